This is an optimization exercise on Yosys and OpenROAD, whose aim is small area, a short achievable clock period and few clock cycles per item, not a production implementation.
RTL that was checked went through simulation tests only; none was proved equivalent to the original.
Runs are listed by start time; runs that overlapped did not see each other's results, and the first one shown may already differ from the original design.
Some runs may be left out. An edit can pass the tests and still lose a function that they never use.
The RTL of runs 5, 7, 11, 12, 19, 23 and 24 was laid out without a check of its function.
Power figures rest on the tool's default switching activity, not on a simulated workload.

==> flow/design.v <==
module cc_block (
	input					i_clk, i_rstn,
	input					i_start,
	input			[255:0]	i_key,
	input			[95:0]	i_non,
	input			[31:0]	i_cnt,
	output	wire	[511:0]	o_stream,
	output	wire			o_done
);
	parameter CONSTANT0 = 32'h61707865;
	parameter CONSTANT1 = 32'h3320646e;
	parameter CONSTANT2 = 32'h79622d32;
	parameter CONSTANT3 = 32'h6b206574;
	parameter IDLE	= 2'b00;
	parameter RND	= 2'b01;
	parameter ADD	= 2'b11;
	parameter DONE	= 2'b10;
	reg		[1:0]	r_fsm;
	reg		[4:0]	r_cnt_rnd;
	reg		[3:0]	r_cnt_calc;
	reg		[31:0]	r_block0, r_block1, r_block2, r_block3, r_block4, r_block5, r_block6, r_block7, r_block8, r_block9, r_block10, r_block11, r_block12, r_block13, r_block14, r_block15;
	wire	[31:0]	w_block4, w_block5, w_block6, w_block7, w_block8, w_block9, w_block10, w_block11, w_block13, w_block14, w_block15;
	wire			w_rnd_done;
	assign	w_block4	= i_key[31:0];
	assign	w_block5	= i_key[63:32];
	assign	w_block6	= i_key[95:64];
	assign	w_block7	= i_key[127:96];
	assign	w_block8	= i_key[159:128];
	assign	w_block9	= i_key[191:160];
	assign	w_block10	= i_key[223:192];
	assign	w_block11	= i_key[255:224];
	assign	w_block13	= i_non[31:0];
	assign	w_block14	= i_non[63:32];
	assign	w_block15	= i_non[95:64];
	assign	w_rnd_done	= (r_cnt_rnd == 5'd19 && r_cnt_calc == 4'd11);
	assign	o_stream = {r_block15, r_block14, r_block13, r_block12,
						r_block11, r_block10, r_block9,  r_block8,
						r_block7,  r_block6,  r_block5,  r_block4,
						r_block3,  r_block2,  r_block1,  r_block0};
	assign	o_done = (r_fsm == DONE);
	always @(posedge i_clk, negedge i_rstn) begin
		if (!i_rstn)
			r_fsm <= IDLE;
		else
			case(r_fsm)
				IDLE	: r_fsm <= (i_start) ? RND : IDLE;
				RND		: r_fsm <= (w_rnd_done) ? ADD : RND;
				ADD		: r_fsm <= DONE;
				DONE	: r_fsm <= IDLE;
				default : r_fsm	<= IDLE;
			endcase
	end
	always @(posedge i_clk, negedge i_rstn) begin
		if (!i_rstn)
			r_cnt_rnd <= 5'd0;
		else if (r_fsm == IDLE)
			r_cnt_rnd <= 5'd0;
		else if (r_fsm == RND)
			r_cnt_rnd <= (r_cnt_calc == 4'd11) ? r_cnt_rnd + 1'b1 : r_cnt_rnd;
		else
			r_cnt_rnd <= r_cnt_rnd;
	end
	always @(posedge i_clk, negedge i_rstn) begin
		if (!i_rstn)
			r_cnt_calc <= 4'd0;
		else if (r_fsm == RND)
			r_cnt_calc <= (r_cnt_calc == 4'd11) ? 4'd0 : r_cnt_calc + 1'b1;
		else
			r_cnt_calc <= 4'd0;
	end
	always @(posedge i_clk, negedge i_rstn) begin
		if (!i_rstn) begin
			r_block0	<= 32'd0;
			r_block1	<= 32'd0;
			r_block2	<= 32'd0;
			r_block3	<= 32'd0;
			r_block4	<= 32'd0;
			r_block5	<= 32'd0;
			r_block6	<= 32'd0;
			r_block7	<= 32'd0;
			r_block8	<= 32'd0;
			r_block9	<= 32'd0;
			r_block10	<= 32'd0;
			r_block11	<= 32'd0;
			r_block12	<= 32'd0;
			r_block13	<= 32'd0;
			r_block14	<= 32'd0;
			r_block15	<= 32'd0;
		end
		else if (i_start) begin
			r_block0	<= CONSTANT0;
			r_block1	<= CONSTANT1;
			r_block2	<= CONSTANT2;
			r_block3	<= CONSTANT3;
			r_block4	<= w_block4;
			r_block5	<= w_block5;
			r_block6	<= w_block6;
			r_block7	<= w_block7;
			r_block8	<= w_block8;
			r_block9	<= w_block9;
			r_block10	<= w_block10;
			r_block11	<= w_block11;
			r_block12	<= i_cnt;
			r_block13	<= w_block13;
			r_block14	<= w_block14;
			r_block15	<= w_block15;
		end
		else if(r_fsm==RND) begin
			if (r_cnt_rnd[0]==0)   
				case (r_cnt_calc)
					4'd0: begin   
						r_block0	<= r_block0 + r_block4;
						r_block1	<= r_block1 + r_block5;
						r_block2	<= r_block2 + r_block6;
						r_block3	<= r_block3 + r_block7;
					end
					4'd1: begin   
						r_block12	<= r_block12 ^ r_block0;
						r_block13	<= r_block13 ^ r_block1;
						r_block14	<= r_block14 ^ r_block2;
						r_block15	<= r_block15 ^ r_block3;
					end
					4'd2: begin   
						r_block12	<= {r_block12[15:0],r_block12[31:16]};
						r_block13	<= {r_block13[15:0],r_block13[31:16]};
						r_block14	<= {r_block14[15:0],r_block14[31:16]};
						r_block15	<= {r_block15[15:0],r_block15[31:16]};
					end
					4'd3: begin   
						r_block8	<= r_block8  + r_block12;
						r_block9	<= r_block9  + r_block13;
						r_block10	<= r_block10 + r_block14;
						r_block11	<= r_block11 + r_block15;
					end
					4'd4: begin   
						r_block4	<= r_block4 ^ r_block8;
						r_block5	<= r_block5 ^ r_block9;
						r_block6	<= r_block6 ^ r_block10;
						r_block7	<= r_block7 ^ r_block11;
					end
					4'd5: begin   
						r_block4	<= {r_block4[19:0],r_block4[31:20]};
						r_block5	<= {r_block5[19:0],r_block5[31:20]};
						r_block6	<= {r_block6[19:0],r_block6[31:20]};
						r_block7	<= {r_block7[19:0],r_block7[31:20]};
					end
					4'd6: begin   
						r_block0	<= r_block0 + r_block4;
						r_block1	<= r_block1 + r_block5;
						r_block2	<= r_block2 + r_block6;
						r_block3	<= r_block3 + r_block7;
					end
					4'd7: begin   
						r_block12	<= r_block12 ^ r_block0;
						r_block13	<= r_block13 ^ r_block1;
						r_block14	<= r_block14 ^ r_block2;
						r_block15	<= r_block15 ^ r_block3;
					end
					4'd8: begin   
						r_block12	<= {r_block12[23:0],r_block12[31:24]};
						r_block13	<= {r_block13[23:0],r_block13[31:24]};
						r_block14	<= {r_block14[23:0],r_block14[31:24]};
						r_block15	<= {r_block15[23:0],r_block15[31:24]};
					end
					4'd9: begin   
						r_block8	<= r_block8  + r_block12;
						r_block9	<= r_block9  + r_block13;
						r_block10	<= r_block10 + r_block14;
						r_block11	<= r_block11 + r_block15;
					end
					4'd10: begin   
						r_block4	<= r_block4 ^ r_block8;
						r_block5	<= r_block5 ^ r_block9;
						r_block6	<= r_block6 ^ r_block10;
						r_block7	<= r_block7 ^ r_block11;
					end
					4'd11: begin   
						r_block4	<= {r_block4[24:0],r_block4[31:25]};
						r_block5	<= {r_block5[24:0],r_block5[31:25]};
						r_block6	<= {r_block6[24:0],r_block6[31:25]};
						r_block7	<= {r_block7[24:0],r_block7[31:25]};
					end
					default: begin
						r_block0	<= 32'd0;
						r_block1	<= 32'd0;
						r_block2	<= 32'd0;
						r_block3	<= 32'd0;
						r_block4	<= 32'd0;
						r_block5	<= 32'd0;
						r_block6	<= 32'd0;
						r_block7	<= 32'd0;
						r_block8	<= 32'd0;
						r_block9	<= 32'd0;
						r_block10	<= 32'd0;
						r_block11	<= 32'd0;
						r_block12	<= 32'd0;
						r_block13	<= 32'd0;
						r_block14	<= 32'd0;
						r_block15	<= 32'd0;
					end
				endcase
			else   
				case (r_cnt_calc)
					4'd0: begin   
						r_block0	<= r_block0 + r_block5;
						r_block1	<= r_block1 + r_block6;
						r_block2	<= r_block2 + r_block7;
						r_block3	<= r_block3 + r_block4;
					end
					4'd1: begin   
						r_block15	<= r_block15 ^ r_block0;
						r_block12	<= r_block12 ^ r_block1;
						r_block13	<= r_block13 ^ r_block2;
						r_block14	<= r_block14 ^ r_block3;
					end
					4'd2: begin   
						r_block15	<= {r_block15[15:0],r_block15[31:16]};
						r_block12	<= {r_block12[15:0],r_block12[31:16]};
						r_block13	<= {r_block13[15:0],r_block13[31:16]};
						r_block14	<= {r_block14[15:0],r_block14[31:16]};
					end
					4'd3: begin   
						r_block10	<= r_block10 + r_block15;
						r_block11	<= r_block11 + r_block12;
						r_block8	<= r_block8  + r_block13;
						r_block9	<= r_block9  + r_block14;
					end
					4'd4: begin   
						r_block5	<= r_block5 ^ r_block10;
						r_block6	<= r_block6 ^ r_block11;
						r_block7	<= r_block7 ^ r_block8;
						r_block4	<= r_block4 ^ r_block9;
					end
					4'd5: begin   
						r_block5	<= {r_block5[19:0],r_block5[31:20]};
						r_block6	<= {r_block6[19:0],r_block6[31:20]};
						r_block7	<= {r_block7[19:0],r_block7[31:20]};
						r_block4	<= {r_block4[19:0],r_block4[31:20]};
					end
					4'd6: begin   
						r_block0	<= r_block0 + r_block5;
						r_block1	<= r_block1 + r_block6;
						r_block2	<= r_block2 + r_block7;
						r_block3	<= r_block3 + r_block4;
					end
					4'd7: begin   
						r_block15	<= r_block15 ^ r_block0;
						r_block12	<= r_block12 ^ r_block1;
						r_block13	<= r_block13 ^ r_block2;
						r_block14	<= r_block14 ^ r_block3;
					end
					4'd8: begin   
						r_block15	<= {r_block15[23:0],r_block15[31:24]};
						r_block12	<= {r_block12[23:0],r_block12[31:24]};
						r_block13	<= {r_block13[23:0],r_block13[31:24]};
						r_block14	<= {r_block14[23:0],r_block14[31:24]};
					end
					4'd9: begin   
						r_block10	<= r_block10 + r_block15;
						r_block11	<= r_block11 + r_block12;
						r_block8	<= r_block8  + r_block13;
						r_block9	<= r_block9  + r_block14;
					end
					4'd10: begin   
						r_block5	<= r_block5 ^ r_block10;
						r_block6	<= r_block6 ^ r_block11;
						r_block7	<= r_block7 ^ r_block8;
						r_block4	<= r_block4 ^ r_block9;
					end
					4'd11: begin   
						r_block5	<= {r_block5[24:0],r_block5[31:25]};
						r_block6	<= {r_block6[24:0],r_block6[31:25]};
						r_block7	<= {r_block7[24:0],r_block7[31:25]};
						r_block4	<= {r_block4[24:0],r_block4[31:25]};
					end
					default: begin
						r_block0	<= 32'd0;
						r_block1	<= 32'd0;
						r_block2	<= 32'd0;
						r_block3	<= 32'd0;
						r_block4	<= 32'd0;
						r_block5	<= 32'd0;
						r_block6	<= 32'd0;
						r_block7	<= 32'd0;
						r_block8	<= 32'd0;
						r_block9	<= 32'd0;
						r_block10	<= 32'd0;
						r_block11	<= 32'd0;
						r_block12	<= 32'd0;
						r_block13	<= 32'd0;
						r_block14	<= 32'd0;
						r_block15	<= 32'd0;
					end
				endcase
		end
		else if(r_fsm==ADD) begin
			r_block0	<= r_block0  + CONSTANT0;
			r_block1	<= r_block1  + CONSTANT1;
			r_block2	<= r_block2  + CONSTANT2;
			r_block3	<= r_block3  + CONSTANT3;
			r_block4	<= r_block4  + w_block4;
			r_block5	<= r_block5  + w_block5;
			r_block6	<= r_block6  + w_block6;
			r_block7	<= r_block7  + w_block7;
			r_block8	<= r_block8  + w_block8;
			r_block9	<= r_block9  + w_block9;
			r_block10	<= r_block10 + w_block10;
			r_block11	<= r_block11 + w_block11;
			r_block12	<= r_block12 + i_cnt;
			r_block13	<= r_block13 + w_block13;
			r_block14	<= r_block14 + w_block14;
			r_block15	<= r_block15 + w_block15;
		end
	end
endmodule 
==> flow/run.sh <==
#!/bin/bash
# synth_recipe.tcl (not shown) runs the flow's synth.tcl, then flattens the netlist and writes it again
# the make line also repeats each setting of config.mk as NAME=value (left out here)
make -C /OpenROAD-flow-scripts/flow DESIGN_CONFIG=/design/flow/config.mk WORK_HOME=/design/flow/orfs CLKGATE_MAP_FILE= SYNTH_SCRIPT=/design/flow/synth_recipe.tcl finish
==> flow/config.mk <==
export PLATFORM = sky130hd
export DESIGN_NAME = cc_block
export DESIGN_NICKNAME = cc_block
export VERILOG_FILES = /design/flow/design.v
export SDC_FILE = /design/flow/constraint.sdc
export NUM_CORES = 8
export LEC_CHECK = 0
export CAP_MARGIN = 20
export CORE_MARGIN = 2
export CORE_UTILIZATION = 40
export SLEW_MARGIN = 20
==> flow/constraint.sdc <==
create_clock -name core_clock -period 5.5 [get_ports {i_clk}]
set_input_delay 1.1000 -clock core_clock [delete_from_list [all_inputs] [get_ports {i_clk}]]
set_output_delay 1.1000 -clock core_clock [all_outputs]
set_load 0.01 [all_outputs]
==> results by group, run 1 <==
Status
  – Status: finished clean

Die
  – Die ar.: 205,000 um2
  – Std cell rows: 164
  – Chip height: 452 um
  – Core Area: 200,000 um2
  – Top-level port count: 900
  – Die W: 452 um
  – Starting density of the core: 40.3%

Critical path
  – Cell depth of the worst setup path: 12
  – Data arrival, critical path: 5420 ps
  – Worst Reg2Reg Path Length in Cells: 12
  – Crit path max-delay family: compound AO/OA/AOI/OAI gates
  – Max incr delay on CP: 1040 ps
  – CP Cell Sequence: ha_1, a211oi_1, o211ai_1, a311oi_1, a21oi_1, a221oi_1, o21ai_0, o41ai_2, nor2_1, nor2_1, xor2_1, a21oi_1
  – Crit end category: register
  – Worst path buffer plus inverter count: 0
  – Critical Path Start Type: register
  – Slowest stage cell, crit path: dfrtp_1
  – Crit-path max FO: 10
  – WS Path Type: register to register
  – Worst EP required: 6140 ps

Yosys
  – Post-synth top area cell: dfrtp_1
  – Top cells by area, synth: dfrtp_1 16%, ha_1 14%, xnor2_1 7.4%
  – Ys async rst share: 100%
  – Sequential fraction of the synthesis area: 16.3%
  – Mapped Area: 80,400 um2
  – Syn_nets: 11.8k
  – Post-synth EDFFs: 0
  – Top FF cell, synth: dfrtp_1
  – List of most frequent post-synthesis cells: 1,118 x o21ai_0, 1,008 x a21oi_1, 891 x nand2_1, 877 x ha_1, 724 x nor2_1
  – Register bit count reported by yosys: 523
  – Synth warn: 1
  – Share of the synthesized area in the top cell type: 16.3%
  – Cell variety after synth: 98
  – Syn Area/Cell: 7.66 um2
  – Most common cell in the netlist: o21ai_0
  – Post-Synthesis Cells: 10.5k

STA
  – Relative slew slack: 16.9%
  – RSZ-0062 raised after global routing: false
  – Pins over their slew limit: 0
  – Min cycle time layout: 4780 ps
  – Skew final: 47.4 ps
  – Final Hold Fails: 0
  – Period utilisation layout: 86.9%
  – Max Fclk: 209 MHz
  – Slew of the pin with the lowest slew margin: 1250 ps
  – Final setup viols: 0
  – Setup TNS: 0 ps
  – Worst slack on hold paths: 320 ps

Clock network
  – Post-cts sizing count: 0
  – TritonCTS clock tree: yes
  – # clock sinks: 523
  – H-tree depth: 3
  – Clk buf depth: 3
  – Worst skew pair latency: 780 ps
  – Post-CTS Setup Bufs: 0
  – CTS clk-pin slew, worst paths: 60 ps
  – CTS root buf: clkbuf_16
  – CTS Hold Bufs: 0
  – CTS buffer count: 80

Cells and area
  – Fin util: 48.6%
  – Post-layout nets: 12.6k
  – P&R area growth vs syn: 20.8%
  – Post-route cell area: 97,100 um2
  – Share of layout cells above drive strength 1: 6.02%

GRT
  – Pin count of the biggest net entering global routing: 113
  – Initial antenna violation count: 50
  – GRT overflow: 0
  – Overall global routing resource usage: 51.6%
  – Vias in the first global route: 92.4k
  – Global-route wire length before repair: 744,000 um

Routing
  – Initial DRC count: 15.6k
  – Detailed Routing Iterations Pass 1: 15
  – WL per Instance: 39.3 um
  – Total routed wirelength: 553,000 um
  – Vias: 99.6k
  – DRC: 0
  – Drt via density: 7.08
  – ANT nets after route: 0

Placed design
  – Post-DP Area: 94,100 um2
  – Routability Congestion: 1.12
  – Port-buffer cells: 899
  – Dpl hpwl: 432,000 um

Power
  – Pwr Density: 303 nW/um2
  – Peak supply drop: 0.000246 V
  – Pleak: 0.0401 uW

Hold path
  – Hold Crit Class: input pin to asynchronous set/reset pin

Job
  – Max-cap violations: 0
-- metal layers --
| layer | vias up | GRT usage (%) | part of all wire [%] |
|---|---|---|---|
| met5 | - | 0 | 0.030 |
| met4 | 26 | 51.7 | 13 |
| met3 | 2084 | 14.6 | 13 |
| met2 | 7854 | 75.0 | 40 |
| met1 | 47734 | 59.6 | 35 |
| li1 | 41853 | - | - |
-- worst reg2reg max path, cell delays in order, from the launching register on --
cell      delay (ps)
dfrtp_1         1040
ha_1             410
a211oi_1         450
o211ai_1         260
a311oi_1         400
a21oi_1          240
a221oi_1         470
o21ai_0          190
o41ai_2          620
nor2_1           120
nor2_1           160
xor2_1           200
a21oi_1          100
-- power breakdown --
part           switching, uW  internal [uW]  total (uW)
registers               2420           4270        6690
logic                   9870           6790       16700
clock network           2510           3560        6070
total                  14800          14600       29400
-- worst paths after layout --
kind	start	to	slack [ps]
min in group core_clock	r_cnt_rnd[4]	r_cnt_rnd[4]	560
min	i_rstn	r_block13[15]	320
min reg2reg	r_cnt_rnd[4]	r_cnt_rnd[4]	560
max	r_block13[1]	r_block13[27]	720
max reg2reg	r_block13[1]	r_block13[27]	720
max in group asynchronous	i_rstn	r_block5[2]	3910
-- registers in the layout, summed over array words and instances (netlist names), 4 cells and up --
signal / count
r_block1: 32
r_block10: 32
r_cnt_rnd: 5
r_block9: 32
r_block5: 32
r_block3: 32
r_block0: 32
r_block8: 32
r_block11: 32
r_block14: 32
r_cnt_calc: 4
r_block4: 32
r_block7: 32
r_block13: 32
r_block2: 32
r_block12: 32
r_block6: 32
r_block15: 32
-- kinds of logic (layout without fill, tap and decap cells) --
logic type      after synthesis  count (layout)  synth area share, %
buf+inv                     794            1676                 3.72
simple gates               2602            2602                 14.9
flops                       523             523                 16.3
fa+ha+maj                   905             905                 14.3
compound gates             4329            4329                 35.5
other cells                   0              36                    0
xor+xnor                    956             956                 10.4
mux                         382             382                 4.80
-- per-stage QoR --
stage,instances,setup WS [ps],power [uW]
final,14065,722,29400
after global routing,14046,592,30300
after CTS,14029,969,28600
after detailed placement,13885,438,22500
after global placement,13882,506,22400
after floorplan,10491,1590,15400
-- final cells by class --
| class | count | area, um2 |
|---|---|---|
| clock buffer | 109 | 2280 |
| inverter | 240 | 908 |
| antenna | 36 | 90.1 |
| fill | 19475 | 103000 |
| timing repair buffer | 1292 | 12300 |
| tap | 2656 | 3320 |
| multi-input combinational | 9174 | 64500 |
| clock inverter | 35 | 598 |
| sequential | 523 | 13100 |
-- layout by cell type (no fill, tap or decap), types with 36 or more instances in the layout --
master and instances:
o21ai_0 1118, a21oi_1 1007, clkdlybuf4s50_1 897, nand2_1 885, ha_1 877, nor2_1 708
xnor2_1 675, dfrtp_1 521, a21o_1 435, buf_4 364, mux2i_1 355, xor2_1 281
a222oi_1 253, inv_1 236, nand3_1 173, nor3_1 162, a211oi_1 161, o22ai_1 139
nand2b_1 122, o211ai_1 120, nor2b_1 109, o21a_1 109, o221ai_1 107, a221oi_1 106
a31oi_1 106, o21bai_1 97, and3_1 91, clkbuf_16 81, nand4_1 80, o31ai_1 69
or3_1 60, a22oi_1 57, a221o_1 42, and2_1 38, diode_2 36
Testbench counts, summed over its fixed seeds: cycles 46,464, blocks 192.
==> run 2: changes to the inputs <==
==> flow/design.v (replaced) <==
module cc_block (
	input					i_clk, i_rstn,
	input					i_start,
	input			[255:0]	i_key,
	input			[95:0]	i_non,
	input			[31:0]	i_cnt,
	output	wire	[511:0]	o_stream,
	output	wire			o_done
);
	localparam [127:0] SIGMA = {32'h6b206574, 32'h79622d32, 32'h3320646e, 32'h61707865};
	wire	[511:0]	w_init = {i_non, i_cnt, i_key, SIGMA};
	reg		[511:0]	r_x;		 
	reg				r_busy;
	reg		[5:0]	r_step;
	reg				r_done;
	wire			w_h = r_step[0];	 
	function automatic integer perm;
		input integer r, j;
		case (r)
			0: perm = (4 - j) % 4;
			1: perm = (5 - j) % 4;
			2: perm = (6 - j) % 4;
			default: perm = (7 - j) % 4;
		endcase
	endfunction
	wire	[511:0]	w_nx;
	genvar gj, gr;
	generate
		for (gj = 0; gj < 4; gj = gj + 1) begin : g_col
			wire [31:0] a = r_x[32*gj +: 32];
			wire [31:0] b = r_x[32*(4+gj) +: 32];
			wire [31:0] c = r_x[32*(8+gj) +: 32];
			wire [31:0] d = r_x[32*(12+gj) +: 32];
			wire [31:0] a1 = a + b;
			wire [31:0] t  = d ^ a1;
			wire [31:0] t16 = {t[15:0], t[31:16]};
			wire [31:0] t8  = {t[23:0], t[31:24]};
			wire [31:0] d1 = w_h ? t8 : t16;
			wire [31:0] c1 = c + d1;
			wire [31:0] u  = b ^ c1;
			wire [31:0] u12 = {u[19:0], u[31:20]};
			wire [31:0] u7  = {u[24:0], u[31:25]};
		end
		for (gr = 0; gr < 4; gr = gr + 1) begin : g_row
			for (gj = 0; gj < 4; gj = gj + 1) begin : g_pos
				localparam integer K = (gr == 0) ? (4 - gj) % 4 : (gr == 1) ? (5 - gj) % 4 :
									   (gr == 2) ? (6 - gj) % 4 : (7 - gj) % 4;
				wire [31:0] s0, s1;
				if (gr == 0) begin : g_a
					assign s0 = g_col[gj].a1; assign s1 = g_col[K].a1;
				end else if (gr == 1) begin : g_b
					assign s0 = g_col[gj].u12; assign s1 = g_col[K].u7;
				end else if (gr == 2) begin : g_c
					assign s0 = g_col[gj].c1; assign s1 = g_col[K].c1;
				end else begin : g_d
					assign s0 = g_col[gj].t16; assign s1 = g_col[K].t8;
				end
				assign w_nx[32*(4*gr+gj) +: 32] = w_h ? s1 : s0;
			end
		end
	endgenerate
	always @(posedge i_clk) begin
		if (i_start)
			r_x <= w_init;
		else
			r_x <= w_nx;
	end
	always @(posedge i_clk, negedge i_rstn) begin
		if (!i_rstn) begin
			r_busy	<= 1'b0;
			r_step	<= 6'd0;
			r_done	<= 1'b0;
		end
		else begin
			r_done	<= r_busy && (r_step == 6'd39);
			if (i_start) begin
				r_busy	<= 1'b1;
				r_step	<= 6'd0;
			end
			else if (r_busy) begin
				r_busy	<= (r_step != 6'd39);
				r_step	<= r_step + 6'd1;
			end
		end
	end
	genvar gw;
	generate
		for (gw = 0; gw < 16; gw = gw + 1) begin : g_out
			assign o_stream[32*gw +: 32] = r_x[32*gw +: 32] + w_init[32*gw +: 32];
		end
	endgenerate
	assign o_done = r_done;
endmodule
==> results by group, run 2 <==
Die
  – Chip height: 372 um
  – Std cell rows: 135
  – Top-level port count: 900
  – Die W: 372 um
  – Starting density of the core: 40.1%
  – Core Area: 135,000 um2
  – Die ar.: 138,000 um2

GRT
  – Initial antenna violation count: 67
  – GRT overflow: 0
  – Overall global routing resource usage: 48.0%
  – Global-route wire length before repair: 475,000 um
  – Vias in the first global route: 67.7k
  – Pin count of the biggest net entering global routing: 196

Yosys
  – Ys async rst share: 1.54%
  – Top FF cell, synth: dfxtp_1
  – Most common cell in the netlist: nand2_1
  – Post-synth EDFFs: 0
  – Post-synth top area cell: dfxtp_1
  – Synth warn: 1
  – List of most frequent post-synthesis cells: 716 x nand2_1, 708 x nor2_1, 629 x ha_1, 555 x a21oi_1, 552 x xnor2_1
  – Cell variety after synth: 108
  – Share of the synthesized area in the top cell type: 18.9%
  – Syn_nets: 8,048
  – Top cells by area, synth: dfxtp_1 19%, ha_1 15%, xnor2_1 8.9%
  – Sequential fraction of the synthesis area: 19.3%
  – Mapped Area: 54,200 um2
  – Register bit count reported by yosys: 520
  – Syn Area/Cell: 7.72 um2
  – Post-Synthesis Cells: 7,012

STA
  – Skew final: 36.6 ps
  – Max Fclk: 161 MHz
  – Pins over their slew limit: 0
  – RSZ-0062 raised after global routing: true
  – Final setup viols: 171
  – Period utilisation layout: 113%
  – Final Hold Fails: 0
  – Relative slew slack: 18.7%
  – Min cycle time layout: 6200 ps
  – Slew of the pin with the lowest slew margin: 1220 ps
  – Final setup margin: -705 ps
  – Setup TNS: -62,720 ps

Critical path
  – Data arrival, critical path: 6820 ps
  – Crit end category: register
  – Worst EP required: 6110 ps
  – Slowest stage cell, crit path: a2111oi_4
  – CP most frequent cell: buf_4
  – Critical Path Start Type: register
  – Crit-path max FO: 4
  – Max incr delay on CP: 430 ps
  – Worst Reg2Reg Path Length in Cells: 32
  – WS Path Type: register to register

Routing
  – WL per Instance: 28.9 um
  – Detailed Routing Iterations Pass 1: 8
  – Initial DRC count: 8,696
  – DRC: 0
  – ANT nets after route: 0
  – Drt via density: 5.87
  – Vias: 71.5k
  – Total routed wirelength: 351,000 um

Job
  – Max-cap violations: 0

Placed design
  – Routability Congestion: 1.12
  – Dpl hpwl: 290,000 um
  – Port-buffer cells: 899

Clock network
  – CTS Hold Bufs: 0
  – H-tree depth: 3
  – CTS buffer count: 72
  – # clock sinks: 520
  – TritonCTS clock tree: yes
  – Worst skew pair latency: 680 ps
  – Clk buf depth: 3
  – CTS clk-pin slew, worst paths: 70 ps
  – CTS root buf: clkbuf_16

Cells and area
  – Max FFs per register: 512
  – P&R area growth vs syn: 74.0%
  – Most frequent cells in the layout: 2,335 x buf_4, 698 x nand2_1, 694 x clkdlybuf4s50_1
  – Share of layout cells above drive strength 1: 36.3%
  – Filler Cell Count: 10.9k
  – Multi-input logic area: 49,200 um2
  – Top reg by flops: r_x
  – FF+latch area: 10,500 um2
  – Post-layout nets: 11.3k
  – Largest registers: r_x: 512 flops, r_step: 6 flops
  – Commonest non-fill, non-tap cell in the layout: buf_4

Hold path
  – Hold Path Depth: 1
  – Hold Crit Class: register to register

Status
  – Status: failed layout checks
  – SO Faults: setup timing
==> run 2: metrics by stage <==
| step | hold slack, ps | area [um2] | instances | worst slack [ps] | utilization [%] |
|---|---|---|---|---|---|
| final | 562 | 94300 | 12173 | -705 | 69.8 |
| after global routing | 593 | 94200 | 12148 | -840 | 69.8 |
| after floorplan | 498 | 54200 | 7012 | 29.8 | - |
| after detailed placement | 555 | 81900 | 11746 | -1330 | 60.7 |
| after CTS | 567 | 90700 | 12054 | -417 | 67.2 |
| after global placement | 536 | 81900 | 11746 | -1290 | 60.7 |
==> run 2: kinds of logic (layout without fill, tap and decap cells) <==
logic type	count (synthesis)	count (layout)	synth area share, %
AOI/OAI and AO/OA	2153	2153	25.8
xor gates and xnor gates	924	924	15.6
adders and majority gates	649	649	15.3
buffers and inverters	486	3823	3.42
DFF	520	520	19.3
muxes	151	151	2.83
other	0	43	0
and+or+nand+nor	2129	2129	17.7
==> run 2: path summary, 6_finish.rpt <==
check	from	end	slack, ps
worst max-delay path	r_x[128]	r_x[134]	-700
worst min-delay path	r_step[5]	r_done	560
worst max register to register	r_x[128]	r_x[134]	-700
worst min register to register	r_step[5]	r_done	560
max in group asynchronous	i_rstn	r_step[0]	4480
min in group asynchronous	i_rstn	r_busy	720
==> run 2: area by class of cell <==
type | count | area share, %
inverters | 275 | 1.11
flip-flops and latches | 520 | 11.1
clock buffers | 101 | 2.22
multi-input cells | 6006 | 52.2
clock inverters | 27 | 0.346
diodes | 43 | 0.114
well taps | 1781 | 2.36
repair buffers | 3420 | 30.5
==> run 2: what timing repair did <==
| item | 4_1_cts | 5_1_grt |
|---|---|---|
| endpoints found under the setup margin | 393 | 344 |
| pin swaps | 479 | 471 |
| resized for setup | 1365 | 655 |
| setup buffers | 255 | 126 |
| gates cloned | 0 | 0 |
==> run 2: critical path, delay by kind of cell, from the launching register on <==
family | cells | cell delay, ps
flops | 1 | 340
simple gates | 3 | 510
buf+inv | 6 | 900
compound gates | 17 | 2840
fa+ha+maj | 4 | 1090
xor+xnor | 2 | 480
==> run 2: layer usage <==
layer | wire, um | global-route usage [%] | vias up | part of all wire [%]
li1 | - | - | 31664 | -
met1 | 134000 | 59.1 | 33992 | 38
met2 | 145000 | 71.0 | 4581 | 41
met3 | 38000 | 12.1 | 1188 | 11
met4 | 34000 | 38.0 | 38 | 9.7
met5 | 258 | 0 | - | 0.073
Testbench counts for the RTL of run 2, summed over its fixed seeds: cycles 7,872, blocks 192.
Power of run 2 is not shown: default switching activity piles up to over one toggle a cycle in this logic, so the estimate is an artifact.
==> run 3: changes to the inputs <==
--- a/flow/config.mk
+++ b/flow/config.mk
@@ -7,5 +7,6 @@
 export LEC_CHECK = 0
 export CAP_MARGIN = 20
 export CORE_MARGIN = 2
-export CORE_UTILIZATION = 40
+export CORE_UTILIZATION = 60
+export GPL_TIMING_DRIVEN = 0
 export SLEW_MARGIN = 20
==> results by group, run 3 <==
Die
  – Std cell rows: 110
  – Starting density of the core: 60.4%
  – Top-level port count: 900
  – Die W: 304 um
  – Chip height: 304 um

Yosys
  – Sequential fraction of the synthesis area: 19.3%
  – Share of the synthesized area in the top cell type: 18.9%
  – Synth warn: 1
  – XOR/XNOR Fraction of Synth Area: 15.6%
  – Synth Area in Adders: 15.3%
  – Syn_nets: 8,048
  – Register bit count reported by yosys: 520
  – Ys async rst share: 1.54%
  – Most common cell in the netlist: nand2_1
  – Top cells by area, synth: dfxtp_1 19%, ha_1 15%, xnor2_1 8.9%
  – Top FF cell, synth: dfxtp_1
  – Post-Synthesis Cells: 7,012
  – Area share of and/or/nand/nor cells after synthesis: 17.7%
  – Cell variety after synth: 108
  – Post-synth top area cell: dfxtp_1
  – Synth Area in Compound Gates: 25.8%
  – List of most frequent post-synthesis cells: 716 x nand2_1, 708 x nor2_1, 629 x ha_1, 555 x a21oi_1, 552 x xnor2_1
  – Mapped Area: 54,200 um2
  – Post-synthesis mux area share: 2.83%
  – Largest family of logic cells by synthesized area: compound AO/OA/AOI/OAI gates
  – Syn Area/Cell: 7.72 um2
  – Post-synth EDFFs: 0

Placed design
  – Routability Congestion: 1.36
  – Dpl hpwl: 251,000 um
  – Port-buffer cells: 898

Clock network
  – # clock sinks: 520
  – H-tree depth: 2
  – CTS root buf: clkbuf_16
  – Clk buf depth: 3
  – CTS buffer count: 60

Status
  – Failed at: global routing (5_1_grt)
  – Status: did not finish
  – Stop Error: [ERROR GRT-0116] Global routing finished with congestion. Check the congestion regions in the DRC Viewer.

GRT
  – Overall global routing resource usage: 77.6%
  – Vias in the first global route: 74.9k
  – Pin count of the biggest net entering global routing: 16
  – GRT overflow: 12
  – Global-route wire length before repair: 530,000 um
[run 3: cell counts after synthesis]
Identical to the previous run, type by type.
[run 3: logic make-up after synthesis]
| kind of cell | Yosys count |
|---|---|
| fa+ha+maj | 649 |
| mux | 151 |
| compound gates | 2153 |
| buf+inv | 486 |
| flops | 520 |
| xor+xnor | 924 |
| simple gates | 2129 |
[run 3: routing by layer]
| metal | global-route usage, % | overflow |
|---|---|---|
| met1 | 74.4 | 0 |
| met5 | 38.2 | 0 |
| met4 | 81.5 | 4 |
| met2 | 94.8 | 7 |
| met3 | 63.1 | 1 |
[run 3: worst max path at each step]
stage / startpoint / end / slack, ps / cells past startpoint
2_1_floorplan: r_x[0] / r_x[166] / 30 / 25
3_3_place_gp: r_x[160] / r_x[130] / -2260 / 25
3_5_place_dp: r_x[0] / r_x[187] / -2040 / 27
4_1_cts: r_x[224] / r_x[235] / -400 / 27
[run 3: through the flow]
step | std cells | cell area, um2 | setup slack [ps] | TNS [ps] | hold WS (ps)
floorplan | 7012 | 54200 | 29.8 | 0 | 498
global placement | 9086 | 64700 | -2260 | -329060 | 537
detailed placement | 9090 | 64800 | -2040 | -351200 | 552
CTS | 9548 | 76200 | -402 | -17560 | 567
[run 3: timing repair]
action | CTS
buffers inserted | 376
hold buffers | 0
resized for setup | 1545
hold endpoints to repair | 0
setup endpoints to repair | 414
pin swaps | 463
==> run 4: changes to the inputs <==
--- a/flow/config.mk
+++ b/flow/config.mk
@@ -8,5 +8,4 @@
 export CAP_MARGIN = 20
 export CORE_MARGIN = 2
 export CORE_UTILIZATION = 60
-export GPL_TIMING_DRIVEN = 0
 export SLEW_MARGIN = 20
==> results by group, run 4 <==
Yosys
  – Post-synth EDFFs: 0
  – Area share of and/or/nand/nor cells after synthesis: 17.7%
  – List of most frequent post-synthesis cells: 716 x nand2_1, 708 x nor2_1, 629 x ha_1, 555 x a21oi_1, 552 x xnor2_1
  – Top cells by area, synth: dfxtp_1 19%, ha_1 15%, xnor2_1 8.9%
  – Register bit count reported by yosys: 520
  – Mapped Area: 54,200 um2
  – Cell variety after synth: 108
  – XOR/XNOR Fraction of Synth Area: 15.6%
  – Post-synth top area cell: dfxtp_1
  – Top FF cell, synth: dfxtp_1
  – Syn_nets: 8,048
  – Post-synthesis mux area share: 2.83%
  – Sequential fraction of the synthesis area: 19.3%
  – Synth warn: 1
  – Post-Synthesis Cells: 7,012
  – Synth Area in Compound Gates: 25.8%
  – Syn Area/Cell: 7.72 um2
  – Most common cell in the netlist: nand2_1
  – Synth Area in Adders: 15.3%
  – Ys async rst share: 1.54%
  – Largest family of logic cells by synthesized area: compound AO/OA/AOI/OAI gates
  – Share of the synthesized area in the top cell type: 18.9%

Placed design
  – Routability Congestion: 1.30
  – Post-DP Area: 78,100 um2
  – Port-buffer cells: 899
  – Dpl hpwl: 244,000 um

Clock network
  – Clk buf depth: 3
  – CTS buffer count: 59
  – H-tree depth: 2
  – # clock sinks: 520
  – CTS root buf: clkbuf_16
  – CTS Hold Bufs: 0

GRT
  – Pin count of the biggest net entering global routing: 203
  – GRT overflow: 5,596
  – Global-route wire length before repair: 735,000 um
  – Vias in the first global route: 103k
  – Overall global routing resource usage: 101%

Status
  – Status: did not finish
  – Stop Error: [ERROR GRT-0116] Global routing finished with congestion. Check the congestion regions in the DRC Viewer.
  – Failed at: global routing (5_1_grt)

Die
  – Std cell rows: 110
  – Top-level port count: 900
  – Starting density of the core: 60.4%
  – Chip height: 304 um
  – Die W: 304 um
-- run 4: cell counts after synthesis --
Identical to the previous run, type by type.
-- run 4: logic make-up after synthesis --
family | after synthesis
compound gates | 2153
mux | 151
simple gates | 2129
flops | 520
buf+inv | 486
xor+xnor | 924
fa+ha+maj | 649
-- run 4: worst min path at each step --
stage / cells after the start / slack, ps / endpoint
after CTS: 1 / 600 / r_done
after detailed placement: 1 / 560 / r_done
after floorplan: 2 / 500 / r_x[130]
after global placement: 2 / 530 / r_step[1]
-- run 4: repair_timing --
action,in CTS
endpoints found under the hold margin,0
pin swaps,508
endpoints found under the setup margin,375
setup buffers,327
resized for setup,1175
-- run 4: routing by layer --
layer  GRT usage (%)  GRT overflow
met3            88.4           180
met4             109          1365
met2             120          3900
met5            70.1            24
met1            92.4           127
-- run 4: per-stage QoR --
| stage | worst slack [ps] | cells | utilization (%) |
|---|---|---|---|
| after floorplan | 29.8 | 7012 | - |
| after global placement | -957 | 10760 | 87.0 |
| after detailed placement | -1110 | 10760 | 87.0 |
| after CTS | -346 | 11144 | 96.7 |
==> run 5: changes to the inputs <==
==> flow/design.v (replaced) <==
module cc_block (
	input					i_clk, i_rstn,
	input					i_start,
	input			[255:0]	i_key,
	input			[95:0]	i_non,
	input			[31:0]	i_cnt,
	output	wire	[511:0]	o_stream,
	output	wire			o_done
);
	localparam [127:0] SIGMA = {32'h6b206574, 32'h79622d32, 32'h3320646e, 32'h61707865};
	wire	[511:0]	w_init = {i_non, i_cnt, i_key, SIGMA};
	reg		[511:0]	r_x;		 
	reg				r_busy;		 
	reg		[5:0]	r_step;		 
	reg				r_fin;		 
	reg				r_done;
	wire			w_h = r_step[0];
	wire	[511:0]	w_nx;
	genvar gj, gr;
	generate
		for (gj = 0; gj < 4; gj = gj + 1) begin : g_col
			wire [31:0] a = r_x[32*gj +: 32];
			wire [31:0] b = r_x[32*(4+gj) +: 32];
			wire [31:0] c = r_x[32*(8+gj) +: 32];
			wire [31:0] d = r_x[32*(12+gj) +: 32];
			wire [31:0] a1 = a + b;
			wire [31:0] t  = d ^ a1;
			wire [31:0] t16 = {t[15:0], t[31:16]};
			wire [31:0] t8  = {t[23:0], t[31:24]};
			wire [31:0] y2 = r_fin ? w_init[32*(8+gj) +: 32] : (w_h ? t8 : t16);
			wire [31:0] c1 = c + y2;
			wire [31:0] u  = b ^ c1;
			wire [31:0] u12 = {u[19:0], u[31:20]};
			wire [31:0] u7  = {u[24:0], u[31:25]};
		end
		for (gr = 0; gr < 4; gr = gr + 1) begin : g_row
			for (gj = 0; gj < 4; gj = gj + 1) begin : g_pos
				localparam integer K = (4 + gr - gj) % 4;
				localparam integer W = 4 * gr + gj;
				wire [31:0] s0, s1, nx;
				if (gr == 0) begin : g_a
					assign s0 = g_col[gj].a1;  assign s1 = g_col[K].a1;
				end else if (gr == 1) begin : g_b
					assign s0 = g_col[gj].u12; assign s1 = g_col[K].u7;
				end else if (gr == 2) begin : g_c
					assign s0 = g_col[gj].c1;  assign s1 = g_col[K].c1;
				end else begin : g_d
					assign s0 = g_col[gj].t16; assign s1 = g_col[K].t8;
				end
				if (gr == 2) begin : g_wc
					assign nx = w_h ? s1 : s0;
				end else begin : g_wo
					wire [31:0] sum = r_x[32*W +: 32] + w_init[32*W +: 32];
					assign nx = r_fin ? sum : (w_h ? s1 : s0);
				end
				assign w_nx[32*W +: 32] = nx;
			end
		end
	endgenerate
	always @(posedge i_clk) begin
		if (i_start)
			r_x <= w_init;
		else
			r_x <= w_nx;
	end
	always @(posedge i_clk, negedge i_rstn) begin
		if (!i_rstn) begin
			r_busy	<= 1'b0;
			r_step	<= 6'd0;
			r_fin	<= 1'b0;
			r_done	<= 1'b0;
		end
		else begin
			r_fin	<= r_busy && (r_step == 6'd39);
			r_done	<= r_fin;
			if (i_start) begin
				r_busy	<= 1'b1;
				r_step	<= 6'd0;
			end
			else begin
				if (r_step == 6'd39)
					r_busy	<= 1'b0;
				r_step	<= r_step + 6'd1;
			end
		end
	end
	assign o_stream = r_x;
	assign o_done = r_done;
endmodule
==> flow/flow/run.sh (new file) <==
#!/bin/bash
# Layout flow: the standard flow (standard.sh), with synthesis mapping
# adders to plain logic for ABC instead of the library's half/full adder cells.
set -uo pipefail
cd "$(dirname "${BASH_SOURCE[0]}")/.."
bash standard.sh ADDER_MAP_FILE= finish > flow_standard.log 2>&1
==> flow/standard.sh (new file) <==
#!/bin/bash
# synth_recipe.tcl (not shown) runs the flow's synth.tcl, then flattens the netlist and writes it again
# the make line also repeats each setting of config.mk as NAME=value (left out here)
make -C /OpenROAD-flow-scripts/flow DESIGN_CONFIG=/design/flow/config.mk WORK_HOME=/design/flow/orfs CLKGATE_MAP_FILE= SYNTH_SCRIPT=/design/flow/synth_recipe.tcl "${@:-finish}"
--- a/flow/config.mk
+++ b/flow/config.mk
@@ -5,7 +5,9 @@
 export SDC_FILE = /design/flow/constraint.sdc
 export NUM_CORES = 8
 export LEC_CHECK = 0
+export ABC_AREA = 1
 export CAP_MARGIN = 20
 export CORE_MARGIN = 2
-export CORE_UTILIZATION = 60
+export CORE_UTILIZATION = 40
+export SETUP_SLACK_MARGIN = 1.5
 export SLEW_MARGIN = 20
removed: flow/run.sh
==> results by group, run 5 <==
Routing
  – Initial DRC count: 15.7k
  – ANT nets after route: 0
  – Vias: 101k
  – Drt via density: 6.14
  – DRC: 0
  – Total routed wirelength: 500,000 um
  – Detailed Routing Iterations Pass 1: 17
  – WL per Instance: 30.4 um

Critical path
  – Worst Reg2Reg Path Length in Cells: 35
  – Worst setup path startpoint: r_x[213]
  – Cell depth of the worst setup path: 35
  – Crit-path max FO: 3
  – Worst path buffer plus inverter count: 8
  – WS Path Type: register to register
  – Worst setup path endpoint: r_x[248]
  – Crit end category: register
  – Data arrival, critical path: 5290 ps
  – R2r setup slk: 850 ps
  – Reg-to-reg endpoint: r_x[248]
  – Slowest stage cell, crit path: dfxtp_2
  – Worst EP required: 6140 ps
  – Max incr delay on CP: 350 ps
  – Worst r2r src: r_x[213]
  – Critical Path Start Type: register
  – CP most frequent cell: nand2_2
  – Crit path max-delay family: simple AND/OR/NAND/NOR gates

Yosys
  – Area share of and/or/nand/nor cells after synthesis: 51.3%
  – Synth warn: 1
  – Sequential fraction of the synthesis area: 16.3%
  – Ys async rst share: 1.73%
  – Synth Area in Compound Gates: 16.2%
  – XOR/XNOR Fraction of Synth Area: 3.45%
  – Most common cell in the netlist: nand2_1
  – Post-synth top area cell: nand2_1
  – Share of the synthesized area in the top cell type: 22.1%
  – List of most frequent post-synthesis cells: 3,777 x nand2_1, 1,557 x inv_1, 1,505 x nor2_1, 1,242 x nand3_1, 797 x a21oi_1
  – Syn_nets: 12.5k
  – Synth Area in Adders: 0%
  – Top cells by area, synth: nand2_1 22%, dfxtp_1 16%, nand3_1 9.7%
  – Syn Area/Cell: 5.30 um2
  – Cell variety after synth: 72
  – Mapped Area: 64,300 um2
  – Post-synth EDFFs: 0
  – Top FF cell, synth: dfxtp_1
  – Register bit count reported by yosys: 521
  – Largest family of logic cells by synthesized area: simple AND/OR/NAND/NOR gates
  – Post-synthesis mux area share: 0%
  – Post-Synthesis Cells: 12.1k

Placed design
  – Routability Congestion: 1.26
  – Dpl hpwl: 397,000 um
  – Port-buffer cells: 899

Cells and area
  – Top reg by flops: r_x
  – Post-layout nets: 14.6k
  – P&R area growth vs syn: 60.9%
  – Max FFs per register: 508
  – Largest registers: r_x: 508 flops, r_step: 6 flops
  – Commonest non-fill, non-tap cell in the layout: nand2_1
  – Filler Cell Count: 14.1k
  – Most frequent cells in the layout: 2,743 x nand2_1, 1,470 x inv_1, 1,280 x nor2_1
  – Share of layout cells above drive strength 1: 34.4%

Die
  – Core Area: 160,000 um2
  – Starting density of the core: 40.2%
  – Die W: 405 um
  – Std cell rows: 147
  – Die ar.: 164,000 um2
  – Chip height: 405 um
  – Top-level port count: 900

Clock network
  – # clock sinks: 521
  – Worst skew pair latency: 710 ps
  – H-tree depth: 3
  – Clk buf depth: 3
  – CTS clk-pin slew, worst paths: 60 ps
  – CTS buffer count: 76
  – TritonCTS clock tree: yes
  – CTS root buf: clkbuf_16

Status
  – Status: finished clean

STA
  – Pins over their slew limit: 0
  – Relative slew slack: 10.6%
  – Period utilisation layout: 84.5%
  – Final Hold Fails: 0
  – Slew of the pin with the lowest slew margin: 1330 ps
  – Skew final: 31.2 ps
  – Setup TNS: 0 ps
  – Max Fclk: 215 MHz
  – RSZ-0062 raised after global routing: true
  – Min cycle time layout: 4650 ps
  – Final setup viols: 0

GRT
  – Initial antenna violation count: 77
  – Pin count of the biggest net entering global routing: 148
  – Vias in the first global route: 89.9k
  – Overall global routing resource usage: 56.3%
  – Global-route wire length before repair: 652,000 um
  – GRT overflow: 0

Hold path
  – Worst Min Path Start: r_busy
  – Hold Crit Class: register to register

Job
  – Max-cap violations: 0
run 5: cells by family after synthesis:
| logic type | Yosys count |
|---|---|
| AO/OA/AOI/OAI | 1796 |
| XOR/XNOR | 232 |
| buffers and inverters | 2091 |
| flip-flops | 521 |
| AND/OR/NAND/NOR | 7491 |
run 5: through the flow:
step | utilization [%] | hold WS, ps | cell area [um2] | worst slack [ps] | cells
after floorplan | - | 391 | 64300 | 1960 | 12131
after global placement | 51.4 | 474 | 82200 | 170 | 15771
after detailed placement | 51.4 | 495 | 82200 | 149 | 15771
after CTS | 58.5 | 504 | 93600 | 1300 | 16178
after global routing | 64.6 | 521 | 103000 | 899 | 16420
final | 64.6 | 516 | 103000 | 852 | 16457
run 5: what timing repair did:
action | CTS | global route
endpoints found under the setup margin | 243 | 242
resized for setup | 1757 | 2013
pin swaps | 370 | 734
gates cloned | 0 | 0
buffers inserted | 273 | 221
hold buffers | 0 | 0
run 5: final cells by class:
class	count	area, um2	area share (%)
diodes	58	145	0.140
clock buffers	104	2160	2.09
repair buffers	2334	21700	21.0
clock inverters	30	362	0.350
flip-flops and latches	521	10900	10.6
multi-input cells	9519	58600	56.7
inverters	1805	6910	6.69
well taps	2086	2610	2.52
run 5: worst min path at each step:
stage | end | slack [ps] | cells past startpoint
2_1_floorplan | r_done | 390 | 0
3_3_place_gp | r_fin | 470 | 2
3_5_place_dp | r_fin | 490 | 2
4_1_cts | r_fin | 500 | 2
5_1_grt | r_fin | 520 | 2
6_report | r_fin | 520 | 2
run 5: metal layers:
metal	GRT usage [%]	vias up	wire length, um
met1	61.3	46371	162000
met2	78.0	8407	190000
met5	0.208	-	565
met3	26.4	2974	81200
met4	57.4	56	65900
li1	-	43186	-
run 5: worst min-delay path, stage by stage (launching register included):
cell and delay [ps]:
dfrtp_1 370, inv_1 70, nor2_1 40
Power of run 5 is left out for the same reason.
==> run 6: changes to the inputs <==
==> flow/design.v: back to that of run 2 <==
==> flow/run.sh (new file) <==
#!/bin/bash
# synth_recipe.tcl (not shown) runs the flow's synth.tcl, then flattens the netlist and writes it again
# the make line also repeats each setting of config.mk as NAME=value (left out here)
make -C /OpenROAD-flow-scripts/flow DESIGN_CONFIG=/design/flow/config.mk WORK_HOME=/design/flow/orfs CLKGATE_MAP_FILE= SYNTH_SCRIPT=/design/flow/synth_recipe.tcl finish
--- a/flow/config.mk
+++ b/flow/config.mk
@@ -9,5 +9,4 @@
 export CAP_MARGIN = 20
 export CORE_MARGIN = 2
 export CORE_UTILIZATION = 40
-export SETUP_SLACK_MARGIN = 1.5
 export SLEW_MARGIN = 20
removed: flow/flow/run.sh
removed: flow/standard.sh
==> results by group, run 6 <==
Status
  – Status: finished clean

Cells and area
  – Max FFs per register: 512
  – Most frequent cells in the layout: 2,402 x nand2_1, 1,038 x inv_1, 892 x clkdlybuf4s50_1
  – Largest registers: r_x: 512 flops, r_step: 6 flops
  – Post-layout nets: 11.4k
  – Multi-input logic area: 43,400 um2
  – FF+latch area: 10,500 um2
  – Fin util: 52.4%
  – Top reg by flops: r_x
  – P&R area growth vs syn: 29.9%
  – Commonest non-fill, non-tap cell in the layout: nand2_1
  – Filler Cell Count: 14.6k
  – Share of layout cells above drive strength 1: 8.29%

Critical path
  – Max incr delay on CP: 610 ps
  – CP most frequent cell: nand3_1
  – Critical Path Start Type: input pin
  – Crit path max-delay family: buffers and inverters
  – Data arrival, critical path: 4290 ps
  – Crit end category: output pin
  – R2r setup slk: 180 ps
  – Worst path buffer plus inverter count: 4
  – Worst Reg2Reg Path Length in Cells: 28
  – CP Cell Sequence: clkdlybuf4s50_1, ha_1, inv_1, fa_1, o21ai_1, a21oi_1, inv_1, nand3_1, nand3_1, nand2_1, o211ai_1, nand2_1, nand3_1, xor2_1, clkdlybuf4s50_1
  – Slowest stage cell, crit path: clkdlybuf4s50_1
  – Worst r2r src: r_x[137]
  – Crit-path max FO: 3
  – WS Path Type: input pin to output pin
  – Worst EP required: 4400 ps
  – Reg-to-reg endpoint: r_x[185]

Routing
  – WL per Instance: 27.0 um
  – Total routed wirelength: 332,000 um
  – Initial DRC count: 8,454
  – Detailed Routing Iterations Pass 1: 28
  – ANT nets after route: 0
  – DRC: 0
  – Vias: 71.5k
  – Drt via density: 5.80

Clock network
  – TritonCTS clock tree: yes
  – H-tree depth: 3
  – CTS clk-pin slew, worst paths: 50 ps
  – # clock sinks: 520
  – Worst skew pair latency: 710 ps
  – CTS Hold Bufs: 0
  – CTS buffer count: 70
  – Clk buf depth: 3
  – CTS root buf: clkbuf_16

STA
  – Setup TNS: 0 ps
  – Min cycle time layout: 5390 ps
  – Final setup viols: 0
  – Period utilisation layout: 98.0%
  – Skew final: 45.1 ps
  – Relative slew slack: 28.0%
  – Final setup margin: 107 ps
  – Final Hold Fails: 0
  – Max Fclk: 185 MHz
  – Slew of the pin with the lowest slew margin: 1080 ps
  – Pins over their slew limit: 0

Hold path
  – Worst Min Path Start: r_step[3]
  – Hold Path Depth: 1
  – Hold Crit Class: register to register
  – Worst Hold End: r_step[3]

Yosys
  – Synth warn: 1
  – Post-synth EDFFs: 0
  – Post-synth top area cell: dfxtp_1
  – Cell variety after synth: 67
  – Ys async rst share: 1.54%
  – List of most frequent post-synthesis cells: 2,415 x nand2_1, 1,040 x inv_1, 758 x nand3_1, 706 x a21oi_1, 675 x nor2_1
  – Syn Area/Cell: 6.36 um2
  – Post-Synthesis Cells: 9,098
  – Register bit count reported by yosys: 520
  – Share of the synthesized area in the top cell type: 17.7%
  – Syn_nets: 10.1k
  – Most common cell in the netlist: nand2_1
  – Mapped Area: 57,900 um2
  – Top cells by area, synth: dfxtp_1 18%, nand2_1 16%, ha_1 14%
  – Sequential fraction of the synthesis area: 18.0%
  – Top FF cell, synth: dfxtp_1

GRT
  – Overall global routing resource usage: 42.9%
  – Initial antenna violation count: 31
  – Global-route wire length before repair: 461,000 um
  – Pin count of the biggest net entering global routing: 174
  – GRT overflow: 0
  – Vias in the first global route: 66.7k

Die
  – Std cell rows: 139
  – Chip height: 384 um
  – Die ar.: 148,000 um2
  – Starting density of the core: 40.3%
  – Top-level port count: 900
  – Core Area: 144,000 um2
  – Die W: 384 um

Job
  – Max-cap violations: 0

Placed design
  – Port-buffer cells: 899
  – Dpl hpwl: 287,000 um
  – Pre-CTS setup slack: -40.4 ps
  – Routability Congestion: 1.13
-- run 6: cell types whose count changed in the layout (fill, tap and decap cells not counted), moves of 282 or more --
cell     previous run  this run
buf_4            1123       434
inv_1            1470      1038
inv_2             291         9
nand2_4           426         0
nor2_1           1280       670
nand3_2           439        25
nand2_1          2743      2402
xor2_1            127       447
ha_1                0       612
nand2_2           907        33
-- run 6: layout make-up --
type / count / area share (%)
sequential: 520 / 13.9
tap: 1903 / 3.17
multi-input combinational: 7362 / 57.6
clock inverter: 32 / 0.662
clock buffer: 94 / 2.65
inverter: 1052 / 5.27
timing repair buffer: 1345 / 16.6
antenna: 18 / 0.0599
-- run 6: per-stage QoR --
stage,cell area [um2],hold WS (ps),cells
global route,75200,590,12324
CTS,74600,547,12304
detailed placement,72100,540,12178
finish,75200,549,12326
floorplan,57900,496,9098
global placement,72100,525,12178
-- run 6: worst max-delay path by stage --
stage	start	to	slack (ps)	depth (start not counted)
2_1_floorplan	r_x[224]	r_x[217]	1250	36
3_3_place_gp	i_key[128]	o_stream[276]	3	15
5_1_grt	r_x[160]	r_x[154]	-9	29
6_report	i_non[64]	o_stream[510]	110	15
3_5_place_dp	i_key[128]	o_stream[276]	-40	15
4_1_cts	i_key[192]	o_stream[342]	8	14
-- run 6: cell families after synthesis --
group | synth area share (%)
compound gates | 17.8
xor+xnor | 11.0
fa+ha+maj | 14.3
buf+inv | 7.97
flops | 18.0
simple gates | 30.9
-- run 6: timing repair --
| item | in CTS | in global routing |
|---|---|---|
| pin swaps | 0 | 8 |
| endpoints found under the setup margin | 3 | 138 |
| buffers inserted | 0 | 4 |
| endpoints found under the hold margin | 0 | 0 |
| resized for setup | 1 | 143 |
-- run 6: routing by layer --
| metal | GRT usage (%) | vias to the layer above | wire length, um |
|---|---|---|---|
| met1 | 55.3 | 33359 | 134000 |
| met2 | 66.0 | 4243 | 142000 |
| met3 | 8.37 | 886 | 32500 |
| li1 | - | 32969 | - |
| met5 | 0 | - | 131 |
| met4 | 25.6 | 22 | 23400 |
Testbench counts for the RTL of run 6, summed over its fixed seeds: cycles 7,872, blocks 192.
Power of run 6 is left out for the same reason.
==> run 7: changes to the inputs <==
--- a/flow/design.v
+++ b/flow/design.v
@@ -83,10 +83,29 @@
 			end
 		end
 	end
+	function automatic [31:0] add_bk;
+		input [31:0] x, y;
+		reg [31:0] p, g, gg, pp;
+		integer i, k;
+		begin
+			p = x ^ y; g = x & y; gg = g; pp = p;
+			for (k = 1; k < 32; k = k * 2)
+				for (i = 2*k - 1; i < 32; i = i + 2*k) begin
+					gg[i] = gg[i] | (pp[i] & gg[i-k]);
+					pp[i] = pp[i] & pp[i-k];
+				end
+			for (k = 8; k >= 1; k = k / 2)
+				for (i = 3*k - 1; i < 32; i = i + 2*k) begin
+					gg[i] = gg[i] | (pp[i] & gg[i-k]);
+					pp[i] = pp[i] & pp[i-k];
+				end
+			add_bk = p ^ {gg[30:0], 1'b0};
+		end
+	endfunction
 	genvar gw;
 	generate
 		for (gw = 0; gw < 16; gw = gw + 1) begin : g_out
-			assign o_stream[32*gw +: 32] = r_x[32*gw +: 32] + w_init[32*gw +: 32];
+			assign o_stream[32*gw +: 32] = add_bk(r_x[32*gw +: 32], w_init[32*gw +: 32]);
 		end
 	endgenerate
 	assign o_done = r_done;
==> flow/flow/run.sh (new file) <==
#!/bin/bash
# Layout flow: the standard flow (standard.sh) with the input and output
# port buffers made from the library's smallest buffer instead of the delay
# cell the placer picks by default. Every port still gets its own buffer.
set -uo pipefail
cd "$(dirname "${BASH_SOURCE[0]}")/.."
bash standard.sh 'BUFFER_PORTS_ARGS=-buffer_cell sky130_fd_sc_hd__buf_1' finish > flow_standard.log 2>&1
==> flow/standard.sh (new file) <==
#!/bin/bash
# synth_recipe.tcl (not shown) runs the flow's synth.tcl, then flattens the netlist and writes it again
# the make line also repeats each setting of config.mk as NAME=value (left out here)
make -C /OpenROAD-flow-scripts/flow DESIGN_CONFIG=/design/flow/config.mk WORK_HOME=/design/flow/orfs CLKGATE_MAP_FILE= SYNTH_SCRIPT=/design/flow/synth_recipe.tcl "${@:-finish}"
--- a/flow/config.mk
+++ b/flow/config.mk
@@ -9,4 +9,5 @@
 export CAP_MARGIN = 20
 export CORE_MARGIN = 2
 export CORE_UTILIZATION = 40
+export SETUP_SLACK_MARGIN = 0.3
 export SLEW_MARGIN = 20
removed: flow/run.sh
==> results by group, run 7 <==
Critical path
  – Data arrival, critical path: 5780 ps
  – Crit end category: register
  – Worst setup path startpoint: r_x[208]
  – Crit-path max FO: 4
  – Worst r2r src: r_x[208]
  – Slowest stage cell, crit path: dfxtp_1
  – CP most frequent cell: nand2_1
  – Max incr delay on CP: 400 ps
  – Worst EP required: 6110 ps
  – WS Path Type: register to register
  – Critical Path Start Type: register

Yosys
  – Top FF cell, synth: dfxtp_1
  – Post-Synthesis Cells: 7,479
  – Synth Area in Compound Gates: 12.6%
  – Post-synthesis mux area share: 0%
  – Syn_nets: 8,728
  – Ys async rst share: 1.54%
  – Sequential fraction of the synthesis area: 19.8%
  – Syn Area/Cell: 7.06 um2
  – Synth Area in Adders: 23.3%
  – Largest family of logic cells by synthesized area: simple AND/OR/NAND/NOR gates
  – Post-synth EDFFs: 0
  – XOR/XNOR Fraction of Synth Area: 9.03%
  – Area share of and/or/nand/nor cells after synthesis: 28.2%
  – Cell variety after synth: 63
  – Post-synth top area cell: dfxtp_1
  – List of most frequent post-synthesis cells: 2,094 x nand2_1, 811 x inv_1, 724 x nand3_1, 662 x ha_1, 512 x dfxtp_1
  – Most common cell in the netlist: nand2_1
  – Top cells by area, synth: dfxtp_1 19%, ha_1 16%, nand2_1 15%
  – Mapped Area: 52,800 um2
  – Register bit count reported by yosys: 520
  – Share of the synthesized area in the top cell type: 19.4%
  – Synth warn: 1

STA
  – Pins over their slew limit: 0
  – RSZ-0062 raised after global routing: true
  – Relative slew slack: 33.0%
  – Period utilisation layout: 93.9%
  – Skew final: 40.8 ps
  – Final Hold Fails: 0
  – Slew of the pin with the lowest slew margin: 1010 ps
  – Min cycle time layout: 5160 ps
  – Max Fclk: 194 MHz
  – Final setup viols: 0

Clock network
  – CTS buffer count: 73
  – Clk buf depth: 3
  – # clock sinks: 520
  – Worst skew pair latency: 690 ps
  – CTS clk-pin slew, worst paths: 60 ps
  – H-tree depth: 3
  – CTS Hold Bufs: 0
  – TritonCTS clock tree: yes
  – CTS root buf: clkbuf_16

Die
  – Die W: 367 um
  – Std cell rows: 133
  – Top-level port count: 900
  – Core Area: 131,000 um2
  – Starting density of the core: 40.2%
  – Chip height: 367 um
  – Die ar.: 135,000 um2

Routing
  – Drt via density: 5.69
  – Initial DRC count: 7,714
  – Detailed Routing Iterations Pass 1: 8
  – Vias: 62.1k
  – WL per Instance: 28.4 um
  – Total routed wirelength: 309,000 um
  – ANT nets after route: 0
  – DRC: 0

GRT
  – Overall global routing resource usage: 43.9%
  – GRT overflow: 0
  – Pin count of the biggest net entering global routing: 146
  – Initial antenna violation count: 40
  – Global-route wire length before repair: 421,000 um
  – Vias in the first global route: 58.3k

Status
  – Status: finished clean

Placed design
  – Routability Congestion: 1.07
  – Dpl hpwl: 269,000 um
  – Port-buffer cells: 899

Cells and area
  – FF+latch area: 10,500 um2
  – P&R area growth vs syn: 28.9%
  – Fin util: 51.9%
  – Filler Cell Count: 13.5k
  – Max FFs per register: 512
  – Most frequent cells in the layout: 1,971 x nand2_1, 878 x buf_1, 793 x inv_1
  – Multi-input logic area: 39,900 um2
  – Share of layout cells above drive strength 1: 15.3%
  – Commonest non-fill, non-tap cell in the layout: nand2_1
  – Post-layout nets: 10.3k
  – Largest registers: r_x: 512 flops, r_step: 6 flops
  – Top reg by flops: r_x

Hold path
  – Hold Crit Class: input pin to asynchronous set/reset pin

Job
  – Max-cap violations: 0
-- run 7: changes by cell type in the layout (fill, tap and decap cells not counted), sizes merged, moves of 33 or more --
cell and change:
inv -237, a21oi -319, fa +180, clkdlybuf4s50 -892
xor2 -131, ha +33, o21a -38, nand2 -331
xnor2 -70, a31oi -36, o21ai -247, buf +1226
nor2 -306, nand3 -40
-- run 7: worst paths after layout --
path / to / slack (ps) / depth (start not counted)
min in group core_clock: r_step[3] / 550 / 1
worst min-delay path: r_done / 340 / 1
max in group asynchronous: r_step[0] / 4830 / 1
worst max register to register: r_x[250] / 340 / 34
worst min register to register: r_step[3] / 550 / 1
worst max-delay path: r_x[250] / 340 / 34
-- run 7: per-layer routing --
metal  vias to the layer above  global-route usage (%)  share of wire [%]
met2                      3637                    65.4                 42
met5                         -                       0              0.062
li1                      28119                       -                  -
met3                       779                    10.0                 11
met4                        32                    26.0                7.1
met1                     29500                    57.6                 41
-- run 7: repair_timing --
item                       in CTS  in global routing
pin swaps                       7                 52
buffers inserted               11                 53
setup endpoints to repair      83                298
gates cloned                    0                  0
gates resized for setup        57                327
-- run 7: cell type report --
class,instances,area share (%)
well taps,1755,3.23
clock inverters,34,0.688
inverters,816,4.52
clock buffers,98,3.06
flip-flops and latches,520,15.4
repair buffers,1686,14.4
multi-input cells,5979,58.6
diodes,16,0.0589
-- run 7: metrics by stage --
step           instance area, um2  hold WS [ps]  TNS (ps)  setup slack (ps)  instances
2_1_floorplan               52800           495         0               967       7479
3_3_place_gp                63600           519      -448              -255      10692
3_5_place_dp                63600           544      -350              -220      10692
4_1_cts                     66400           329         0               300      10835
5_1_grt                     68000           378         0               196      10894
6_report                    68000           338         0               337      10904
-- run 7: logic make-up (layout without fill, tap and decap cells) --
kind of cell | count (synthesis) | count (layout)
simple gates | 3516 | 3516
flops | 520 | 520
compound gates | 1073 | 1073
buf+inv | 980 | 2634
fa+ha+maj | 862 | 862
xor+xnor | 528 | 528
other cells | 0 | 16
-- run 7: critical path, delay by kind of cell (launching register included) --
family | cells | cell delay (ps)
simple gates | 26 | 3010
compound gates | 1 | 200
fa+ha+maj | 2 | 670
xor+xnor | 1 | 200
buf+inv | 4 | 590
flops | 1 | 400
Power of run 7 is left out for the same reason.
==> run 8: changes to the inputs <==
--- a/flow/design.v
+++ b/flow/design.v
@@ -23,6 +23,23 @@
 			default: perm = (7 - j) % 4;
 		endcase
 	endfunction
+	function automatic [31:0] add_ks;
+		input [31:0] x, y;
+		reg [31:0] p, g, gg, pp, gn, pn;
+		integer i, k;
+		begin
+			p = x ^ y; g = x & y; gg = g; pp = p;
+			for (k = 1; k < 32; k = k * 2) begin
+				gn = gg; pn = pp;
+				for (i = k; i < 32; i = i + 1) begin
+					gn[i] = gg[i] | (pp[i] & gg[i-k]);
+					pn[i] = pp[i] & pp[i-k];
+				end
+				gg = gn; pp = pn;
+			end
+			add_ks = p ^ {gg[30:0], 1'b0};
+		end
+	endfunction
 	wire	[511:0]	w_nx;
 	genvar gj, gr;
 	generate
@@ -31,12 +48,12 @@
 			wire [31:0] b = r_x[32*(4+gj) +: 32];
 			wire [31:0] c = r_x[32*(8+gj) +: 32];
 			wire [31:0] d = r_x[32*(12+gj) +: 32];
-			wire [31:0] a1 = a + b;
+			wire [31:0] a1 = add_ks(a, b);
 			wire [31:0] t  = d ^ a1;
 			wire [31:0] t16 = {t[15:0], t[31:16]};
 			wire [31:0] t8  = {t[23:0], t[31:24]};
 			wire [31:0] d1 = w_h ? t8 : t16;
-			wire [31:0] c1 = c + d1;
+			wire [31:0] c1 = add_ks(c, d1);
 			wire [31:0] u  = b ^ c1;
 			wire [31:0] u12 = {u[19:0], u[31:20]};
 			wire [31:0] u7  = {u[24:0], u[31:25]};
--- a/flow/config.mk
+++ b/flow/config.mk
@@ -9,5 +9,4 @@
 export CAP_MARGIN = 20
 export CORE_MARGIN = 2
 export CORE_UTILIZATION = 40
-export SETUP_SLACK_MARGIN = 0.3
 export SLEW_MARGIN = 20
==> results by group, run 8 <==
STA
  – Worst slack on hold paths: 354 ps
  – Period utilisation layout: 96.6%
  – Final setup margin: 187 ps
  – Final Hold Fails: 0
  – Slew of the pin with the lowest slew margin: 1130 ps
  – Relative slew slack: 24.4%
  – Max Fclk: 188 MHz
  – Min cycle time layout: 5310 ps
  – Pins over their slew limit: 0
  – Setup TNS: 0 ps
  – Final setup viols: 0
  – Skew final: 43.0 ps

Cells and area
  – P&R area growth vs syn: 20.6%
  – Post-layout nets: 9,837
  – Filler Cell Count: 13.6k
  – Max FFs per register: 512
  – Top reg by flops: r_x
  – Share of layout cells above drive strength 1: 8.11%
  – Largest registers: r_x: 512 flops, r_step: 6 flops
  – Most frequent cells in the layout: 1,961 x nand2_1, 895 x buf_1, 773 x inv_1
  – Commonest non-fill, non-tap cell in the layout: nand2_1
  – Fin util: 48.6%

Clock network
  – TritonCTS clock tree: yes
  – CTS clk-pin slew, worst paths: 60 ps
  – # clock sinks: 520
  – Clk buf depth: 3
  – CTS buffer count: 72
  – Worst skew pair latency: 690 ps
  – CTS root buf: clkbuf_16
  – H-tree depth: 3

GRT
  – GRT overflow: 0
  – Initial antenna violation count: 51
  – Global-route wire length before repair: 404,000 um
  – Overall global routing resource usage: 42.8%
  – Vias in the first global route: 55.7k
  – Pin count of the biggest net entering global routing: 137

Yosys
  – Mapped Area: 52,300 um2
  – Top FF cell, synth: dfxtp_1
  – Top cells by area, synth: dfxtp_1 20%, ha_1 16%, nand2_1 14%
  – Syn Area/Cell: 7.08 um2
  – Post-synth EDFFs: 0
  – Post-synth top area cell: dfxtp_1
  – Post-Synthesis Cells: 7,383
  – Sequential fraction of the synthesis area: 20.0%
  – Most common cell in the netlist: nand2_1
  – Syn_nets: 8,632
  – Register bit count reported by yosys: 520
  – Synth warn: 1
  – Cell variety after synth: 63
  – Share of the synthesized area in the top cell type: 19.6%
  – List of most frequent post-synthesis cells: 1,971 x nand2_1, 775 x inv_1, 700 x nand3_1, 662 x ha_1, 512 x dfxtp_1
  – Ys async rst share: 1.54%

Critical path
  – WS Path Type: register to register
  – CP most frequent cell: nand3_1
  – Slowest stage cell, crit path: dfxtp_1
  – Worst EP required: 6060 ps
  – Critical Path Start Type: register
  – Crit path max-delay family: simple AND/OR/NAND/NOR gates
  – Crit-path max FO: 4
  – Crit end category: register
  – Data arrival, critical path: 5870 ps
  – Max incr delay on CP: 510 ps
  – Worst path buffer plus inverter count: 5

Die
  – Top-level port count: 900
  – Std cell rows: 132
  – Core Area: 130,000 um2
  – Die W: 366 um
  – Chip height: 366 um
  – Die ar.: 134,000 um2
  – Starting density of the core: 40.3%

Routing
  – WL per Instance: 28.4 um
  – Initial DRC count: 7,095
  – Detailed Routing Iterations Pass 1: 6
  – ANT nets after route: 0
  – WL met2: 128,000 um
  – Vias: 59.6k
  – Top routing layer used: met5
  – Met3 wire length: 29,000 um
  – Drt via density: 5.73
  – Total routed wirelength: 296,000 um
  – Metal-1 WL: 118,000 um
  – DRC: 0

Hold path
  – Hold Crit Class: input pin to asynchronous set/reset pin

Job
  – Max-cap violations: 0

Placed design
  – Pre-CTS setup slack: 46.3 ps
  – Routability Congestion: 1.05
  – Dpl hpwl: 257,000 um
  – Port-buffer cells: 899

Status
  – Status: finished clean
-- run 8: cell count changes after synthesis, sizes merged, moves of 12 or more --
| cell | previous run | this run |
|---|---|---|
| nor2 | 379 | 459 |
| nand2 | 2104 | 1983 |
| a31oi | 43 | 135 |
| nor3 | 89 | 77 |
| nand3 | 731 | 708 |
| a21o | 70 | 56 |
| inv | 816 | 778 |
-- run 8: cells by family (layout without fill, tap and decap cells) --
group / after synthesis / count (layout) / share of synthesized area, %
DFF: 520 / 520 / 20.0
adders and majority gates: 862 / 862 / 23.5
AOI/OAI and AO/OA: 1111 / 1111 / 13.2
and+or+nand+nor: 3439 / 3439 / 27.9
buffers and inverters: 942 / 2201 / 6.87
other: 0 / 21 / 0
xor gates and xnor gates: 509 / 509 / 8.60
-- run 8: path summary, 6_finish.rpt --
path | startpoint | to | slack [ps] | cells after the start
worst min-delay path | i_rstn | r_done | 350 | 1
worst max register to register | r_x[203] | r_x[247] | 190 | 27
worst max-delay path | r_x[203] | r_x[247] | 190 | 27
max in group asynchronous | i_rstn | r_step[0] | 4780 | 1
worst min register to register | r_step[3] | r_step[3] | 570 | 1
min in group core_clock | r_step[3] | r_step[3] | 570 | 1
-- run 8: stage by stage --
stage	instances	area, um2
after global routing	10402	63100
final	10405	63100
after global placement	10249	60300
after detailed placement	10249	60300
after floorplan	7383	52300
after CTS	10377	62800
-- run 8: area by class of cell --
| cell class | instances | area, um2 | area share (%) |
|---|---|---|---|
| multi-input cells | 5921 | 38400 | 60.9 |
| well taps | 1742 | 2180 | 3.46 |
| clock inverters | 30 | 480 | 0.762 |
| clock buffers | 98 | 2060 | 3.27 |
| inverters | 780 | 2940 | 4.66 |
| repair buffers | 1293 | 6480 | 10.3 |
| diodes | 21 | 52.6 | 0.0833 |
| flip-flops and latches | 520 | 10500 | 16.6 |
-- run 8: routing by layer --
metal  global-route usage (%)  vias to the layer above
met5                        0                        -
met4                     26.4                       38
met3                     8.43                      669
met2                     65.9                     3289
met1                     55.0                    28381
li1                         -                    27234
-- run 8: repair_timing --
item | CTS | global route
endpoints found under the setup margin | 0 | 58
hold buffers | 0 | 0
buffers inserted | 0 | 7
resized for setup | 0 | 43
Testbench counts for the RTL of run 8, summed over its fixed seeds: cycles 7,872, blocks 192.
Power of run 8 is left out for the same reason.
==> run 9: changes to the inputs <==
--- a/flow/config.mk
+++ b/flow/config.mk
@@ -9,4 +9,5 @@
 export CAP_MARGIN = 20
 export CORE_MARGIN = 2
 export CORE_UTILIZATION = 40
+export GPL_TIMING_DRIVEN = 0
 export SLEW_MARGIN = 20
==> results by group, run 9 <==
Die
  – Die W: 366 um
  – Die ar.: 134,000 um2
  – Chip height: 366 um
  – Std cell rows: 132
  – Top-level port count: 900
  – Core Area: 130,000 um2
  – Starting density of the core: 40.3%

Cells and area
  – Post-layout nets: 9,659
  – Largest registers: r_x: 512 flops, r_step: 6 flops
  – Most frequent cells in the layout: 1,896 x nand2_1, 885 x buf_1, 769 x inv_1
  – Max FFs per register: 512
  – P&R area growth vs syn: 19.6%
  – Multi-input logic area: 39,900 um2
  – Filler Cell Count: 13.6k
  – Share of layout cells above drive strength 1: 8.10%
  – Post-route cell area: 62,600 um2
  – Commonest non-fill, non-tap cell in the layout: nand2_1
  – FF+latch area: 10,500 um2
  – Top reg by flops: r_x
  – Fin util: 48.3%

STA
  – Final setup viols: 7
  – RSZ-0062 raised after global routing: true
  – Setup TNS: -466 ps
  – Skew final: 26.3 ps
  – Final Hold Fails: 0
  – Pins over their slew limit: 0
  – Max Fclk: 175 MHz
  – Period utilisation layout: 104%
  – Final setup margin: -208 ps
  – Slew of the pin with the lowest slew margin: 1450 ps
  – Relative slew slack: 3.22%
  – Min cycle time layout: 5710 ps

Status
  – Status: failed layout checks
  – SO Faults: setup timing

Clock network
  – Clk buf depth: 3
  – CTS clk-pin slew, worst paths: 70 ps
  – CTS root buf: clkbuf_16
  – TritonCTS clock tree: yes
  – Worst skew pair latency: 690 ps
  – H-tree depth: 3
  – CTS buffer count: 72
  – # clock sinks: 520

Routing
  – ANT nets after route: 0
  – DRC: 0
  – Detailed Routing Iterations Pass 1: 6
  – Initial DRC count: 8,115
  – WL per Instance: 33.2 um
  – Vias: 61.9k
  – Total routed wirelength: 339,000 um
  – Drt via density: 6.05

Yosys
  – Sequential fraction of the synthesis area: 20.0%
  – Syn Area/Cell: 7.08 um2
  – Share of the synthesized area in the top cell type: 19.6%
  – Synth warn: 1
  – Post-synth top area cell: dfxtp_1
  – Post-synth EDFFs: 0
  – Ys async rst share: 1.54%
  – Most common cell in the netlist: nand2_1
  – Syn_nets: 8,632
  – Cell variety after synth: 63
  – Register bit count reported by yosys: 520
  – Top FF cell, synth: dfxtp_1
  – List of most frequent post-synthesis cells: 1,971 x nand2_1, 775 x inv_1, 700 x nand3_1, 662 x ha_1, 512 x dfxtp_1
  – Mapped Area: 52,300 um2
  – Top cells by area, synth: dfxtp_1 20%, ha_1 16%, nand2_1 14%
  – Post-Synthesis Cells: 7,383

GRT
  – GRT overflow: 0
  – Initial antenna violation count: 67
  – Pin count of the biggest net entering global routing: 12
  – Global-route wire length before repair: 447,000 um
  – Overall global routing resource usage: 49.0%
  – Vias in the first global route: 56.8k

Placed design
  – Routability Congestion: 1.10
  – Port-buffer cells: 899
  – Post-DP Area: 58,200 um2
  – Dpl hpwl: 292,000 um

Job
  – Max-cap violations: 0

Critical path
  – Crit end category: register
  – WS Path Type: register to register
  – Crit-path max FO: 5
  – Worst EP required: 6090 ps
  – Data arrival, critical path: 6300 ps
  – Critical Path Start Type: register

Hold path
  – Hold Crit Class: input pin to asynchronous set/reset pin
run 9: cell counts after synthesis:
Identical to the previous run, type by type.
run 9: cell families (layout without fill, tap and decap cells):
family	Yosys count	count (layout)	synth area share, %
buffers and inverters	942	2018	6.87
other	0	31	0
DFF	520	520	20.0
and+or+nand+nor	3439	3439	27.9
adders and majority gates	862	862	23.5
xor gates and xnor gates	509	509	8.60
AOI/OAI and AO/OA	1111	1111	13.2
run 9: path summary, 6_finish.rpt:
path                            from        end  depth (start not counted)  slack, ps
max in group asynchronous     i_rstn     r_busy                          1       4840
hold / removal                i_rstn  r_step[3]                          1        340
hold reg to reg            r_step[3]  r_step[3]                          1        560
setup reg to reg            r_x[224]   r_x[197]                         22       -210
setup / recovery            r_x[224]   r_x[197]                         22       -210
min in group core_clock    r_step[3]  r_step[3]                          1        560
run 9: repair_timing:
action | 4_1_cts | 5_1_grt
endpoints found under the setup margin | 184 | 223
resized for setup | 103 | 262
hold buffers | 0 | 0
setup buffers | 8 | 39
pin swaps | 7 | 34
cloned | 0 | 0
run 9: critical path, cell delays in order (launching register included):
cell	delay, ps
dfxtp_1	500
ha_1	250
fa_1	260
nand2_1	70
nand2_1	80
a21oi_2	80
o21ai_2	290
a21oi_4	130
xnor2_1	910
xor2_1	210
nand2_1	240
nand2_1	260
ha_1	430
nand2_1	140
nor4_2	350
nand2_1	140
o211ai_4	250
a21oi_1	130
nand2_1	100
nand2_1	100
nand2_1	90
nand3_1	360
nand3_1	240
run 9: per-layer routing:
metal | GRT usage, % | wire, um | vias to the layer above
met3 | 15.8 | 42200 | 1073
li1 | - | - | 26838
met4 | 36.4 | 30400 | 40
met1 | 60.3 | 129000 | 29709
met5 | 0.545 | 344 | -
met2 | 71.1 | 138000 | 4271
run 9: cell type report:
type | instances | area share, %
Multi-Input combinational cell | 5921 | 63.7
Sequential cell | 520 | 16.8
Timing Repair Buffer | 953 | 6.26
Inverter | 780 | 4.68
Tap cell | 1742 | 3.48
Clock buffer | 98 | 3.23
Buffer | 162 | 1.22
Clock inverter | 25 | 0.496
Antenna cell | 31 | 0.124
run 9: metrics by stage:
step | cells | setup slack, ps | hold slack, ps
floorplan | 7383 | 904 | 496
global placement | 10024 | -1400 | 520
detailed placement | 10031 | -881 | 544
CTS | 10162 | -63.7 | 313
global route | 10218 | -157 | 362
finish | 10232 | -208 | 337
Power of run 9 is left out for the same reason.
==> run 10: changes to the inputs <==
--- a/flow/config.mk
+++ b/flow/config.mk
@@ -8,6 +8,5 @@
 export ABC_AREA = 1
 export CAP_MARGIN = 20
 export CORE_MARGIN = 2
-export CORE_UTILIZATION = 40
-export GPL_TIMING_DRIVEN = 0
+export CORE_UTILIZATION = 48
 export SLEW_MARGIN = 20
==> results by group, run 10 <==
STA
  – Skew final: 23.1 ps
  – Pins over their slew limit: 0
  – Final Hold Fails: 0
  – Relative slew slack: 33.5%
  – Setup TNS: 0 ps
  – Final setup viols: 0
  – Period utilisation layout: 99.0%
  – Slew of the pin with the lowest slew margin: 995 ps
  – Max Fclk: 184 MHz
  – Min cycle time layout: 5450 ps

Critical path
  – Crit end category: register
  – Max incr delay on CP: 600 ps
  – Worst EP required: 6090 ps
  – Crit-path max FO: 5
  – Data arrival, critical path: 6040 ps
  – WS Path Type: register to register
  – R2r setup slk: 50 ps
  – Reg-to-reg endpoint: r_x[184]
  – Critical Path Start Type: register
  – Slowest stage cell, crit path: dfxtp_1
  – Worst r2r src: r_x[166]
  – CP most frequent cell: nand2_1
  – CP Cell Sequence: ha_1, nand2_1, inv_1, a21oi_1, nand2_2, nand2_1, nand2_2, a21oi_1, xor2_1, xor2_1, inv_1, nand2_1, nand2_1, ha_1, a21oi_1, nand2_1, a21oi_2, o21bai_1, nand2_1, nand2_1, xnor2_1, xor2_1, or2_2, nand3_1
  – Worst Reg2Reg Path Length in Cells: 24

Die
  – Std cell rows: 121
  – Core Area: 108,000 um2
  – Chip height: 334 um
  – Starting density of the core: 48.3%
  – Die ar.: 112,000 um2
  – Top-level port count: 900
  – Die W: 334 um

Yosys
  – Synth Area in Adders: 23.5%
  – Syn_nets: 8,632
  – Syn Area/Cell: 7.08 um2
  – Top FF cell, synth: dfxtp_1
  – Post-synth EDFFs: 0
  – Post-Synthesis Cells: 7,383
  – Synth Area in Compound Gates: 13.2%
  – Post-synthesis mux area share: 0%
  – Top cells by area, synth: dfxtp_1 20%, ha_1 16%, nand2_1 14%
  – Synth warn: 1
  – List of most frequent post-synthesis cells: 1,971 x nand2_1, 775 x inv_1, 700 x nand3_1, 662 x ha_1, 512 x dfxtp_1
  – Cell variety after synth: 63
  – Most common cell in the netlist: nand2_1
  – Register bit count reported by yosys: 520
  – Share of the synthesized area in the top cell type: 19.6%
  – Sequential fraction of the synthesis area: 20.0%
  – Mapped Area: 52,300 um2
  – Ys async rst share: 1.54%
  – Post-synth top area cell: dfxtp_1
  – XOR/XNOR Fraction of Synth Area: 8.60%
  – Area share of and/or/nand/nor cells after synthesis: 27.9%
  – Largest family of logic cells by synthesized area: simple AND/OR/NAND/NOR gates

Routing
  – Drt via density: 6.02
  – Total routed wirelength: 273,000 um
  – Detailed Routing Iterations Pass 1: 7
  – Vias: 59.8k
  – DRC: 0
  – ANT nets after route: 0
  – Initial DRC count: 7,340
  – WL per Instance: 27.5 um

Cells and area
  – Post-layout nets: 9,703
  – Post-route cell area: 61,400 um2
  – Most frequent cells in the layout: 1,962 x nand2_1, 897 x buf_1, 772 x inv_1
  – Share of layout cells above drive strength 1: 6.46%
  – Commonest non-fill, non-tap cell in the layout: nand2_1
  – Largest registers: r_x: 512 flops, r_step: 6 flops
  – P&R area growth vs syn: 17.4%
  – Max FFs per register: 512
  – Filler Cell Count: 10.9k
  – Top reg by flops: r_x
  – Fin util: 56.7%

Placed design
  – Dpl hpwl: 235,000 um
  – Routability Congestion: 1.08
  – Post-DP Area: 58,900 um2
  – Port-buffer cells: 899

GRT
  – GRT overflow: 0
  – Overall global routing resource usage: 47.1%
  – Global-route wire length before repair: 380,000 um
  – Pin count of the biggest net entering global routing: 163
  – Initial antenna violation count: 34
  – Vias in the first global route: 55.6k

Clock network
  – Worst skew pair latency: 660 ps
  – TritonCTS clock tree: yes
  – Clk buf depth: 3
  – # clock sinks: 520
  – CTS Hold Bufs: 0
  – CTS buffer count: 67
  – CTS clk-pin slew, worst paths: 60 ps
  – CTS root buf: clkbuf_16
  – H-tree depth: 3

Hold path
  – Hold Crit Class: input pin to asynchronous set/reset pin

Job
  – Max-cap violations: 0

Status
  – Status: finished clean
[run 10: cell counts after synthesis]
Identical to the previous run, type by type.
[run 10: worst max-delay path by stage]
stage	to	slack, ps	startpoint	depth (start not counted)
2_1_floorplan	o_stream[511]	900	i_non[64]	23
4_1_cts	o_stream[286]	60	i_key[128]	23
3_3_place_gp	o_stream[350]	-40	i_key[192]	23
6_report	r_x[184]	50	r_x[166]	24
5_1_grt	r_x[255]	-30	r_x[192]	31
3_5_place_dp	o_stream[350]	-5	i_key[192]	23
[run 10: through the flow]
stage               hold WS (ps)  std cells  setup slack [ps]
floorplan                    496       7383               904
global placement             515       9793             -42.3
detailed placement           530       9793             -4.76
CTS                          374       9912              65.0
global route                 418       9935             -34.3
finish                       387       9944              52.6
[run 10: area by class of cell]
| cell class | count | area, um2 | area share (%) |
|---|---|---|---|
| inverter | 780 | 2940 | 4.79 |
| sequential | 520 | 10500 | 17.0 |
| timing repair buffer | 1164 | 5470 | 8.90 |
| tap | 1414 | 1770 | 2.88 |
| clock buffer | 100 | 2000 | 3.25 |
| antenna | 26 | 65.1 | 0.106 |
| clock inverter | 19 | 313 | 0.509 |
| multi-input combinational | 5921 | 38400 | 62.5 |
[run 10: per-layer routing]
layer	track usage [%]	vias to the layer above	part of all wire, %	wire length [um]
met5	0	-	0.038	103
met4	30.5	16	7.8	21300
met3	11.7	834	11	31300
met2	73.3	3768	43	118000
met1	58.0	28265	38	103000
li1	-	26963	-	-
[run 10: logic make-up after synthesis]
| logic type | count (synthesis) |
|---|---|
| DFF | 520 |
| and+or+nand+nor | 3439 |
| buffers and inverters | 942 |
| AOI/OAI and AO/OA | 1111 |
| xor gates and xnor gates | 509 |
| adders and majority gates | 862 |
[run 10: worst max-delay path, delay by kind of cell (launching register included)]
| kind | cells | cell delay, ps |
|---|---|---|
| fa+ha+maj | 2 | 750 |
| xor+xnor | 4 | 1470 |
| simple gates | 11 | 1530 |
| flops | 1 | 600 |
| buf+inv | 2 | 120 |
| compound gates | 5 | 900 |
[run 10: repair_timing]
| action | in CTS | in global routing |
|---|---|---|
| setup endpoints to repair | 2 | 52 |
| gates resized for setup | 2 | 34 |
| buffers inserted | 0 | 6 |
| pin swaps | 0 | 1 |
Power of run 10 is left out for the same reason.
==> run 11: changes to the inputs <==
==> flow/design.v (replaced) <==
module cc_block (
	input					i_clk, i_rstn,
	input					i_start,
	input			[255:0]	i_key,
	input			[95:0]	i_non,
	input			[31:0]	i_cnt,
	output	wire	[511:0]	o_stream,
	output	wire			o_done
);
	localparam [127:0] SIGMA = {32'h6b206574, 32'h79622d32, 32'h3320646e, 32'h61707865};
	wire	[511:0]	w_init = {i_non, i_cnt, i_key, SIGMA};
	reg		[511:0]	r_x;		 
	reg				r_busy;
	reg		[5:0]	r_step;
	reg				r_done;
	wire			w_h = r_step[0];	 
	function automatic [31:0] add_ks;
		input [31:0] x, y;
		reg [31:0] p, g, gg, pp, gn, pn;
		integer i, k;
		begin
			p = x ^ y; g = x & y; gg = g; pp = p;
			for (k = 1; k < 32; k = k * 2) begin
				gn = gg; pn = pp;
				for (i = k; i < 32; i = i + 1) begin
					gn[i] = gg[i] | (pp[i] & gg[i-k]);
					pn[i] = pp[i] & pp[i-k];
				end
				gg = gn; pp = pn;
			end
			add_ks = p ^ {gg[30:0], 1'b0};
		end
	endfunction
	function automatic [31:0] add_bk;
		input [31:0] x, y;
		reg [31:0] p, g, gg, pp;
		integer i, k;
		begin
			p = x ^ y; g = x & y; gg = g; pp = p;
			for (k = 1; k < 32; k = k * 2)
				for (i = 2*k - 1; i < 32; i = i + 2*k) begin
					gg[i] = gg[i] | (pp[i] & gg[i-k]);
					pp[i] = pp[i] & pp[i-k];
				end
			for (k = 8; k >= 1; k = k / 2)
				for (i = 3*k - 1; i < 32; i = i + 2*k) begin
					gg[i] = gg[i] | (pp[i] & gg[i-k]);
					pp[i] = pp[i] & pp[i-k];
				end
			add_bk = p ^ {gg[30:0], 1'b0};
		end
	endfunction
	wire	[511:0]	w_nx;
	genvar gj;
	generate
		for (gj = 0; gj < 4; gj = gj + 1) begin : g_col
			wire [31:0] a = r_x[32*gj +: 32];
			wire [31:0] b = r_x[32*(4+gj) +: 32];
			wire [31:0] c = r_x[32*(8+gj) +: 32];
			wire [31:0] d = r_x[32*(12+gj) +: 32];
			wire [31:0] a1 = add_ks(a, b);
			wire [31:0] t  = d ^ a1;
			wire [31:0] t16 = {t[15:0], t[31:16]};
			wire [31:0] t8  = {t[23:0], t[31:24]};
			wire [31:0] d1 = w_h ? t8 : t16;
			wire [31:0] c1 = add_ks(c, d1);
			wire [31:0] u  = b ^ c1;
			wire [31:0] u12 = {u[19:0], u[31:20]};
			wire [31:0] u7  = {u[24:0], u[31:25]};
		end
		for (gj = 0; gj < 4; gj = gj + 1) begin : g_pos
			localparam integer S  = (gj == 0) ? 2 : (gj == 1) ? 0 : (gj == 2) ? 3 : 1;
			localparam integer TB = (gj == 0) ? 1 : (gj == 1) ? 2 : (gj == 2) ? 0 : 3;
			localparam integer TC = (gj == 0) ? 3 : (gj == 1) ? 1 : (gj == 2) ? 2 : 0;
			localparam integer TD = (gj == 0) ? 0 : (gj == 1) ? 3 : (gj == 2) ? 1 : 2;
			assign w_nx[32*gj +: 32]      = g_col[S].a1;
			assign w_nx[32*(4+gj) +: 32]  = w_h ? g_col[TB].u7 : g_col[S].u12;
			assign w_nx[32*(8+gj) +: 32]  = w_h ? g_col[TC].c1 : g_col[S].c1;
			assign w_nx[32*(12+gj) +: 32] = w_h ? g_col[TD].t8 : g_col[S].t16;
		end
	endgenerate
	always @(posedge i_clk) begin
		if (i_start)
			r_x <= w_init;
		else
			r_x <= w_nx;
	end
	always @(posedge i_clk, negedge i_rstn) begin
		if (!i_rstn) begin
			r_busy	<= 1'b0;
			r_step	<= 6'd0;
			r_done	<= 1'b0;
		end
		else begin
			r_done	<= r_busy && (r_step == 6'd39);
			if (i_start) begin
				r_busy	<= 1'b1;
				r_step	<= 6'd0;
			end
			else if (r_busy) begin
				r_busy	<= (r_step != 6'd39);
				r_step	<= r_step + 6'd1;
			end
		end
	end
	generate
		for (gj = 0; gj < 16; gj = gj + 1) begin : g_out
			assign o_stream[32*gj +: 32] = add_bk(r_x[32*gj +: 32], w_init[32*gj +: 32]);
		end
	endgenerate
	assign o_done = r_done;
endmodule
==> results by group, run 11 <==
Routing
  – Initial DRC count: 10.8k
  – WL met2: 134,000 um
  – Metal-1 WL: 118,000 um
  – Detailed Routing Iterations Pass 1: 9
  – Met3 wire length: 53,000 um
  – Top routing layer used: met5
  – DRC: 0
  – Total routed wirelength: 350,000 um
  – Drt via density: 6.27
  – ANT nets after route: 0
  – WL per Instance: 32.3 um
  – Vias: 67.8k

STA
  – Slew of the pin with the lowest slew margin: 1100 ps
  – Final setup margin: -82.3 ps
  – Pins over their slew limit: 0
  – Min cycle time layout: 5580 ps
  – Max Fclk: 179 MHz
  – Relative slew slack: 26.1%
  – Final Hold Fails: 0
  – Skew final: 40.1 ps
  – Final setup viols: 4
  – Period utilisation layout: 101%

Die
  – Starting density of the core: 48.3%
  – Top-level port count: 900
  – Core Area: 111,000 um2
  – Std cell rows: 122
  – Die ar.: 114,000 um2
  – Die W: 337 um
  – Chip height: 337 um

Critical path
  – Slowest stage cell, crit path: dfxtp_1
  – CP most frequent cell: nand2_1
  – Worst Reg2Reg Path Length in Cells: 25
  – WS Path Type: register to register
  – Data arrival, critical path: 6110 ps
  – Cell depth of the worst setup path: 25
  – Crit end category: register
  – Worst EP required: 6030 ps
  – Max incr delay on CP: 520 ps
  – Crit-path max FO: 4
  – Critical Path Start Type: register
  – Crit path max-delay family: simple AND/OR/NAND/NOR gates
  – Worst path buffer plus inverter count: 2

Placed design
  – Port-buffer cells: 899
  – Dpl hpwl: 303,000 um
  – Pre-CTS setup slack: -9.46 ps
  – Routability Congestion: 1.19

Yosys
  – Post-synth top area cell: dfxtp_1
  – Mapped Area: 53,300 um2
  – Sequential fraction of the synthesis area: 19.6%
  – Ys async rst share: 1.54%
  – Synth warn: 1
  – Cell variety after synth: 62
  – Most common cell in the netlist: nand2_1
  – Share of the synthesized area in the top cell type: 19.2%
  – Top cells by area, synth: dfxtp_1 19%, ha_1 16%, nand2_1 14%
  – Top FF cell, synth: dfxtp_1
  – List of most frequent post-synthesis cells: 2,035 x nand2_1, 832 x inv_1, 739 x nand3_1, 662 x ha_1, 512 x dfxtp_1
  – Post-synth EDFFs: 0
  – Syn Area/Cell: 7.04 um2
  – Register bit count reported by yosys: 520
  – Post-Synthesis Cells: 7,575
  – Syn_nets: 8,824

GRT
  – Overall global routing resource usage: 58.7%
  – Pin count of the biggest net entering global routing: 154
  – Initial antenna violation count: 78
  – Global-route wire length before repair: 459,000 um
  – Vias in the first global route: 61.8k
  – GRT overflow: 0

Clock network
  – CTS buffer count: 67
  – Worst skew pair latency: 690 ps
  – Clk buf depth: 3
  – TritonCTS clock tree: yes
  – # clock sinks: 520
  – CTS clk-pin slew, worst paths: 60 ps
  – H-tree depth: 3
  – CTS root buf: clkbuf_16

Cells and area
  – Largest registers: r_x: 512 flops, r_step: 6 flops
  – FF+latch area: 10,500 um2
  – Share of layout cells above drive strength 1: 13.8%
  – Most frequent cells in the layout: 2,003 x nand2_1, 896 x buf_1, 830 x inv_1
  – Commonest non-fill, non-tap cell in the layout: nand2_1
  – Top reg by flops: r_x
  – P&R area growth vs syn: 26.8%
  – Multi-input logic area: 39,400 um2
  – Max FFs per register: 512
  – Post-layout nets: 10.5k
  – Filler Cell Count: 10.0k

Status
  – SO Faults: setup timing
  – Status: failed layout checks

Job
  – Max-cap violations: 0

Hold path
  – Hold Crit Class: input pin to asynchronous set/reset pin
## run 11: cell families (layout without fill, tap and decap cells)
family          Yosys count  in the layout  synth area share [%]
compound gates         1066           1066                  12.8
flops                   520            520                  19.6
simple gates           3615           3615                  29.0
other cells               0             47                     0
fa+ha+maj               862            862                  23.0
xor+xnor                506            506                  8.38
buf+inv                1006           2713                  7.17
## run 11: worst paths after layout
check,from,to,slack [ps]
min in group core_clock,r_step[3],r_step[3],540
max in group asynchronous,i_rstn,r_step[0],4840
min,i_rstn,r_busy,330
max,r_x[238],r_x[195],-80
min reg2reg,r_step[3],r_step[3],540
max reg2reg,r_x[238],r_x[195],-80
## run 11: routing by layer
| metal | GRT usage (%) | up-vias |
|---|---|---|
| li1 | - | 28619 |
| met1 | 65.8 | 31398 |
| met2 | 81.3 | 5961 |
| met3 | 25.3 | 1793 |
| met4 | 59.0 | 54 |
| met5 | 0 | - |
## run 11: final cells by class
type,instances,area share [%]
multi-input cells,6049,58.2
flip-flops and latches,520,15.5
repair buffers,1750,15.3
inverters,844,4.70
clock buffers,92,2.88
well taps,1488,2.75
clock inverters,27,0.474
diodes,47,0.174
## run 11: stage by stage
| stage | cell area [um2] | TNS [ps] | utilization (%) | hold slack (ps) | instances |
|---|---|---|---|---|---|
| after floorplan | 53300 | 0 | - | 496 | 7575 |
| after global placement | 64900 | 0 | 58.7 | 525 | 10646 |
| after detailed placement | 64900 | -9.46 | 58.7 | 534 | 10646 |
| after CTS | 67100 | 0 | 60.8 | 330 | 10765 |
| after global routing | 67500 | -167 | 61.1 | 374 | 10783 |
| final | 67600 | -152 | 61.2 | 329 | 10817 |
## run 11: worst reg2reg max path: cells and delay by family (launching register included)
kind            cells  cell delay [ps]
xor+xnor            1              340
simple gates       17             3040
flops               1              520
compound gates      3              630
buf+inv             2              200
fa+ha+maj           2              730
## run 11: repair_timing
action | 4_1_cts | 5_1_grt
setup endpoints to repair | 1 | 173
gates resized for setup | 1 | 101
cloned | 0 | 0
hold buffers | 0 | 0
endpoints found under the hold margin | 0 | 0
buffers inserted | 0 | 5
pin swaps | 0 | 5
Power of run 11 is left out for the same reason.
==> run 12: changes to the inputs <==
--- a/flow/design.v
+++ b/flow/design.v
@@ -26,6 +26,7 @@
 					gn[i] = gg[i] | (pp[i] & gg[i-k]);
 					pn[i] = pp[i] & pp[i-k];
 				end
+				if (k == 1) gn[1] = g[1] | (p[1] & x[0] & y[0]);
 				gg = gn; pp = pn;
 			end
 			add_ks = p ^ {gg[30:0], 1'b0};
==> results by group, run 12 <==
Status
  – Status: failed layout checks
  – SO Faults: capacitance limit, slew limit, setup timing

Yosys
  – Cell variety after synth: 74
  – Share of the synthesized area in the top cell type: 19.8%
  – Post-synth EDFFs: 0
  – Mapped Area: 51,800 um2
  – Syn_nets: 8,253
  – Ys async rst share: 1.54%
  – Sequential fraction of the synthesis area: 20.2%
  – Synth warn: 1
  – Register bit count reported by yosys: 520
  – Post-Synthesis Cells: 7,014
  – Top cells by area, synth: dfxtp_1 20%, ha_1 16%, nand2_1 12%
  – List of most frequent post-synthesis cells: 1,711 x nand2_1, 660 x ha_1, 633 x inv_1, 557 x nand3_1, 512 x dfxtp_1
  – Most common cell in the netlist: nand2_1
  – Post-synth top area cell: dfxtp_1
  – Syn Area/Cell: 7.39 um2
  – Top FF cell, synth: dfxtp_1

Routing
  – Metal-1 WL: 117,000 um
  – Drt via density: 6.47
  – Initial DRC count: 11.9k
  – WL met2: 137,000 um
  – Total routed wirelength: 367,000 um
  – WL per Instance: 33.8 um
  – Met3 wire length: 60,500 um
  – Detailed Routing Iterations Pass 1: 15
  – Top routing layer used: met5
  – ANT nets after route: 0
  – DRC: 0
  – Vias: 70.2k

Die
  – Std cell rows: 120
  – Chip height: 333 um
  – Core Area: 107,000 um2
  – Die W: 333 um
  – Starting density of the core: 48.4%
  – Die ar.: 111,000 um2
  – Top-level port count: 900

Cells and area
  – Commonest non-fill, non-tap cell in the layout: nand2_1
  – Post-Layout Cell Count: 10.8k
  – Most frequent cells in the layout: 1,575 x nand2_1, 1,453 x buf_4, 859 x buf_1
  – P&R area growth vs syn: 41.3%
  – Post-layout nets: 10.6k
  – Top reg by flops: r_x
  – Max FFs per register: 512
  – FF+latch area: 10,500 um2
  – Share of layout cells above drive strength 1: 26.5%
  – Multi-input logic area: 40,400 um2
  – Largest registers: r_x: 512 flops, r_step: 6 flops
  – Filler Cell Count: 8,846

Critical path
  – CP most frequent cell: nand2_1
  – Data arrival, critical path: 6520 ps
  – Worst r2r src: r_x[98]
  – WS Path Type: register to register
  – Reg-to-reg endpoint: r_x[229]
  – Crit-path max FO: 5
  – Worst Reg2Reg Path Length in Cells: 21
  – Slowest stage cell, crit path: xor2_1
  – Crit path max-delay family: simple AND/OR/NAND/NOR gates
  – R2r setup slk: -470 ps
  – Worst EP required: 6050 ps
  – Max incr delay on CP: 1290 ps
  – Crit end category: register
  – CP Cell Sequence: ha_4, nand2_1, inv_1, nand2_2, nand2_2, buf_4, xor2_1, xor2_1, nand2_1, nand2_1, ha_1, nand2_1, nor2_1, inv_1, o21ai_0, a221oi_1, nand2_2, nand2_2, nand3_2, nand3_1, nand2_1
  – Critical Path Start Type: register
  – Worst path buffer plus inverter count: 3

GRT
  – Pin count of the biggest net entering global routing: 169
  – Global-route wire length before repair: 484,000 um
  – Initial antenna violation count: 60
  – Overall global routing resource usage: 62.6%
  – Vias in the first global route: 64.4k
  – GRT overflow: 0

Placed design
  – Dpl hpwl: 302,000 um
  – Port-buffer cells: 899
  – Routability Congestion: 1.23
  – Placed Instances: 10.6k

Hold path
  – Hold Crit Class: input pin to asynchronous set/reset pin

STA
  – Slew of the pin with the lowest slew margin: 2070 ps
  – Relative slew slack: -38.7%
  – Min cycle time layout: 5970 ps
  – RSZ-0062 raised after global routing: true
  – Period utilisation layout: 109%
  – Final Hold Fails: 0
  – Final setup margin: -472 ps
  – Max Fclk: 167 MHz
  – Skew final: 32.0 ps
  – Pins over their slew limit: 6
  – Setup TNS: -13,770 ps
  – Final setup viols: 77

Clock network
  – Clk buf depth: 3
  – TritonCTS clock tree: yes
  – Worst skew pair latency: 690 ps
  – CTS clk-pin slew, worst paths: 60 ps
  – # clock sinks: 520
  – CTS Hold Bufs: 0
  – CTS root buf: clkbuf_16
  – CTS buffer count: 66
  – H-tree depth: 3

Job
  – Max-cap violations: 2
-- run 12: cell types whose count changed after synthesis, sizes merged, moves of 34 or more --
cell	change
nand2	-214
inv	-202
nand3	-182
xor2	+56
nor2	-35
nand4	-34
-- run 12: worst register-to-register path, stage by stage, from the launching register on --
cell and delay [ps]:
dfxtp_2 580, ha_4 300, nand2_1 70, inv_1 50
nand2_2 60, nand2_2 60, buf_4 150, xor2_1 1290
xor2_1 360, nand2_1 260, nand2_1 230, ha_1 450
nand2_1 160, nor2_1 80, inv_1 80, o21ai_0 170
a221oi_1 610, nand2_2 130, nand2_2 310, nand3_2 130
nand3_1 230, nand2_1 80
-- run 12: cell type report --
type | instances | share of cell area (%)
tap | 1403 | 2.40
timing repair buffer | 2416 | 21.3
clock inverter | 24 | 0.441
clock buffer | 94 | 2.68
antenna | 56 | 0.191
multi-input combinational | 5687 | 55.2
sequential | 520 | 14.4
inverter | 642 | 3.33
-- run 12: worst max-delay path by stage --
stage / from / to / slack [ps] / cells past startpoint
6_report: r_x[98] / r_x[229] / -470 / 21
5_1_grt: r_x[98] / r_x[230] / -530 / 22
4_1_cts: i_key[0] / o_stream[159] / -70 / 28
3_5_place_dp: i_key[0] / o_stream[159] / -680 / 30
3_3_place_gp: i_key[0] / o_stream[159] / -770 / 30
2_1_floorplan: i_non[5] / o_stream[447] / 690 / 20
-- run 12: routing by layer --
| layer | GRT usage (%) | vias to the layer above |
|---|---|---|
| met1 | 67.6 | 32343 |
| met4 | 65.6 | 56 |
| met2 | 85.1 | 6970 |
| li1 | - | 28269 |
| met3 | 31.4 | 2555 |
| met5 | 2.13 | - |
-- run 12: logic make-up (layout without fill, tap and decap cells) --
family	Yosys count	after routing	synth area share, %
simple gates	3116	3116	26.4
compound gates	1131	1131	13.9
flops	520	520	20.2
xor+xnor	588	588	10.3
other cells	0	56	0
buf+inv	807	3176	5.98
fa+ha+maj	852	852	23.4
-- run 12: what timing repair did --
| item | 4_1_cts | 5_1_grt |
|---|---|---|
| pin swaps | 30 | 128 |
| gates resized for setup | 140 | 476 |
| setup buffers | 22 | 62 |
| setup endpoints to repair | 172 | 283 |
-- run 12: metrics by stage --
step                cell area [um2]  utilization, %  hold WS [ps]  setup WS [ps]
finish                        73200            68.4           419           -472
global route                  73100            68.3           440           -532
CTS                           70800            66.1           396          -72.1
detailed placement            67800            63.4           521           -683
global placement              67800            63.4           510           -774
floorplan                     51800               -           496            689
Power of run 12 is left out for the same reason.
==> run 13: changes to the inputs <==
==> flow/design.v: back to that of run 8 <==
--- a/flow/config.mk
+++ b/flow/config.mk
@@ -9,4 +9,5 @@
 export CAP_MARGIN = 20
 export CORE_MARGIN = 2
 export CORE_UTILIZATION = 48
+export SETUP_SLACK_MARGIN = 0.25
 export SLEW_MARGIN = 20
==> results by group, run 13 <==
Placed design
  – Routability Congestion: 1.08
  – Pre-CTS setup slack: -4.76 ps
  – Port-buffer cells: 899
  – Dpl hpwl: 235,000 um

Clock network
  – CTS buffer count: 67
  – CTS Hold Bufs: 0
  – # clock sinks: 520
  – H-tree depth: 3
  – CTS root buf: clkbuf_16
  – Worst skew pair latency: 650 ps
  – Clk buf depth: 3
  – TritonCTS clock tree: yes
  – CTS clk-pin slew, worst paths: 60 ps

Die
  – Die ar.: 112,000 um2
  – Die W: 334 um
  – Std cell rows: 121
  – Starting density of the core: 48.3%
  – Chip height: 334 um
  – Core Area: 108,000 um2
  – Top-level port count: 900

GRT
  – Global-route wire length before repair: 380,000 um
  – Pin count of the biggest net entering global routing: 163
  – Vias in the first global route: 55.6k
  – Initial antenna violation count: 32
  – GRT overflow: 0
  – Overall global routing resource usage: 47.1%

Cells and area
  – Max FFs per register: 512
  – Most frequent cells in the layout: 1,890 x nand2_1, 886 x buf_1, 768 x inv_1
  – Largest registers: r_x: 512 flops, r_step: 6 flops
  – P&R area growth vs syn: 19.3%
  – Share of layout cells above drive strength 1: 9.08%
  – Post-layout nets: 9,742
  – Commonest non-fill, non-tap cell in the layout: nand2_1
  – Fin util: 57.6%
  – Filler Cell Count: 10.8k
  – Top reg by flops: r_x

Yosys
  – Post-Synthesis Cells: 7,383
  – Mapped Area: 52,300 um2
  – Top FF cell, synth: dfxtp_1
  – List of most frequent post-synthesis cells: 1,971 x nand2_1, 775 x inv_1, 700 x nand3_1, 662 x ha_1, 512 x dfxtp_1
  – Register bit count reported by yosys: 520
  – Top cells by area, synth: dfxtp_1 20%, ha_1 16%, nand2_1 14%
  – Post-synth EDFFs: 0
  – Ys async rst share: 1.54%
  – Sequential fraction of the synthesis area: 20.0%
  – Cell variety after synth: 63
  – Synth warn: 1
  – Share of the synthesized area in the top cell type: 19.6%
  – Post-synth top area cell: dfxtp_1
  – Syn Area/Cell: 7.08 um2
  – Most common cell in the netlist: nand2_1
  – Syn_nets: 8,632

Routing
  – DRC: 0
  – Total routed wirelength: 274,000 um
  – Vias: 59.9k
  – Initial DRC count: 7,052
  – ANT nets after route: 0
  – WL per Instance: 27.5 um
  – Detailed Routing Iterations Pass 1: 9
  – Drt via density: 6.00

STA
  – Period utilisation layout: 94.1%
  – Final Hold Fails: 0
  – Final setup viols: 0
  – Min cycle time layout: 5180 ps
  – Setup TNS: 0 ps
  – Max Fclk: 193 MHz
  – Skew final: 21.9 ps
  – RSZ-0062 raised after global routing: true
  – Pins over their slew limit: 0
  – Slew of the pin with the lowest slew margin: 996 ps
  – Final setup margin: 324 ps
  – Relative slew slack: 33.4%

Critical path
  – Crit end category: register
  – Worst path buffer plus inverter count: 2
  – CP most frequent cell: nand2_1
  – Worst EP required: 6000 ps
  – Critical Path Start Type: register
  – CP Cell Sequence: ha_1, nand2_1, nor2_1, inv_1, o21ai_0, a21oi_1, xnor2_1, xor2_1, nand2_1, nand2_1, ha_1, nand2_1, inv_1, a21oi_1, o21ai_0, a21oi_1, nand2_1, or2_2, nand3_1, nand3_1
  – Slowest stage cell, crit path: xnor2_1
  – WS Path Type: register to register
  – Data arrival, critical path: 5680 ps
  – Max incr delay on CP: 680 ps
  – Crit path max-delay family: simple AND/OR/NAND/NOR gates
  – Crit-path max FO: 5

Status
  – Status: finished clean

Job
  – Max-cap violations: 0

Hold path
  – Hold Crit Class: input pin to asynchronous set/reset pin
run 13: cell count changes in the layout (fill, tap and decap cells not counted), moves of 51 or more:
| cell | change |
|---|---|
| buf_12 | -52 |
| buf_4 | -1157 |
| inv_1 | +155 |
| nand2_1 | +315 |
| nand2_2 | -145 |
| nand3_1 | +187 |
| nand3_2 | -51 |
run 13: stage by stage:
step / hold slack, ps / instance area [um2] / cells
2_1_floorplan: 496 / 52300 / 7383
3_3_place_gp: 515 / 58900 / 9793
3_5_place_dp: 530 / 58900 / 9793
4_1_cts: 374 / 61200 / 9915
5_1_grt: 418 / 62400 / 9973
6_report: 392 / 62400 / 9979
run 13: worst paths after layout:
path	cells past startpoint	slack (ps)	to	startpoint
max	20	320	r_x[346]	r_x[137]
min	1	390	r_done	i_rstn
max reg2reg	20	320	r_x[346]	r_x[137]
min reg2reg	2	570	r_step[4]	r_step[4]
max in group asynchronous	1	4730	r_step[0]	i_rstn
min in group core_clock	2	570	r_step[4]	r_step[4]
run 13: final cells by class:
class	count	area, um2	share of cell area (%)
Multi-Input combinational cell	5921	39100	62.6
Timing Repair Buffer	1203	5780	9.27
Sequential cell	520	10500	16.8
Tap cell	1414	1770	2.83
Antenna cell	22	55.1	0.0882
Inverter	780	2940	4.71
Clock buffer	100	2000	3.20
Clock inverter	19	313	0.501
run 13: cells by family (layout without fill, tap and decap cells):
family / count (synthesis) / count (layout) / synth area share (%)
buffers and inverters: 942 / 2102 / 6.87
other: 0 / 22 / 0
xor gates and xnor gates: 509 / 509 / 8.60
AOI/OAI and AO/OA: 1111 / 1111 / 13.2
and+or+nand+nor: 3439 / 3439 / 27.9
adders and majority gates: 862 / 862 / 23.5
DFF: 520 / 520 / 20.0
run 13: metal layers:
metal | track usage [%] | routed length, um | vias up
met5 | 0 | 120 | -
met4 | 30.3 | 21400 | 18
met3 | 12.3 | 31900 | 848
met2 | 73.5 | 119000 | 3773
met1 | 57.6 | 102000 | 28232
li1 | - | - | 27010
run 13: what timing repair did:
action	in CTS	in global routing
endpoints found under the setup margin	24	214
pin swaps	0	40
buffers inserted	3	42
gates resized for setup	12	238
Testbench counts for the RTL of run 13, summed over its fixed seeds: cycles 7,872, blocks 192.
Power of run 13 is left out for the same reason.
==> run 14: changes to the inputs <==
--- a/flow/config.mk
+++ b/flow/config.mk
@@ -6,8 +6,7 @@
 export NUM_CORES = 8
 export LEC_CHECK = 0
 export ABC_AREA = 1
-export CAP_MARGIN = 20
+export CAP_MARGIN = 0
 export CORE_MARGIN = 2
 export CORE_UTILIZATION = 48
-export SETUP_SLACK_MARGIN = 0.25
-export SLEW_MARGIN = 20
+export SLEW_MARGIN = 0
==> results by group, run 14 <==
Routing
  – ANT nets after route: 0
  – Total routed wirelength: 273,000 um
  – Initial DRC count: 7,340
  – DRC: 0
  – Vias: 59.8k
  – WL per Instance: 27.5 um
  – Drt via density: 6.02
  – Detailed Routing Iterations Pass 1: 7

Critical path
  – Worst EP required: 6090 ps
  – Critical Path Start Type: register
  – Crit end category: register
  – Crit-path max FO: 5
  – Slowest stage cell, crit path: dfxtp_1
  – Data arrival, critical path: 6040 ps
  – WS Path Type: register to register
  – Max incr delay on CP: 600 ps
  – R2r setup slk: 50 ps
  – Crit path max-delay family: simple AND/OR/NAND/NOR gates
  – Worst r2r src: r_x[166]
  – CP most frequent cell: nand2_1
  – CP Cell Sequence: ha_1, nand2_1, inv_1, a21oi_1, nand2_2, nand2_1, nand2_2, a21oi_1, xor2_1, xor2_1, inv_1, nand2_1, nand2_1, ha_1, a21oi_1, nand2_1, a21oi_2, o21bai_1, nand2_1, nand2_1, xnor2_1, xor2_1, or2_2, nand3_1
  – Worst Reg2Reg Path Length in Cells: 24
  – Reg-to-reg endpoint: r_x[184]
  – Worst path buffer plus inverter count: 2

Yosys
  – Synth warn: 1
  – Share of the synthesized area in the top cell type: 19.6%
  – List of most frequent post-synthesis cells: 1,971 x nand2_1, 775 x inv_1, 700 x nand3_1, 662 x ha_1, 512 x dfxtp_1
  – Most common cell in the netlist: nand2_1
  – Post-Synthesis Cells: 7,383
  – Mapped Area: 52,300 um2
  – Top FF cell, synth: dfxtp_1
  – Post-synth EDFFs: 0
  – Ys async rst share: 1.54%
  – Top cells by area, synth: dfxtp_1 20%, ha_1 16%, nand2_1 14%
  – Syn Area/Cell: 7.08 um2
  – Register bit count reported by yosys: 520
  – Post-synth top area cell: dfxtp_1
  – Sequential fraction of the synthesis area: 20.0%
  – Syn_nets: 8,632
  – Cell variety after synth: 63

GRT
  – Pin count of the biggest net entering global routing: 163
  – Global-route wire length before repair: 380,000 um
  – Vias in the first global route: 55.6k
  – Initial antenna violation count: 34
  – GRT overflow: 0
  – Overall global routing resource usage: 47.1%

Placed design
  – Pre-CTS setup slack: -4.76 ps
  – Routability Congestion: 1.08
  – Port-buffer cells: 899
  – Dpl hpwl: 235,000 um
  – Placed Instances: 9,793

Clock network
  – Clk buf depth: 3
  – CTS root buf: clkbuf_16
  – CTS buffer count: 67
  – Worst skew pair latency: 660 ps
  – TritonCTS clock tree: yes
  – H-tree depth: 3
  – CTS clk-pin slew, worst paths: 60 ps
  – # clock sinks: 520
  – CTS Hold Bufs: 0

Hold path
  – Hold Crit Class: input pin to asynchronous set/reset pin

Job
  – Max-cap violations: 0

STA
  – Final setup margin: 52.6 ps
  – Period utilisation layout: 99.0%
  – Skew final: 23.1 ps
  – Pins over their slew limit: 0
  – Final Hold Fails: 0
  – Final setup viols: 0
  – Relative slew slack: 33.5%
  – Min cycle time layout: 5450 ps
  – Max Fclk: 184 MHz
  – Slew of the pin with the lowest slew margin: 995 ps

Die
  – Die ar.: 112,000 um2
  – Chip height: 334 um
  – Top-level port count: 900
  – Std cell rows: 121
  – Die W: 334 um
  – Starting density of the core: 48.3%
  – Core Area: 108,000 um2

Cells and area
  – Share of layout cells above drive strength 1: 6.46%
  – Multi-input logic area: 38,400 um2
  – FF+latch area: 10,500 um2
  – Top reg by flops: r_x
  – Most frequent cells in the layout: 1,962 x nand2_1, 897 x buf_1, 772 x inv_1
  – P&R area growth vs syn: 17.4%
  – Commonest non-fill, non-tap cell in the layout: nand2_1
  – Post-Layout Cell Count: 9,944
  – Post-layout nets: 9,703
  – Largest registers: r_x: 512 flops, r_step: 6 flops
  – Filler Cell Count: 10.9k
  – Max FFs per register: 512

Status
  – Status: finished clean
==> run 14: stage by stage <==
stage / instance area (um2) / setup TNS (ps) / util (%) / hold slack (ps)
after floorplan: 52300 / 0 / - / 496
after global placement: 58900 / -42.3 / 54.3 / 515
after detailed placement: 58900 / -4.76 / 54.3 / 530
after CTS: 61200 / 0 / 56.4 / 374
after global routing: 61400 / -70.6 / 56.6 / 418
final: 61400 / 0 / 56.7 / 387
==> run 14: cells by family (layout without fill, tap and decap cells) <==
group,count (synthesis),in the layout,synth area share [%]
XOR/XNOR,509,509,8.60
flip-flops,520,520,20.0
AND/OR/NAND/NOR,3439,3439,27.9
adder cells (fa/ha/maj),862,862,23.5
other,0,26,0
AO/OA/AOI/OAI,1111,1111,13.2
buffers and inverters,942,2063,6.87
==> run 14: cell type report <==
type                            instances  share of cell area [%]
Antenna cell                           26                   0.106
Clock buffer                          100                    3.25
Clock inverter                         19                   0.509
Inverter                              780                    4.79
Multi-Input combinational cell       5921                    62.5
Sequential cell                       520                    17.0
Tap cell                             1414                    2.88
Timing Repair Buffer                 1164                    8.90
==> run 14: worst max-delay path by stage <==
stage | cells past startpoint | from | end
after floorplan | 23 | i_non[64] | o_stream[511]
after detailed placement | 23 | i_key[192] | o_stream[350]
after CTS | 23 | i_key[128] | o_stream[286]
after global routing | 31 | r_x[192] | r_x[255]
final | 24 | r_x[166] | r_x[184]
after global placement | 23 | i_key[192] | o_stream[350]
==> run 14: repair_timing <==
item	4_1_cts	5_1_grt
pin swaps	0	1
gates cloned	0	0
endpoints found under the setup margin	2	52
buffers inserted	0	6
resized for setup	2	34
==> run 14: layer usage <==
| metal | GRT usage [%] | up-vias | wire (um) |
|---|---|---|---|
| met5 | 0 | - | 103 |
| met4 | 30.5 | 16 | 21300 |
| met1 | 58.0 | 28265 | 103000 |
| li1 | - | 26963 | - |
| met3 | 11.7 | 834 | 31300 |
| met2 | 73.3 | 3768 | 118000 |
Power of run 14 is left out for the same reason.
==> run 15: changes to the inputs <==
--- a/flow/config.mk
+++ b/flow/config.mk
@@ -6,7 +6,8 @@
 export NUM_CORES = 8
 export LEC_CHECK = 0
 export ABC_AREA = 1
-export CAP_MARGIN = 0
+export CAP_MARGIN = 20
 export CORE_MARGIN = 2
 export CORE_UTILIZATION = 48
-export SLEW_MARGIN = 0
+export SETUP_SLACK_MARGIN = 0.8
+export SLEW_MARGIN = 20
==> results by group, run 15 <==
Clock network
  – TritonCTS clock tree: yes
  – CTS clk-pin slew, worst paths: 60 ps
  – Clk buf depth: 3
  – Worst skew pair latency: 650 ps
  – H-tree depth: 3
  – # clock sinks: 520
  – CTS root buf: clkbuf_16
  – CTS buffer count: 67

Critical path
  – CP Cell Sequence: ha_4, inv_4, fa_2, inv_2, nand3_2, nand2_2, nand3_2, nand2_2, nand3_2, nand2_2, nand2_2, nand2_4, nand3_4, o21ai_4, nand3_2, nand2_2, nand2_2, nand2_4, nand2_2, nand2_2, fa_2, buf_6
  – CP most frequent cell: nand2_2
  – Crit-path max FO: 2
  – Worst path buffer plus inverter count: 3
  – Max incr delay on CP: 580 ps
  – Slowest stage cell, crit path: dfxtp_1
  – Critical Path Start Type: register
  – Data arrival, critical path: 4040 ps
  – Worst EP required: 4400 ps
  – WS Path Type: register to output pin
  – Crit end category: output pin
  – Crit path max-delay family: simple AND/OR/NAND/NOR gates

Yosys
  – Register bit count reported by yosys: 520
  – List of most frequent post-synthesis cells: 1,971 x nand2_1, 775 x inv_1, 700 x nand3_1, 662 x ha_1, 512 x dfxtp_1
  – Syn_nets: 8,632
  – Mapped Area: 52,300 um2
  – Share of the synthesized area in the top cell type: 19.6%
  – Top cells by area, synth: dfxtp_1 20%, ha_1 16%, nand2_1 14%
  – Post-synth EDFFs: 0
  – Syn Area/Cell: 7.08 um2
  – Post-Synthesis Cells: 7,383
  – Synth warn: 1
  – Cell variety after synth: 63
  – Ys async rst share: 1.54%
  – Sequential fraction of the synthesis area: 20.0%
  – Post-synth top area cell: dfxtp_1
  – Top FF cell, synth: dfxtp_1
  – Most common cell in the netlist: nand2_1

Cells and area
  – P&R area growth vs syn: 35.9%
  – Most frequent cells in the layout: 1,651 x nand2_1, 727 x inv_1, 710 x buf_1
  – Share of layout cells above drive strength 1: 25.6%
  – Max FFs per register: 512
  – Filler Cell Count: 9,518
  – Post-route cell area: 71,100 um2
  – Multi-input logic area: 44,000 um2
  – Top reg by flops: r_x
  – FF+latch area: 10,700 um2
  – Fin util: 65.6%
  – Post-layout nets: 10.1k
  – Commonest non-fill, non-tap cell in the layout: nand2_1
  – Largest registers: r_x: 512 flops, r_step: 6 flops

STA
  – Min cycle time layout: 5140 ps
  – Pins over their slew limit: 0
  – Relative slew slack: 31.3%
  – Slew of the pin with the lowest slew margin: 1030 ps
  – Skew final: 17.3 ps
  – Max Fclk: 194 MHz
  – Final Hold Fails: 0
  – RSZ-0062 raised after global routing: true
  – Period utilisation layout: 93.5%
  – Final setup viols: 0

GRT
  – Pin count of the biggest net entering global routing: 163
  – Vias in the first global route: 58.3k
  – Overall global routing resource usage: 48.4%
  – Global-route wire length before repair: 392,000 um
  – Initial antenna violation count: 30
  – GRT overflow: 0

Routing
  – WL per Instance: 28.2 um
  – DRC: 0
  – ANT nets after route: 0
  – Initial DRC count: 7,733
  – Detailed Routing Iterations Pass 1: 9
  – Total routed wirelength: 291,000 um
  – Vias: 62.9k
  – Drt via density: 6.10

Die
  – Starting density of the core: 48.3%
  – Die W: 334 um
  – Core Area: 108,000 um2
  – Top-level port count: 900
  – Std cell rows: 121
  – Die ar.: 112,000 um2
  – Chip height: 334 um

Hold path
  – Hold Crit Class: input pin to asynchronous set/reset pin

Placed design
  – Port-buffer cells: 899
  – Dpl hpwl: 235,000 um
  – Post-DP Area: 58,900 um2
  – Routability Congestion: 1.08

Job
  – Max-cap violations: 0

Status
  – Status: finished clean
-- run 15: cell families (layout without fill, tap and decap cells) --
logic type	after synthesis	in the layout	share of synthesized area, %
and+or+nand+nor	3439	3439	27.9
AOI/OAI and AO/OA	1111	1111	13.2
buffers and inverters	942	2434	6.87
adders and majority gates	862	862	23.5
DFF	520	520	20.0
xor gates and xnor gates	509	509	8.60
other	0	21	0
-- run 15: cell type report --
| type | count | share of cell area [%] |
|---|---|---|
| sequential | 520 | 15.1 |
| antenna | 21 | 0.0739 |
| inverter | 780 | 4.15 |
| multi-input combinational | 5921 | 61.9 |
| timing repair buffer | 1535 | 13.1 |
| clock buffer | 100 | 2.81 |
| clock inverter | 19 | 0.440 |
| tap | 1414 | 2.49 |
-- run 15: stage by stage --
step,setup slack [ps],hold WS (ps),TNS [ps],std cells
detailed placement,-4.76,530,-4.76,9793
finish,358,389,0,10310
global placement,-42.3,515,-42.3,9793
CTS,591,374,0,10150
floorplan,904,496,0,7383
global route,265,413,0,10303
-- run 15: metal layers --
| metal | wire length, um | GRT usage (%) |
|---|---|---|
| met1 | 105000 | 58.8 |
| met2 | 123000 | 74.8 |
| met3 | 34400 | 11.8 |
| met4 | 28100 | 34.7 |
| met5 | 80 | 0 |
-- run 15: path summary, 6_finish.rpt --
check                      startpoint            end  slack, ps  cells past startpoint
min                            i_rstn         r_done        390                      1
min in group core_clock     r_step[3]      r_step[3]        560                      1
max                          r_x[352]  o_stream[382]        360                     22
max reg2reg                  r_x[160]       r_x[166]        740                     31
max in group asynchronous      i_rstn      r_step[0]       4730                      1
min reg2reg                 r_step[3]      r_step[3]        560                      1
-- run 15: repair_timing --
action / CTS / global route
hold buffers: 0 / 0
pin swaps: 152 / 324
setup buffers: 238 / 139
endpoints found under the setup margin: 375 / 412
resized for setup: 576 / 1318
Power of run 15 is left out for the same reason.
==> run 16: changes to the inputs <==
--- a/flow/config.mk
+++ b/flow/config.mk
@@ -9,5 +9,5 @@
 export CAP_MARGIN = 20
 export CORE_MARGIN = 2
 export CORE_UTILIZATION = 48
-export SETUP_SLACK_MARGIN = 0.8
+export SETUP_SLACK_MARGIN = 0.5
 export SLEW_MARGIN = 20
==> results by group, run 16 <==
Status
  – Status: finished clean

Clock network
  – Clk buf depth: 3
  – # clock sinks: 520
  – Worst skew pair latency: 660 ps
  – H-tree depth: 3
  – CTS buffer count: 67
  – CTS Hold Bufs: 0
  – CTS root buf: clkbuf_16
  – CTS clk-pin slew, worst paths: 60 ps
  – TritonCTS clock tree: yes

GRT
  – Initial antenna violation count: 35
  – Vias in the first global route: 56.1k
  – Global-route wire length before repair: 382,000 um
  – GRT overflow: 0
  – Overall global routing resource usage: 47.3%
  – Pin count of the biggest net entering global routing: 163

Cells and area
  – Post-route cell area: 64,500 um2
  – Largest registers: r_x: 512 flops, r_step: 6 flops
  – FF+latch area: 10,600 um2
  – Most frequent cells in the layout: 1,818 x nand2_1, 860 x buf_1, 755 x inv_1
  – Multi-input logic area: 40,400 um2
  – Top reg by flops: r_x
  – Commonest non-fill, non-tap cell in the layout: nand2_1
  – Post-layout nets: 9,816
  – P&R area growth vs syn: 23.4%
  – Share of layout cells above drive strength 1: 13.7%
  – Filler Cell Count: 10.5k
  – Max FFs per register: 512

Critical path
  – Crit end category: output pin
  – Critical Path Start Type: input pin
  – Data arrival, critical path: 3950 ps
  – Crit-path max FO: 2
  – Worst EP required: 4400 ps
  – WS Path Type: input pin to output pin

Die
  – Std cell rows: 121
  – Chip height: 334 um
  – Core Area: 108,000 um2
  – Starting density of the core: 48.3%
  – Die W: 334 um
  – Top-level port count: 900
  – Die ar.: 112,000 um2

Routing
  – Detailed Routing Iterations Pass 1: 8
  – Drt via density: 6.01
  – Vias: 60.4k
  – Initial DRC count: 7,332
  – ANT nets after route: 0
  – DRC: 0
  – Total routed wirelength: 277,000 um
  – WL per Instance: 27.5 um

Yosys
  – Syn_nets: 8,632
  – Ys async rst share: 1.54%
  – Post-Synthesis Cells: 7,383
  – Cell variety after synth: 63
  – Post-synth EDFFs: 0
  – Syn Area/Cell: 7.08 um2
  – List of most frequent post-synthesis cells: 1,971 x nand2_1, 775 x inv_1, 700 x nand3_1, 662 x ha_1, 512 x dfxtp_1
  – Top FF cell, synth: dfxtp_1
  – Most common cell in the netlist: nand2_1
  – Share of the synthesized area in the top cell type: 19.6%
  – Top cells by area, synth: dfxtp_1 20%, ha_1 16%, nand2_1 14%
  – Post-synth top area cell: dfxtp_1
  – Sequential fraction of the synthesis area: 20.0%
  – Register bit count reported by yosys: 520
  – Mapped Area: 52,300 um2
  – Synth warn: 1

Placed design
  – Dpl hpwl: 235,000 um
  – Port-buffer cells: 899
  – Routability Congestion: 1.08
  – Post-DP Area: 58,900 um2

STA
  – Max Fclk: 198 MHz
  – RSZ-0062 raised after global routing: true
  – Final Hold Fails: 0
  – Min cycle time layout: 5050 ps
  – Pins over their slew limit: 0
  – Slew of the pin with the lowest slew margin: 990 ps
  – Skew final: 28.5 ps
  – Relative slew slack: 33.8%
  – Final setup viols: 0
  – Period utilisation layout: 91.8%

Job
  – Max-cap violations: 0

Hold path
  – Hold Crit Class: input pin to asynchronous set/reset pin
==> run 16: cell counts after synthesis <==
Identical to the previous run, type by type.
==> run 16: logic make-up after synthesis <==
group	Yosys count	synth area share [%]
AND/OR/NAND/NOR	3439	27.9
AO/OA/AOI/OAI	1111	13.2
buffers and inverters	942	6.87
adder cells (fa/ha/maj)	862	23.5
flip-flops	520	20.0
XOR/XNOR	509	8.60
==> run 16: per-stage QoR <==
stage | TNS, ps | hold WS [ps] | setup WS, ps | utilization (%) | cells
5_1_grt | 0 | 418 | 364 | 59.5 | 10048
3_5_place_dp | -4.76 | 530 | -4.76 | 54.3 | 9793
3_3_place_gp | -42.3 | 515 | -42.3 | 54.3 | 9793
4_1_cts | 0 | 374 | 386 | 57.1 | 9950
2_1_floorplan | 0 | 496 | 904 | - | 7383
6_report | 0 | 388 | 452 | 59.5 | 10056
==> run 16: repair_timing <==
action,in CTS,in global routing
resized for setup,140,521
buffers inserted,38,81
setup endpoints to repair,168,308
pin swaps,25,115
==> run 16: final timing paths <==
path	from	cells after the start	slack, ps	end
min in group core_clock	r_step[3]	1	560	r_step[3]
hold reg to reg	r_step[3]	1	560	r_step[3]
hold / removal	i_rstn	1	390	r_done
setup / recovery	i_key[128]	22	450	o_stream[263]
max in group asynchronous	i_rstn	1	4740	r_step[0]
setup reg to reg	r_x[103]	23	600	r_x[216]
==> run 16: layout make-up <==
type	instances	area share (%)
multi-input cells	5921	62.7
flip-flops and latches	520	16.4
repair buffers	1277	9.96
inverters	780	4.56
clock buffers	100	3.09
well taps	1414	2.74
clock inverters	19	0.485
diodes	25	0.0970
==> run 16: metal layers <==
layer / routed length [um] / vias up / track usage, % / share of wire (%)
li1: - / 27159 / - / -
met3: 32100 / 909 / 12.2 / 12
met5: 136 / - / 0 / 0.049
met1: 102000 / 28613 / 57.6 / 37
met2: 120000 / 3748 / 73.8 / 43
met4: 22300 / 20 / 30.8 / 8.1
==> run 16: critical path, cell delays in order <==
cell and delay, ps:
buf_8 100, ha_4 140, inv_2 50, fa_2 190, inv_2 40, nand3_2 70, nand2_4 90, nand3_2 70
nand2_2 60, buf_4 140, buf_4 130, buf_4 120, buf_4 120, buf_4 130, buf_4 120, buf_4 130
buf_4 120, buf_4 120, buf_4 120, fa_2 320, xor2_1 230, buf_4 210
Power of run 16 is left out for the same reason.
==> run 17: changes to the inputs <==
--- a/flow/config.mk
+++ b/flow/config.mk
@@ -8,6 +8,6 @@
 export ABC_AREA = 1
 export CAP_MARGIN = 20
 export CORE_MARGIN = 2
-export CORE_UTILIZATION = 48
+export CORE_UTILIZATION = 55
 export SETUP_SLACK_MARGIN = 0.5
 export SLEW_MARGIN = 20
==> results by group, run 17 <==
Placed design
  – Pre-CTS setup slack: -14.6 ps
  – Post-DP Area: 58,200 um2
  – Port-buffer cells: 899
  – Dpl hpwl: 227,000 um
  – Placed Instances: 9,579
  – Routability Congestion: 1.14

Yosys
  – Top cells by area, synth: dfxtp_1 20%, ha_1 16%, nand2_1 14%
  – Mapped Area: 52,300 um2
  – Register bit count reported by yosys: 520
  – Most common cell in the netlist: nand2_1
  – List of most frequent post-synthesis cells: 1,971 x nand2_1, 775 x inv_1, 700 x nand3_1, 662 x ha_1, 512 x dfxtp_1
  – Ys async rst share: 1.54%
  – Share of the synthesized area in the top cell type: 19.6%
  – Post-synth EDFFs: 0
  – Post-synth top area cell: dfxtp_1
  – Sequential fraction of the synthesis area: 20.0%
  – Syn Area/Cell: 7.08 um2
  – Post-Synthesis Cells: 7,383
  – Top FF cell, synth: dfxtp_1
  – Synth warn: 1
  – Syn_nets: 8,632
  – Cell variety after synth: 63

Critical path
  – Slowest stage cell, crit path: fa_2
  – Cell depth of the worst setup path: 22
  – Reg-to-reg endpoint: r_x[215]
  – Worst Reg2Reg Path Length in Cells: 27
  – CP Cell Sequence: clkbuf_2, inv_1, fa_2, inv_2, nand3_2, nand2_2, nand3_2, nand2_2, nand3_2, nand2_2, nand4_1, nand2_2, nand2_1, o211ai_1, nand2_1, nand2_2, nand2_2, nand2_4, nand2_2, nand2_2, fa_2, buf_6
  – WS Path Type: input pin to output pin
  – Worst path buffer plus inverter count: 4
  – Worst setup path startpoint: i_key[129]
  – Critical Path Start Type: input pin
  – Crit path max-delay family: simple AND/OR/NAND/NOR gates
  – Worst r2r src: r_x[192]
  – CP most frequent cell: nand2_2
  – Crit-path max FO: 2
  – Worst EP required: 4400 ps
  – Crit end category: output pin
  – Data arrival, critical path: 4030 ps
  – R2r setup slk: 440 ps
  – Worst setup path endpoint: o_stream[286]
  – Max incr delay on CP: 440 ps

STA
  – Slew of the pin with the lowest slew margin: 1130 ps
  – Final setup viols: 0
  – Max Fclk: 195 MHz
  – Final Hold Fails: 0
  – Relative slew slack: 24.9%
  – Min cycle time layout: 5130 ps
  – Pins over their slew limit: 0
  – RSZ-0062 raised after global routing: true
  – Period utilisation layout: 93.2%
  – Skew final: 30.0 ps
  – Final setup margin: 374 ps

Clock network
  – Clk buf depth: 3
  – # clock sinks: 520
  – TritonCTS clock tree: yes
  – CTS buffer count: 68
  – H-tree depth: 3
  – CTS Hold Bufs: 0
  – CTS root buf: clkbuf_16
  – CTS clk-pin slew, worst paths: 60 ps
  – Worst skew pair latency: 660 ps

Cells and area
  – Max FFs per register: 512
  – Post-route cell area: 63,600 um2
  – Top reg by flops: r_x
  – Commonest non-fill, non-tap cell in the layout: nand2_1
  – P&R area growth vs syn: 21.6%
  – Share of layout cells above drive strength 1: 13.2%
  – Post-layout nets: 9,760
  – Most frequent cells in the layout: 1,808 x nand2_1, 854 x buf_1, 756 x inv_1
  – Post-Layout Cell Count: 9,848
  – Largest registers: r_x: 512 flops, r_step: 6 flops

Routing
  – Initial DRC count: 9,119
  – Total routed wirelength: 274,000 um
  – DRC: 0
  – ANT nets after route: 0
  – Detailed Routing Iterations Pass 1: 10
  – Vias: 62.5k
  – WL per Instance: 27.8 um
  – Drt via density: 6.35

Job
  – Max-cap violations: 0

Die
  – Die W: 312 um
  – Top-level port count: 900
  – Chip height: 312 um
  – Core Area: 94,600 um2
  – Die ar.: 97,600 um2
  – Std cell rows: 113
  – Starting density of the core: 55.3%

Status
  – Status: finished clean

GRT
  – Overall global routing resource usage: 52.8%
  – Vias in the first global route: 57.5k
  – GRT overflow: 0
  – Global-route wire length before repair: 377,000 um
  – Initial antenna violation count: 32
  – Pin count of the biggest net entering global routing: 162

Hold path
  – Hold Crit Class: input pin to asynchronous set/reset pin
-- run 17: cell count changes in the layout (fill, tap and decap cells not counted), sizes merged --
cell and delta:
buf -65, clkinv +9, clkinvlp +4, clkbuf -3, diode -3, bufinv -2
inv +1
-- run 17: cell families (layout without fill, tap and decap cells) --
group	after synthesis	in the layout	synth area share, %
compound gates	1111	1111	13.2
xor+xnor	509	509	8.60
fa+ha+maj	862	862	23.5
buf+inv	942	2120	6.87
flops	520	520	20.0
other cells	0	22	0
simple gates	3439	3439	27.9
-- run 17: final cells by class --
class | count | area, um2
repair buffers | 1220 | 5980
clock buffers | 89 | 1930
fillers | 8223 | 31000
inverters | 780 | 2940
clock inverters | 31 | 370
well taps | 1265 | 1580
flip-flops and latches | 520 | 10600
diodes | 22 | 55.1
multi-input cells | 5921 | 40200
-- run 17: through the flow --
stage / util [%] / hold slack, ps / setup TNS (ps)
floorplan: - / 496 / 0
global placement: 61.5 / 522 / 0
detailed placement: 61.5 / 532 / -14.6
CTS: 64.7 / 363 / 0
global route: 67.2 / 373 / 0
finish: 67.2 / 352 / 0
-- run 17: metal layers --
metal	GRT usage (%)	wire length (um)	vias to the layer above
li1	-	-	27031
met1	63.1	94800	28853
met2	77.7	112000	5117
met3	16.3	38000	1481
met4	43.5	29300	26
met5	0	277	-
-- run 17: timing repair --
item,in CTS,in global routing
setup buffers,39,88
gates resized for setup,144,491
endpoints found under the setup margin,176,310
gates cloned,0,0
pin swaps,31,116
-- run 17: worst min-delay path by stage --
| stage | start | endpoint | depth (start not counted) |
|---|---|---|---|
| after detailed placement | r_step[3] | r_step[3] | 1 |
| after global routing | i_rstn | r_done | 1 |
| after floorplan | r_step[3] | r_step[3] | 1 |
| after global placement | r_step[3] | r_step[3] | 1 |
| final | i_rstn | r_done | 1 |
| after CTS | i_rstn | r_done | 1 |
Power of run 17 is left out for the same reason.
==> run 18: changes to the inputs <==
--- a/flow/config.mk
+++ b/flow/config.mk
@@ -8,6 +8,8 @@
 export ABC_AREA = 1
 export CAP_MARGIN = 20
 export CORE_MARGIN = 2
-export CORE_UTILIZATION = 55
+export CORE_UTILIZATION = 48
+export CTS_CLUSTER_SIZE = 30
+export PLACE_DENSITY = 0.7
 export SETUP_SLACK_MARGIN = 0.5
 export SLEW_MARGIN = 20
==> results by group, run 18 <==
Status
  – Status: finished clean

Yosys
  – Syn Area/Cell: 7.08 um2
  – List of most frequent post-synthesis cells: 1,971 x nand2_1, 775 x inv_1, 700 x nand3_1, 662 x ha_1, 512 x dfxtp_1
  – Post-synth top area cell: dfxtp_1
  – Cell variety after synth: 63
  – Ys async rst share: 1.54%
  – Register bit count reported by yosys: 520
  – Share of the synthesized area in the top cell type: 19.6%
  – Most common cell in the netlist: nand2_1
  – Post-Synthesis Cells: 7,383
  – Top FF cell, synth: dfxtp_1
  – Synth warn: 1
  – Sequential fraction of the synthesis area: 20.0%
  – Syn_nets: 8,632
  – Top cells by area, synth: dfxtp_1 20%, ha_1 16%, nand2_1 14%
  – Mapped Area: 52,300 um2
  – Post-synth EDFFs: 0

STA
  – Slew of the pin with the lowest slew margin: 849 ps
  – Final Hold Fails: 0
  – RSZ-0062 raised after global routing: true
  – Period utilisation layout: 91.2%
  – Relative slew slack: 43.4%
  – Final setup viols: 0
  – Min cycle time layout: 5020 ps
  – Max Fclk: 199 MHz
  – Setup TNS: 0 ps
  – Skew final: 25.9 ps
  – Pins over their slew limit: 0

Routing
  – ANT nets after route: 0
  – Total routed wirelength: 278,000 um
  – Vias: 60.7k
  – DRC: 0
  – Detailed Routing Iterations Pass 1: 9
  – Drt via density: 6.06
  – Initial DRC count: 7,576
  – WL per Instance: 27.7 um

Die
  – Chip height: 334 um
  – Starting density of the core: 48.3%
  – Die ar.: 112,000 um2
  – Core Area: 108,000 um2
  – Std cell rows: 121
  – Top-level port count: 900
  – Die W: 334 um

Placed design
  – Dpl hpwl: 236,000 um
  – Routability Congestion: 1.10
  – Placed Instances: 9,772
  – Port-buffer cells: 899

Critical path
  – WS Path Type: input pin to output pin
  – Worst EP required: 4400 ps
  – Data arrival, critical path: 3920 ps
  – Cell depth of the worst setup path: 25
  – Reg-to-reg endpoint: r_x[181]
  – Crit-path max FO: 2
  – Worst Reg2Reg Path Length in Cells: 24
  – Crit end category: output pin
  – Slowest stage cell, crit path: fa_2
  – Worst path buffer plus inverter count: 6
  – Worst r2r src: r_x[142]
  – Crit path max-delay family: simple AND/OR/NAND/NOR gates
  – R2r setup slk: 590 ps
  – Critical Path Start Type: input pin
  – CP most frequent cell: nand2_2
  – Max incr delay on CP: 430 ps

Cells and area
  – P&R area growth vs syn: 22.7%
  – Multi-input logic area: 40,300 um2
  – Most frequent cells in the layout: 1,816 x nand2_1, 853 x buf_1, 755 x inv_1
  – FF+latch area: 10,600 um2
  – Max FFs per register: 512
  – Commonest non-fill, non-tap cell in the layout: nand2_1
  – Share of layout cells above drive strength 1: 13.4%
  – Top reg by flops: r_x
  – Largest registers: r_x: 512 flops, r_step: 6 flops
  – Post-Layout Cell Count: 10.0k
  – Post-layout nets: 9,782
  – Filler Cell Count: 10.5k

Clock network
  – CTS Hold Bufs: 0
  – H-tree depth: 3
  – CTS clk-pin slew, worst paths: 60 ps
  – Clk buf depth: 3
  – Worst skew pair latency: 660 ps
  – CTS buffer count: 66
  – # clock sinks: 520
  – CTS root buf: clkbuf_16
  – TritonCTS clock tree: yes

GRT
  – GRT overflow: 0
  – Vias in the first global route: 56.0k
  – Overall global routing resource usage: 47.4%
  – Initial antenna violation count: 34
  – Global-route wire length before repair: 382,000 um
  – Pin count of the biggest net entering global routing: 146

Job
  – Max-cap violations: 0

Hold path
  – Hold Crit Class: input pin to asynchronous set/reset pin
-- run 18: changes by cell type in the layout (fill, tap and decap cells not counted), sizes merged --
cell	delta
buf	+27
clkbuf	-2
clkinv	-1
clkinvlp	-6
diode	+4
inv	+3
-- run 18: cell families (layout without fill, tap and decap cells) --
| logic type | count (synthesis) | after routing | share of synthesized area (%) |
|---|---|---|---|
| buf+inv | 942 | 2141 | 6.87 |
| flops | 520 | 520 | 20.0 |
| xor+xnor | 509 | 509 | 8.60 |
| fa+ha+maj | 862 | 862 | 23.5 |
| simple gates | 3439 | 3439 | 27.9 |
| other cells | 0 | 26 | 0 |
| compound gates | 1111 | 1111 | 13.2 |
-- run 18: worst max-delay path by stage --
stage	to	slack (ps)	from
detailed placement	o_stream[286]	90	i_key[128]
global placement	o_stream[286]	70	i_key[128]
floorplan	o_stream[511]	900	i_non[64]
CTS	o_stream[350]	430	i_key[192]
global route	o_stream[186]	390	r_x[160]
finish	o_stream[350]	480	i_key[192]
-- run 18: through the flow --
stage / hold WS, ps / worst slack (ps) / area [um2] / utilization, %
after floorplan: 496 / 904 / 52300 / -
after global placement: 519 / 71.8 / 58800 / 54.2
after detailed placement: 532 / 87.3 / 58800 / 54.2
after CTS: 357 / 434 / 61700 / 56.9
after global routing: 394 / 388 / 64100 / 59.2
final: 365 / 483 / 64200 / 59.2
-- run 18: worst register-to-register path, cell delays in order (launching register included) --
cell	delay (ps)
dfxtp_1	470
ha_1	370
nand2_1	150
inv_1	50
a21oi_1	180
nand2_1	120
a21oi_1	200
o21bai_1	120
xnor2_1	530
xor2_1	200
inv_1	70
nand2_1	140
nand2_1	100
ha_1	360
a21oi_1	180
nand2_2	100
a21oi_4	210
o21ai_4	140
a21boi_4	200
xor2_1	200
buf_4	180
inv_1	60
or2_1	220
nand3_1	130
o211ai_1	110
-- run 18: timing repair --
action | CTS | global route
pin swaps | 35 | 102
setup endpoints to repair | 168 | 306
setup buffers | 33 | 74
resized for setup | 164 | 491
-- run 18: final cells by class --
class                   count  share of cell area, %
multi-input cells        5921                   62.8
well taps                1414                   2.76
repair buffers           1244                   9.78
diodes                     26                  0.101
flip-flops and latches    520                   16.5
clock inverters            27                  0.523
inverters                 780                   4.59
clock buffers              90                   2.94
-- run 18: routing by layer --
metal / global-route usage (%) / up-vias / part of all wire (%)
met5: 0 / - / 0.044
met4: 33.3 / 16 / 8.7
met3: 12.1 / 951 / 12
met2: 72.7 / 3969 / 43
met1: 58.2 / 28702 / 37
li1: - / 27103 / -
Power of run 18 is left out for the same reason.
==> run 19: changes to the inputs <==
--- a/flow/design.v
+++ b/flow/design.v
@@ -119,10 +119,28 @@
 			add_bk = p ^ {gg[30:0], 1'b0};
 		end
 	endfunction
+	function automatic [31:0] add_sk;
+		input [31:0] x, y;
+		reg [31:0] p, g, gg, pp, gn, pn;
+		integer i, k;
+		begin
+			p = x ^ y; g = x & y; gg = g; pp = p;
+			for (k = 1; k < 32; k = k * 2) begin
+				gn = gg; pn = pp;
+				for (i = 0; i < 32; i = i + 1)
+					if ((i / k) % 2 == 1) begin
+						gn[i] = gg[i] | (pp[i] & gg[(i/k)*k - 1]);
+						pn[i] = pp[i] & pp[(i/k)*k - 1];
+					end
+				gg = gn; pp = pn;
+			end
+			add_sk = p ^ {gg[30:0], 1'b0};
+		end
+	endfunction
 	genvar gw;
 	generate
 		for (gw = 0; gw < 16; gw = gw + 1) begin : g_out
-			assign o_stream[32*gw +: 32] = add_bk(r_x[32*gw +: 32], w_init[32*gw +: 32]);
+			assign o_stream[32*gw +: 32] = add_sk(r_x[32*gw +: 32], w_init[32*gw +: 32]);
 		end
 	endgenerate
 	assign o_done = r_done;
--- a/flow/config.mk
+++ b/flow/config.mk
@@ -9,7 +9,6 @@
 export CAP_MARGIN = 20
 export CORE_MARGIN = 2
 export CORE_UTILIZATION = 48
-export CTS_CLUSTER_SIZE = 30
 export PLACE_DENSITY = 0.7
 export SETUP_SLACK_MARGIN = 0.5
 export SLEW_MARGIN = 20
==> results by group, run 19 <==
GRT
  – GRT overflow: 0
  – Pin count of the biggest net entering global routing: 171
  – GR Util met2: 75.1%
  – Global-route wire length before repair: 433,000 um
  – Vias in the first global route: 62.3k
  – GR Util met1: 60.9%
  – Met3 GRT Util: 14.1%
  – Top Usage Layer GRT: met2
  – Initial antenna violation count: 28
  – Overall global routing resource usage: 51.5%

Routing
  – Total routed wirelength: 316,000 um
  – ANT nets after route: 0
  – Detailed Routing Iterations Pass 1: 10
  – Initial DRC count: 9,414
  – Vias: 68.2k
  – DRC: 0
  – WL per Instance: 28.4 um
  – Drt via density: 6.13

Clock network
  – Clk buf depth: 3
  – Worst skew pair latency: 660 ps
  – CTS buffer count: 67
  – CTS clk-pin slew, worst paths: 70 ps
  – CTS root buf: clkbuf_16
  – # clock sinks: 520
  – TritonCTS clock tree: yes
  – H-tree depth: 3

Yosys
  – Post-synth EDFFs: 0
  – Sequential fraction of the synthesis area: 19.2%
  – Post-synth top area cell: dfxtp_1
  – Most common cell in the netlist: nand2_1
  – Register bit count reported by yosys: 520
  – List of most frequent post-synthesis cells: 2,109 x nand2_1, 1,009 x inv_1, 791 x nand3_1, 738 x nor2_1, 630 x ha_1
  – Post-Synthesis Cells: 8,303
  – Syn Area/Cell: 6.57 um2
  – Ys async rst share: 1.54%
  – Synth warn: 1
  – Mapped Area: 54,500 um2
  – Cell variety after synth: 67
  – Top FF cell, synth: dfxtp_1
  – Syn_nets: 9,388
  – Share of the synthesized area in the top cell type: 18.8%
  – Top cells by area, synth: dfxtp_1 19%, nand2_1 15%, ha_1 14%

STA
  – Skew final: 27.5 ps
  – Final Hold Fails: 0
  – Final setup viols: 0
  – Max Fclk: 197 MHz
  – Pins over their slew limit: 0
  – Relative slew slack: 23.9%
  – Slew of the pin with the lowest slew margin: 1140 ps
  – Min cycle time layout: 5080 ps
  – Period utilisation layout: 92.4%
  – Setup TNS: 0 ps
  – RSZ-0062 raised after global routing: true

Die
  – Chip height: 341 um
  – Std cell rows: 123
  – Die ar.: 116,000 um2
  – Die W: 341 um
  – Core Area: 113,000 um2
  – Top-level port count: 900
  – Starting density of the core: 48.4%

Cells and area
  – Commonest non-fill, non-tap cell in the layout: nand2_1
  – Most frequent cells in the layout: 2,008 x nand2_1, 989 x inv_1, 865 x buf_1
  – P&R area growth vs syn: 22.8%
  – Largest registers: r_x: 512 flops, r_step: 6 flops
  – Max FFs per register: 512
  – Top reg by flops: r_x
  – Share of layout cells above drive strength 1: 13.5%
  – Post-layout nets: 10.6k

Hold path
  – Hold Crit Class: input pin to asynchronous set/reset pin

Placed design
  – Port-buffer cells: 899
  – Routability Congestion: 1.14
  – Dpl hpwl: 269,000 um

Critical path
  – Crit-path max FO: 5
  – Slowest stage cell, crit path: fa_1
  – WS Path Type: register to register
  – Worst EP required: 6030 ps
  – Crit end category: register
  – Worst Reg2Reg Path Length in Cells: 30
  – Critical Path Start Type: register
  – Data arrival, critical path: 5610 ps
  – CP most frequent cell: buf_4
  – Max incr delay on CP: 420 ps

Status
  – Status: finished clean

Job
  – Max-cap violations: 0
[run 19: logic make-up after synthesis]
kind of cell               Yosys count  share of synthesized area, %
and+or+nand+nor                   3997                          31.2
adders and majority gates          698                          17.0
buffers and inverters             1190                          8.44
xor gates and xnor gates           596                          9.60
AOI/OAI and AO/OA                 1302                          14.6
DFF                                520                          19.2
[run 19: stage by stage]
step	setup WS, ps	area (um2)	hold WS (ps)	util, %	instances
after floorplan	1140	54500	496	-	8303
after global placement	1.21	62400	515	55.4	10955
after detailed placement	14.8	62400	532	55.4	10955
after CTS	395	65000	354	57.7	11081
after global routing	354	66900	408	59.4	11122
final	416	66900	359	59.4	11133
[run 19: area by class of cell]
class	count	area, um2
Clock inverter	38	473
Fill cell	10783	45700
Clock buffer	85	1870
Timing Repair Buffer	1360	7050
Sequential cell	520	10600
Inverter	1017	3830
Tap cell	1500	1880
Antenna cell	20	50.0
Multi-Input combinational cell	6593	41200
[run 19: worst paths after layout]
check                             to  slack, ps       from
max                         r_x[128]        420   r_x[147]
min in group core_clock    r_step[3]        540  r_step[3]
max reg2reg                 r_x[128]        420   r_x[147]
min                           r_done        360     i_rstn
max in group asynchronous  r_step[0]       4800     i_rstn
min reg2reg                r_step[3]        540  r_step[3]
[run 19: critical path, delay by kind of cell (launching register included)]
kind                     cells  cell delay, ps
AO/OA/AOI/OAI                5             770
XOR/XNOR                     1              70
adder cells (fa/ha/maj)      3             990
buffers and inverters        7             870
flip-flops                   1             410
AND/OR/NAND/NOR             14            1800
[run 19: what timing repair did]
item / CTS / global route
hold buffers: 0 / 0
gates cloned: 0 / 1
setup endpoints to repair: 152 / 332
buffers inserted: 3 / 31
pin swaps: 8 / 45
resized for setup: 88 / 494
[run 19: per-layer routing]
layer / vias to the layer above / part of all wire [%]
met5: - / 0.047
li1: 30072 / -
met1: 31369 / 35
met4: 20 / 12
met3: 1468 / 13
met2: 5303 / 40
Power of run 19 is left out for the same reason.
==> run 20: changes to the inputs <==
--- a/flow/design.v
+++ b/flow/design.v
@@ -119,28 +119,10 @@
 			add_bk = p ^ {gg[30:0], 1'b0};
 		end
 	endfunction
-	function automatic [31:0] add_sk;
-		input [31:0] x, y;
-		reg [31:0] p, g, gg, pp, gn, pn;
-		integer i, k;
-		begin
-			p = x ^ y; g = x & y; gg = g; pp = p;
-			for (k = 1; k < 32; k = k * 2) begin
-				gn = gg; pn = pp;
-				for (i = 0; i < 32; i = i + 1)
-					if ((i / k) % 2 == 1) begin
-						gn[i] = gg[i] | (pp[i] & gg[(i/k)*k - 1]);
-						pn[i] = pp[i] & pp[(i/k)*k - 1];
-					end
-				gg = gn; pp = pn;
-			end
-			add_sk = p ^ {gg[30:0], 1'b0};
-		end
-	endfunction
 	genvar gw;
 	generate
 		for (gw = 0; gw < 16; gw = gw + 1) begin : g_out
-			assign o_stream[32*gw +: 32] = add_sk(r_x[32*gw +: 32], w_init[32*gw +: 32]);
+			assign o_stream[32*gw +: 32] = add_bk(r_x[32*gw +: 32], w_init[32*gw +: 32]);
 		end
 	endgenerate
 	assign o_done = r_done;
==> flow/run.sh (new file) <==
#!/bin/bash
# synth_recipe.tcl (not shown) runs the flow's synth.tcl, then flattens the netlist and writes it again
# the make line also repeats each setting of config.mk as NAME=value (left out here)
make -C /OpenROAD-flow-scripts/flow DESIGN_CONFIG=/design/flow/config.mk WORK_HOME=/design/flow/orfs CLKGATE_MAP_FILE= SYNTH_SCRIPT=/design/flow/synth_recipe.tcl finish
removed: flow/flow/run.sh
removed: flow/standard.sh
==> results by group, run 20 <==
GRT
  – Initial antenna violation count: 35
  – Overall global routing resource usage: 48.3%
  – GRT overflow: 0
  – Global-route wire length before repair: 392,000 um
  – Pin count of the biggest net entering global routing: 145
  – Vias in the first global route: 58.4k

Placed design
  – Placed Instances: 9,926
  – Dpl hpwl: 238,000 um
  – Routability Congestion: 1.11
  – Port-buffer cells: 899

Die
  – Core Area: 108,000 um2
  – Top-level port count: 900
  – Std cell rows: 121
  – Starting density of the core: 48.3%
  – Chip height: 334 um
  – Die ar.: 112,000 um2
  – Die W: 334 um

Yosys
  – Syn Area/Cell: 7.08 um2
  – Post-synth EDFFs: 0
  – Most common cell in the netlist: nand2_1
  – Post-Synthesis Cells: 7,383
  – Register bit count reported by yosys: 520
  – Sequential fraction of the synthesis area: 20.0%
  – Syn_nets: 8,632
  – Post-synth top area cell: dfxtp_1
  – Mapped Area: 52,300 um2
  – Top cells by area, synth: dfxtp_1 20%, ha_1 16%, nand2_1 14%
  – Share of the synthesized area in the top cell type: 19.6%
  – Synth warn: 1
  – Top FF cell, synth: dfxtp_1
  – Ys async rst share: 1.54%
  – List of most frequent post-synthesis cells: 1,971 x nand2_1, 775 x inv_1, 700 x nand3_1, 662 x ha_1, 512 x dfxtp_1
  – Cell variety after synth: 63

Clock network
  – CTS buffer count: 67
  – Worst skew pair latency: 660 ps
  – H-tree depth: 3
  – CTS Hold Bufs: 0
  – Clk buf depth: 3
  – TritonCTS clock tree: yes
  – CTS root buf: clkbuf_16
  – CTS clk-pin slew, worst paths: 70 ps
  – # clock sinks: 520

STA
  – Skew final: 33.0 ps
  – Min cycle time layout: 5140 ps
  – Relative slew slack: 31.1%
  – Period utilisation layout: 93.5%
  – RSZ-0062 raised after global routing: true
  – Max Fclk: 195 MHz
  – Pins over their slew limit: 0
  – Final setup viols: 0
  – Slew of the pin with the lowest slew margin: 1030 ps
  – Final Hold Fails: 0

Cells and area
  – Share of layout cells above drive strength 1: 17.6%
  – Post-Layout Cell Count: 10.2k
  – Top reg by flops: r_x
  – Post-layout nets: 9,949
  – Commonest non-fill, non-tap cell in the layout: nand2_1
  – P&R area growth vs syn: 37.3%
  – Multi-input logic area: 41,600 um2
  – Largest registers: r_x: 512 flops, r_step: 6 flops
  – Most frequent cells in the layout: 1,828 x nand2_1, 751 x inv_1, 620 x nand3_1
  – FF+latch area: 10,600 um2
  – Max FFs per register: 512
  – Filler Cell Count: 9,321

Routing
  – Drt via density: 6.15
  – DRC: 0
  – Initial DRC count: 7,860
  – Total routed wirelength: 286,000 um
  – Vias: 62.6k
  – Detailed Routing Iterations Pass 1: 8
  – WL per Instance: 28.0 um
  – ANT nets after route: 0

Critical path
  – Worst EP required: 4400 ps
  – WS Path Type: input pin to output pin
  – Critical Path Start Type: input pin
  – Crit end category: output pin
  – Crit-path max FO: 3
  – Data arrival, critical path: 4040 ps

Job
  – Max-cap violations: 0

Status
  – Status: finished clean

Hold path
  – Hold Crit Class: register to register
-- run 20: cell types whose count changed after synthesis, moves of 45 or more --
cell	before	now
nor2_1	738	456
inv_1	1009	775
nand2_1	2109	1971
fa_1	68	200
xor2_1	414	320
a21oi_1	472	381
nand3_1	791	700
o21ai_0	217	172
-- run 20: layout make-up --
| cell class | instances | share of cell area [%] |
|---|---|---|
| Multi-Input combinational cell | 5921 | 58.0 |
| Timing Repair Buffer | 1410 | 17.6 |
| Sequential cell | 520 | 14.7 |
| Inverter | 780 | 4.09 |
| Clock buffer | 90 | 2.60 |
| Tap cell | 1414 | 2.46 |
| Clock inverter | 28 | 0.481 |
| Antenna cell | 21 | 0.0732 |
-- run 20: per-layer routing --
metal	up-vias	part of all wire (%)	global-route usage, %
li1	27428	-	-
met1	29447	36	57.9
met2	4445	42	73.4
met3	1262	12	12.8
met4	20	10	38.1
met5	-	0.046	0
-- run 20: worst max-delay path: stages --
cell and delay, ps:
clkdlybuf4s50_1 640, ha_4 280, a21oi_2 180, nand2_4 80, nand3_2 70, nand2_2 60
buf_4 130, buf_4 120, buf_4 130, fa_1 370, xor2_1 280, clkdlybuf4s50_1 610
-- run 20: through the flow --
step	TNS (ps)	hold WS [ps]	worst slack, ps	util [%]	area [um2]
floorplan	0	496	904	-	52300
global placement	-22640	524	-945	60.5	65500
detailed placement	-31680	542	-947	60.5	65500
CTS	0	554	336	63.6	68900
global route	0	592	233	66.2	71800
finish	0	554	359	66.2	71800
-- run 20: cells by family (layout without fill, tap and decap cells) --
| logic type | Yosys count | after routing | share of synthesized area (%) |
|---|---|---|---|
| buffers and inverters | 942 | 2308 | 6.87 |
| AOI/OAI and AO/OA | 1111 | 1111 | 13.2 |
| DFF | 520 | 520 | 20.0 |
| and+or+nand+nor | 3439 | 3439 | 27.9 |
| other | 0 | 21 | 0 |
| adders and majority gates | 862 | 862 | 23.5 |
| xor gates and xnor gates | 509 | 509 | 8.60 |
-- run 20: worst paths after layout --
kind / startpoint / to / slack, ps / depth (start not counted)
max: i_key[197] / o_stream[329] / 360 / 12
min: r_step[3] / r_step[3] / 550 / 1
max reg2reg: r_x[164] / r_x[180] / 540 / 26
min reg2reg: r_step[3] / r_step[3] / 550 / 1
max in group asynchronous: i_rstn / r_step[0] / 4440 / 1
min in group asynchronous: i_rstn / r_step[3] / 740 / 1
-- run 20: repair_timing --
item / CTS / global route
pin swaps: 122 / 115
gates resized for setup: 757 / 664
endpoints found under the setup margin: 398 / 440
buffers inserted: 67 / 52
Testbench counts for the RTL of run 20, summed over its fixed seeds: cycles 7,872, blocks 192.
Power of run 20 is left out for the same reason.
==> run 21: changes to the inputs <==
==> flow/flow/run.sh (new file) <==
#!/bin/bash
# Layout flow: the standard flow (standard.sh) with the input and output
# port buffers made from the library's smallest buffer instead of the delay
# cell the placer picks by default. Every port still gets its own buffer.
set -uo pipefail
cd "$(dirname "${BASH_SOURCE[0]}")/.."
bash standard.sh 'BUFFER_PORTS_ARGS=-buffer_cell sky130_fd_sc_hd__buf_1' finish > flow_standard.log 2>&1
==> flow/standard.sh (new file) <==
#!/bin/bash
# synth_recipe.tcl (not shown) runs the flow's synth.tcl, then flattens the netlist and writes it again
# the make line also repeats each setting of config.mk as NAME=value (left out here)
make -C /OpenROAD-flow-scripts/flow DESIGN_CONFIG=/design/flow/config.mk WORK_HOME=/design/flow/orfs CLKGATE_MAP_FILE= SYNTH_SCRIPT=/design/flow/synth_recipe.tcl "${@:-finish}"
--- a/flow/config.mk
+++ b/flow/config.mk
@@ -9,6 +9,6 @@
 export CAP_MARGIN = 20
 export CORE_MARGIN = 2
 export CORE_UTILIZATION = 48
-export PLACE_DENSITY = 0.7
-export SETUP_SLACK_MARGIN = 0.5
+export PLACE_DENSITY = 0.75
+export SETUP_SLACK_MARGIN = 0.6
 export SLEW_MARGIN = 20
removed: flow/run.sh
==> results by group, run 21 <==
Routing
  – Detailed Routing Iterations Pass 1: 9
  – WL per Instance: 28.2 um
  – ANT nets after route: 0
  – Vias: 62.1k
  – Total routed wirelength: 285,000 um
  – Drt via density: 6.13
  – Initial DRC count: 7,707
  – DRC: 0

Die
  – Chip height: 334 um
  – Core Area: 108,000 um2
  – Die W: 334 um
  – Die ar.: 112,000 um2
  – Starting density of the core: 48.3%
  – Std cell rows: 121
  – Top-level port count: 900

Yosys
  – Syn Area/Cell: 7.08 um2
  – Register bit count reported by yosys: 520
  – Top cells by area, synth: dfxtp_1 20%, ha_1 16%, nand2_1 14%
  – Most common cell in the netlist: nand2_1
  – Syn_nets: 8,632
  – Synth warn: 1
  – Ys async rst share: 1.54%
  – Share of the synthesized area in the top cell type: 19.6%
  – Post-synth top area cell: dfxtp_1
  – Sequential fraction of the synthesis area: 20.0%
  – Post-synth EDFFs: 0
  – Mapped Area: 52,300 um2
  – Post-Synthesis Cells: 7,383
  – Cell variety after synth: 63
  – List of most frequent post-synthesis cells: 1,971 x nand2_1, 775 x inv_1, 700 x nand3_1, 662 x ha_1, 512 x dfxtp_1
  – Top FF cell, synth: dfxtp_1

GRT
  – Overall global routing resource usage: 48.4%
  – GRT overflow: 0
  – Global-route wire length before repair: 390,000 um
  – Met3 GRT Util: 12.5%
  – Pin count of the biggest net entering global routing: 144
  – GR Util met2: 73.2%
  – Vias in the first global route: 56.9k
  – GR Util met1: 59.5%
  – Top Usage Layer GRT: met2
  – Initial antenna violation count: 38

Clock network
  – CTS buffer count: 67
  – CTS clk-pin slew, worst paths: 70 ps
  – # clock sinks: 520
  – CTS Hold Bufs: 0
  – Worst skew pair latency: 660 ps
  – TritonCTS clock tree: yes
  – Clk buf depth: 3
  – H-tree depth: 3
  – CTS root buf: clkbuf_16

Placed design
  – Port-buffer cells: 899
  – Pre-CTS setup slack: 23.4 ps
  – Dpl hpwl: 240,000 um
  – Routability Congestion: 1.07

Job
  – Max-cap violations: 0

STA
  – Final setup margin: 479 ps
  – Final setup viols: 0
  – Period utilisation layout: 91.3%
  – Max Fclk: 199 MHz
  – Min cycle time layout: 5020 ps
  – RSZ-0062 raised after global routing: true
  – Setup TNS: 0 ps
  – Pins over their slew limit: 0
  – Final Hold Fails: 0
  – Relative slew slack: 33.8%
  – Slew of the pin with the lowest slew margin: 993 ps
  – Skew final: 31.2 ps

Critical path
  – R2r setup slk: 610 ps
  – Critical Path Start Type: input pin
  – Worst EP required: 4400 ps
  – Crit end category: output pin
  – Crit-path max FO: 2
  – WS Path Type: input pin to output pin
  – Data arrival, critical path: 3920 ps

Cells and area
  – Post-layout nets: 9,892
  – P&R area growth vs syn: 26.7%
  – Top reg by flops: r_x
  – Most frequent cells in the layout: 1,772 x nand2_1, 825 x buf_1, 744 x inv_1
  – Max FFs per register: 512
  – Largest registers: r_x: 512 flops, r_step: 6 flops
  – Commonest non-fill, non-tap cell in the layout: nand2_1
  – Share of layout cells above drive strength 1: 17.1%

Status
  – Status: finished clean

Hold path
  – Hold Crit Class: input pin to asynchronous set/reset pin
run 21: changes by cell type in the layout (fill, tap and decap cells not counted), moves of 36 or more:
| cell | before | now |
|---|---|---|
| dlygate4sd2_1 | 129 | 0 |
| buf_4 | 490 | 431 |
| dlymetal6s2s_1 | 61 | 0 |
| nand2_2 | 142 | 189 |
| buf_2 | 66 | 30 |
| clkdlybuf4s50_1 | 583 | 0 |
| buf_1 | 0 | 825 |
| nand2_1 | 1828 | 1772 |
run 21: worst max-delay path, cell delays in order:
cell     delay [ps]
buf_8           100
ha_4            150
inv_2            50
fa_2            200
inv_2            50
nand3_2          60
nand2_2          70
buf_4           140
buf_6           110
buf_6           110
buf_6           100
buf_4           120
buf_4           120
buf_4           120
buf_4           130
buf_6           110
buf_4           130
buf_4           130
buf_6           110
fa_2            380
xor2_1          180
buf_2           160
run 21: kinds of logic after synthesis:
family / Yosys count / share of synthesized area (%)
AO/OA/AOI/OAI: 1111 / 13.2
buffers and inverters: 942 / 6.87
XOR/XNOR: 509 / 8.60
AND/OR/NAND/NOR: 3439 / 27.9
flip-flops: 520 / 20.0
adder cells (fa/ha/maj): 862 / 23.5
run 21: through the flow:
| stage | std cells | utilization, % | hold slack, ps | cell area (um2) |
|---|---|---|---|---|
| 6_report | 10128 | 61.1 | 378 | 66300 |
| 3_5_place_dp | 9819 | 54.5 | 535 | 59100 |
| 2_1_floorplan | 7383 | - | 496 | 52300 |
| 5_1_grt | 10114 | 61.1 | 396 | 66200 |
| 4_1_cts | 10018 | 58.0 | 363 | 62900 |
| 3_3_place_gp | 9819 | 54.5 | 520 | 59100 |
run 21: path summary, 6_finish.rpt:
kind	startpoint	to	cells past startpoint
hold reg to reg	r_step[3]	r_step[3]	1
setup reg to reg	r_x[192]	r_x[212]	26
min in group core_clock	r_step[3]	r_step[3]	1
setup / recovery	i_key[128]	o_stream[261]	22
hold / removal	i_rstn	r_done	1
max in group asynchronous	i_rstn	r_step[0]	1
run 21: layout make-up:
class,count,area (um2)
fillers,10141,42100
multi-input cells,5921,41400
flip-flops and latches,520,10600
repair buffers,1353,7200
inverters,780,2940
clock buffers,91,1900
well taps,1414,1770
clock inverters,29,405
diodes,20,50.0
run 21: timing repair:
item / 4_1_cts / 5_1_grt
resized for setup: 256 / 699
endpoints found under the setup margin: 268 / 337
pin swaps: 57 / 160
hold endpoints to repair: 0 / 0
setup buffers: 79 / 90
run 21: routing by layer:
metal | vias up | wire (um)
li1 | 27313 | -
met1 | 29104 | 104000
met2 | 4489 | 119000
met3 | 1170 | 34800
met4 | 38 | 27100
met5 | - | 223
Power of run 21 is left out for the same reason.
==> run 22: changes to the inputs <==
--- a/flow/config.mk
+++ b/flow/config.mk
@@ -8,7 +8,7 @@
 export ABC_AREA = 1
 export CAP_MARGIN = 20
 export CORE_MARGIN = 2
-export CORE_UTILIZATION = 48
-export PLACE_DENSITY = 0.75
-export SETUP_SLACK_MARGIN = 0.6
+export CORE_UTILIZATION = 45
+export PLACE_DENSITY = 0.7
+export SETUP_SLACK_MARGIN = 0.4
 export SLEW_MARGIN = 20
==> results by group, run 22 <==
GRT
  – Overall global routing resource usage: 45.4%
  – Vias in the first global route: 55.2k
  – GRT overflow: 0
  – Pin count of the biggest net entering global routing: 140
  – Initial antenna violation count: 47
  – Global-route wire length before repair: 386,000 um

STA
  – Final Hold Fails: 0
  – Max Fclk: 196 MHz
  – Slew of the pin with the lowest slew margin: 1070 ps
  – Relative slew slack: 28.8%
  – Final setup viols: 0
  – Period utilisation layout: 92.7%
  – Setup TNS: 0 ps
  – Pins over their slew limit: 0
  – Min cycle time layout: 5100 ps
  – Skew final: 36.5 ps
  – Final setup margin: 403 ps
  – RSZ-0062 raised after global routing: false

Critical path
  – CP Cell Sequence: ha_1, nand2_1, inv_1, a21oi_1, nand2_1, a21oi_1, xor2_1, xnor2_1, nand2_1, nand2_1, ha_1, a21o_1, a21oi_1, o21ai_0, a21oi_1, nand2_2, or2_2, nand3_1, nand3_1
  – Crit path max-delay family: simple AND/OR/NAND/NOR gates
  – Worst path buffer plus inverter count: 1
  – WS Path Type: register to register
  – Worst EP required: 6020 ps
  – Critical Path Start Type: register
  – Slowest stage cell, crit path: xor2_1
  – Max incr delay on CP: 500 ps
  – Crit end category: register
  – Crit-path max FO: 5
  – Data arrival, critical path: 5620 ps
  – R2r setup slk: 400 ps

Placed design
  – Port-buffer cells: 899
  – Routability Congestion: 1.08
  – Placed Instances: 9,934
  – Dpl hpwl: 244,000 um
  – Pre-CTS setup slack: 94.5 ps

Yosys
  – Register bit count reported by yosys: 520
  – Cell variety after synth: 63
  – Post-synth EDFFs: 0
  – Ys async rst share: 1.54%
  – Syn_nets: 8,632
  – Mapped Area: 52,300 um2
  – List of most frequent post-synthesis cells: 1,971 x nand2_1, 775 x inv_1, 700 x nand3_1, 662 x ha_1, 512 x dfxtp_1
  – Synth warn: 1
  – Share of the synthesized area in the top cell type: 19.6%
  – Top cells by area, synth: dfxtp_1 20%, ha_1 16%, nand2_1 14%
  – Most common cell in the netlist: nand2_1
  – Sequential fraction of the synthesis area: 20.0%
  – Post-synth top area cell: dfxtp_1
  – Syn Area/Cell: 7.08 um2
  – Top FF cell, synth: dfxtp_1
  – Post-Synthesis Cells: 7,383

Status
  – Status: finished clean

Hold path
  – Hold Crit Class: input pin to asynchronous set/reset pin

Cells and area
  – P&R area growth vs syn: 22.4%
  – Most frequent cells in the layout: 1,827 x nand2_1, 864 x buf_1, 759 x inv_1
  – Commonest non-fill, non-tap cell in the layout: nand2_1
  – Filler Cell Count: 11.6k
  – Share of layout cells above drive strength 1: 12.5%
  – Largest registers: r_x: 512 flops, r_step: 6 flops
  – Post-layout nets: 9,805
  – Max FFs per register: 512
  – Top reg by flops: r_x
  – Post-Layout Cell Count: 10.2k

Clock network
  – CTS Hold Bufs: 0
  – Clk buf depth: 3
  – Worst skew pair latency: 680 ps
  – # clock sinks: 520
  – CTS buffer count: 68
  – CTS clk-pin slew, worst paths: 60 ps
  – H-tree depth: 3
  – CTS root buf: clkbuf_16
  – TritonCTS clock tree: yes

Die
  – Chip height: 345 um
  – Die ar.: 119,000 um2
  – Std cell rows: 125
  – Starting density of the core: 45.2%
  – Die W: 345 um
  – Core Area: 116,000 um2
  – Top-level port count: 900

Routing
  – Vias: 60.5k
  – Detailed Routing Iterations Pass 1: 6
  – Total routed wirelength: 284,000 um
  – DRC: 0
  – Initial DRC count: 6,924
  – ANT nets after route: 0
  – WL per Instance: 28.0 um
  – Drt via density: 5.95

Job
  – Max-cap violations: 0
==> run 22: kinds of logic after synthesis <==
family                     Yosys count  synth area share, %
and+or+nand+nor                   3439                 27.9
buffers and inverters              942                 6.87
xor gates and xnor gates           509                 8.60
AOI/OAI and AO/OA                 1111                 13.2
DFF                                520                 20.0
adders and majority gates          862                 23.5
==> run 22: routing by layer <==
layer  share of wire [%]  vias up  global-route usage, %
met1                  38    28645                   57.3
met2                  43     3790                   68.9
met5               0.094        -                      0
met4                 7.6       38                   29.0
met3                  12      863                   11.5
li1                    -    27147                      -
==> run 22: worst reg2reg max path, cell delays in order, from the launching register on <==
cell and delay, ps:
dfxtp_2 490, ha_1 340, nand2_1 110, inv_1 80, a21oi_1 140, nand2_1 190, a21oi_1 210, xor2_1 500
xnor2_1 220, nand2_1 160, nand2_1 270, ha_1 330, a21o_1 210, a21oi_1 240, o21ai_0 190, a21oi_1 190
nand2_2 130, or2_2 340, nand3_1 460, nand3_1 150
==> run 22: per-stage QoR <==
stage,util [%],area [um2],hold WS [ps]
after floorplan,-,52300,496
after global placement,51.2,59300,522
after detailed placement,51.2,59300,536
after CTS,53.6,62000,353
after global routing,55.3,64000,403
final,55.3,64000,366
==> run 22: layout make-up <==
class                   count  area, um2  share of cell area [%]
inverters                 780       2940                    4.60
clock buffers              91       1950                    3.04
diodes                     25       62.6                  0.0977
multi-input cells        5921      39800                    62.2
repair buffers           1265       6350                    9.92
clock inverters            33        467                   0.729
flip-flops and latches    520      10500                    16.5
well taps                1524       1910                    2.98
==> run 22: path summary, 6_finish.rpt <==
check / start / endpoint / depth (start not counted)
setup / recovery: r_x[134] / r_x[346] / 19
hold reg to reg: r_step[3] / r_step[3] / 1
setup reg to reg: r_x[134] / r_x[346] / 19
max in group asynchronous: i_rstn / r_step[0] / 1
min in group core_clock: r_step[3] / r_step[3] / 1
hold / removal: i_rstn / r_done / 1
==> run 22: repair_timing <==
action                                  4_1_cts  5_1_grt
buffers inserted                             15       61
pin swaps                                     7       90
resized for setup                            72      443
endpoints found under the setup margin      140      275
Power of run 22 is left out for the same reason.
==> run 23: changes to the inputs <==
--- a/flow/design.v
+++ b/flow/design.v
@@ -35,6 +35,7 @@
 					gn[i] = gg[i] | (pp[i] & gg[i-k]);
 					pn[i] = pp[i] & pp[i-k];
 				end
+				if (k == 1) gn[1] = g[1] | (p[1] & x[0] & y[0]);
 				gg = gn; pp = pn;
 			end
 			add_ks = p ^ {gg[30:0], 1'b0};
--- a/flow/config.mk
+++ b/flow/config.mk
@@ -8,7 +8,7 @@
 export ABC_AREA = 1
 export CAP_MARGIN = 20
 export CORE_MARGIN = 2
-export CORE_UTILIZATION = 45
+export CORE_UTILIZATION = 48
 export PLACE_DENSITY = 0.7
-export SETUP_SLACK_MARGIN = 0.4
+export SETUP_SLACK_MARGIN = 0.5
 export SLEW_MARGIN = 20
==> results by group, run 23 <==
Status
  – Status: finished clean

Yosys
  – Post-Synthesis Cells: 7,127
  – Post-synth top area cell: dfxtp_1
  – Register bit count reported by yosys: 520
  – Top FF cell, synth: dfxtp_1
  – Mapped Area: 51,700 um2
  – Cell variety after synth: 66
  – Ys async rst share: 1.54%
  – Most common cell in the netlist: nand2_1
  – List of most frequent post-synthesis cells: 1,806 x nand2_1, 683 x inv_1, 662 x ha_1, 565 x nand3_1, 512 x dfxtp_1
  – Syn Area/Cell: 7.25 um2
  – Syn_nets: 8,368
  – Share of the synthesized area in the top cell type: 19.8%
  – Post-synth EDFFs: 0
  – Sequential fraction of the synthesis area: 20.2%
  – Synth warn: 1
  – Top cells by area, synth: dfxtp_1 20%, ha_1 16%, nand2_1 13%

Clock network
  – # clock sinks: 520
  – Clk buf depth: 3
  – H-tree depth: 3
  – CTS buffer count: 69
  – TritonCTS clock tree: yes
  – CTS root buf: clkbuf_16
  – CTS clk-pin slew, worst paths: 60 ps
  – Worst skew pair latency: 680 ps

Placed design
  – Routability Congestion: 1.15
  – Port-buffer cells: 899
  – Dpl hpwl: 268,000 um
  – Post-DP Area: 65,900 um2

Cells and area
  – Commonest non-fill, non-tap cell in the layout: nand2_1
  – Share of layout cells above drive strength 1: 30.5%
  – Max FFs per register: 512
  – FF+latch area: 10,600 um2
  – Post-layout nets: 10.7k
  – Top reg by flops: r_x
  – P&R area growth vs syn: 47.4%
  – Multi-input logic area: 43,300 um2
  – Filler Cell Count: 8,402
  – Post-route cell area: 76,200 um2
  – Most frequent cells in the layout: 1,484 x nand2_1, 1,412 x buf_4, 840 x buf_1
  – Largest registers: r_x: 512 flops, r_step: 6 flops

STA
  – Skew final: 31.6 ps
  – RSZ-0062 raised after global routing: true
  – Max Fclk: 187 MHz
  – Slew of the pin with the lowest slew margin: 1270 ps
  – Final Hold Fails: 0
  – Relative slew slack: 14.8%
  – Period utilisation layout: 97.0%
  – Min cycle time layout: 5340 ps
  – Final setup viols: 0
  – Pins over their slew limit: 0

Critical path
  – Crit-path max FO: 2
  – WS Path Type: register to output pin
  – Slowest stage cell, crit path: fa_1
  – Worst Reg2Reg Path Length in Cells: 27
  – Cell depth of the worst setup path: 21
  – Data arrival, critical path: 4240 ps
  – Worst EP required: 4400 ps
  – Max incr delay on CP: 550 ps
  – Critical Path Start Type: register
  – CP Cell Sequence: buf_12, buf_8, ha_4, inv_2, fa_2, inv_2, nand3_2, nand2_4, nand4_1, nand2_2, nand2_1, nand2_2, nand3_2, nand2_2, nand3_2, nand2_4, a21oi_4, buf_4, o21ai_0, fa_1, buf_1
  – Worst path buffer plus inverter count: 6
  – Crit path max-delay family: adder cells
  – Crit end category: output pin

GRT
  – Global-route wire length before repair: 442,000 um
  – Initial antenna violation count: 39
  – Top Usage Layer GRT: met2
  – Overall global routing resource usage: 56.1%
  – GR Util met1: 65.1%
  – Met3 GRT Util: 20.6%
  – Pin count of the biggest net entering global routing: 123
  – GR Util met2: 80.0%
  – GRT overflow: 0
  – Vias in the first global route: 63.2k

Die
  – Die W: 332 um
  – Starting density of the core: 48.3%
  – Core Area: 107,000 um2
  – Die ar.: 110,000 um2
  – Chip height: 332 um
  – Top-level port count: 900
  – Std cell rows: 120

Routing
  – Drt via density: 6.18
  – Vias: 67.5k
  – ANT nets after route: 0
  – Detailed Routing Iterations Pass 1: 9
  – Initial DRC count: 9,716
  – Total routed wirelength: 330,000 um
  – WL per Instance: 30.2 um
  – DRC: 0

Job
  – Max-cap violations: 0

Hold path
  – Hold Crit Class: input pin to asynchronous set/reset pin
-- run 23: routing by layer --
layer,wire length (um),up-vias
met5,440,-
met4,39400,24
met3,48600,1752
met2,130000,5542
met1,112000,31589
li1,-,28566
-- run 23: through the flow --
stage          setup slack, ps  hold WS [ps]  TNS [ps]  util, %  cells
2_1_floorplan              681           496         0        -   7127
6_report                   164           360         0     71.2  10915
3_5_place_dp              -257           531     -2660     61.7  10501
3_3_place_gp              -209           511     -1160     61.7  10501
5_1_grt                   60.3           404         0     71.2  10899
4_1_cts                    355           359         0     67.3  10788
-- run 23: cells by family after synthesis --
group | Yosys count | synth area share [%]
AND/OR/NAND/NOR | 3147 | 26.1
XOR/XNOR | 575 | 9.81
adder cells (fa/ha/maj) | 854 | 23.5
buffers and inverters | 855 | 6.28
AO/OA/AOI/OAI | 1176 | 14.1
flip-flops | 520 | 20.2
-- run 23: repair_timing --
item,CTS,global route
pin swaps,179,312
buffers inserted,159,100
resized for setup,602,721
setup endpoints to repair,254,315
hold buffers,0,0
-- run 23: layout make-up --
cell class	count	area share (%)
Antenna cell	27	0.0887
Clock buffer	94	2.65
Clock inverter	34	0.498
Inverter	688	3.42
Multi-Input combinational cell	5752	56.9
Sequential cell	520	13.9
Tap cell	1403	2.30
Timing Repair Buffer	2397	20.3
-- run 23: worst paths after layout --
check	startpoint	to	slack, ps
max	r_x[128]	o_stream[150]	160
min	i_rstn	r_step[4]	360
max reg2reg	r_x[168]	r_x[134]	370
min reg2reg	r_step[3]	r_step[3]	550
max in group asynchronous	i_rstn	r_step[0]	4780
min in group core_clock	r_step[3]	r_step[3]	550
Power of run 23 is left out for the same reason.
==> run 24: changes to the inputs <==
--- a/flow/design.v
+++ b/flow/design.v
@@ -23,24 +23,6 @@
 			default: perm = (7 - j) % 4;
 		endcase
 	endfunction
-	function automatic [31:0] add_ks;
-		input [31:0] x, y;
-		reg [31:0] p, g, gg, pp, gn, pn;
-		integer i, k;
-		begin
-			p = x ^ y; g = x & y; gg = g; pp = p;
-			for (k = 1; k < 32; k = k * 2) begin
-				gn = gg; pn = pp;
-				for (i = k; i < 32; i = i + 1) begin
-					gn[i] = gg[i] | (pp[i] & gg[i-k]);
-					pn[i] = pp[i] & pp[i-k];
-				end
-				if (k == 1) gn[1] = g[1] | (p[1] & x[0] & y[0]);
-				gg = gn; pp = pn;
-			end
-			add_ks = p ^ {gg[30:0], 1'b0};
-		end
-	endfunction
 	wire	[511:0]	w_nx;
 	genvar gj, gr;
 	generate
@@ -49,12 +31,12 @@
 			wire [31:0] b = r_x[32*(4+gj) +: 32];
 			wire [31:0] c = r_x[32*(8+gj) +: 32];
 			wire [31:0] d = r_x[32*(12+gj) +: 32];
-			wire [31:0] a1 = add_ks(a, b);
+			wire [31:0] a1 = a + b;
 			wire [31:0] t  = d ^ a1;
 			wire [31:0] t16 = {t[15:0], t[31:16]};
 			wire [31:0] t8  = {t[23:0], t[31:24]};
 			wire [31:0] d1 = w_h ? t8 : t16;
-			wire [31:0] c1 = add_ks(c, d1);
+			wire [31:0] c1 = c + d1;
 			wire [31:0] u  = b ^ c1;
 			wire [31:0] u12 = {u[19:0], u[31:20]};
 			wire [31:0] u7  = {u[24:0], u[31:25]};
==> results by group, run 24 <==
Status
  – Status: finished clean

Critical path
  – Crit end category: output pin
  – Crit-path max FO: 3
  – CP Cell Sequence: buf_4, inv_1, fa_2, inv_2, nand3_2, nand2_4, nand3_2, nand2_2, nand3_2, nand2_2, nand4_1, nand2_2, nand2_1, o211ai_1, nand2_1, nand2_2, nand2_2, nand2_2, nand2_1, nand2_2, fa_2, buf_2
  – Worst path buffer plus inverter count: 4
  – Max incr delay on CP: 460 ps
  – WS Path Type: register to output pin
  – Slowest stage cell, crit path: dfxtp_2
  – Worst EP required: 4400 ps
  – Crit path max-delay family: simple AND/OR/NAND/NOR gates
  – Data arrival, critical path: 3990 ps
  – CP most frequent cell: nand2_2
  – Critical Path Start Type: register

Clock network
  – CTS Hold Bufs: 0
  – CTS buffer count: 67
  – TritonCTS clock tree: yes
  – H-tree depth: 3
  – # clock sinks: 520
  – CTS clk-pin slew, worst paths: 60 ps
  – Worst skew pair latency: 680 ps
  – Clk buf depth: 3
  – CTS root buf: clkbuf_16

Cells and area
  – Multi-input logic area: 41,400 um2
  – Largest registers: r_x: 512 flops, r_step: 6 flops
  – Top reg by flops: r_x
  – Most frequent cells in the layout: 1,884 x nand2_1, 848 x buf_1, 786 x inv_1
  – FF+latch area: 10,600 um2
  – Share of layout cells above drive strength 1: 18.2%
  – Max FFs per register: 512
  – P&R area growth vs syn: 29.1%
  – Commonest non-fill, non-tap cell in the layout: nand2_1
  – Filler Cell Count: 10.1k
  – Post-layout nets: 10.2k

Yosys
  – Sequential fraction of the synthesis area: 19.8%
  – Top cells by area, synth: dfxtp_1 19%, ha_1 16%, nand2_1 15%
  – Syn Area/Cell: 7.06 um2
  – List of most frequent post-synthesis cells: 2,094 x nand2_1, 811 x inv_1, 724 x nand3_1, 662 x ha_1, 512 x dfxtp_1
  – Post-synth EDFFs: 0
  – Most common cell in the netlist: nand2_1
  – Post-Synthesis Cells: 7,479
  – Register bit count reported by yosys: 520
  – Synth warn: 1
  – Mapped Area: 52,800 um2
  – Post-synth top area cell: dfxtp_1
  – Top FF cell, synth: dfxtp_1
  – Ys async rst share: 1.54%
  – Share of the synthesized area in the top cell type: 19.4%
  – Cell variety after synth: 63
  – Syn_nets: 8,728

Routing
  – Detailed Routing Iterations Pass 1: 9
  – Total routed wirelength: 310,000 um
  – WL per Instance: 29.6 um
  – Vias: 64.9k
  – ANT nets after route: 0
  – DRC: 0
  – Initial DRC count: 9,246
  – Drt via density: 6.20

Die
  – Die W: 336 um
  – Top-level port count: 900
  – Std cell rows: 121
  – Chip height: 336 um
  – Core Area: 109,000 um2
  – Die ar.: 113,000 um2
  – Starting density of the core: 48.4%

Placed design
  – Dpl hpwl: 263,000 um
  – Routability Congestion: 1.14
  – Port-buffer cells: 899

Job
  – Max-cap violations: 0

STA
  – Skew final: 33.2 ps
  – Slew of the pin with the lowest slew margin: 1030 ps
  – Max Fclk: 197 MHz
  – Final Hold Fails: 0
  – Final setup viols: 0
  – Setup TNS: 0 ps
  – Pins over their slew limit: 0
  – Period utilisation layout: 92.5%
  – RSZ-0062 raised after global routing: true
  – Relative slew slack: 31.3%
  – Min cycle time layout: 5090 ps

GRT
  – Pin count of the biggest net entering global routing: 131
  – Overall global routing resource usage: 52.2%
  – Vias in the first global route: 59.7k
  – GRT overflow: 0
  – Global-route wire length before repair: 416,000 um
  – Initial antenna violation count: 52

Hold path
  – Hold Crit Class: input pin to asynchronous set/reset pin
==> run 24: cell types whose count changed after synthesis, sizes merged, moves of 44 or more <==
cell   change
a31oi    -110
inv      +130
nand2    +186
nand3    +142
nor2      -68
nor3      +44
xor2      -64
==> run 24: layout make-up <==
cell class                      count  share of cell area [%]
Multi-Input combinational cell   5979                    60.7
Clock buffer                       87                    2.73
Timing Repair Buffer             1576                    13.0
Inverter                          816                    4.51
Tap cell                         1414                    2.60
Sequential cell                   520                    15.5
Antenna cell                       30                   0.110
Clock inverter                     34                   0.773
==> run 24: kinds of logic (layout without fill, tap and decap cells) <==
logic type                 count (synthesis)  after routing  synth area share, %
and+or+nand+nor                         3516           3516                 28.2
AOI/OAI and AO/OA                       1073           1073                 12.6
buffers and inverters                    980           2513                 7.06
adders and majority gates                862            862                 23.3
xor gates and xnor gates                 528            528                 9.03
DFF                                      520            520                 19.8
other                                      0             30                    0
==> run 24: layer usage <==
layer  global-route usage, %  part of all wire, %  vias up  wire, um
met4                    40.3                  9.6       30     29600
met5                       0                0.065        -       202
met1                    64.3                   36    30473    112000
met3                    20.4                   15     1370     46000
met2                    72.4                   39     5065    122000
li1                        -                    -    27929         -
==> run 24: repair_timing <==
action / 4_1_cts / 5_1_grt
pin swaps: 37 / 147
gates resized for setup: 175 / 678
endpoints found under the setup margin: 228 / 321
buffers inserted: 51 / 72
==> run 24: final timing paths <==
kind	startpoint	cells after the start	end	slack, ps
worst min-delay path	i_rstn	1	r_done	430
worst max register to register	r_x[160]	28	r_x[156]	520
worst max-delay path	r_x[161]	22	o_stream[190]	410
max in group asynchronous	i_rstn	1	r_step[0]	4620
worst min register to register	r_step[3]	1	r_step[3]	560
min in group core_clock	r_step[3]	1	r_step[3]	560
==> run 24: stage by stage <==
stage               util (%)  area, um2  hold slack, ps  cells  setup slack (ps)
floorplan                  -      52800             495   7479               967
global placement        56.6      61700             524  10182               105
detailed placement      56.6      61700             531  10182              56.2
CTS                     59.6      65000             422  10354               470
global route            62.5      68100             432  10440               362
finish                  62.5      68200             426  10456               414
Power of run 24 is left out for the same reason.
==> run 25: changes to the inputs <==
--- a/flow/design.v
+++ b/flow/design.v
@@ -23,6 +23,23 @@
 			default: perm = (7 - j) % 4;
 		endcase
 	endfunction
+	function automatic [31:0] add_ks;
+		input [31:0] x, y;
+		reg [31:0] p, g, gg, pp, gn, pn;
+		integer i, k;
+		begin
+			p = x ^ y; g = x & y; gg = g; pp = p;
+			for (k = 1; k < 32; k = k * 2) begin
+				gn = gg; pn = pp;
+				for (i = k; i < 32; i = i + 1) begin
+					gn[i] = gg[i] | (pp[i] & gg[i-k]);
+					pn[i] = pp[i] & pp[i-k];
+				end
+				gg = gn; pp = pn;
+			end
+			add_ks = p ^ {gg[30:0], 1'b0};
+		end
+	endfunction
 	wire	[511:0]	w_nx;
 	genvar gj, gr;
 	generate
@@ -31,12 +48,12 @@
 			wire [31:0] b = r_x[32*(4+gj) +: 32];
 			wire [31:0] c = r_x[32*(8+gj) +: 32];
 			wire [31:0] d = r_x[32*(12+gj) +: 32];
-			wire [31:0] a1 = a + b;
+			wire [31:0] a1 = add_ks(a, b);
 			wire [31:0] t  = d ^ a1;
 			wire [31:0] t16 = {t[15:0], t[31:16]};
 			wire [31:0] t8  = {t[23:0], t[31:24]};
 			wire [31:0] d1 = w_h ? t8 : t16;
-			wire [31:0] c1 = c + d1;
+			wire [31:0] c1 = add_ks(c, d1);
 			wire [31:0] u  = b ^ c1;
 			wire [31:0] u12 = {u[19:0], u[31:20]};
 			wire [31:0] u7  = {u[24:0], u[31:25]};
==> results by group, run 25 <==
STA
  – RSZ-0062 raised after global routing: true
  – Pins over their slew limit: 0
  – Slew of the pin with the lowest slew margin: 849 ps
  – Skew final: 25.9 ps
  – Setup TNS: 0 ps
  – Relative slew slack: 43.4%
  – Final setup margin: 483 ps
  – Min cycle time layout: 5020 ps
  – Final setup viols: 0
  – Final Hold Fails: 0
  – Max Fclk: 199 MHz
  – Period utilisation layout: 91.2%

Placed design
  – Routability Congestion: 1.10
  – Placed Instances: 9,772
  – Dpl hpwl: 236,000 um
  – Port-buffer cells: 899
  – Pre-CTS setup slack: 87.3 ps

GRT
  – Initial antenna violation count: 34
  – GRT overflow: 0
  – GR Util met2: 72.7%
  – Top Usage Layer GRT: met2
  – Met3 GRT Util: 12.1%
  – Pin count of the biggest net entering global routing: 146
  – GR Util met1: 58.2%
  – Overall global routing resource usage: 47.4%
  – Vias in the first global route: 56.0k
  – Global-route wire length before repair: 382,000 um

Die
  – Die W: 334 um
  – Starting density of the core: 48.3%
  – Std cell rows: 121
  – Die ar.: 112,000 um2
  – Chip height: 334 um
  – Core Area: 108,000 um2
  – Top-level port count: 900

Routing
  – Initial DRC count: 7,576
  – Drt via density: 6.06
  – Detailed Routing Iterations Pass 1: 9
  – WL per Instance: 27.7 um
  – Total routed wirelength: 278,000 um
  – ANT nets after route: 0
  – Vias: 60.7k
  – DRC: 0

Cells and area
  – Post-Layout Cell Count: 10.0k
  – Share of layout cells above drive strength 1: 13.4%
  – Top reg by flops: r_x
  – Commonest non-fill, non-tap cell in the layout: nand2_1
  – Fin util: 59.2%
  – Most frequent cells in the layout: 1,816 x nand2_1, 853 x buf_1, 755 x inv_1
  – Largest registers: r_x: 512 flops, r_step: 6 flops
  – Max FFs per register: 512
  – P&R area growth vs syn: 22.7%
  – Post-layout nets: 9,782

Critical path
  – Slowest stage cell, crit path: fa_2
  – Crit path max-delay family: simple AND/OR/NAND/NOR gates
  – Cell depth of the worst setup path: 25
  – Worst setup path endpoint: o_stream[350]
  – Worst setup path startpoint: i_key[192]
  – Worst EP required: 4400 ps
  – Crit-path max FO: 2
  – Worst r2r src: r_x[142]
  – Max incr delay on CP: 430 ps
  – WS Path Type: input pin to output pin
  – Crit end category: output pin
  – CP most frequent cell: nand2_2
  – Worst Reg2Reg Path Length in Cells: 24
  – Data arrival, critical path: 3920 ps
  – Worst path buffer plus inverter count: 6
  – Reg-to-reg endpoint: r_x[181]
  – Critical Path Start Type: input pin
  – R2r setup slk: 590 ps

Yosys
  – Top cells by area, synth: dfxtp_1 20%, ha_1 16%, nand2_1 14%
  – Sequential fraction of the synthesis area: 20.0%
  – Post-synth EDFFs: 0
  – Cell variety after synth: 63
  – Ys async rst share: 1.54%
  – Most common cell in the netlist: nand2_1
  – Post-synth top area cell: dfxtp_1
  – Top FF cell, synth: dfxtp_1
  – Mapped Area: 52,300 um2
  – Synth warn: 1
  – Syn_nets: 8,632
  – List of most frequent post-synthesis cells: 1,971 x nand2_1, 775 x inv_1, 700 x nand3_1, 662 x ha_1, 512 x dfxtp_1
  – Register bit count reported by yosys: 520
  – Share of the synthesized area in the top cell type: 19.6%
  – Post-Synthesis Cells: 7,383
  – Syn Area/Cell: 7.08 um2

Clock network
  – CTS clk-pin slew, worst paths: 60 ps
  – # clock sinks: 520
  – Worst skew pair latency: 660 ps
  – H-tree depth: 3
  – Clk buf depth: 3
  – CTS root buf: clkbuf_16
  – TritonCTS clock tree: yes
  – CTS buffer count: 66

Status
  – Status: finished clean

Hold path
  – Hold Crit Class: input pin to asynchronous set/reset pin

Job
  – Max-cap violations: 0
## run 25: cell types whose count changed after synthesis, moves of 12 or more
cell	before	now
nand2_1	2094	1971
a21o_1	70	56
nand3_1	724	700
o211ai_1	63	51
inv_1	811	775
o21ai_0	187	172
a21oi_1	396	381
nor2_1	374	456
a31oi_1	43	135
## run 25: area by class of cell
type	count	area, um2
Sequential cell	520	10600
Timing Repair Buffer	1244	6270
Multi-Input combinational cell	5921	40300
Tap cell	1414	1770
Clock buffer	90	1880
Inverter	780	2940
Clock inverter	27	335
Fill cell	10515	44200
Antenna cell	26	65.1
## run 25: cells by family after synthesis
group | synth area share [%]
simple gates | 27.9
compound gates | 13.2
buf+inv | 6.87
fa+ha+maj | 23.5
flops | 20.0
xor+xnor | 8.60
## run 25: per-layer routing
| metal | wire, um | up-vias | part of all wire [%] |
|---|---|---|---|
| met3 | 32500 | 951 | 12 |
| met1 | 103000 | 28702 | 37 |
| li1 | - | 27103 | - |
| met4 | 24200 | 16 | 8.7 |
| met5 | 121 | - | 0.044 |
| met2 | 118000 | 3969 | 43 |
## run 25: per-stage QoR
step                area (um2)  hold WS (ps)
finish                   64200           365
global route             64100           394
CTS                      61700           357
detailed placement       58800           532
global placement         58800           519
floorplan                52300           496
## run 25: timing repair
action / 4_1_cts / 5_1_grt
pin swaps: 35 / 102
hold buffers: 0 / 0
endpoints found under the setup margin: 168 / 306
gates resized for setup: 164 / 491
setup buffers: 33 / 74
## run 25: how the worst min path moves through the flow
stage | start | to | slack (ps) | cells past startpoint
3_3_place_gp | r_step[3] | r_step[3] | 520 | 1
5_1_grt | i_rstn | r_done | 390 | 1
2_1_floorplan | r_step[3] | r_step[3] | 500 | 1
4_1_cts | i_rstn | r_done | 360 | 1
6_report | i_rstn | r_done | 370 | 1
3_5_place_dp | r_step[3] | r_step[3] | 530 | 1
Testbench counts for the RTL of run 25, summed over its fixed seeds: cycles 7,872, blocks 192.
Power of run 25 is left out for the same reason.
==> run 26: changes to the inputs <==
--- a/flow/config.mk
+++ b/flow/config.mk
@@ -9,6 +9,7 @@
 export CAP_MARGIN = 20
 export CORE_MARGIN = 2
 export CORE_UTILIZATION = 48
+export GPL_TIMING_DRIVEN = 0
 export PLACE_DENSITY = 0.7
 export SETUP_SLACK_MARGIN = 0.5
 export SLEW_MARGIN = 20
==> results by group, run 26 <==
Die
  – Starting density of the core: 48.3%
  – Chip height: 334 um
  – Die W: 334 um
  – Core Area: 108,000 um2
  – Top-level port count: 900
  – Std cell rows: 121
  – Die ar.: 112,000 um2

GRT
  – Overall global routing resource usage: 55.2%
  – Initial antenna violation count: 62
  – Global-route wire length before repair: 431,000 um
  – Pin count of the biggest net entering global routing: 12
  – Vias in the first global route: 58.7k
  – GRT overflow: 0

Cells and area
  – Largest registers: r_x: 512 flops, r_step: 6 flops
  – Post-layout nets: 9,795
  – Most frequent cells in the layout: 1,763 x nand2_1, 849 x buf_1, 749 x inv_1
  – Max FFs per register: 512
  – Top reg by flops: r_x
  – Share of layout cells above drive strength 1: 15.6%
  – P&R area growth vs syn: 25.7%
  – Commonest non-fill, non-tap cell in the layout: nand2_1

Critical path
  – CP Cell Sequence: clkbuf_4, ha_4, a21oi_2, nand2_2, buf_4, buf_4, buf_4, buf_4, buf_4, buf_4, buf_4, buf_4, buf_4, buf_4, buf_4, fa_1, xor2_2, buf_1
  – Worst path buffer plus inverter count: 13
  – Slowest stage cell, crit path: fa_1
  – Crit end category: output pin
  – Critical Path Start Type: input pin
  – R2r setup slk: 420 ps
  – Worst r2r src: r_x[167]
  – Crit-path max FO: 3
  – Crit path max-delay family: buffers and inverters
  – CP most frequent cell: buf_4
  – Max incr delay on CP: 410 ps
  – Data arrival, critical path: 4040 ps
  – WS Path Type: input pin to output pin
  – Worst Reg2Reg Path Length in Cells: 22
  – Worst EP required: 4400 ps
  – Reg-to-reg endpoint: r_x[145]

Yosys
  – Cell variety after synth: 63
  – Syn Area/Cell: 7.08 um2
  – Post-synth top area cell: dfxtp_1
  – Mapped Area: 52,300 um2
  – Top FF cell, synth: dfxtp_1
  – Synth warn: 1
  – Most common cell in the netlist: nand2_1
  – Ys async rst share: 1.54%
  – Post-Synthesis Cells: 7,383
  – Share of the synthesized area in the top cell type: 19.6%
  – Post-synth EDFFs: 0
  – Sequential fraction of the synthesis area: 20.0%
  – Register bit count reported by yosys: 520
  – Top cells by area, synth: dfxtp_1 20%, ha_1 16%, nand2_1 14%
  – Syn_nets: 8,632
  – List of most frequent post-synthesis cells: 1,971 x nand2_1, 775 x inv_1, 700 x nand3_1, 662 x ha_1, 512 x dfxtp_1

Job
  – Max-cap violations: 0

Routing
  – Detailed Routing Iterations Pass 1: 11
  – Total routed wirelength: 325,000 um
  – Vias: 64.5k
  – DRC: 0
  – Drt via density: 6.42
  – WL per Instance: 32.3 um
  – Top routing layer used: met5
  – ANT nets after route: 0
  – Initial DRC count: 9,284
  – WL met2: 128,000 um
  – Met3 wire length: 48,600 um
  – Metal-1 WL: 113,000 um

STA
  – Max Fclk: 195 MHz
  – Period utilisation layout: 93.4%
  – RSZ-0062 raised after global routing: true
  – Min cycle time layout: 5140 ps
  – Relative slew slack: 5.89%
  – Final setup viols: 0
  – Pins over their slew limit: 0
  – Setup TNS: 0 ps
  – Slew of the pin with the lowest slew margin: 1410 ps
  – Skew final: 32.3 ps
  – Final setup margin: 361 ps
  – Final Hold Fails: 0

Placed design
  – Dpl hpwl: 272,000 um
  – Pre-CTS setup slack: -635 ps
  – Routability Congestion: 1.15
  – Port-buffer cells: 899

Clock network
  – CTS root buf: clkbuf_16
  – CTS buffer count: 68
  – H-tree depth: 3
  – CTS Hold Bufs: 0
  – # clock sinks: 520
  – TritonCTS clock tree: yes
  – CTS clk-pin slew, worst paths: 60 ps
  – Worst skew pair latency: 670 ps
  – Clk buf depth: 3

Hold path
  – Hold Crit Class: input pin to asynchronous set/reset pin

Status
  – Status: finished clean
-- run 26: worst register-to-register path, delay by kind of cell, from the launching register on --
family                     cells  cell delay [ps]
DFF                            1              410
xor gates and xnor gates       2              600
buffers and inverters          3              340
and+or+nand+nor               10             1730
adders and majority gates      2              840
AOI/OAI and AO/OA              5              950
-- run 26: layer usage --
layer | GRT usage, % | vias to the layer above
li1 | - | 27128
met1 | 65.3 | 30412
met2 | 78.6 | 5325
met3 | 22.0 | 1615
met4 | 45.1 | 44
met5 | 0 | -
-- run 26: stage by stage --
| step | hold slack (ps) | std cells | utilization, % | instance area (um2) |
|---|---|---|---|---|
| global route | 395 | 10024 | 60.6 | 65700 |
| CTS | 361 | 9905 | 57.5 | 62300 |
| floorplan | 496 | 7383 | - | 52300 |
| detailed placement | 536 | 9699 | 53.1 | 57600 |
| finish | 362 | 10052 | 60.7 | 65800 |
| global placement | 522 | 9696 | 53.0 | 57500 |
-- run 26: worst max path at each step --
stage	from	end	slack (ps)	cells after the start
global placement	r_step[0]	r_x[245]	-1030	18
detailed placement	r_step[0]	r_x[181]	-630	19
floorplan	i_non[64]	o_stream[511]	900	23
finish	i_key[131]	o_stream[261]	360	18
global route	i_key[128]	o_stream[284]	300	21
CTS	r_x[128]	r_x[191]	460	32
-- run 26: layout make-up --
| class | count | area [um2] |
|---|---|---|
| sequential | 520 | 10600 |
| timing repair buffer | 1093 | 5150 |
| antenna | 42 | 105 |
| clock buffer | 96 | 1990 |
| fill | 10033 | 42600 |
| buffer | 162 | 753 |
| inverter | 780 | 2940 |
| clock inverter | 24 | 211 |
| multi-input combinational | 5921 | 42200 |
| tap | 1414 | 1770 |
-- run 26: timing repair --
item                       4_1_cts  5_1_grt
cloned                           0        0
buffers inserted                86      105
gates resized for setup        436      648
setup endpoints to repair      334      315
pin swaps                       70      167
-- run 26: kinds of logic (layout without fill, tap and decap cells) --
kind of cell | count (synthesis) | count (layout) | synth area share (%)
other cells | 0 | 42 | 0
simple gates | 3439 | 3439 | 27.9
flops | 520 | 520 | 20.0
buf+inv | 942 | 2155 | 6.87
xor+xnor | 509 | 509 | 8.60
compound gates | 1111 | 1111 | 13.2
fa+ha+maj | 862 | 862 | 23.5
Power of run 26 is left out for the same reason.
==> run 27: changes to the inputs <==
--- a/flow/config.mk
+++ b/flow/config.mk
@@ -9,7 +9,7 @@
 export CAP_MARGIN = 20
 export CORE_MARGIN = 2
 export CORE_UTILIZATION = 48
-export GPL_TIMING_DRIVEN = 0
+export CTS_BUF_LIST = sky130_fd_sc_hd__clkbuf_8
 export PLACE_DENSITY = 0.7
 export SETUP_SLACK_MARGIN = 0.5
 export SLEW_MARGIN = 20
==> results by group, run 27 <==
GRT
  – Pin count of the biggest net entering global routing: 146
  – GRT overflow: 0
  – Initial antenna violation count: 40
  – Overall global routing resource usage: 47.4%
  – Global-route wire length before repair: 382,000 um
  – Vias in the first global route: 56.2k

Die
  – Chip height: 334 um
  – Die ar.: 112,000 um2
  – Core Area: 108,000 um2
  – Std cell rows: 121
  – Top-level port count: 900
  – Starting density of the core: 48.3%
  – Die W: 334 um

Placed design
  – Placed Instances: 9,772
  – Routability Congestion: 1.10
  – Dpl hpwl: 236,000 um
  – Port-buffer cells: 899

STA
  – Skew final: 49.6 ps
  – Setup TNS: 0 ps
  – Pins over their slew limit: 0
  – Slew of the pin with the lowest slew margin: 873 ps
  – Period utilisation layout: 91.1%
  – Min cycle time layout: 5010 ps
  – Relative slew slack: 41.8%
  – RSZ-0062 raised after global routing: true
  – Final Hold Fails: 0
  – Final setup viols: 0
  – Max Fclk: 199 MHz

Yosys
  – List of most frequent post-synthesis cells: 1,971 x nand2_1, 775 x inv_1, 700 x nand3_1, 662 x ha_1, 512 x dfxtp_1
  – Post-synth EDFFs: 0
  – Cell variety after synth: 63
  – Share of the synthesized area in the top cell type: 19.6%
  – Top cells by area, synth: dfxtp_1 20%, ha_1 16%, nand2_1 14%
  – Post-Synthesis Cells: 7,383
  – Synth Area in Adders: 23.5%
  – Largest family of logic cells by synthesized area: simple AND/OR/NAND/NOR gates
  – Synth warn: 1
  – Sequential fraction of the synthesis area: 20.0%
  – Top FF cell, synth: dfxtp_1
  – Mapped Area: 52,300 um2
  – Syn Area/Cell: 7.08 um2
  – Post-synth top area cell: dfxtp_1
  – Register bit count reported by yosys: 520
  – Most common cell in the netlist: nand2_1
  – Post-synthesis mux area share: 0%
  – Synth Area in Compound Gates: 13.2%
  – Area share of and/or/nand/nor cells after synthesis: 27.9%
  – Ys async rst share: 1.54%
  – Syn_nets: 8,632
  – XOR/XNOR Fraction of Synth Area: 8.60%

Cells and area
  – Top reg by flops: r_x
  – P&R area growth vs syn: 22.9%
  – Max FFs per register: 512
  – Post-layout nets: 9,816
  – Most frequent cells in the layout: 1,812 x nand2_1, 846 x buf_1, 774 x inv_1
  – Post-Layout Cell Count: 10.1k
  – Commonest non-fill, non-tap cell in the layout: nand2_1
  – Largest registers: r_x: 512 flops, r_step: 6 flops
  – Share of layout cells above drive strength 1: 14.2%

Critical path
  – Data arrival, critical path: 3910 ps
  – Crit end category: output pin
  – Critical Path Start Type: input pin
  – Worst EP required: 4400 ps
  – Crit-path max FO: 4
  – WS Path Type: input pin to output pin

Routing
  – Drt via density: 6.02
  – ANT nets after route: 0
  – DRC: 0
  – Detailed Routing Iterations Pass 1: 9
  – WL per Instance: 27.6 um
  – Initial DRC count: 7,491
  – Vias: 60.7k
  – Total routed wirelength: 278,000 um

Clock network
  – H-tree depth: 3
  – CTS clk-pin slew, worst paths: 60 ps
  – CTS buffer count: 98
  – # clock sinks: 520
  – TritonCTS clock tree: yes
  – CTS root buf: clkbuf_8
  – Worst skew pair latency: 780 ps
  – Clk buf depth: 3

Status
  – Status: finished clean

Hold path
  – Hold Crit Class: input pin to asynchronous set/reset pin

Job
  – Max-cap violations: 0
[run 27: worst paths after layout]
path / depth (start not counted) / slack, ps / end / startpoint
min: 1 / 270 / r_done / i_rstn
min in group core_clock: 3 / 550 / r_x[448] / i_non[32]
max in group asynchronous: 1 / 4880 / r_step[0] / i_rstn
max reg2reg: 27 / 600 / r_x[192] / r_x[114]
max: 13 / 490 / o_stream[222] / i_key[83]
min reg2reg: 1 / 560 / r_step[3] / r_step[3]
[run 27: kinds of logic (layout without fill, tap and decap cells)]
group,after synthesis,count (layout)
adders and majority gates,862,862
AOI/OAI and AO/OA,1111,1111
other,0,28
and+or+nand+nor,3439,3439
DFF,520,520
xor gates and xnor gates,509,509
buffers and inverters,942,2203
[run 27: area by class of cell]
type                       count  area, um2
fill                       10537      44100
clock inverter                50        415
clock buffer                 127       1750
sequential                   520      10600
timing repair buffer        1246       6290
multi-input combinational   5921      40500
tap                         1414       1770
inverter                     780       2940
antenna                       28       70.1
[run 27: per-stage QoR]
stage | worst slack, ps | hold WS (ps) | cell area, um2 | utilization [%]
after global placement | 71.8 | 519 | 58800 | 54.2
final | 487 | 270 | 64300 | 59.3
after floorplan | 904 | 496 | 52300 | -
after global routing | 321 | 307 | 64300 | 59.3
after detailed placement | 87.3 | 532 | 58800 | 54.2
after CTS | 458 | 243 | 61700 | 56.9
[run 27: what timing repair did]
| item | CTS | global route |
|---|---|---|
| pin swaps | 36 | 104 |
| setup endpoints to repair | 175 | 296 |
| gates resized for setup | 174 | 518 |
| hold buffers | 0 | 0 |
| setup buffers | 37 | 72 |
[run 27: worst max-delay path, stage by stage]
cell     delay (ps)
buf_1           200
ha_1            500
nand2_1          70
o21ai_0         650
inv_1           170
o221a_2         290
nand2_2         100
nand2_2          70
nand2_4          80
nand2_2          50
nand2_2          60
fa_1            420
buf_2           160
[run 27: layer usage]
metal  vias up  routed length, um  track usage [%]
li1      27160                  -                -
met1     28638             103000             57.7
met2      3934             118000             72.6
met3       939              32800             12.5
met4        26              23700             33.9
met5         -                179                0
Power of run 27 is left out for the same reason.
==> run 28: changes to the inputs <==
--- a/flow/design.v
+++ b/flow/design.v
@@ -14,15 +14,6 @@
 	reg		[5:0]	r_step;
 	reg				r_done;
 	wire			w_h = r_step[0];	 
-	function automatic integer perm;
-		input integer r, j;
-		case (r)
-			0: perm = (4 - j) % 4;
-			1: perm = (5 - j) % 4;
-			2: perm = (6 - j) % 4;
-			default: perm = (7 - j) % 4;
-		endcase
-	endfunction
 	function automatic [31:0] add_ks;
 		input [31:0] x, y;
 		reg [31:0] p, g, gg, pp, gn, pn;
--- a/flow/config.mk
+++ b/flow/config.mk
@@ -9,7 +9,7 @@
 export CAP_MARGIN = 20
 export CORE_MARGIN = 2
 export CORE_UTILIZATION = 48
-export CTS_BUF_LIST = sky130_fd_sc_hd__clkbuf_8
 export PLACE_DENSITY = 0.7
 export SETUP_SLACK_MARGIN = 0.5
 export SLEW_MARGIN = 20
+export TNS_END_PERCENT = 20
==> results by group, run 28 <==
STA
  – Setup TNS: 0 ps
  – Skew final: 26.9 ps
  – Pins over their slew limit: 0
  – Final setup viols: 0
  – Slew of the pin with the lowest slew margin: 850 ps
  – Max Fclk: 198 MHz
  – Final Hold Fails: 0
  – Relative slew slack: 43.3%
  – Min cycle time layout: 5060 ps
  – Final setup margin: 440 ps
  – Period utilisation layout: 92.0%
  – RSZ-0062 raised after global routing: true

Yosys
  – Register bit count reported by yosys: 520
  – Synth warn: 1
  – Post-Synthesis Cells: 7,383
  – Top FF cell, synth: dfxtp_1
  – Sequential fraction of the synthesis area: 20.0%
  – Share of the synthesized area in the top cell type: 19.6%
  – Top cells by area, synth: dfxtp_1 20%, ha_1 16%, nand2_1 14%
  – Cell variety after synth: 63
  – Post-synth EDFFs: 0
  – Ys async rst share: 1.54%
  – Syn_nets: 8,632
  – Post-synth top area cell: dfxtp_1
  – Mapped Area: 52,300 um2
  – List of most frequent post-synthesis cells: 1,971 x nand2_1, 775 x inv_1, 700 x nand3_1, 662 x ha_1, 512 x dfxtp_1
  – Syn Area/Cell: 7.08 um2
  – Most common cell in the netlist: nand2_1

Die
  – Die ar.: 112,000 um2
  – Die W: 334 um
  – Top-level port count: 900
  – Std cell rows: 121
  – Core Area: 108,000 um2
  – Starting density of the core: 48.3%
  – Chip height: 334 um

Routing
  – Drt via density: 6.04
  – WL per Instance: 27.7 um
  – Initial DRC count: 7,588
  – Vias: 60.4k
  – Total routed wirelength: 277,000 um
  – Detailed Routing Iterations Pass 1: 10
  – ANT nets after route: 0
  – DRC: 0

Clock network
  – CTS buffer count: 66
  – CTS root buf: clkbuf_16
  – CTS clk-pin slew, worst paths: 60 ps
  – CTS Hold Bufs: 0
  – TritonCTS clock tree: yes
  – Clk buf depth: 3
  – H-tree depth: 3
  – # clock sinks: 520
  – Worst skew pair latency: 670 ps

Cells and area
  – Share of layout cells above drive strength 1: 12.5%
  – P&R area growth vs syn: 21.9%
  – Post-layout nets: 9,767
  – Most frequent cells in the layout: 1,831 x nand2_1, 867 x buf_1, 756 x inv_1
  – Largest registers: r_x: 512 flops, r_step: 6 flops
  – Max FFs per register: 512
  – Multi-input logic area: 40,100 um2
  – Top reg by flops: r_x
  – Filler Cell Count: 10.6k
  – FF+latch area: 10,600 um2
  – Post-Layout Cell Count: 10.0k
  – Commonest non-fill, non-tap cell in the layout: nand2_1

Job
  – Max-cap violations: 0

Placed design
  – Dpl hpwl: 236,000 um
  – Port-buffer cells: 899
  – Routability Congestion: 1.10
  – Pre-CTS setup slack: 87.3 ps
  – Placed Instances: 9,772

GRT
  – Global-route wire length before repair: 381,000 um
  – Top Usage Layer GRT: met2
  – GR Util met1: 57.7%
  – Vias in the first global route: 55.8k
  – GRT overflow: 0
  – Initial antenna violation count: 39
  – GR Util met2: 72.5%
  – Pin count of the biggest net entering global routing: 146
  – Met3 GRT Util: 12.8%
  – Overall global routing resource usage: 47.4%

Status
  – Status: finished clean

Critical path
  – Crit end category: output pin
  – Worst Reg2Reg Path Length in Cells: 26
  – WS Path Type: input pin to output pin
  – Crit-path max FO: 2
  – Data arrival, critical path: 3960 ps
  – R2r setup slk: 510 ps
  – Worst EP required: 4400 ps
  – Reg-to-reg endpoint: r_x[181]
  – Critical Path Start Type: input pin
  – Worst r2r src: r_x[137]

Hold path
  – Hold Crit Class: input pin to asynchronous set/reset pin
run 28: cell count changes in the layout (fill, tap and decap cells not counted), moves of 8 or more:
cell	before	now
a21oi_1	349	357
buf_1	846	867
buf_2	25	16
buf_4	327	309
clkbuf_1	0	12
clkbuf_16	0	68
clkbuf_2	19	11
clkbuf_8	127	10
inv_1	774	756
nand2_1	1812	1831
nand2_2	157	143
nand3_1	632	646
nand3_2	72	59
run 28: cell families (layout without fill, tap and decap cells):
family,Yosys count,count (layout),synth area share (%)
other cells,0,27,0
buf+inv,942,2126,6.87
fa+ha+maj,862,862,23.5
flops,520,520,20.0
compound gates,1111,1111,13.2
simple gates,3439,3439,27.9
xor+xnor,509,509,8.60
run 28: worst max path at each step:
stage,startpoint,endpoint,slack (ps)
after global routing,i_non[32],o_stream[478],330
after CTS,i_cnt[0],o_stream[414],340
after floorplan,i_non[64],o_stream[511],900
after detailed placement,i_key[128],o_stream[286],90
final,i_key[192],o_stream[350],440
after global placement,i_key[128],o_stream[286],70
run 28: worst max-delay path: stages:
cell and delay (ps):
buf_1 80, buf_6 150, ha_4 150, inv_4 40, fa_2 330, inv_2 70
nand3_2 60, nand2_2 90, buf_12 130, nand3_2 70, nand2_2 80, nand3_2 80
nand2_2 80, nand4_1 100, nand2_2 120, nand2_2 70, nand3_4 90, nand2_2 70
nand2_4 100, nand2_4 60, nand2_4 80, nand3_2 80, nand2_2 70, fa_2 430
buf_6 130
run 28: timing repair:
item / 4_1_cts / 5_1_grt
cloned: 0 / 0
setup endpoints to repair: 168 / 334
setup buffers: 24 / 68
pin swaps: 27 / 80
gates resized for setup: 119 / 447
run 28: cell type report:
cell class | count | area share (%)
Antenna cell | 27 | 0.106
Clock buffer | 90 | 2.96
Clock inverter | 27 | 0.526
Inverter | 780 | 4.62
Multi-Input combinational cell | 5921 | 62.8
Sequential cell | 520 | 16.6
Tap cell | 1414 | 2.78
Timing Repair Buffer | 1229 | 9.61
run 28: per-stage QoR:
step / hold WS (ps) / instance area [um2] / utilization (%)
3_5_place_dp: 532 / 58800 / 54.2
3_3_place_gp: 519 / 58800 / 54.2
2_1_floorplan: 496 / 52300 / -
6_report: 358 / 63800 / 58.8
5_1_grt: 394 / 63700 / 58.8
4_1_cts: 357 / 61500 / 56.7
run 28: routing by layer:
layer / routed length (um) / vias up
met2: 118000 / 3928
li1: - / 27094
met4: 24000 / 26
met1: 102000 / 28454
met5: 192 / -
met3: 33400 / 913
Testbench counts for the RTL of run 28, summed over its fixed seeds: cycles 7,872, blocks 192.
Power of run 28 is left out for the same reason.
==> run 29: changes to the inputs <==
--- a/flow/config.mk
+++ b/flow/config.mk
@@ -10,6 +10,6 @@
 export CORE_MARGIN = 2
 export CORE_UTILIZATION = 48
 export PLACE_DENSITY = 0.7
-export SETUP_SLACK_MARGIN = 0.5
+export SETUP_SLACK_MARGIN = 0.7
 export SLEW_MARGIN = 20
-export TNS_END_PERCENT = 20
+export TNS_END_PERCENT = 10
==> results by group, run 29 <==
Hold path
  – Hold Crit Class: input pin to asynchronous set/reset pin

Yosys
  – Top FF cell, synth: dfxtp_1
  – Post-synth top area cell: dfxtp_1
  – Share of the synthesized area in the top cell type: 19.6%
  – Top cells by area, synth: dfxtp_1 20%, ha_1 16%, nand2_1 14%
  – Synth warn: 1
  – Most common cell in the netlist: nand2_1
  – Post-Synthesis Cells: 7,383
  – Ys async rst share: 1.54%
  – Syn Area/Cell: 7.08 um2
  – Post-synth EDFFs: 0
  – List of most frequent post-synthesis cells: 1,971 x nand2_1, 775 x inv_1, 700 x nand3_1, 662 x ha_1, 512 x dfxtp_1
  – Cell variety after synth: 63
  – Sequential fraction of the synthesis area: 20.0%
  – Mapped Area: 52,300 um2
  – Register bit count reported by yosys: 520
  – Syn_nets: 8,632

Cells and area
  – Top reg by flops: r_x
  – Fin util: 60.8%
  – Commonest non-fill, non-tap cell in the layout: nand2_1
  – Largest registers: r_x: 512 flops, r_step: 6 flops
  – Post-Layout Cell Count: 10.1k
  – Filler Cell Count: 10.3k
  – Most frequent cells in the layout: 1,768 x nand2_1, 854 x buf_1, 752 x inv_1
  – P&R area growth vs syn: 25.9%
  – Max FFs per register: 512
  – Share of layout cells above drive strength 1: 16.5%
  – Post-layout nets: 9,821

Critical path
  – Crit end category: output pin
  – Worst setup path startpoint: i_key[192]
  – Worst EP required: 4400 ps
  – Data arrival, critical path: 3910 ps
  – CP Cell Sequence: buf_1, buf_6, ha_4, inv_4, fa_2, inv_2, nand3_2, nand2_2, buf_12, nand3_4, nand2_4, nand3_2, nand2_2, nand4_1, nand2_2, nand2_2, nand3_4, buf_6, nand2_4, nand2_4, nand3_2, nand2_2, fa_2, buf_6
  – Critical Path Start Type: input pin
  – Worst path buffer plus inverter count: 7
  – Worst r2r src: r_x[245]
  – Slowest stage cell, crit path: fa_2
  – Crit path max-delay family: simple AND/OR/NAND/NOR gates
  – CP most frequent cell: nand2_2
  – WS Path Type: input pin to output pin
  – Max incr delay on CP: 440 ps
  – Crit-path max FO: 3

STA
  – Worst slack on hold paths: 364 ps
  – Skew final: 31.5 ps
  – Relative slew slack: 42.1%
  – Min cycle time layout: 5010 ps
  – Setup TNS: 0 ps
  – Period utilisation layout: 91.1%
  – Slew of the pin with the lowest slew margin: 869 ps
  – Final setup viols: 0
  – Final Hold Fails: 0
  – Pins over their slew limit: 0
  – RSZ-0062 raised after global routing: true
  – Max Fclk: 200 MHz

Die
  – Starting density of the core: 48.3%
  – Std cell rows: 121
  – Die ar.: 112,000 um2
  – Chip height: 334 um
  – Core Area: 108,000 um2
  – Top-level port count: 900
  – Die W: 334 um

Clock network
  – # clock sinks: 520
  – Clk buf depth: 3
  – CTS clk-pin slew, worst paths: 60 ps
  – H-tree depth: 3
  – CTS Hold Bufs: 0
  – CTS root buf: clkbuf_16
  – TritonCTS clock tree: yes
  – Worst skew pair latency: 670 ps
  – CTS buffer count: 66

Routing
  – Met3 wire length: 33,500 um
  – Detailed Routing Iterations Pass 1: 7
  – Metal-1 WL: 102,000 um
  – Total routed wirelength: 280,000 um
  – DRC: 0
  – Top routing layer used: met5
  – WL per Instance: 27.9 um
  – ANT nets after route: 0
  – Initial DRC count: 7,426
  – Drt via density: 6.08
  – WL met2: 119,000 um
  – Vias: 61.2k

Job
  – Max-cap violations: 0

Status
  – Status: finished clean

GRT
  – GRT overflow: 0
  – Pin count of the biggest net entering global routing: 146
  – Global-route wire length before repair: 384,000 um
  – Vias in the first global route: 56.5k
  – Overall global routing resource usage: 47.7%
  – Initial antenna violation count: 42

Placed design
  – Placed Instances: 9,772
  – Port-buffer cells: 899
  – Dpl hpwl: 236,000 um
  – Routability Congestion: 1.10
[run 29: layout make-up]
cell class | instances | area (um2) | share of cell area, %
Multi-Input combinational cell | 5921 | 41700 | 63.2
Sequential cell | 520 | 10600 | 16.1
Tap cell | 1414 | 1770 | 2.69
Clock buffer | 90 | 1880 | 2.86
Inverter | 780 | 2940 | 4.47
Clock inverter | 27 | 335 | 0.509
Antenna cell | 29 | 72.6 | 0.110
Timing Repair Buffer | 1283 | 6580 | 9.99
[run 29: worst reg2reg max path: cells and delay by family (launching register included)]
family / cells / cell delay, ps
buf+inv: 1 / 50
xor+xnor: 3 / 950
fa+ha+maj: 2 / 770
flops: 1 / 400
compound gates: 5 / 840
simple gates: 14 / 1760
[run 29: per-layer routing]
| metal | vias to the layer above | global-route usage, % |
|---|---|---|
| met5 | - | 0 |
| met3 | 995 | 12.5 |
| met4 | 28 | 34.2 |
| li1 | 27218 | - |
| met2 | 3955 | 73.0 |
| met1 | 29019 | 57.9 |
[run 29: logic make-up after synthesis]
group	Yosys count	synth area share, %
AND/OR/NAND/NOR	3439	27.9
AO/OA/AOI/OAI	1111	13.2
XOR/XNOR	509	8.60
buffers and inverters	942	6.87
adder cells (fa/ha/maj)	862	23.5
flip-flops	520	20.0
[run 29: final timing paths]
check                           slack [ps]  cells after the start             to
worst min register to register         550                      1      r_step[3]
worst max-delay path                   490                     24  o_stream[342]
worst min-delay path                   360                      1         r_done
max in group asynchronous             4790                      1      r_step[0]
min in group core_clock                550                      1      r_step[3]
worst max register to register         660                     25       r_x[219]
[run 29: per-stage QoR]
stage / setup WS, ps / area, um2
5_1_grt: 332 / 65900
2_1_floorplan: 904 / 52300
3_3_place_gp: 71.8 / 58800
4_1_cts: 466 / 62500
3_5_place_dp: 87.3 / 58800
6_report: 492 / 65900
[run 29: repair_timing]
item                                    CTS  global route
hold endpoints to repair                  0             0
resized for setup                       271           684
pin swaps                                73           124
endpoints found under the setup margin  314           391
buffers inserted                         84            62
Power of run 29 is left out for the same reason.
==> run 30: changes to the inputs <==
--- a/flow/config.mk
+++ b/flow/config.mk
@@ -10,6 +10,5 @@
 export CORE_MARGIN = 2
 export CORE_UTILIZATION = 48
 export PLACE_DENSITY = 0.7
-export SETUP_SLACK_MARGIN = 0.7
+export SETUP_SLACK_MARGIN = 0.5
 export SLEW_MARGIN = 20
-export TNS_END_PERCENT = 10
==> results by group, run 30 <==
Status
  – Status: finished clean

Yosys
  – Post-synthesis mux area share: 0%
  – Ys async rst share: 1.54%
  – List of most frequent post-synthesis cells: 1,971 x nand2_1, 775 x inv_1, 700 x nand3_1, 662 x ha_1, 512 x dfxtp_1
  – Syn Area/Cell: 7.08 um2
  – Top cells by area, synth: dfxtp_1 20%, ha_1 16%, nand2_1 14%
  – Area share of and/or/nand/nor cells after synthesis: 27.9%
  – Top FF cell, synth: dfxtp_1
  – Cell variety after synth: 63
  – Synth warn: 1
  – Syn_nets: 8,632
  – Post-synth top area cell: dfxtp_1
  – Post-Synthesis Cells: 7,383
  – XOR/XNOR Fraction of Synth Area: 8.60%
  – Largest family of logic cells by synthesized area: simple AND/OR/NAND/NOR gates
  – Register bit count reported by yosys: 520
  – Mapped Area: 52,300 um2
  – Synth Area in Compound Gates: 13.2%
  – Post-synth EDFFs: 0
  – Most common cell in the netlist: nand2_1
  – Share of the synthesized area in the top cell type: 19.6%
  – Sequential fraction of the synthesis area: 20.0%
  – Synth Area in Adders: 23.5%

GRT
  – GRT overflow: 0
  – Global-route wire length before repair: 382,000 um
  – Vias in the first global route: 56.0k
  – Overall global routing resource usage: 47.4%
  – Initial antenna violation count: 34
  – Pin count of the biggest net entering global routing: 146

Critical path
  – Reg-to-reg endpoint: r_x[181]
  – Critical Path Start Type: input pin
  – Worst EP required: 4400 ps
  – Crit path max-delay family: simple AND/OR/NAND/NOR gates
  – CP most frequent cell: nand2_2
  – WS Path Type: input pin to output pin
  – Worst r2r src: r_x[142]
  – Worst Reg2Reg Path Length in Cells: 24
  – Slowest stage cell, crit path: fa_2
  – Max incr delay on CP: 430 ps
  – Worst path buffer plus inverter count: 6
  – Crit-path max FO: 2
  – R2r setup slk: 590 ps
  – Data arrival, critical path: 3920 ps
  – Crit end category: output pin

Die
  – Die W: 334 um
  – Starting density of the core: 48.3%
  – Std cell rows: 121
  – Core Area: 108,000 um2
  – Top-level port count: 900
  – Chip height: 334 um
  – Die ar.: 112,000 um2

Cells and area
  – Largest registers: r_x: 512 flops, r_step: 6 flops
  – Multi-input logic area: 40,300 um2
  – Top reg by flops: r_x
  – Most frequent cells in the layout: 1,816 x nand2_1, 853 x buf_1, 755 x inv_1
  – Share of layout cells above drive strength 1: 13.4%
  – P&R area growth vs syn: 22.7%
  – Post-Layout Cell Count: 10.0k
  – Filler Cell Count: 10.5k
  – Commonest non-fill, non-tap cell in the layout: nand2_1
  – FF+latch area: 10,600 um2
  – Max FFs per register: 512
  – Post-layout nets: 9,782

Job
  – Max-cap violations: 0

STA
  – Setup TNS: 0 ps
  – Relative slew slack: 43.4%
  – Pins over their slew limit: 0
  – Final Hold Fails: 0
  – Min cycle time layout: 5020 ps
  – Skew final: 25.9 ps
  – RSZ-0062 raised after global routing: true
  – Max Fclk: 199 MHz
  – Slew of the pin with the lowest slew margin: 849 ps
  – Final setup viols: 0
  – Period utilisation layout: 91.2%

Routing
  – Detailed Routing Iterations Pass 1: 9
  – Drt via density: 6.06
  – Total routed wirelength: 278,000 um
  – Initial DRC count: 7,576
  – ANT nets after route: 0
  – WL per Instance: 27.7 um
  – DRC: 0
  – Vias: 60.7k

Clock network
  – CTS clk-pin slew, worst paths: 60 ps
  – CTS buffer count: 66
  – # clock sinks: 520
  – TritonCTS clock tree: yes
  – Clk buf depth: 3
  – Worst skew pair latency: 660 ps
  – CTS root buf: clkbuf_16
  – H-tree depth: 3

Placed design
  – Dpl hpwl: 236,000 um
  – Port-buffer cells: 899
  – Placed Instances: 9,772
  – Routability Congestion: 1.10

Hold path
  – Hold Crit Class: input pin to asynchronous set/reset pin
[run 30: worst register-to-register path, delay by kind of cell (launching register included)]
| family | cells | cell delay (ps) |
|---|---|---|
| AO/OA/AOI/OAI | 8 | 1340 |
| flip-flops | 1 | 470 |
| adder cells (fa/ha/maj) | 2 | 730 |
| XOR/XNOR | 3 | 930 |
| AND/OR/NAND/NOR | 7 | 960 |
| buffers and inverters | 4 | 360 |
[run 30: layout make-up]
cell class,count,share of cell area (%)
diodes,26,0.101
clock buffers,90,2.94
clock inverters,27,0.523
well taps,1414,2.76
inverters,780,4.59
multi-input cells,5921,62.8
flip-flops and latches,520,16.5
repair buffers,1244,9.78
[run 30: per-stage QoR]
step | worst slack, ps | cell area, um2 | hold slack [ps] | utilization [%]
6_report | 483 | 64200 | 365 | 59.2
5_1_grt | 388 | 64100 | 394 | 59.2
4_1_cts | 434 | 61700 | 357 | 56.9
3_5_place_dp | 87.3 | 58800 | 532 | 54.2
3_3_place_gp | 71.8 | 58800 | 519 | 54.2
2_1_floorplan | 904 | 52300 | 496 | -
[run 30: kinds of logic (layout without fill, tap and decap cells)]
logic type      after synthesis  after routing
flops                       520            520
buf+inv                     942           2141
other cells                   0             26
fa+ha+maj                   862            862
simple gates               3439           3439
compound gates             1111           1111
xor+xnor                    509            509
[run 30: how the worst max path moves through the flow]
stage          slack [ps]       start  cells after the start            end
6_report              480  i_key[192]                     25  o_stream[350]
5_1_grt               390    r_x[160]                     22  o_stream[186]
4_1_cts               430  i_key[192]                     25  o_stream[350]
3_5_place_dp           90  i_key[128]                     23  o_stream[286]
3_3_place_gp           70  i_key[128]                     23  o_stream[286]
2_1_floorplan         900   i_non[64]                     23  o_stream[511]
[run 30: per-layer routing]
| layer | vias up | routed length [um] | track usage [%] |
|---|---|---|---|
| li1 | 27103 | - | - |
| met1 | 28702 | 103000 | 58.2 |
| met2 | 3969 | 118000 | 72.7 |
| met3 | 951 | 32500 | 12.1 |
| met4 | 16 | 24200 | 33.3 |
| met5 | - | 121 | 0 |
[run 30: what timing repair did]
| item | in CTS | in global routing |
|---|---|---|
| endpoints found under the setup margin | 168 | 306 |
| buffers inserted | 33 | 74 |
| hold buffers | 0 | 0 |
| resized for setup | 164 | 491 |
| pin swaps | 35 | 102 |
Power of run 30 is left out for the same reason.

## re-timing with driven ports
The flow's constraints put no driver on any port. The routed layouts listed below were extracted and timed again, unchanged, in two steps. Step 1 (the two cells are an assumption about what drives the block):
set clk [get_ports {i_clk}]
set_driving_cell -lib_cell sky130_fd_sc_hd__clkbuf_16 $clk
set_driving_cell -lib_cell sky130_fd_sc_hd__buf_2 [delete_from_list [all_inputs] $clk]
Step 2 also shifts input and output timing later by t, the mid clock arrival at the registers, as if the neighbouring blocks saw the same clock. a / b / c = ideal / step 1 / step 2; a / b = the first two.
run | t, ns | slack for setup (ns) | latest minus earliest clock arrival (ns)
run 1 | 0.867 | 0.722 / 0.722 / 0.170 | 0.050 / 0.051
run 2 | 0.752 | -0.705 / -0.705 / -0.705 | 0.036 / 0.037
run 5 | 0.791 | 0.852 / 0.852 / 0.466 | 0.032 / 0.032
run 6 | 0.780 | 0.107 / 0.050 / 0.050 | 0.045 / 0.045
run 7 | 0.768 | 0.337 / 0.299 / 0.321 | 0.041 / 0.041
run 8 | 0.750 | 0.187 / 0.113 / 0.113 | 0.043 / 0.043
run 9 | 0.754 | -0.208 / -0.208 / -0.208 | 0.028 / 0.028
run 10 | 0.722 | 0.053 / 0.053 / 0.053 | 0.023 / 0.023
run 11 | 0.756 | -0.082 / -0.082 / -0.082 | 0.041 / 0.041
run 12 | 0.762 | -0.472 / -0.495 / -0.495 | 0.032 / 0.032
run 13 | 0.713 | 0.324 / 0.293 / 0.322 | 0.022 / 0.022
run 14 | 0.722 | 0.053 / 0.053 / 0.053 | 0.023 / 0.023
run 15 | 0.718 | 0.358 / 0.285 / -0.106 | 0.018 / 0.018
run 16 | 0.714 | 0.452 / 0.404 / 0.412 | 0.029 / 0.029
run 17 | 0.735 | 0.374 / 0.327 / 0.327 | 0.030 / 0.030
run 18 | 0.734 | 0.483 / 0.374 / 0.374 | 0.026 / 0.026
run 19 | 0.739 | 0.416 / 0.416 / 0.416 | 0.028 / 0.028
run 20 | 0.734 | 0.359 / 0.287 / 0.316 | 0.035 / 0.035
run 21 | 0.734 | 0.479 / 0.411 / 0.437 | 0.032 / 0.032
run 22 | 0.739 | 0.403 / 0.382 / 0.382 | 0.036 / 0.036
run 23 | 0.756 | 0.164 / 0.076 / 0.120 | 0.032 / 0.032
run 24 | 0.756 | 0.414 / 0.323 / 0.376 | 0.034 / 0.033
run 25 | 0.734 | 0.483 / 0.374 / 0.374 | 0.026 / 0.026
run 26 | 0.736 | 0.361 / 0.271 / 0.271 | 0.033 / 0.032
run 27 | 0.832 | 0.487 / 0.412 / 0.440 | 0.049 / 0.049
run 28 | 0.738 | 0.440 / 0.323 / 0.323 | 0.027 / 0.027
run 29 | 0.734 | 0.492 / 0.408 / 0.408 | 0.032 / 0.031
run 30 | 0.734 | 0.483 / 0.374 / 0.374 | 0.026 / 0.026
Met with ideal ports but missed after step 2: setup timing in run 15. For run 1, which loses most, drivers alone change the setup slack by 0.000 ns; drivers and shift together by -0.552 ns.
